Source: an optimization exercise on an open RTL-to-GDS flow (aim: small area). Production flows keep margins and buffers that such runs may drop. In this exercise RTL edits were held to simulation tests only and were not proved equivalent to the original. Order is by start time. A run may have started before the one above it ended, and the first run may already hold edits. Some runs may be left out. An edit can pass the tests and still lose a function that they never use. Power and IR drop assume default switching activity.

**flow/design.v**
```verilog
module OpCodeALUCodeDecoder(ALUCode, ExecuteIR);
    input [31:0] ExecuteIR;
    output [4:0] ALUCode;
    wire IsRType, ALUShouldAdd;
    wire [4:0] RTypeCode, NotRTypeCode;
    assign IsRType = (~ExecuteIR[31] & ~ExecuteIR[30] & ~ExecuteIR[29] & ~ExecuteIR[28] & ~ExecuteIR[27]);
    assign RTypeCode = ExecuteIR[6:2];
    assign ALUShouldAdd = (~ExecuteIR[31] & ~ExecuteIR[30] & ExecuteIR[29] & ExecuteIR[27]) | (~ExecuteIR[31] & ExecuteIR[30] & ~ExecuteIR[29] & ~ExecuteIR[28] & ~ExecuteIR[27]);  
    assign NotRTypeCode = ALUShouldAdd ? 5'b0 : 5'b00001;
    assign ALUCode = IsRType ? RTypeCode : NotRTypeCode;
endmodule
module adder_cell(S, A, B, Cin);
    input A, B, Cin;
    output S;
    xor CALC(S, A, B, Cin); 
endmodule
module alu(data_operandA, data_operandB, ctrl_ALUopcode, ctrl_shiftamt, data_result, isNotEqual, isLessThan, overflow);
    input [31:0] data_operandA, data_operandB;
    input [4:0] ctrl_ALUopcode, ctrl_shiftamt;
    output [31:0] data_result;
    output isNotEqual, isLessThan, overflow;
    wire [31:0] NOTdata_operandB, ApmB, selectB, bitwiseAND, bitwiseOR, leftShiftedA, rightShiftedA, dontCare;
    assign dontCare = 32'd0;
    bitwise_not BNOT(NOTdata_operandB, data_operandB);
    busmux_2 NCCB(selectB, ctrl_ALUopcode[0], data_operandB, NOTdata_operandB);
    carry_lookahead_adder ADDER(ApmB, overflow, isLessThan, isNotEqual, data_operandA, selectB, ctrl_ALUopcode[0]);
    logical_left_shifter LLS(leftShiftedA, ctrl_shiftamt, data_operandA);
    arithmetic_right_shifter ARS(rightShiftedA, ctrl_shiftamt, data_operandA);
    bitwise_and BWAND(bitwiseAND, data_operandA, data_operandB);
    bitwise_or BWOR(bitwiseOR, data_operandA, data_operandB);
    busmux_32 FINALSELECT(data_result, ctrl_ALUopcode, ApmB, ApmB, bitwiseAND, bitwiseOR, leftShiftedA, rightShiftedA, dontCare, dontCare, dontCare, dontCare, dontCare, dontCare, dontCare, dontCare, dontCare, dontCare, dontCare, dontCare, dontCare, dontCare, dontCare, dontCare, dontCare, dontCare, dontCare, dontCare, dontCare, dontCare, dontCare, dontCare, dontCare, dontCare);
endmodule
module arithmetic_right_shifter(out, shamt, A);
    input [31:0] A;
    input [4:0] shamt;
    output [31:0] out;
    wire [31:0] w1, w2, w3, w4;
    ars_1 BY_ONE(w1, shamt[0], A);
    ars_2 BY_TWO(w2, shamt[1], w1);
    ars_4 BY_FOUR(w3, shamt[2], w2);
    ars_8 BY_EIGHT(w4, shamt[3], w3);
    ars_16 BY_SIXTEEN(out, shamt[4], w4);
endmodule
module ars_1(out, s, A);
    input s;
    input [31:0] A;
    output [31:0] out;
    mux_2 BIT0(out[0], s, A[0], A[1]);
    mux_2 BIT1(out[1], s, A[1], A[2]);
    mux_2 BIT2(out[2], s, A[2], A[3]);
    mux_2 BIT3(out[3], s, A[3], A[4]);
    mux_2 BIT4(out[4], s, A[4], A[5]);
    mux_2 BIT5(out[5], s, A[5], A[6]);
    mux_2 BIT6(out[6], s, A[6], A[7]);
    mux_2 BIT7(out[7], s, A[7], A[8]);
    mux_2 BIT8(out[8], s, A[8], A[9]);
    mux_2 BIT9(out[9], s, A[9], A[10]);
    mux_2 BIT10(out[10], s, A[10], A[11]);
    mux_2 BIT11(out[11], s, A[11], A[12]);
    mux_2 BIT12(out[12], s, A[12], A[13]);
    mux_2 BIT13(out[13], s, A[13], A[14]);
    mux_2 BIT14(out[14], s, A[14], A[15]);
    mux_2 BIT15(out[15], s, A[15], A[16]);
    mux_2 BIT16(out[16], s, A[16], A[17]);
    mux_2 BIT17(out[17], s, A[17], A[18]);
    mux_2 BIT18(out[18], s, A[18], A[19]);
    mux_2 BIT19(out[19], s, A[19], A[20]);
    mux_2 BIT20(out[20], s, A[20], A[21]);
    mux_2 BIT21(out[21], s, A[21], A[22]);
    mux_2 BIT22(out[22], s, A[22], A[23]);
    mux_2 BIT23(out[23], s, A[23], A[24]);
    mux_2 BIT24(out[24], s, A[24], A[25]);
    mux_2 BIT25(out[25], s, A[25], A[26]);
    mux_2 BIT26(out[26], s, A[26], A[27]);
    mux_2 BIT27(out[27], s, A[27], A[28]);
    mux_2 BIT28(out[28], s, A[28], A[29]);
    mux_2 BIT29(out[29], s, A[29], A[30]);
    mux_2 BIT30(out[30], s, A[30], A[31]);
    mux_2 BIT31(out[31], s, A[31], A[31]);
endmodule
module ars_16(out, s, A);
    input s;
    input [31:0] A;
    output [31:0] out;
    mux_2 BIT0(out[0], s, A[0], A[16]);
    mux_2 BIT1(out[1], s, A[1], A[17]);
    mux_2 BIT2(out[2], s, A[2], A[18]);
    mux_2 BIT3(out[3], s, A[3], A[19]);
    mux_2 BIT4(out[4], s, A[4], A[20]);
    mux_2 BIT5(out[5], s, A[5], A[21]);
    mux_2 BIT6(out[6], s, A[6], A[22]);
    mux_2 BIT7(out[7], s, A[7], A[23]);
    mux_2 BIT8(out[8], s, A[8], A[24]);
    mux_2 BIT9(out[9], s, A[9], A[25]);
    mux_2 BIT10(out[10], s, A[10], A[26]);
    mux_2 BIT11(out[11], s, A[11], A[27]);
    mux_2 BIT12(out[12], s, A[12], A[28]);
    mux_2 BIT13(out[13], s, A[13], A[29]);
    mux_2 BIT14(out[14], s, A[14], A[30]);
    mux_2 BIT15(out[15], s, A[15], A[31]);
    mux_2 BIT16(out[16], s, A[16], A[31]);
    mux_2 BIT17(out[17], s, A[17], A[31]);
    mux_2 BIT18(out[18], s, A[18], A[31]);
    mux_2 BIT19(out[19], s, A[19], A[31]);
    mux_2 BIT20(out[20], s, A[20], A[31]);
    mux_2 BIT21(out[21], s, A[21], A[31]);
    mux_2 BIT22(out[22], s, A[22], A[31]);
    mux_2 BIT23(out[23], s, A[23], A[31]);
    mux_2 BIT24(out[24], s, A[24], A[31]);
    mux_2 BIT25(out[25], s, A[25], A[31]);
    mux_2 BIT26(out[26], s, A[26], A[31]);
    mux_2 BIT27(out[27], s, A[27], A[31]);
    mux_2 BIT28(out[28], s, A[28], A[31]);
    mux_2 BIT29(out[29], s, A[29], A[31]);
    mux_2 BIT30(out[30], s, A[30], A[31]);
    mux_2 BIT31(out[31], s, A[31], A[31]);
endmodule
module ars_2(out, s, A);
    input s;
    input [31:0] A;
    output [31:0] out;
    mux_2 BIT0(out[0], s, A[0], A[2]);
    mux_2 BIT1(out[1], s, A[1], A[3]);
    mux_2 BIT2(out[2], s, A[2], A[4]);
    mux_2 BIT3(out[3], s, A[3], A[5]);
    mux_2 BIT4(out[4], s, A[4], A[6]);
    mux_2 BIT5(out[5], s, A[5], A[7]);
    mux_2 BIT6(out[6], s, A[6], A[8]);
    mux_2 BIT7(out[7], s, A[7], A[9]);
    mux_2 BIT8(out[8], s, A[8], A[10]);
    mux_2 BIT9(out[9], s, A[9], A[11]);
    mux_2 BIT10(out[10], s, A[10], A[12]);
    mux_2 BIT11(out[11], s, A[11], A[13]);
    mux_2 BIT12(out[12], s, A[12], A[14]);
    mux_2 BIT13(out[13], s, A[13], A[15]);
    mux_2 BIT14(out[14], s, A[14], A[16]);
    mux_2 BIT15(out[15], s, A[15], A[17]);
    mux_2 BIT16(out[16], s, A[16], A[18]);
    mux_2 BIT17(out[17], s, A[17], A[19]);
    mux_2 BIT18(out[18], s, A[18], A[20]);
    mux_2 BIT19(out[19], s, A[19], A[21]);
    mux_2 BIT20(out[20], s, A[20], A[22]);
    mux_2 BIT21(out[21], s, A[21], A[23]);
    mux_2 BIT22(out[22], s, A[22], A[24]);
    mux_2 BIT23(out[23], s, A[23], A[25]);
    mux_2 BIT24(out[24], s, A[24], A[26]);
    mux_2 BIT25(out[25], s, A[25], A[27]);
    mux_2 BIT26(out[26], s, A[26], A[28]);
    mux_2 BIT27(out[27], s, A[27], A[29]);
    mux_2 BIT28(out[28], s, A[28], A[30]);
    mux_2 BIT29(out[29], s, A[29], A[31]);
    mux_2 BIT30(out[30], s, A[30], A[31]);
    mux_2 BIT31(out[31], s, A[31], A[31]);
endmodule
module ars_2_65bit(out, s, A);
    input s;
    input [64:0] A;
    output [64:0] out;
    mux_2 BIT0(out[0], s, A[0], A[2]);
    mux_2 BIT1(out[1], s, A[1], A[3]);
    mux_2 BIT2(out[2], s, A[2], A[4]);
    mux_2 BIT3(out[3], s, A[3], A[5]);
    mux_2 BIT4(out[4], s, A[4], A[6]);
    mux_2 BIT5(out[5], s, A[5], A[7]);
    mux_2 BIT6(out[6], s, A[6], A[8]);
    mux_2 BIT7(out[7], s, A[7], A[9]);
    mux_2 BIT8(out[8], s, A[8], A[10]);
    mux_2 BIT9(out[9], s, A[9], A[11]);
    mux_2 BIT10(out[10], s, A[10], A[12]);
    mux_2 BIT11(out[11], s, A[11], A[13]);
    mux_2 BIT12(out[12], s, A[12], A[14]);
    mux_2 BIT13(out[13], s, A[13], A[15]);
    mux_2 BIT14(out[14], s, A[14], A[16]);
    mux_2 BIT15(out[15], s, A[15], A[17]);
    mux_2 BIT16(out[16], s, A[16], A[18]);
    mux_2 BIT17(out[17], s, A[17], A[19]);
    mux_2 BIT18(out[18], s, A[18], A[20]);
    mux_2 BIT19(out[19], s, A[19], A[21]);
    mux_2 BIT20(out[20], s, A[20], A[22]);
    mux_2 BIT21(out[21], s, A[21], A[23]);
    mux_2 BIT22(out[22], s, A[22], A[24]);
    mux_2 BIT23(out[23], s, A[23], A[25]);
    mux_2 BIT24(out[24], s, A[24], A[26]);
    mux_2 BIT25(out[25], s, A[25], A[27]);
    mux_2 BIT26(out[26], s, A[26], A[28]);
    mux_2 BIT27(out[27], s, A[27], A[29]);
    mux_2 BIT28(out[28], s, A[28], A[30]);
    mux_2 BIT29(out[29], s, A[29], A[31]);
    mux_2 BIT30(out[30], s, A[30], A[32]);
    mux_2 BIT31(out[31], s, A[31], A[33]);
    mux_2 BIT32(out[32], s, A[32], A[34]);
    mux_2 BIT33(out[33], s, A[33], A[35]);
    mux_2 BIT34(out[34], s, A[34], A[36]);
    mux_2 BIT35(out[35], s, A[35], A[37]);
    mux_2 BIT36(out[36], s, A[36], A[38]);
    mux_2 BIT37(out[37], s, A[37], A[39]);
    mux_2 BIT38(out[38], s, A[38], A[40]);
    mux_2 BIT39(out[39], s, A[39], A[41]);
    mux_2 BIT40(out[40], s, A[40], A[42]);
    mux_2 BIT41(out[41], s, A[41], A[43]);
    mux_2 BIT42(out[42], s, A[42], A[44]);
    mux_2 BIT43(out[43], s, A[43], A[45]);
    mux_2 BIT44(out[44], s, A[44], A[46]);
    mux_2 BIT45(out[45], s, A[45], A[47]);
    mux_2 BIT46(out[46], s, A[46], A[48]);
    mux_2 BIT47(out[47], s, A[47], A[49]);
    mux_2 BIT48(out[48], s, A[48], A[50]);
    mux_2 BIT49(out[49], s, A[49], A[51]);
    mux_2 BIT50(out[50], s, A[50], A[52]);
    mux_2 BIT51(out[51], s, A[51], A[53]);
    mux_2 BIT52(out[52], s, A[52], A[54]);
    mux_2 BIT53(out[53], s, A[53], A[55]);
    mux_2 BIT54(out[54], s, A[54], A[56]);
    mux_2 BIT55(out[55], s, A[55], A[57]);
    mux_2 BIT56(out[56], s, A[56], A[58]);
    mux_2 BIT57(out[57], s, A[57], A[59]);
    mux_2 BIT58(out[58], s, A[58], A[60]);
    mux_2 BIT59(out[59], s, A[59], A[61]);
    mux_2 BIT60(out[60], s, A[60], A[62]);
    mux_2 BIT61(out[61], s, A[61], A[63]);
    mux_2 BIT62(out[62], s, A[62], A[64]);
    mux_2 BIT63(out[63], s, A[63], A[64]);
    mux_2 BIT64(out[64], s, A[64], A[64]);
endmodule
module ars_4(out, s, A);
    input s;
    input [31:0] A;
    output [31:0] out;
    mux_2 BIT0(out[0], s, A[0], A[4]);
    mux_2 BIT1(out[1], s, A[1], A[5]);
    mux_2 BIT2(out[2], s, A[2], A[6]);
    mux_2 BIT3(out[3], s, A[3], A[7]);
    mux_2 BIT4(out[4], s, A[4], A[8]);
    mux_2 BIT5(out[5], s, A[5], A[9]);
    mux_2 BIT6(out[6], s, A[6], A[10]);
    mux_2 BIT7(out[7], s, A[7], A[11]);
    mux_2 BIT8(out[8], s, A[8], A[12]);
    mux_2 BIT9(out[9], s, A[9], A[13]);
    mux_2 BIT10(out[10], s, A[10], A[14]);
    mux_2 BIT11(out[11], s, A[11], A[15]);
    mux_2 BIT12(out[12], s, A[12], A[16]);
    mux_2 BIT13(out[13], s, A[13], A[17]);
    mux_2 BIT14(out[14], s, A[14], A[18]);
    mux_2 BIT15(out[15], s, A[15], A[19]);
    mux_2 BIT16(out[16], s, A[16], A[20]);
    mux_2 BIT17(out[17], s, A[17], A[21]);
    mux_2 BIT18(out[18], s, A[18], A[22]);
    mux_2 BIT19(out[19], s, A[19], A[23]);
    mux_2 BIT20(out[20], s, A[20], A[24]);
    mux_2 BIT21(out[21], s, A[21], A[25]);
    mux_2 BIT22(out[22], s, A[22], A[26]);
    mux_2 BIT23(out[23], s, A[23], A[27]);
    mux_2 BIT24(out[24], s, A[24], A[28]);
    mux_2 BIT25(out[25], s, A[25], A[29]);
    mux_2 BIT26(out[26], s, A[26], A[30]);
    mux_2 BIT27(out[27], s, A[27], A[31]);
    mux_2 BIT28(out[28], s, A[28], A[31]);
    mux_2 BIT29(out[29], s, A[29], A[31]);
    mux_2 BIT30(out[30], s, A[30], A[31]);
    mux_2 BIT31(out[31], s, A[31], A[31]);
endmodule
module ars_8(out, s, A);
    input s;
    input [31:0] A;
    output [31:0] out;
    mux_2 BIT0(out[0], s, A[0], A[8]);
    mux_2 BIT1(out[1], s, A[1], A[9]);
    mux_2 BIT2(out[2], s, A[2], A[10]);
    mux_2 BIT3(out[3], s, A[3], A[11]);
    mux_2 BIT4(out[4], s, A[4], A[12]);
    mux_2 BIT5(out[5], s, A[5], A[13]);
    mux_2 BIT6(out[6], s, A[6], A[14]);
    mux_2 BIT7(out[7], s, A[7], A[15]);
    mux_2 BIT8(out[8], s, A[8], A[16]);
    mux_2 BIT9(out[9], s, A[9], A[17]);
    mux_2 BIT10(out[10], s, A[10], A[18]);
    mux_2 BIT11(out[11], s, A[11], A[19]);
    mux_2 BIT12(out[12], s, A[12], A[20]);
    mux_2 BIT13(out[13], s, A[13], A[21]);
    mux_2 BIT14(out[14], s, A[14], A[22]);
    mux_2 BIT15(out[15], s, A[15], A[23]);
    mux_2 BIT16(out[16], s, A[16], A[24]);
    mux_2 BIT17(out[17], s, A[17], A[25]);
    mux_2 BIT18(out[18], s, A[18], A[26]);
    mux_2 BIT19(out[19], s, A[19], A[27]);
    mux_2 BIT20(out[20], s, A[20], A[28]);
    mux_2 BIT21(out[21], s, A[21], A[29]);
    mux_2 BIT22(out[22], s, A[22], A[30]);
    mux_2 BIT23(out[23], s, A[23], A[31]);
    mux_2 BIT24(out[24], s, A[24], A[31]);
    mux_2 BIT25(out[25], s, A[25], A[31]);
    mux_2 BIT26(out[26], s, A[26], A[31]);
    mux_2 BIT27(out[27], s, A[27], A[31]);
    mux_2 BIT28(out[28], s, A[28], A[31]);
    mux_2 BIT29(out[29], s, A[29], A[31]);
    mux_2 BIT30(out[30], s, A[30], A[31]);
    mux_2 BIT31(out[31], s, A[31], A[31]);
endmodule
module bitwise_and(out, A, B);
    input [31:0] A, B;
    output [31:0] out;
    and GATE0(out[0], A[0], B[0]);
    and GATE1(out[1], A[1], B[1]);
    and GATE2(out[2], A[2], B[2]);
    and GATE3(out[3], A[3], B[3]);
    and GATE4(out[4], A[4], B[4]);
    and GATE5(out[5], A[5], B[5]);
    and GATE6(out[6], A[6], B[6]);
    and GATE7(out[7], A[7], B[7]);
    and GATE8(out[8], A[8], B[8]);
    and GATE9(out[9], A[9], B[9]);
    and GATE10(out[10], A[10], B[10]);
    and GATE11(out[11], A[11], B[11]);
    and GATE12(out[12], A[12], B[12]);
    and GATE13(out[13], A[13], B[13]);
    and GATE14(out[14], A[14], B[14]);
    and GATE15(out[15], A[15], B[15]);
    and GATE16(out[16], A[16], B[16]);
    and GATE17(out[17], A[17], B[17]);
    and GATE18(out[18], A[18], B[18]);
    and GATE19(out[19], A[19], B[19]);
    and GATE20(out[20], A[20], B[20]);
    and GATE21(out[21], A[21], B[21]);
    and GATE22(out[22], A[22], B[22]);
    and GATE23(out[23], A[23], B[23]);
    and GATE24(out[24], A[24], B[24]);
    and GATE25(out[25], A[25], B[25]);
    and GATE26(out[26], A[26], B[26]);
    and GATE27(out[27], A[27], B[27]);
    and GATE28(out[28], A[28], B[28]);
    and GATE29(out[29], A[29], B[29]);
    and GATE30(out[30], A[30], B[30]);
    and GATE31(out[31], A[31], B[31]);
endmodule
module bitwise_not(out, A);
    input [31:0] A;
    output [31:0] out;
    not BIT0(out[0], A[0]);
    not BIT1(out[1], A[1]);
    not BIT2(out[2], A[2]);
    not BIT3(out[3], A[3]);
    not BIT4(out[4], A[4]);
    not BIT5(out[5], A[5]);
    not BIT6(out[6], A[6]);
    not BIT7(out[7], A[7]);
    not BIT8(out[8], A[8]);
    not BIT9(out[9], A[9]);
    not BIT10(out[10], A[10]);
    not BIT11(out[11], A[11]);
    not BIT12(out[12], A[12]);
    not BIT13(out[13], A[13]);
    not BIT14(out[14], A[14]);
    not BIT15(out[15], A[15]);
    not BIT16(out[16], A[16]);
    not BIT17(out[17], A[17]);
    not BIT18(out[18], A[18]);
    not BIT19(out[19], A[19]);
    not BIT20(out[20], A[20]);
    not BIT21(out[21], A[21]);
    not BIT22(out[22], A[22]);
    not BIT23(out[23], A[23]);
    not BIT24(out[24], A[24]);
    not BIT25(out[25], A[25]);
    not BIT26(out[26], A[26]);
    not BIT27(out[27], A[27]);
    not BIT28(out[28], A[28]);
    not BIT29(out[29], A[29]);
    not BIT30(out[30], A[30]);
    not BIT31(out[31], A[31]);
endmodule
module bitwise_or(out, A, B);
    input [31:0] A, B;
    output [31:0] out;
    or GATE0(out[0], A[0], B[0]);
    or GATE1(out[1], A[1], B[1]);
    or GATE2(out[2], A[2], B[2]);
    or GATE3(out[3], A[3], B[3]);
    or GATE4(out[4], A[4], B[4]);
    or GATE5(out[5], A[5], B[5]);
    or GATE6(out[6], A[6], B[6]);
    or GATE7(out[7], A[7], B[7]);
    or GATE8(out[8], A[8], B[8]);
    or GATE9(out[9], A[9], B[9]);
    or GATE10(out[10], A[10], B[10]);
    or GATE11(out[11], A[11], B[11]);
    or GATE12(out[12], A[12], B[12]);
    or GATE13(out[13], A[13], B[13]);
    or GATE14(out[14], A[14], B[14]);
    or GATE15(out[15], A[15], B[15]);
    or GATE16(out[16], A[16], B[16]);
    or GATE17(out[17], A[17], B[17]);
    or GATE18(out[18], A[18], B[18]);
    or GATE19(out[19], A[19], B[19]);
    or GATE20(out[20], A[20], B[20]);
    or GATE21(out[21], A[21], B[21]);
    or GATE22(out[22], A[22], B[22]);
    or GATE23(out[23], A[23], B[23]);
    or GATE24(out[24], A[24], B[24]);
    or GATE25(out[25], A[25], B[25]);
    or GATE26(out[26], A[26], B[26]);
    or GATE27(out[27], A[27], B[27]);
    or GATE28(out[28], A[28], B[28]);
    or GATE29(out[29], A[29], B[29]);
    or GATE30(out[30], A[30], B[30]);
    or GATE31(out[31], A[31], B[31]);
endmodule
module boothControlUnit(multiTimesTwo, addOrSub, result_or_zero, count, clk, reset, lowBits);
    input clk, reset;
    input [2:0] lowBits;
    output multiTimesTwo, addOrSub, result_or_zero;
    output [3:0] count;
    assign addOrSub = lowBits[2];
    assign multiTimesTwo = ~(lowBits[1] ^ lowBits[0]);
    assign result_or_zero = ((~lowBits[2]) & (~lowBits[1]) & (~lowBits[0])) | ((lowBits[2]) & (lowBits[1]) & (lowBits[0]));
    counter ITERCOUNTER(count, clk, reset);
endmodule
module busmux65bit_2(out, select, in0, in1);
    input select;
    input [64:0] in0, in1;
    output [64:0] out;
    assign out = select ? in1 : in0;
endmodule
module busmux_2(out, select, in0, in1);
    input select;
    input [31:0] in0, in1;
    output [31:0] out;
    assign out = select ? in1 : in0;
endmodule
module busmux_32(out, select, in0, in1, in2, in3, in4, in5, in6, in7, in8, in9, in10, in11, in12, in13, in14, in15, in16, in17, in18, in19, in20, in21, in22, in23, in24, in25, in26, in27, in28, in29, in30, in31);
    input [4:0] select;
    input [31:0] in0, in1, in2, in3, in4, in5, in6, in7, in8, in9, in10, in11, in12, in13, in14, in15, in16, in17, in18, in19, in20, in21, in22, in23, in24, in25, in26, in27, in28, in29, in30, in31;
    output [31:0] out;
    wire [31:0] w1, w2, w3, w4;
    busmux_8 first_top(w1, select[2:0], in0, in1, in2, in3, in4, in5, in6, in7);
    busmux_8 first_midtop(w2, select[2:0], in8, in9, in10, in11, in12, in13, in14, in15);
    busmux_8 first_midbottom(w3, select[2:0], in16, in17, in18, in19, in20, in21, in22, in23);
    busmux_8 first_bottom(w4, select[2:0], in24, in25, in26, in27, in28, in29, in30, in31);
    busmux_4 second(out, select[4:3], w1, w2, w3, w4);
endmodule
module busmux_4(out, select, in0, in1, in2, in3);
    input [1:0] select;
    input [31:0] in0, in1, in2, in3;
    output [31:0] out;
    wire [31:0] w1, w2;
    busmux_2 first_top(w1, select[0], in0, in1);
    busmux_2 first_bottom(w2, select[0], in2, in3);
    busmux_2 second(out, select[1], w1, w2);
endmodule
module busmux_8(out, select, in0, in1, in2, in3, in4, in5, in6, in7);
    input [2:0] select;
    input [31:0] in0, in1, in2, in3, in4, in5, in6, in7;
    output [31:0] out;
    wire [31:0] w1, w2;
    busmux_4 first_top(w1, select[1:0], in0, in1, in2, in3);
    busmux_4 first_bottom(w2, select[1:0], in4, in5, in6, in7);
    busmux_2 second(out, select[2], w1, w2);
endmodule
module carry_lookahead_adder(out, ovf, AleB, AneB, A, B, c0);
    input c0;
    input [31:0] A, B;
    output ovf, AleB, AneB;
    output [31:0] out;
    wire [7:0] w0, w1, w2, w3;
    wire P0, G0, P1, G1, P2, G2, P3, G3;
    wire c8, c16, c24, c32, w8_0, w16_0, w16_1, w24_0, w24_1, w24_2, w32_0, w32_1, w32_2, w32_3;
    wire notA_MSB, notB_MSB, notOUT_MSB, ovf1, ovf2;
    eightbit_adder_block B0_7(w0, G0, P0, A[7:0], B[7:0], c0);
    and C8T1(w8_0, P0, c0);
    or C8CALC(c8, G0, w8_0);
    eightbit_adder_block B8_15(w1, G1, P1, A[15:8], B[15:8], c8);
    and C16T1(w16_0, P1, P0, c0);
    and C16T2(w16_1, P1, G0);
    or C16CALC(c16, G1, w16_1, w16_0);
    eightbit_adder_block B16_23(w2, G2, P2, A[23:16], B[23:16], c16);
    and C24T1(w24_0, P2, P1, P0, c0);
    and C24T2(w24_1, P2, P1, G0);
    and C24T3(w24_2, P2, G1);
    or C24CALC(c24, G2, w24_2, w24_1, w24_0);
    eightbit_adder_block B24_31(w3, G3, P3, A[31:24], B[31:24], c24);
    and C32T1(w32_0, P3, P2, P1, P0, c0);
    and C32T2(w32_1, P3, P2, P1, G0);
    and C32T3(w32_2, P3, P2, G1);
    and C32T4(w32_3, P3, G2);
    or C32CALC(c32, G3, w32_3, w32_2, w32_1, w32_0);
    assign out = {w3, w2, w1, w0};
    not ANOT(notA_MSB, A[31]);
    not BNOT(notB_MSB, B[31]);
    not OUTNOT(notOUT_MSB, out[31]);
    and FIRSTOVF(ovf1, notA_MSB, notB_MSB, out[31]);
    and SECONDOVF(ovf2, A[31], B[31], notOUT_MSB);
    or OVFCALC(ovf, ovf1, ovf2);
    xor(AleB, out[31], ovf);
    or NOTEQUAL(AneB, out[0], out[1], out[2], out[3], out[4], out[5], out[6], out[7], out[8], out[9], out[10], out[11], out[12], out[13], out[14], out[15], out[16], out[17], out[18], out[19], out[20], out[21], out[22], out[23], out[24], out[25], out[26], out[27], out[28], out[29], out[30], out[31]);
endmodule
module counter(out, clk, reset);
    input clk, reset;
    output [3:0] out;
    wire in3, in2, in1, in0, q3, q2, q1, q0;
    assign in3 = (~q3 & q2 & q1 & q0) | (q3 & ~q2) | (q3 & ~q1) | (q3 & ~q0);
    assign in2 = (~q2 & q1 & q0) | (q2 & ~q1) | (q2 & ~q0);
    assign in1 = (q1 ^ q0);
    assign in0 = ~q0;
    dffe_sync BIT3(q3, in3, clk, 1'b1, reset);  
    dffe_sync BIT2(q2, in2, clk, 1'b1, reset);
    dffe_sync BIT1(q1, in1, clk, 1'b1, reset);
    dffe_sync BIT0(q0, in0, clk, 1'b1, reset);  
    assign out = {q3, q2, q1, q0};
endmodule
module decoder32(out, select, enable);
    input [4:0] select;
    input enable;
    output [31:0] out;
    assign out = enable << select;
endmodule
module dffe_ref (q, d, clk, en, clr);
   input d, clk, en, clr;
   wire clr;
   output q;
   reg q;
   always @(posedge clk or posedge clr) begin
       if (clr) begin
           q <= 1'b0;
       end else if (en) begin
           q <= d;
       end
   end
endmodule
module dffe_ref_n (q, d, clk, en, clr);
   input d, clk, en, clr;
   wire clr;
   output q;
   reg q;
   always @(negedge clk or posedge clr) begin
       if (clr) begin
           q <= 1'b0;
       end else if (en) begin
           q <= d;
       end
   end
endmodule
module dffe_sync (q, d, clk, en, clr);
   input d, clk, en, clr;
   output q;
   reg q;
   always @(posedge clk) begin
       if (clr) begin
           q <= 1'b0;
       end else if (en) begin
           q <= d;
       end
   end
endmodule
module divControlUnit(n_iter, newDiv, clk);
    output [4:0] n_iter;
    input newDiv, clk;
    wire in4, in3, in2, in1, in0, q4, q3, q2, q1, q0;
    assign in4 = (~(q4) & q3 & q2 & q1 & q0) | (q4 & ~(q3)) | (q4 & ~(q2)) | (q4 & ~(q1)) | (q4 & ~(q0));
    assign in3 = (~(q3) & q2 & q1 & q0) | (q3 & ~(q2)) | (q3 & ~(q1)) | (q3 & ~(q0));
    assign in2 = (~(q2) & q1 & q0) | (q2 & ~(q1)) | (q2 & ~(q0));
    assign in1 = (q1 ^ q0);
    assign in0 = ~q0;
    dffe_sync BIT4(q4, in4, clk, 1'b1, newDiv);  
    dffe_sync BIT3(q3, in3, clk, 1'b1, newDiv);
    dffe_sync BIT2(q2, in2, clk, 1'b1, newDiv);
    dffe_sync BIT1(q1, in1, clk, 1'b1, newDiv);
    dffe_sync BIT0(q0, in0, clk, 1'b1, newDiv);  
    assign n_iter = {q4, q3, q2, q1, q0};
endmodule
module eightbit_adder_block(out, G, P, A, B, c0);
    input [7:0] A, B;
    input c0;
    output [7:0] out;
    output G, P;
    wire c1, c2, c3, c4, c5, c6, c7;
    wire g0, g1, g2, g3, g4, g5, g6, g7, p0, p1, p2, p3, p4, p5, p6, p7, w1_0, w2_0, w2_1, w3_0, w3_1, w3_2, w4_0, w4_1, w4_2, w4_3, w5_0, w5_1, w5_2, w5_3, w5_4, w6_0, w6_1, w6_2, w6_3, w6_4, w6_5, w7_0, w7_1, w7_2, w7_3, w7_4, w7_5, w7_6, wg0, wg1, wg2, wg3, wg4, wg5, wg6;
    and A0ANDB0(g0, A[0], B[0]);
    and A1ANDB1(g1, A[1], B[1]);
    and A2ANDB2(g2, A[2], B[2]);
    and A3ANDB3(g3, A[3], B[3]);
    and A4ANDB4(g4, A[4], B[4]);
    and A5ANDB5(g5, A[5], B[5]);
    and A6ANDB6(g6, A[6], B[6]);
    and A7ANDB7(g7, A[7], B[7]);
    or A0ORB0(p0, A[0], B[0]);
    or A1ORB1(p1, A[1], B[1]);
    or A2ORB2(p2, A[2], B[2]);
    or A3ORB3(p3, A[3], B[3]);
    or A4ORB4(p4, A[4], B[4]);
    or A5ORB5(p5, A[5], B[5]);
    or A6ORB6(p6, A[6], B[6]);
    or A7ORB7(p7, A[7], B[7]);
    and C1T1(w1_0, p0, c0);
    or C1CALC(c1, g0, w1_0);
    and C2T1(w2_0, p1, p0, c0);
    and C2T2(w2_1, p1, g0);
    or C2CALC(c2, g1, w2_1, w2_0);
    and C3T1(w3_0, p2, p1, p0, c0);
    and C3T2(w3_1, p2, p1, g0);
    and C3T3(w3_2, p2, g1);
    or C3CALC(c3, g2, w3_2, w3_1, w3_0);
    and C4T1(w4_0, p3, p2, p1, p0, c0);
    and C4T2(w4_1, p3, p2, p1, g0);
    and C4T3(w4_2, p3, p2, g1);
    and C4T4(w4_3, p3, g2);
    or C4CALC(c4, g3, w4_3, w4_2, w4_1, w4_0);
    and C5T1(w5_0, p4, p3, p2, p1, p0, c0);
    and C5T2(w5_1, p4, p3, p2, p1, g0);
    and C5T3(w5_2, p4, p3, p2, g1);
    and C5T4(w5_3, p4, p3, g2);
    and C5T5(w5_4, p4, g3);
    or C5CALC(c5, g4, w5_4, w5_3, w5_2, w5_1, w5_0);
    and C6T1(w6_0, p5, p4, p3, p2, p1, p0, c0);
    and C6T2(w6_1, p5, p4, p3, p2, p1, g0);
    and C6T3(w6_2, p5, p4, p3, p2, g1);
    and C6T4(w6_3, p5, p4, p3, g2);
    and C6T5(w6_4, p5, p4, g3);
    and C6T6(w6_5, p5, g4);
    or C6CALC(c6, g5, w6_5, w6_4, w6_3, w6_2, w6_1, w6_0);
    and C7T1(w7_0, p6, p5, p4, p3, p2, p1, p0, c0);
    and C7T2(w7_1, p6, p5, p4, p3, p2, p1, g0);
    and C7T3(w7_2, p6, p5, p4, p3, p2, g1);
    and C7T4(w7_3, p6, p5, p4, p3, g2);
    and C7T5(w7_4, p6, p5, p4, g3);
    and C7T6(w7_5, p6, p5, g4);
    and C7T7(w7_6, p6, g5);
    or C7CALC(c7, g6, w7_6, w7_5, w7_4, w7_3, w7_2, w7_1, w7_0);
    and PCALC(P, p7, p6, p5, p4, p3, p2, p1, p0);
    and WG1(wg0, p7, p6, p5, p4, p3, p2, p1, g0);
    and WG2(wg1, p7, p6, p5, p4, p3, p2, g1);
    and WG3(wg2, p7, p6, p5, p4, p3, g2);
    and WG4(wg3, p7, p6, p5, p4, g3);
    and WG5(wg4, p7, p6, p5, g4);
    and WG6(wg5, p7, p6, g5);
    and WG7(wg6, p7, g6);
    or GCALC(G, g7, wg6, wg5, wg4, wg3, wg2, wg1, wg0);
    adder_cell O0(out[0], A[0], B[0], c0);
    adder_cell O1(out[1], A[1], B[1], c1);
    adder_cell O2(out[2], A[2], B[2], c2);
    adder_cell O3(out[3], A[3], B[3], c3);
    adder_cell O4(out[4], A[4], B[4], c4);
    adder_cell O5(out[5], A[5], B[5], c5);
    adder_cell O6(out[6], A[6], B[6], c6);
    adder_cell O7(out[7], A[7], B[7], c7);
endmodule
module lls_1(out, s, A);
    input s;
    input [31:0] A;
    output [31:0] out;
    mux_2 BIT0(out[0], s, A[0], 1'b0);
    mux_2 BIT1(out[1], s, A[1], A[0]);
    mux_2 BIT2(out[2], s, A[2], A[1]);
    mux_2 BIT3(out[3], s, A[3], A[2]);
    mux_2 BIT4(out[4], s, A[4], A[3]);
    mux_2 BIT5(out[5], s, A[5], A[4]);
    mux_2 BIT6(out[6], s, A[6], A[5]);
    mux_2 BIT7(out[7], s, A[7], A[6]);
    mux_2 BIT8(out[8], s, A[8], A[7]);
    mux_2 BIT9(out[9], s, A[9], A[8]);
    mux_2 BIT10(out[10], s, A[10], A[9]);
    mux_2 BIT11(out[11], s, A[11], A[10]);
    mux_2 BIT12(out[12], s, A[12], A[11]);
    mux_2 BIT13(out[13], s, A[13], A[12]);
    mux_2 BIT14(out[14], s, A[14], A[13]);
    mux_2 BIT15(out[15], s, A[15], A[14]);
    mux_2 BIT16(out[16], s, A[16], A[15]);
    mux_2 BIT17(out[17], s, A[17], A[16]);
    mux_2 BIT18(out[18], s, A[18], A[17]);
    mux_2 BIT19(out[19], s, A[19], A[18]);
    mux_2 BIT20(out[20], s, A[20], A[19]);
    mux_2 BIT21(out[21], s, A[21], A[20]);
    mux_2 BIT22(out[22], s, A[22], A[21]);
    mux_2 BIT23(out[23], s, A[23], A[22]);
    mux_2 BIT24(out[24], s, A[24], A[23]);
    mux_2 BIT25(out[25], s, A[25], A[24]);
    mux_2 BIT26(out[26], s, A[26], A[25]);
    mux_2 BIT27(out[27], s, A[27], A[26]);
    mux_2 BIT28(out[28], s, A[28], A[27]);
    mux_2 BIT29(out[29], s, A[29], A[28]);
    mux_2 BIT30(out[30], s, A[30], A[29]);
    mux_2 BIT31(out[31], s, A[31], A[30]);
endmodule
module lls_16(out, s, A);
    input s;
    input [31:0] A;
    output [31:0] out;
    mux_2 BIT0(out[0], s, A[0], 1'b0);
    mux_2 BIT1(out[1], s, A[1], 1'b0);
    mux_2 BIT2(out[2], s, A[2], 1'b0);
    mux_2 BIT3(out[3], s, A[3], 1'b0);
    mux_2 BIT4(out[4], s, A[4], 1'b0);
    mux_2 BIT5(out[5], s, A[5], 1'b0);
    mux_2 BIT6(out[6], s, A[6], 1'b0);
    mux_2 BIT7(out[7], s, A[7], 1'b0);
    mux_2 BIT8(out[8], s, A[8], 1'b0);
    mux_2 BIT9(out[9], s, A[9], 1'b0);
    mux_2 BIT10(out[10], s, A[10], 1'b0);
    mux_2 BIT11(out[11], s, A[11], 1'b0);
    mux_2 BIT12(out[12], s, A[12], 1'b0);
    mux_2 BIT13(out[13], s, A[13], 1'b0);
    mux_2 BIT14(out[14], s, A[14], 1'b0);
    mux_2 BIT15(out[15], s, A[15], 1'b0);
    mux_2 BIT16(out[16], s, A[16], A[0]);
    mux_2 BIT17(out[17], s, A[17], A[1]);
    mux_2 BIT18(out[18], s, A[18], A[2]);
    mux_2 BIT19(out[19], s, A[19], A[3]);
    mux_2 BIT20(out[20], s, A[20], A[4]);
    mux_2 BIT21(out[21], s, A[21], A[5]);
    mux_2 BIT22(out[22], s, A[22], A[6]);
    mux_2 BIT23(out[23], s, A[23], A[7]);
    mux_2 BIT24(out[24], s, A[24], A[8]);
    mux_2 BIT25(out[25], s, A[25], A[9]);
    mux_2 BIT26(out[26], s, A[26], A[10]);
    mux_2 BIT27(out[27], s, A[27], A[11]);
    mux_2 BIT28(out[28], s, A[28], A[12]);
    mux_2 BIT29(out[29], s, A[29], A[13]);
    mux_2 BIT30(out[30], s, A[30], A[14]);
    mux_2 BIT31(out[31], s, A[31], A[15]);
endmodule
module lls_2(out, s, A);
    input s;
    input [31:0] A;
    output [31:0] out;
    mux_2 BIT0(out[0], s, A[0], 1'b0);
    mux_2 BIT1(out[1], s, A[1], 1'b0);
    mux_2 BIT2(out[2], s, A[2], A[0]);
    mux_2 BIT3(out[3], s, A[3], A[1]);
    mux_2 BIT4(out[4], s, A[4], A[2]);
    mux_2 BIT5(out[5], s, A[5], A[3]);
    mux_2 BIT6(out[6], s, A[6], A[4]);
    mux_2 BIT7(out[7], s, A[7], A[5]);
    mux_2 BIT8(out[8], s, A[8], A[6]);
    mux_2 BIT9(out[9], s, A[9], A[7]);
    mux_2 BIT10(out[10], s, A[10], A[8]);
    mux_2 BIT11(out[11], s, A[11], A[9]);
    mux_2 BIT12(out[12], s, A[12], A[10]);
    mux_2 BIT13(out[13], s, A[13], A[11]);
    mux_2 BIT14(out[14], s, A[14], A[12]);
    mux_2 BIT15(out[15], s, A[15], A[13]);
    mux_2 BIT16(out[16], s, A[16], A[14]);
    mux_2 BIT17(out[17], s, A[17], A[15]);
    mux_2 BIT18(out[18], s, A[18], A[16]);
    mux_2 BIT19(out[19], s, A[19], A[17]);
    mux_2 BIT20(out[20], s, A[20], A[18]);
    mux_2 BIT21(out[21], s, A[21], A[19]);
    mux_2 BIT22(out[22], s, A[22], A[20]);
    mux_2 BIT23(out[23], s, A[23], A[21]);
    mux_2 BIT24(out[24], s, A[24], A[22]);
    mux_2 BIT25(out[25], s, A[25], A[23]);
    mux_2 BIT26(out[26], s, A[26], A[24]);
    mux_2 BIT27(out[27], s, A[27], A[25]);
    mux_2 BIT28(out[28], s, A[28], A[26]);
    mux_2 BIT29(out[29], s, A[29], A[27]);
    mux_2 BIT30(out[30], s, A[30], A[28]);
    mux_2 BIT31(out[31], s, A[31], A[29]);
endmodule
module lls_4(out, s, A);
    input s;
    input [31:0] A;
    output [31:0] out;
    mux_2 BIT0(out[0], s, A[0], 1'b0);
    mux_2 BIT1(out[1], s, A[1], 1'b0);
    mux_2 BIT2(out[2], s, A[2], 1'b0);
    mux_2 BIT3(out[3], s, A[3], 1'b0);
    mux_2 BIT4(out[4], s, A[4], A[0]);
    mux_2 BIT5(out[5], s, A[5], A[1]);
    mux_2 BIT6(out[6], s, A[6], A[2]);
    mux_2 BIT7(out[7], s, A[7], A[3]);
    mux_2 BIT8(out[8], s, A[8], A[4]);
    mux_2 BIT9(out[9], s, A[9], A[5]);
    mux_2 BIT10(out[10], s, A[10], A[6]);
    mux_2 BIT11(out[11], s, A[11], A[7]);
    mux_2 BIT12(out[12], s, A[12], A[8]);
    mux_2 BIT13(out[13], s, A[13], A[9]);
    mux_2 BIT14(out[14], s, A[14], A[10]);
    mux_2 BIT15(out[15], s, A[15], A[11]);
    mux_2 BIT16(out[16], s, A[16], A[12]);
    mux_2 BIT17(out[17], s, A[17], A[13]);
    mux_2 BIT18(out[18], s, A[18], A[14]);
    mux_2 BIT19(out[19], s, A[19], A[15]);
    mux_2 BIT20(out[20], s, A[20], A[16]);
    mux_2 BIT21(out[21], s, A[21], A[17]);
    mux_2 BIT22(out[22], s, A[22], A[18]);
    mux_2 BIT23(out[23], s, A[23], A[19]);
    mux_2 BIT24(out[24], s, A[24], A[20]);
    mux_2 BIT25(out[25], s, A[25], A[21]);
    mux_2 BIT26(out[26], s, A[26], A[22]);
    mux_2 BIT27(out[27], s, A[27], A[23]);
    mux_2 BIT28(out[28], s, A[28], A[24]);
    mux_2 BIT29(out[29], s, A[29], A[25]);
    mux_2 BIT30(out[30], s, A[30], A[26]);
    mux_2 BIT31(out[31], s, A[31], A[27]);
endmodule
module lls_8(out, s, A);
    input s;
    input [31:0] A;
    output [31:0] out;
    mux_2 BIT0(out[0], s, A[0], 1'b0);
    mux_2 BIT1(out[1], s, A[1], 1'b0);
    mux_2 BIT2(out[2], s, A[2], 1'b0);
    mux_2 BIT3(out[3], s, A[3], 1'b0);
    mux_2 BIT4(out[4], s, A[4], 1'b0);
    mux_2 BIT5(out[5], s, A[5], 1'b0);
    mux_2 BIT6(out[6], s, A[6], 1'b0);
    mux_2 BIT7(out[7], s, A[7], 1'b0);
    mux_2 BIT8(out[8], s, A[8], A[0]);
    mux_2 BIT9(out[9], s, A[9], A[1]);
    mux_2 BIT10(out[10], s, A[10], A[2]);
    mux_2 BIT11(out[11], s, A[11], A[3]);
    mux_2 BIT12(out[12], s, A[12], A[4]);
    mux_2 BIT13(out[13], s, A[13], A[5]);
    mux_2 BIT14(out[14], s, A[14], A[6]);
    mux_2 BIT15(out[15], s, A[15], A[7]);
    mux_2 BIT16(out[16], s, A[16], A[8]);
    mux_2 BIT17(out[17], s, A[17], A[9]);
    mux_2 BIT18(out[18], s, A[18], A[10]);
    mux_2 BIT19(out[19], s, A[19], A[11]);
    mux_2 BIT20(out[20], s, A[20], A[12]);
    mux_2 BIT21(out[21], s, A[21], A[13]);
    mux_2 BIT22(out[22], s, A[22], A[14]);
    mux_2 BIT23(out[23], s, A[23], A[15]);
    mux_2 BIT24(out[24], s, A[24], A[16]);
    mux_2 BIT25(out[25], s, A[25], A[17]);
    mux_2 BIT26(out[26], s, A[26], A[18]);
    mux_2 BIT27(out[27], s, A[27], A[19]);
    mux_2 BIT28(out[28], s, A[28], A[20]);
    mux_2 BIT29(out[29], s, A[29], A[21]);
    mux_2 BIT30(out[30], s, A[30], A[22]);
    mux_2 BIT31(out[31], s, A[31], A[23]);
endmodule
module logical_left_shifter(out, shamt, A);
    input [31:0] A;
    input [4:0] shamt;
    output [31:0] out;
    wire [31:0] w1, w2, w3, w4;
    lls_1 BY_ONE(w1, shamt[0], A);
    lls_2 BY_TWO(w2, shamt[1], w1);
    lls_4 BY_FOUR(w3, shamt[2], w2);
    lls_8 BY_EIGHT(w4, shamt[3], w3);
    lls_16 BY_SIXTEEN(out, shamt[4], w4);
endmodule
module minialu(data_result, data_operandA, data_operandB, ctrl_ALUopcode);
    input [31:0] data_operandA, data_operandB;
    input ctrl_ALUopcode;
    output [31:0] data_result;
    wire [31:0] NOTdata_operandB, cla_input;
    bitwise_not BNOT(NOTdata_operandB, data_operandB);
    busmux_2 NCCB(cla_input, ctrl_ALUopcode, data_operandB, NOTdata_operandB);
    minicla ADDER(data_result, data_operandA, cla_input, ctrl_ALUopcode);
endmodule
module minicla(out, A, B, c0);
    input c0;
    input [31:0] A, B;
    output [31:0] out;
    wire [7:0] w0, w1, w2, w3;
    wire P0, G0, P1, G1, P2, G2, P3, G3;
    wire c8, c16, c24, c32, w8_0, w16_0, w16_1, w24_0, w24_1, w24_2, w32_0, w32_1, w32_2, w32_3;
    wire notA_MSB, notB_MSB, notOUT_MSB, ovf1, ovf2;
    eightbit_adder_block B0_7(w0, G0, P0, A[7:0], B[7:0], c0);
    and C8T1(w8_0, P0, c0);
    or C8CALC(c8, G0, w8_0);
    eightbit_adder_block B8_15(w1, G1, P1, A[15:8], B[15:8], c8);
    and C16T1(w16_0, P1, P0, c0);
    and C16T2(w16_1, P1, G0);
    or C16CALC(c16, G1, w16_1, w16_0);
    eightbit_adder_block B16_23(w2, G2, P2, A[23:16], B[23:16], c16);
    and C24T1(w24_0, P2, P1, P0, c0);
    and C24T2(w24_1, P2, P1, G0);
    and C24T3(w24_2, P2, G1);
    or C24CALC(c24, G2, w24_2, w24_1, w24_0);
    eightbit_adder_block B24_31(w3, G3, P3, A[31:24], B[31:24], c24);
    and C32T1(w32_0, P3, P2, P1, P0, c0);
    and C32T2(w32_1, P3, P2, P1, G0);
    and C32T3(w32_2, P3, P2, G1);
    and C32T4(w32_3, P3, G2);
    or C32CALC(c32, G3, w32_3, w32_2, w32_1, w32_0);
    assign out = {w3, w2, w1, w0};
endmodule
module multModBooths(data_out, result_ready, ovf, multiplicand, multiplier, clk, newMult);
    input newMult, clk; 
    input [31:0] multiplicand, multiplier;
    output result_ready, ovf;
    output [31:0] data_out;
    wire [3:0] n_iter;
    wire [2:0] low3bitsAdj;
    wire [31:0] multiplicand_bus, twotimes_multiplicand_bus, sum_input_bus, sum_out_bus, next_high_32_product_reg;
    wire [64:0] result_reg_output, result_reg_input, resetProductReg, shiftedSum, beforeShiftSum;
    wire twotimes_multiplicand_control, add_or_sub_control, result_or_zero, notOvf;
    reg32 MULTIPLICANDREG(multiplicand_bus, multiplicand, clk, newMult, 1'b0);
    assign resetProductReg = {32'b0, multiplier, 1'b0};
    busmux65bit_2 SHIFTEDSUM_OR_MULTIPLIER(result_reg_input, newMult, shiftedSum, resetProductReg);
    reg65 RESULTREG(result_reg_output, result_reg_input, clk, 1'b1, 1'b0);
    lls_1 TWOTIMESMULTIPLICAND(twotimes_multiplicand_bus, 1'b1, multiplicand_bus);
    busmux_2 TWOTIMESMULTIPLICAND_OR_NOT(sum_input_bus, twotimes_multiplicand_control, multiplicand_bus, twotimes_multiplicand_bus);
    minialu BOOTHADDER(sum_out_bus, result_reg_output[64:33], sum_input_bus, add_or_sub_control);
    busmux_2 RESULTORZERO(next_high_32_product_reg, result_or_zero, sum_out_bus, result_reg_output[64:33]);
    assign beforeShiftSum = {next_high_32_product_reg, result_reg_output[32:0]};
    ars_2_65bit SHIFTER(shiftedSum, 1'b1, beforeShiftSum);
    assign low3bitsAdj = newMult ? resetProductReg[2:0] : result_reg_output[2:0];
    boothControlUnit CTRL(twotimes_multiplicand_control, add_or_sub_control, result_or_zero, n_iter, clk, newMult, low3bitsAdj);
    assign data_out = result_reg_output[32:1];
    dffe_sync PRODREADY(result_ready, (n_iter[3] & n_iter[2] & n_iter[1] & n_iter[0]), clk, 1'b1, newMult);
    assign notOvf = (result_reg_output[32] & result_reg_output[33] & result_reg_output[34] & result_reg_output[35] & result_reg_output[36] & result_reg_output[37] & result_reg_output[38] & result_reg_output[39] & result_reg_output[40] & result_reg_output[41] & result_reg_output[42] & result_reg_output[43] & result_reg_output[44] & result_reg_output[45] & result_reg_output[46] & result_reg_output[47] & result_reg_output[48] & result_reg_output[49] & result_reg_output[50] & result_reg_output[51] & result_reg_output[52] & result_reg_output[53] & result_reg_output[54] & result_reg_output[55] & result_reg_output[56] & result_reg_output[57] & result_reg_output[58] & result_reg_output[59] & result_reg_output[60] & result_reg_output[61] & result_reg_output[62] & result_reg_output[63] & result_reg_output[64]) | ~(result_reg_output[32] | result_reg_output[33] | result_reg_output[34] | result_reg_output[35] | result_reg_output[36] | result_reg_output[37] | result_reg_output[38] | result_reg_output[39] | result_reg_output[40] | result_reg_output[41] | result_reg_output[42] | result_reg_output[43] | result_reg_output[44] | result_reg_output[45] | result_reg_output[46] | result_reg_output[47] | result_reg_output[48] | result_reg_output[49] | result_reg_output[50] | result_reg_output[51] | result_reg_output[52] | result_reg_output[53] | result_reg_output[54] | result_reg_output[55] | result_reg_output[56] | result_reg_output[57] | result_reg_output[58] | result_reg_output[59] | result_reg_output[60] | result_reg_output[61] | result_reg_output[62] | result_reg_output[63] | result_reg_output[64]);
    assign ovf = (~notOvf) | (multiplicand[31] & multiplier[31] & result_reg_output[32]);
endmodule
module multdiv(
	data_operandA, data_operandB, 
	ctrl_MULT, ctrl_DIV, 
	clock, 
	data_result, data_exception, data_resultRDY);
    input [31:0] data_operandA, data_operandB;
    input ctrl_MULT, ctrl_DIV, clock;
    output [31:0] data_result;
    output data_exception, data_resultRDY;
    wire [31:0] multResult, divResult;
    wire multOverflow, multReady, divException, divReady, currentlyMult;
    multModBooths multUnit(multResult, multReady, multOverflow, data_operandA, data_operandB, clock, ctrl_MULT);
    nonRestDiv divUnit(divResult, divReady, divException, data_operandA, data_operandB, clock, ctrl_DIV);
    dffe_sync multOp(currentlyMult, ctrl_MULT, clock, ctrl_MULT, ctrl_DIV);
    assign data_result = currentlyMult ? multResult : divResult;
    assign data_resultRDY = ~(ctrl_MULT | ctrl_DIV) & (currentlyMult ? multReady : divReady);
    assign data_exception = currentlyMult ? multOverflow : divException;
endmodule
module mux_16(out, select, in0, in1, in2, in3, in4, in5, in6, in7, in8, in9, in10, in11, in12, in13, in14, in15);
    input [3:0] select;
    input in0, in1, in2, in3, in4, in5, in6, in7, in8, in9, in10, in11, in12, in13, in14, in15;
    output out;
    wire w1, w2;
    mux_8 TOPLEFT(w1, select[2:0], in0, in1, in2, in3, in4, in5, in6, in7);
    mux_8 BOTTOMLEFT(w2, select[2:0], in8, in9, in10, in11, in12, in13, in14, in15);
    mux_2 FINAL(out, select[3], w1, w2);
endmodule
module mux_2(out, select, in0, in1);
    input select, in0, in1;
    output out;
    assign out = select ? in1 : in0;
endmodule
module mux_4(out, select, in0, in1, in2, in3);
    input [1:0] select;
    input in0, in1, in2, in3;
    output out;
    wire w1, w2;
    mux_2 TOPLEFT(w1, select[0], in0, in1);
    mux_2 BOTTOMLEFT(w2, select[0], in2, in3);
    mux_2 FINAL(out, select[1], w1, w2);
endmodule
module mux_8(out, select, in0, in1, in2, in3, in4, in5, in6, in7);
    input [2:0] select;
    input in0, in1, in2, in3, in4, in5, in6, in7;
    output out;
    wire w1, w2;
    mux_4 TOPLEFT(w1, select[1:0], in0, in1, in2, in3);
    mux_4 BOTTOMLEFT(w2, select[1:0], in4, in5, in6, in7);
    mux_2 FINAL(out, select[2], w1, w2);
endmodule
module nonRestDiv(signed_data_out, result_ready, exception, signed_dividend, signed_divisor, clk, newDiv);
    input newDiv, clk; 
    input [31:0] signed_dividend, signed_divisor;
    output result_ready, exception;
    output [31:0] signed_data_out;
    wire [63:0] result_reg_input, result_reg_output, shiftedAQ, sumNewLSB, OpInput;
    wire [31:0] sum_out, dividend, divisor, data_out, notDividend, notDivisor, not_data_out;
    wire [4:0] n_iter;
    wire signMisMatch;
    assign signMisMatch = signed_dividend[31] ^ signed_divisor[31];
    minialu dividentInverter(notDividend, ~signed_dividend, 32'b1, 1'b0);
    minialu divisorInverter(notDivisor, ~signed_divisor, 32'b1, 1'b0);
    assign dividend = signed_dividend[31] ? notDividend : signed_dividend;
    assign divisor = signed_divisor[31] ? notDivisor : signed_divisor;
    assign result_reg_input = newDiv ? {32'b0, dividend} : sumNewLSB;
    reg64 AQreg(result_reg_output, result_reg_input, clk, 1'b1, 1'b0);
    assign OpInput = newDiv ? {32'b0, dividend} : result_reg_output;
    assign shiftedAQ = OpInput << 1;
    minialu divAdder(sum_out, shiftedAQ[63:32], divisor, ~shiftedAQ[63]);
    assign sumNewLSB = {sum_out, shiftedAQ[31:1], ~(sum_out[31])};
    divControlUnit CTRL(n_iter, newDiv, clk);
    assign data_out = result_reg_output[31:0];
    minialu resultInverter(not_data_out, ~data_out, 32'b1, 1'b0);
    assign signed_data_out = signMisMatch ? not_data_out : data_out;
    dffe_sync divReady(result_ready, (n_iter[4] & n_iter[3] & n_iter[2] & n_iter[1] & n_iter[0]), clk, 1'b1, newDiv);
    assign exception = ~(divisor[0] | divisor[1] | divisor[2] | divisor[3] | divisor[4] | divisor[5] | divisor[6] | divisor[7] | divisor[8] | divisor[9] | divisor[10] | divisor[11] | divisor[12] | divisor[13] | divisor[14] | divisor[15] | divisor[16] | divisor[17] | divisor[18] | divisor[19] | divisor[20] | divisor[21] | divisor[22] | divisor[23] | divisor[24] | divisor[25] | divisor[26] | divisor[27] | divisor[28] | divisor[29] | divisor[30] | divisor[31]);
endmodule
module reg32(data_out, data_in, clk, writeEnable, reset);
    input [31:0] data_in;
    input clk, writeEnable, reset;
    output [31:0] data_out;
    dffe_ref BIT0(data_out[0], data_in[0], clk, writeEnable, reset);
    dffe_ref BIT1(data_out[1], data_in[1], clk, writeEnable, reset);
    dffe_ref BIT2(data_out[2], data_in[2], clk, writeEnable, reset);
    dffe_ref BIT3(data_out[3], data_in[3], clk, writeEnable, reset);
    dffe_ref BIT4(data_out[4], data_in[4], clk, writeEnable, reset);
    dffe_ref BIT5(data_out[5], data_in[5], clk, writeEnable, reset);
    dffe_ref BIT6(data_out[6], data_in[6], clk, writeEnable, reset);
    dffe_ref BIT7(data_out[7], data_in[7], clk, writeEnable, reset);
    dffe_ref BIT8(data_out[8], data_in[8], clk, writeEnable, reset);
    dffe_ref BIT9(data_out[9], data_in[9], clk, writeEnable, reset);
    dffe_ref BIT10(data_out[10], data_in[10], clk, writeEnable, reset);
    dffe_ref BIT11(data_out[11], data_in[11], clk, writeEnable, reset);
    dffe_ref BIT12(data_out[12], data_in[12], clk, writeEnable, reset);
    dffe_ref BIT13(data_out[13], data_in[13], clk, writeEnable, reset);
    dffe_ref BIT14(data_out[14], data_in[14], clk, writeEnable, reset);
    dffe_ref BIT15(data_out[15], data_in[15], clk, writeEnable, reset);
    dffe_ref BIT16(data_out[16], data_in[16], clk, writeEnable, reset);
    dffe_ref BIT17(data_out[17], data_in[17], clk, writeEnable, reset);
    dffe_ref BIT18(data_out[18], data_in[18], clk, writeEnable, reset);
    dffe_ref BIT19(data_out[19], data_in[19], clk, writeEnable, reset);
    dffe_ref BIT20(data_out[20], data_in[20], clk, writeEnable, reset);
    dffe_ref BIT21(data_out[21], data_in[21], clk, writeEnable, reset);
    dffe_ref BIT22(data_out[22], data_in[22], clk, writeEnable, reset);
    dffe_ref BIT23(data_out[23], data_in[23], clk, writeEnable, reset);
    dffe_ref BIT24(data_out[24], data_in[24], clk, writeEnable, reset);
    dffe_ref BIT25(data_out[25], data_in[25], clk, writeEnable, reset);
    dffe_ref BIT26(data_out[26], data_in[26], clk, writeEnable, reset);
    dffe_ref BIT27(data_out[27], data_in[27], clk, writeEnable, reset);
    dffe_ref BIT28(data_out[28], data_in[28], clk, writeEnable, reset);
    dffe_ref BIT29(data_out[29], data_in[29], clk, writeEnable, reset);
    dffe_ref BIT30(data_out[30], data_in[30], clk, writeEnable, reset);
    dffe_ref BIT31(data_out[31], data_in[31], clk, writeEnable, reset);
endmodule
module reg64(data_out, data_in, clk, writeEnable, reset);
    input [63:0] data_in;
    input clk, writeEnable, reset;
    output [63:0] data_out;
    dffe_ref BIT0(data_out[0], data_in[0], clk, writeEnable, reset);
    dffe_ref BIT1(data_out[1], data_in[1], clk, writeEnable, reset);
    dffe_ref BIT2(data_out[2], data_in[2], clk, writeEnable, reset);
    dffe_ref BIT3(data_out[3], data_in[3], clk, writeEnable, reset);
    dffe_ref BIT4(data_out[4], data_in[4], clk, writeEnable, reset);
    dffe_ref BIT5(data_out[5], data_in[5], clk, writeEnable, reset);
    dffe_ref BIT6(data_out[6], data_in[6], clk, writeEnable, reset);
    dffe_ref BIT7(data_out[7], data_in[7], clk, writeEnable, reset);
    dffe_ref BIT8(data_out[8], data_in[8], clk, writeEnable, reset);
    dffe_ref BIT9(data_out[9], data_in[9], clk, writeEnable, reset);
    dffe_ref BIT10(data_out[10], data_in[10], clk, writeEnable, reset);
    dffe_ref BIT11(data_out[11], data_in[11], clk, writeEnable, reset);
    dffe_ref BIT12(data_out[12], data_in[12], clk, writeEnable, reset);
    dffe_ref BIT13(data_out[13], data_in[13], clk, writeEnable, reset);
    dffe_ref BIT14(data_out[14], data_in[14], clk, writeEnable, reset);
    dffe_ref BIT15(data_out[15], data_in[15], clk, writeEnable, reset);
    dffe_ref BIT16(data_out[16], data_in[16], clk, writeEnable, reset);
    dffe_ref BIT17(data_out[17], data_in[17], clk, writeEnable, reset);
    dffe_ref BIT18(data_out[18], data_in[18], clk, writeEnable, reset);
    dffe_ref BIT19(data_out[19], data_in[19], clk, writeEnable, reset);
    dffe_ref BIT20(data_out[20], data_in[20], clk, writeEnable, reset);
    dffe_ref BIT21(data_out[21], data_in[21], clk, writeEnable, reset);
    dffe_ref BIT22(data_out[22], data_in[22], clk, writeEnable, reset);
    dffe_ref BIT23(data_out[23], data_in[23], clk, writeEnable, reset);
    dffe_ref BIT24(data_out[24], data_in[24], clk, writeEnable, reset);
    dffe_ref BIT25(data_out[25], data_in[25], clk, writeEnable, reset);
    dffe_ref BIT26(data_out[26], data_in[26], clk, writeEnable, reset);
    dffe_ref BIT27(data_out[27], data_in[27], clk, writeEnable, reset);
    dffe_ref BIT28(data_out[28], data_in[28], clk, writeEnable, reset);
    dffe_ref BIT29(data_out[29], data_in[29], clk, writeEnable, reset);
    dffe_ref BIT30(data_out[30], data_in[30], clk, writeEnable, reset);
    dffe_ref BIT31(data_out[31], data_in[31], clk, writeEnable, reset);
    dffe_ref BIT32(data_out[32], data_in[32], clk, writeEnable, reset);
    dffe_ref BIT33(data_out[33], data_in[33], clk, writeEnable, reset);
    dffe_ref BIT34(data_out[34], data_in[34], clk, writeEnable, reset);
    dffe_ref BIT35(data_out[35], data_in[35], clk, writeEnable, reset);
    dffe_ref BIT36(data_out[36], data_in[36], clk, writeEnable, reset);
    dffe_ref BIT37(data_out[37], data_in[37], clk, writeEnable, reset);
    dffe_ref BIT38(data_out[38], data_in[38], clk, writeEnable, reset);
    dffe_ref BIT39(data_out[39], data_in[39], clk, writeEnable, reset);
    dffe_ref BIT40(data_out[40], data_in[40], clk, writeEnable, reset);
    dffe_ref BIT41(data_out[41], data_in[41], clk, writeEnable, reset);
    dffe_ref BIT42(data_out[42], data_in[42], clk, writeEnable, reset);
    dffe_ref BIT43(data_out[43], data_in[43], clk, writeEnable, reset);
    dffe_ref BIT44(data_out[44], data_in[44], clk, writeEnable, reset);
    dffe_ref BIT45(data_out[45], data_in[45], clk, writeEnable, reset);
    dffe_ref BIT46(data_out[46], data_in[46], clk, writeEnable, reset);
    dffe_ref BIT47(data_out[47], data_in[47], clk, writeEnable, reset);
    dffe_ref BIT48(data_out[48], data_in[48], clk, writeEnable, reset);
    dffe_ref BIT49(data_out[49], data_in[49], clk, writeEnable, reset);
    dffe_ref BIT50(data_out[50], data_in[50], clk, writeEnable, reset);
    dffe_ref BIT51(data_out[51], data_in[51], clk, writeEnable, reset);
    dffe_ref BIT52(data_out[52], data_in[52], clk, writeEnable, reset);
    dffe_ref BIT53(data_out[53], data_in[53], clk, writeEnable, reset);
    dffe_ref BIT54(data_out[54], data_in[54], clk, writeEnable, reset);
    dffe_ref BIT55(data_out[55], data_in[55], clk, writeEnable, reset);
    dffe_ref BIT56(data_out[56], data_in[56], clk, writeEnable, reset);
    dffe_ref BIT57(data_out[57], data_in[57], clk, writeEnable, reset);
    dffe_ref BIT58(data_out[58], data_in[58], clk, writeEnable, reset);
    dffe_ref BIT59(data_out[59], data_in[59], clk, writeEnable, reset);
    dffe_ref BIT60(data_out[60], data_in[60], clk, writeEnable, reset);
    dffe_ref BIT61(data_out[61], data_in[61], clk, writeEnable, reset);
    dffe_ref BIT62(data_out[62], data_in[62], clk, writeEnable, reset);
    dffe_ref BIT63(data_out[63], data_in[63], clk, writeEnable, reset);
endmodule
module reg65(data_out, data_in, clk, writeEnable, reset);
    input [64:0] data_in;
    input clk, writeEnable, reset;
    output [64:0] data_out;
    dffe_ref BIT0(data_out[0], data_in[0], clk, writeEnable, reset);
    dffe_ref BIT1(data_out[1], data_in[1], clk, writeEnable, reset);
    dffe_ref BIT2(data_out[2], data_in[2], clk, writeEnable, reset);
    dffe_ref BIT3(data_out[3], data_in[3], clk, writeEnable, reset);
    dffe_ref BIT4(data_out[4], data_in[4], clk, writeEnable, reset);
    dffe_ref BIT5(data_out[5], data_in[5], clk, writeEnable, reset);
    dffe_ref BIT6(data_out[6], data_in[6], clk, writeEnable, reset);
    dffe_ref BIT7(data_out[7], data_in[7], clk, writeEnable, reset);
    dffe_ref BIT8(data_out[8], data_in[8], clk, writeEnable, reset);
    dffe_ref BIT9(data_out[9], data_in[9], clk, writeEnable, reset);
    dffe_ref BIT10(data_out[10], data_in[10], clk, writeEnable, reset);
    dffe_ref BIT11(data_out[11], data_in[11], clk, writeEnable, reset);
    dffe_ref BIT12(data_out[12], data_in[12], clk, writeEnable, reset);
    dffe_ref BIT13(data_out[13], data_in[13], clk, writeEnable, reset);
    dffe_ref BIT14(data_out[14], data_in[14], clk, writeEnable, reset);
    dffe_ref BIT15(data_out[15], data_in[15], clk, writeEnable, reset);
    dffe_ref BIT16(data_out[16], data_in[16], clk, writeEnable, reset);
    dffe_ref BIT17(data_out[17], data_in[17], clk, writeEnable, reset);
    dffe_ref BIT18(data_out[18], data_in[18], clk, writeEnable, reset);
    dffe_ref BIT19(data_out[19], data_in[19], clk, writeEnable, reset);
    dffe_ref BIT20(data_out[20], data_in[20], clk, writeEnable, reset);
    dffe_ref BIT21(data_out[21], data_in[21], clk, writeEnable, reset);
    dffe_ref BIT22(data_out[22], data_in[22], clk, writeEnable, reset);
    dffe_ref BIT23(data_out[23], data_in[23], clk, writeEnable, reset);
    dffe_ref BIT24(data_out[24], data_in[24], clk, writeEnable, reset);
    dffe_ref BIT25(data_out[25], data_in[25], clk, writeEnable, reset);
    dffe_ref BIT26(data_out[26], data_in[26], clk, writeEnable, reset);
    dffe_ref BIT27(data_out[27], data_in[27], clk, writeEnable, reset);
    dffe_ref BIT28(data_out[28], data_in[28], clk, writeEnable, reset);
    dffe_ref BIT29(data_out[29], data_in[29], clk, writeEnable, reset);
    dffe_ref BIT30(data_out[30], data_in[30], clk, writeEnable, reset);
    dffe_ref BIT31(data_out[31], data_in[31], clk, writeEnable, reset);
    dffe_ref BIT32(data_out[32], data_in[32], clk, writeEnable, reset);
    dffe_ref BIT33(data_out[33], data_in[33], clk, writeEnable, reset);
    dffe_ref BIT34(data_out[34], data_in[34], clk, writeEnable, reset);
    dffe_ref BIT35(data_out[35], data_in[35], clk, writeEnable, reset);
    dffe_ref BIT36(data_out[36], data_in[36], clk, writeEnable, reset);
    dffe_ref BIT37(data_out[37], data_in[37], clk, writeEnable, reset);
    dffe_ref BIT38(data_out[38], data_in[38], clk, writeEnable, reset);
    dffe_ref BIT39(data_out[39], data_in[39], clk, writeEnable, reset);
    dffe_ref BIT40(data_out[40], data_in[40], clk, writeEnable, reset);
    dffe_ref BIT41(data_out[41], data_in[41], clk, writeEnable, reset);
    dffe_ref BIT42(data_out[42], data_in[42], clk, writeEnable, reset);
    dffe_ref BIT43(data_out[43], data_in[43], clk, writeEnable, reset);
    dffe_ref BIT44(data_out[44], data_in[44], clk, writeEnable, reset);
    dffe_ref BIT45(data_out[45], data_in[45], clk, writeEnable, reset);
    dffe_ref BIT46(data_out[46], data_in[46], clk, writeEnable, reset);
    dffe_ref BIT47(data_out[47], data_in[47], clk, writeEnable, reset);
    dffe_ref BIT48(data_out[48], data_in[48], clk, writeEnable, reset);
    dffe_ref BIT49(data_out[49], data_in[49], clk, writeEnable, reset);
    dffe_ref BIT50(data_out[50], data_in[50], clk, writeEnable, reset);
    dffe_ref BIT51(data_out[51], data_in[51], clk, writeEnable, reset);
    dffe_ref BIT52(data_out[52], data_in[52], clk, writeEnable, reset);
    dffe_ref BIT53(data_out[53], data_in[53], clk, writeEnable, reset);
    dffe_ref BIT54(data_out[54], data_in[54], clk, writeEnable, reset);
    dffe_ref BIT55(data_out[55], data_in[55], clk, writeEnable, reset);
    dffe_ref BIT56(data_out[56], data_in[56], clk, writeEnable, reset);
    dffe_ref BIT57(data_out[57], data_in[57], clk, writeEnable, reset);
    dffe_ref BIT58(data_out[58], data_in[58], clk, writeEnable, reset);
    dffe_ref BIT59(data_out[59], data_in[59], clk, writeEnable, reset);
    dffe_ref BIT60(data_out[60], data_in[60], clk, writeEnable, reset);
    dffe_ref BIT61(data_out[61], data_in[61], clk, writeEnable, reset);
    dffe_ref BIT62(data_out[62], data_in[62], clk, writeEnable, reset);
    dffe_ref BIT63(data_out[63], data_in[63], clk, writeEnable, reset);
    dffe_ref BIT64(data_out[64], data_in[64], clk, writeEnable, reset);
endmodule
module regfile (
	clock,
	ctrl_writeEnable, ctrl_reset, ctrl_writeReg,
	ctrl_readRegA, ctrl_readRegB, data_writeReg,
	data_readRegA, data_readRegB
);
	input clock, ctrl_writeEnable, ctrl_reset;
	input [4:0] ctrl_writeReg, ctrl_readRegA, ctrl_readRegB;
	input [31:0] data_writeReg;
	output [31:0] data_readRegA, data_readRegB;
	wire [31:0] write, read1, read2;
	wire [31:0] r0, r1, r2, r3, r4, r5, r6, r7, r8, r9, r10, r11, r12, r13, r14, r15, r16, r17, r18, r19, r20, r21, r22, r23, r24, r25, r26, r27, r28, r29, r30, r31;
	decoder32 WRITEREG(write, ctrl_writeReg, 1'b1);
	decoder32 READ1REG(read1, ctrl_readRegA, 1'b1);
	decoder32 READ2REG(read2, ctrl_readRegB, 1'b1);
	single_reg R0(r0, 32'b0, clock, write[0], ctrl_writeEnable, ctrl_reset);
	single_reg R1(r1, data_writeReg, clock, write[1], ctrl_writeEnable, ctrl_reset);
	single_reg R2(r2, data_writeReg, clock, write[2], ctrl_writeEnable, ctrl_reset);
	single_reg R3(r3, data_writeReg, clock, write[3], ctrl_writeEnable, ctrl_reset);
	single_reg R4(r4, data_writeReg, clock, write[4], ctrl_writeEnable, ctrl_reset);
	single_reg R5(r5, data_writeReg, clock, write[5], ctrl_writeEnable, ctrl_reset);
	single_reg R6(r6, data_writeReg, clock, write[6], ctrl_writeEnable, ctrl_reset);
	single_reg R7(r7, data_writeReg, clock, write[7], ctrl_writeEnable, ctrl_reset);
	single_reg R8(r8, data_writeReg, clock, write[8], ctrl_writeEnable, ctrl_reset);
	single_reg R9(r9, data_writeReg, clock, write[9], ctrl_writeEnable, ctrl_reset);
	single_reg R10(r10, data_writeReg, clock, write[10], ctrl_writeEnable, ctrl_reset);
	single_reg R11(r11, data_writeReg, clock, write[11], ctrl_writeEnable, ctrl_reset);
	single_reg R12(r12, data_writeReg, clock, write[12], ctrl_writeEnable, ctrl_reset);
	single_reg R13(r13, data_writeReg, clock, write[13], ctrl_writeEnable, ctrl_reset);
	single_reg R14(r14, data_writeReg, clock, write[14], ctrl_writeEnable, ctrl_reset);
	single_reg R15(r15, data_writeReg, clock, write[15], ctrl_writeEnable, ctrl_reset);
	single_reg R16(r16, data_writeReg, clock, write[16], ctrl_writeEnable, ctrl_reset);
	single_reg R17(r17, data_writeReg, clock, write[17], ctrl_writeEnable, ctrl_reset);
	single_reg R18(r18, data_writeReg, clock, write[18], ctrl_writeEnable, ctrl_reset);
	single_reg R19(r19, data_writeReg, clock, write[19], ctrl_writeEnable, ctrl_reset);
	single_reg R20(r20, data_writeReg, clock, write[20], ctrl_writeEnable, ctrl_reset);
	single_reg R21(r21, data_writeReg, clock, write[21], ctrl_writeEnable, ctrl_reset);
	single_reg R22(r22, data_writeReg, clock, write[22], ctrl_writeEnable, ctrl_reset);
	single_reg R23(r23, data_writeReg, clock, write[23], ctrl_writeEnable, ctrl_reset);
	single_reg R24(r24, data_writeReg, clock, write[24], ctrl_writeEnable, ctrl_reset);
	single_reg R25(r25, data_writeReg, clock, write[25], ctrl_writeEnable, ctrl_reset);
	single_reg R26(r26, data_writeReg, clock, write[26], ctrl_writeEnable, ctrl_reset);
	single_reg R27(r27, data_writeReg, clock, write[27], ctrl_writeEnable, ctrl_reset);
	single_reg R28(r28, data_writeReg, clock, write[28], ctrl_writeEnable, ctrl_reset);
	single_reg R29(r29, data_writeReg, clock, write[29], ctrl_writeEnable, ctrl_reset);
	single_reg R30(r30, data_writeReg, clock, write[30], ctrl_writeEnable, ctrl_reset);
	single_reg R31(r31, data_writeReg, clock, write[31], ctrl_writeEnable, ctrl_reset);
	assign data_readRegA = ({32{read1[0]}} & r0) |
		({32{read1[1]}} & r1) |
		({32{read1[2]}} & r2) |
		({32{read1[3]}} & r3) |
		({32{read1[4]}} & r4) |
		({32{read1[5]}} & r5) |
		({32{read1[6]}} & r6) |
		({32{read1[7]}} & r7) |
		({32{read1[8]}} & r8) |
		({32{read1[9]}} & r9) |
		({32{read1[10]}} & r10) |
		({32{read1[11]}} & r11) |
		({32{read1[12]}} & r12) |
		({32{read1[13]}} & r13) |
		({32{read1[14]}} & r14) |
		({32{read1[15]}} & r15) |
		({32{read1[16]}} & r16) |
		({32{read1[17]}} & r17) |
		({32{read1[18]}} & r18) |
		({32{read1[19]}} & r19) |
		({32{read1[20]}} & r20) |
		({32{read1[21]}} & r21) |
		({32{read1[22]}} & r22) |
		({32{read1[23]}} & r23) |
		({32{read1[24]}} & r24) |
		({32{read1[25]}} & r25) |
		({32{read1[26]}} & r26) |
		({32{read1[27]}} & r27) |
		({32{read1[28]}} & r28) |
		({32{read1[29]}} & r29) |
		({32{read1[30]}} & r30) |
		({32{read1[31]}} & r31);
	assign data_readRegB = ({32{read2[0]}} & r0) |
		({32{read2[1]}} & r1) |
		({32{read2[2]}} & r2) |
		({32{read2[3]}} & r3) |
		({32{read2[4]}} & r4) |
		({32{read2[5]}} & r5) |
		({32{read2[6]}} & r6) |
		({32{read2[7]}} & r7) |
		({32{read2[8]}} & r8) |
		({32{read2[9]}} & r9) |
		({32{read2[10]}} & r10) |
		({32{read2[11]}} & r11) |
		({32{read2[12]}} & r12) |
		({32{read2[13]}} & r13) |
		({32{read2[14]}} & r14) |
		({32{read2[15]}} & r15) |
		({32{read2[16]}} & r16) |
		({32{read2[17]}} & r17) |
		({32{read2[18]}} & r18) |
		({32{read2[19]}} & r19) |
		({32{read2[20]}} & r20) |
		({32{read2[21]}} & r21) |
		({32{read2[22]}} & r22) |
		({32{read2[23]}} & r23) |
		({32{read2[24]}} & r24) |
		({32{read2[25]}} & r25) |
		({32{read2[26]}} & r26) |
		({32{read2[27]}} & r27) |
		({32{read2[28]}} & r28) |
		({32{read2[29]}} & r29) |
		({32{read2[30]}} & r30) |
		({32{read2[31]}} & r31);
endmodule
module single_reg(data_out, data_in, clk, specificWriteEnable, generalWriteEnable, reset);
    input [31:0] data_in;
    input clk, specificWriteEnable, generalWriteEnable, reset;
    output [31:0] data_out;
    wire writeEnable;
    and WE(writeEnable, specificWriteEnable, generalWriteEnable);
    dffe_ref BIT0(data_out[0], data_in[0], clk, writeEnable, reset);
    dffe_ref BIT1(data_out[1], data_in[1], clk, writeEnable, reset);
    dffe_ref BIT2(data_out[2], data_in[2], clk, writeEnable, reset);
    dffe_ref BIT3(data_out[3], data_in[3], clk, writeEnable, reset);
    dffe_ref BIT4(data_out[4], data_in[4], clk, writeEnable, reset);
    dffe_ref BIT5(data_out[5], data_in[5], clk, writeEnable, reset);
    dffe_ref BIT6(data_out[6], data_in[6], clk, writeEnable, reset);
    dffe_ref BIT7(data_out[7], data_in[7], clk, writeEnable, reset);
    dffe_ref BIT8(data_out[8], data_in[8], clk, writeEnable, reset);
    dffe_ref BIT9(data_out[9], data_in[9], clk, writeEnable, reset);
    dffe_ref BIT10(data_out[10], data_in[10], clk, writeEnable, reset);
    dffe_ref BIT11(data_out[11], data_in[11], clk, writeEnable, reset);
    dffe_ref BIT12(data_out[12], data_in[12], clk, writeEnable, reset);
    dffe_ref BIT13(data_out[13], data_in[13], clk, writeEnable, reset);
    dffe_ref BIT14(data_out[14], data_in[14], clk, writeEnable, reset);
    dffe_ref BIT15(data_out[15], data_in[15], clk, writeEnable, reset);
    dffe_ref BIT16(data_out[16], data_in[16], clk, writeEnable, reset);
    dffe_ref BIT17(data_out[17], data_in[17], clk, writeEnable, reset);
    dffe_ref BIT18(data_out[18], data_in[18], clk, writeEnable, reset);
    dffe_ref BIT19(data_out[19], data_in[19], clk, writeEnable, reset);
    dffe_ref BIT20(data_out[20], data_in[20], clk, writeEnable, reset);
    dffe_ref BIT21(data_out[21], data_in[21], clk, writeEnable, reset);
    dffe_ref BIT22(data_out[22], data_in[22], clk, writeEnable, reset);
    dffe_ref BIT23(data_out[23], data_in[23], clk, writeEnable, reset);
    dffe_ref BIT24(data_out[24], data_in[24], clk, writeEnable, reset);
    dffe_ref BIT25(data_out[25], data_in[25], clk, writeEnable, reset);
    dffe_ref BIT26(data_out[26], data_in[26], clk, writeEnable, reset);
    dffe_ref BIT27(data_out[27], data_in[27], clk, writeEnable, reset);
    dffe_ref BIT28(data_out[28], data_in[28], clk, writeEnable, reset);
    dffe_ref BIT29(data_out[29], data_in[29], clk, writeEnable, reset);
    dffe_ref BIT30(data_out[30], data_in[30], clk, writeEnable, reset);
    dffe_ref BIT31(data_out[31], data_in[31], clk, writeEnable, reset);
endmodule
module single_reg_n(data_out, data_in, clk, specificWriteEnable, generalWriteEnable, reset);
    input [31:0] data_in;
    input clk, specificWriteEnable, generalWriteEnable, reset;
    output [31:0] data_out;
    wire writeEnable;
    and WE(writeEnable, specificWriteEnable, generalWriteEnable);
    dffe_ref_n BIT0(data_out[0], data_in[0], clk, writeEnable, reset);
    dffe_ref_n BIT1(data_out[1], data_in[1], clk, writeEnable, reset);
    dffe_ref_n BIT2(data_out[2], data_in[2], clk, writeEnable, reset);
    dffe_ref_n BIT3(data_out[3], data_in[3], clk, writeEnable, reset);
    dffe_ref_n BIT4(data_out[4], data_in[4], clk, writeEnable, reset);
    dffe_ref_n BIT5(data_out[5], data_in[5], clk, writeEnable, reset);
    dffe_ref_n BIT6(data_out[6], data_in[6], clk, writeEnable, reset);
    dffe_ref_n BIT7(data_out[7], data_in[7], clk, writeEnable, reset);
    dffe_ref_n BIT8(data_out[8], data_in[8], clk, writeEnable, reset);
    dffe_ref_n BIT9(data_out[9], data_in[9], clk, writeEnable, reset);
    dffe_ref_n BIT10(data_out[10], data_in[10], clk, writeEnable, reset);
    dffe_ref_n BIT11(data_out[11], data_in[11], clk, writeEnable, reset);
    dffe_ref_n BIT12(data_out[12], data_in[12], clk, writeEnable, reset);
    dffe_ref_n BIT13(data_out[13], data_in[13], clk, writeEnable, reset);
    dffe_ref_n BIT14(data_out[14], data_in[14], clk, writeEnable, reset);
    dffe_ref_n BIT15(data_out[15], data_in[15], clk, writeEnable, reset);
    dffe_ref_n BIT16(data_out[16], data_in[16], clk, writeEnable, reset);
    dffe_ref_n BIT17(data_out[17], data_in[17], clk, writeEnable, reset);
    dffe_ref_n BIT18(data_out[18], data_in[18], clk, writeEnable, reset);
    dffe_ref_n BIT19(data_out[19], data_in[19], clk, writeEnable, reset);
    dffe_ref_n BIT20(data_out[20], data_in[20], clk, writeEnable, reset);
    dffe_ref_n BIT21(data_out[21], data_in[21], clk, writeEnable, reset);
    dffe_ref_n BIT22(data_out[22], data_in[22], clk, writeEnable, reset);
    dffe_ref_n BIT23(data_out[23], data_in[23], clk, writeEnable, reset);
    dffe_ref_n BIT24(data_out[24], data_in[24], clk, writeEnable, reset);
    dffe_ref_n BIT25(data_out[25], data_in[25], clk, writeEnable, reset);
    dffe_ref_n BIT26(data_out[26], data_in[26], clk, writeEnable, reset);
    dffe_ref_n BIT27(data_out[27], data_in[27], clk, writeEnable, reset);
    dffe_ref_n BIT28(data_out[28], data_in[28], clk, writeEnable, reset);
    dffe_ref_n BIT29(data_out[29], data_in[29], clk, writeEnable, reset);
    dffe_ref_n BIT30(data_out[30], data_in[30], clk, writeEnable, reset);
    dffe_ref_n BIT31(data_out[31], data_in[31], clk, writeEnable, reset);
endmodule
module processor(
    clock,                           
    reset,                           
    address_imem,                    
    q_imem,                          
    address_dmem,                    
    data,                            
    wren,                            
    q_dmem,                          
    ctrl_writeEnable,                
    ctrl_writeReg,                   
    ctrl_readRegA,                   
    ctrl_readRegB,                   
    data_writeReg,                   
    data_readRegA,                   
    data_readRegB                    
	);
	input clock, reset;
    output [31:0] address_imem;
	input [31:0] q_imem;
	output [31:0] address_dmem, data;
	output wren;
	input [31:0] q_dmem;
	output ctrl_writeEnable;
	output [4:0] ctrl_writeReg, ctrl_readRegA, ctrl_readRegB;
	output [31:0] data_writeReg;
	input [31:0] data_readRegA, data_readRegB;
    wire [31:0] FetchPCP1, PCinput;
    wire [1:0] PCselect;
    wire DC1, DC2, DC3, BranchTaken;  
    single_reg_n PC_F(address_imem, PCinput, clock, PipelineOn, StallLogic, reset);
    carry_lookahead_adder PCADDER(FetchPCP1, DC1, DC2, DC3, address_imem, 32'b1, 1'b0);
    assign PCselect = {((~DXOpCode[4] & ~DXOpCode[3] & DXOpCode[2] & ~DXOpCode[1] & ~DXOpCode[0]) | (~DXOpCode[4] & ~DXOpCode[3] & DXOpCode[2] & DXOpCode[1] & ~DXOpCode[0] & rdLessThanRs) | (~DXOpCode[4] & ~DXOpCode[3] & ~DXOpCode[2] & DXOpCode[1] & ~DXOpCode[0] & rdNotEqualRs)), ((~DXOpCode[4] & ~DXOpCode[3] & ~DXOpCode[2] & DXOpCode[0]) | (~DXOpCode[4] & ~DXOpCode[3] & DXOpCode[2] & DXOpCode[1] & ~DXOpCode[0] & rdLessThanRs) | (~DXOpCode[4] & ~DXOpCode[3] & ~DXOpCode[2] & DXOpCode[1] & ~DXOpCode[0] & rdNotEqualRs) | (DXOpCode[4] & ~DXOpCode[3] & DXOpCode[2] & DXOpCode[1] & ~DXOpCode[0] & rstatusNotZero))};
    busmux_4 PCMUX(PCinput, PCselect, FetchPCP1, target, ALUinputB, PCP1PlusN);  
    assign BranchTaken = PCselect[1] | PCselect[0];
    wire [31:0] DecodePC, DecodeIR, IR_FD_INPUT;
    wire MultDivStall, StallLogic, BypassStall, LoadRDisNextRS, LoadRDisNextRT, LoadRDisNextRD;
    single_reg_n PC_FD(DecodePC, FetchPCP1, clock, PipelineOn, StallLogic, reset);
    assign IR_FD_INPUT = BranchTaken ? 32'b0 : q_imem;
    single_reg_n IR_FD(DecodeIR, IR_FD_INPUT, clock, PipelineOn, StallLogic, reset);
    assign ctrl_readRegA = (DecodeIR[31] & ~DecodeIR[30] & DecodeIR[29] & DecodeIR[28] & ~DecodeIR[27]) ? 5'b11110 : DecodeIR[21:17];
    assign ctrl_readRegB = ((~DecodeIR[31] & ~DecodeIR[30] & DecodeIR[29] & ~(DecodeIR[28] ^ DecodeIR[27])) | (~DecodeIR[31] & ~DecodeIR[30] & DecodeIR[28] & ~DecodeIR[27])) ? DecodeIR[26:22] : DecodeIR[16:12];  
    assign MultDivStall = (~DecodeIR[31] & ~DecodeIR[30] & ~DecodeIR[29] & ~DecodeIR[28] & ~DecodeIR[27] & ~DecodeIR[6] & ~DecodeIR[5] & DecodeIR[4] & DecodeIR[3] & ~ALUOp[4] & ~ALUOp[3] & ALUOp[2] & ALUOp[1]);  
    assign StallLogic = ~MultDivStall & ~BypassStall;
    assign BypassStall = (ExecuteIR[31:27] == 5'b01000) & ((LoadRDisNextRS | (LoadRDisNextRT & (DecodeIR[31:27] != 5'b00111))) | (LoadRDisNextRD & (DecodeIR[31:27] != 5'b00111) & ((DecodeIR[31:27] != 5'b00010) | (DecodeIR[31:27] != 5'b00100) | (DecodeIR[31:27] != 5'b00110))));
    assign LoadRDisNextRS = (DecodeIR[21:17] == ExecuteIR[26:22]);
    assign LoadRDisNextRT = (DecodeIR[16:12] == ExecuteIR[26:22]);
    assign LoadRDisNextRD = (DecodeIR[26:22] == ExecuteIR[26:22]);
    wire [31:0] ExecutePC, ExecuteIR, ALUinputA, ALUinputB, ImmSX, ALUinputBorImmSX, ALUResult, multDivResult, XstageResult, target, IR_DX_INPUT, PCP1PlusN, setxIsnIn, DXAReg, DXBReg, ALUinputAnoException, ALUinputBnoException;
    wire [4:0] DXOpCode, ALUOp;
    wire IsImmOp, ALessThanB, ALUovf, ctrlMult, ctrlDiv, dataException, multDivResultReady, rdLessThanRs, rdNotEqualRs, rstatusNotZero, isMultOp, isDivOp, delayedMultOp, delayedDivOp, addOverflow, addiOverflow, subOverflow, multOverflow, divOverflow, WBtoXBypassA, MtoXBypassA, WBtoXBypassB, MtoXBypassB, MchangesReg, MtoXBypassBRegular, MtoXBypassBjrbneblt, WBtoXBypassBRegular, WBtoXBypassBjrbneblt, MExceptionBypassA, MExceptionBypassB, ovfInExecute;
    wire DC5, DC6, DC7;
    single_reg_n PC_DX(ExecutePC, DecodePC, clock, PipelineOn, PipelineOn, reset);
    assign IR_DX_INPUT = BranchTaken | MultDivStall | BypassStall ? 32'b0 : DecodeIR;
    single_reg_n IR_DX(ExecuteIR, IR_DX_INPUT, clock, PipelineOn, PipelineOn, reset);
    single_reg_n A_DX(DXAReg, data_readRegA, clock, PipelineOn, PipelineOn, reset);
    single_reg_n B_DX(DXBReg, data_readRegB, clock, PipelineOn, PipelineOn, reset);
    busmux_4 InABypass(ALUinputAnoException, {WBtoXBypassA & ctrl_writeEnable, MtoXBypassA & MchangesReg}, DXAReg, address_dmem, data_writeReg, address_dmem);  
    assign WBtoXBypassA = (ExecuteIR[21:17] == ctrl_writeReg) & (ExecuteIR[21:17] != 5'b0);  
    assign MtoXBypassA = (ExecuteIR[21:17] == MemoryIR[26:22]) & (ExecuteIR[21:17] != 5'b0);
    assign MExceptionBypassA = (ExecuteIR[21:17] == 5'b11110) & (setxIsnOutXM[2] | setxIsnOutXM[1] | setxIsnOutXM[0]);
    assign ALUinputA = MExceptionBypassA ? {29'b0, setxIsnOutXM[2:0]} : ALUinputAnoException;
    busmux_4 InBBypass(ALUinputBnoException, {WBtoXBypassB & ctrl_writeEnable, MtoXBypassB & MchangesReg}, DXBReg, address_dmem, data_writeReg, address_dmem);  
    assign MtoXBypassBRegular = (ExecuteIR[16:12] == MemoryIR[26:22]) & (ExecuteIR[16:12] != 5'b0);
    assign MtoXBypassBjrbneblt = (ExecuteIR[26:22] == MemoryIR[26:22]) & (ExecuteIR[26:22] != 5'b0);
    assign MtoXBypassB = ((ExecuteIR[31:27] == 5'b00100) | (ExecuteIR[31:27] == 5'b00010) | (ExecuteIR[31:27] == 5'b00110)) ? MtoXBypassBjrbneblt : MtoXBypassBRegular;
    assign MchangesReg = ((~MemoryIR[31] & ~MemoryIR[29] & ~MemoryIR[28] & ~MemoryIR[27]) | (~MemoryIR[30] & MemoryIR[29] & ~MemoryIR[28] & MemoryIR[27]) | (~MemoryIR[31] & ~MemoryIR[30] & ~MemoryIR[29] & MemoryIR[28] & MemoryIR[27])) & ~(((MemoryIR[31:27] == 5'b00000) | (MemoryIR[31:27] == 5'b01000) | (MemoryIR[31:27] == 5'b00101)) & (MemoryIR[26:22] == 5'b0));
    assign WBtoXBypassBRegular = (ExecuteIR[16:12] == ctrl_writeReg);  
    assign WBtoXBypassBjrbneblt = (ExecuteIR[26:22] == ctrl_writeReg);
    assign WBtoXBypassB = ((ExecuteIR[31:27] == 5'b00100) | (ExecuteIR[31:27] == 5'b00010) | (ExecuteIR[31:27] == 5'b00110)) ? WBtoXBypassBjrbneblt : WBtoXBypassBRegular;
    assign MExceptionBypassB = (ExecuteIR[16:12] == 5'b11110) & (setxIsnOutXM[2] | setxIsnOutXM[1] | setxIsnOutXM[0]);
    assign ALUinputB = MExceptionBypassB ? {29'b0, setxIsnOutXM[2:0]} : ALUinputBnoException;
    assign DXOpCode = ExecuteIR[31:27];
    OpCodeALUCodeDecoder XALUDECODE(ALUOp, ExecuteIR);
    assign ImmSX = {ExecuteIR[16], ExecuteIR[16], ExecuteIR[16], ExecuteIR[16], ExecuteIR[16], ExecuteIR[16], ExecuteIR[16], ExecuteIR[16], ExecuteIR[16], ExecuteIR[16], ExecuteIR[16], ExecuteIR[16], ExecuteIR[16], ExecuteIR[16], ExecuteIR[16], ExecuteIR[16:0]};
    assign IsImmOp = (~DXOpCode[4] & ~DXOpCode[3] & DXOpCode[2] & ~DXOpCode[1] & DXOpCode[0]) | (~DXOpCode[4] & ~DXOpCode[3] & DXOpCode[2] & DXOpCode[1] & DXOpCode[0]) | (~DXOpCode[4] & DXOpCode[3] & ~DXOpCode[2] & ~DXOpCode[1] & ~DXOpCode[0]);  
    assign ALUinputBorImmSX = IsImmOp ? ImmSX : ALUinputB;
    alu MainALU(ALUinputA, ALUinputBorImmSX, ALUOp, ExecuteIR[11:7], ALUResult, rdNotEqualRs, ALessThanB, ALUovf);
    assign rstatusNotZero = (ALUinputA[0] | ALUinputA[1] | ALUinputA[2] | ALUinputA[3] | ALUinputA[4] | ALUinputA[5] | ALUinputA[6] | ALUinputA[7] | ALUinputA[8] | ALUinputA[9] | ALUinputA[10] | ALUinputA[11] | ALUinputA[12] | ALUinputA[13] | ALUinputA[14] | ALUinputA[15] | ALUinputA[16] | ALUinputA[17] | ALUinputA[18] | ALUinputA[19] | ALUinputA[20] | ALUinputA[21] | ALUinputA[22] | ALUinputA[23] | ALUinputA[24] | ALUinputA[25] | ALUinputA[26] | ALUinputA[27] | ALUinputA[28] | ALUinputA[29] | ALUinputA[30] | ALUinputA[31]);
    assign target = {5'b0, ExecuteIR[26:0]};
    assign rdLessThanRs = ~(~rdNotEqualRs | ALessThanB);
    carry_lookahead_adder PC_N_ADDER(PCP1PlusN, DC5, DC6, DC7, ExecutePC, ImmSX, 1'b0);
    wire PipelineOn, PipelineOff, PipelineOffReg;
    dffe_ref PIPELINE_CTRL(PipelineOffReg, (~ALUOp[4] & ~ALUOp[3] & ALUOp[2] & ALUOp[1]) & ~multDivResultReady, clock, 1'b1, reset);
    assign PipelineOff = PipelineOffReg & ~multDivResultReady;
    assign PipelineOn = ~PipelineOff;
    multdiv MD(ALUinputA, ALUinputB, ctrlMult, ctrlDiv, clock, multDivResult, dataException, multDivResultReady);
    assign isMultOp = (~ALUOp[4] & ~ALUOp[3] & ALUOp[2] & ALUOp[1] & ~ALUOp[0]);
    assign isDivOp = (~ALUOp[4] & ~ALUOp[3] & ALUOp[2] & ALUOp[1] & ALUOp[0]);
    dffe_ref_n DELAYED_MULT(delayedMultOp, isMultOp, clock, 1'b1, reset);
    dffe_ref_n DELAYED_DIV(delayedDivOp, isDivOp, clock, 1'b1, reset);
    assign ctrlMult = isMultOp & ~delayedMultOp;
    assign ctrlDiv = isDivOp & ~delayedDivOp;
    assign XstageResult = (~ALUOp[4] & ~ALUOp[3] & ALUOp[2] & ALUOp[1]) ? multDivResult : ALUResult;
    assign addOverflow = ALUovf & ~ExecuteIR[31] & ~ExecuteIR[30] & ~ExecuteIR[29] & ~ExecuteIR[28] & ~ExecuteIR[27] & ~ALUOp[4] & ~ALUOp[3] & ~ALUOp[2] & ~ALUOp[1] & ~ALUOp[0];
    assign addiOverflow = ALUovf & ~ExecuteIR[31] & ~ExecuteIR[30] & ExecuteIR[29] & ~ExecuteIR[28] & ExecuteIR[27] & ~ALUOp[4] & ~ALUOp[3] & ~ALUOp[2] & ~ALUOp[1] & ~ALUOp[0];
    assign subOverflow = ALUovf & ~ExecuteIR[31] & ~ExecuteIR[30] & ~ExecuteIR[29] & ~ExecuteIR[28] & ~ExecuteIR[27] & ~ALUOp[4] & ~ALUOp[3] & ~ALUOp[2] & ~ALUOp[1] & ALUOp[0];
    assign multOverflow = dataException & ~ExecuteIR[31] & ~ExecuteIR[30] & ~ExecuteIR[29] & ~ExecuteIR[28] & ~ExecuteIR[27] & ~ALUOp[4] & ~ALUOp[3] & ALUOp[2] & ALUOp[1] & ~ALUOp[0];
    assign divOverflow = dataException & ~ExecuteIR[31] & ~ExecuteIR[30] & ~ExecuteIR[29] & ~ExecuteIR[28] & ~ExecuteIR[27] & ~ALUOp[4] & ~ALUOp[3] & ALUOp[2] & ALUOp[1] & ALUOp[0];
    assign setxIsnIn = {5'b10101, 24'b0, (multOverflow | divOverflow), (addiOverflow | subOverflow), (addOverflow | subOverflow | divOverflow)};
    assign ovfInExecute = addOverflow | addiOverflow | subOverflow | multOverflow | divOverflow;
    wire [31:0] MemoryPC, MemoryIR, setxIsnOutXM, XMRegB, MemIRinput;
    wire [4:0] XMOpCode;
    wire isSetXInstruction, WMDependence;
    single_reg_n DATA_EXCEPTIONSXM(setxIsnOutXM, setxIsnIn, clock, PipelineOn, PipelineOn, reset);
    single_reg_n PC_XM(MemoryPC, ExecutePC, clock, PipelineOn, PipelineOn, reset);
    assign MemIRinput = ovfInExecute ? setxIsnIn : ExecuteIR;
    single_reg_n IR_XM(MemoryIR, MemIRinput, clock, PipelineOn, PipelineOn, reset);
    single_reg_n O_XM(address_dmem, XstageResult, clock, PipelineOn, PipelineOn, reset);
    single_reg_n B_XM(XMRegB, ALUinputB, clock, PipelineOn, PipelineOn, reset);
    assign XMOpCode = MemoryIR[31:27];
    assign wren = (~XMOpCode[4] & ~XMOpCode[3] & XMOpCode[2] & XMOpCode[1] & XMOpCode[0]);
    assign data = WMDependence & ctrl_writeEnable ? data_writeReg : XMRegB;  
    assign WMDependence = (ctrl_writeReg == MemoryIR[26:22]);
    wire [31:0] WriteBackPC, WriteBackIR, WB_ALUOut, WB_DMemOut, setxTarget, setxIsnOutMW, dataExceptionMWInput, WriteBackIRInput;
    wire [4:0] MWOpCode, WBrd, prelim_rd;
    wire [1:0] selectWB;
    wire IsJalInstruction, IsAddi;
    single_reg_n PC_MW(WriteBackPC, MemoryPC, clock, PipelineOn, PipelineOn, reset);
    single_reg_n IR_MW(WriteBackIR, MemoryIR, clock, PipelineOn, PipelineOn, reset);
    single_reg_n O_MW(WB_ALUOut, address_dmem, clock, PipelineOn, PipelineOn, reset);
    single_reg_n D_MW(WB_DMemOut, q_dmem, clock, PipelineOn, PipelineOn, reset);
    assign MWOpCode = WriteBackIR[31:27];
    assign IsJalInstruction = (~MWOpCode[4] & ~MWOpCode[3] & ~MWOpCode[2] & MWOpCode[1] & MWOpCode[0]);
    assign IsAddi = (~MWOpCode[4] & ~MWOpCode[3] & MWOpCode[2] & ~MWOpCode[1] & MWOpCode[0]);
    assign selectWB = {IsJalInstruction | isSetXInstruction, (~MWOpCode[4] & MWOpCode[3] & ~MWOpCode[2] & ~MWOpCode[1] & ~MWOpCode[0]) | isSetXInstruction};
    assign setxTarget = {5'b0, WriteBackIR[26:0]};
    assign isSetXInstruction = (MWOpCode[4] & ~MWOpCode[3] & MWOpCode[2] & ~MWOpCode[1] & MWOpCode[0]);
    busmux_4 WriteToRegFile(data_writeReg, selectWB, WB_ALUOut, WB_DMemOut, WriteBackPC, setxTarget);
    assign ctrl_writeEnable = ((~MWOpCode[4] & ~MWOpCode[2] & ~MWOpCode[1] & ~MWOpCode[0]) | IsJalInstruction | IsAddi | isSetXInstruction) & ~(((WriteBackIR[31:27] == 5'b00000) | (WriteBackIR[31:27] == 5'b01000) | (WriteBackIR[31:27] == 5'b00101)) & (WriteBackIR[26:22] == 5'b0));  
	assign WBrd = WriteBackIR[26:22];
    assign prelim_rd = IsJalInstruction ? 5'b11111 : WBrd;
    assign ctrl_writeReg = isSetXInstruction ? 5'b11110 : prelim_rd;
endmodule
module cpu(
    input         clock,
    input         reset,
    output [31:0] address_imem,
    input  [31:0] q_imem,
    output [31:0] address_dmem,
    output [31:0] data,
    output        wren,
    input  [31:0] q_dmem,
    output        ctrl_writeEnable,
    output [4:0]  ctrl_writeReg,
    output [31:0] data_writeReg
);
    wire [4:0] rs1, rs2;
    wire [31:0] regA, regB;
    processor CPU(.clock(clock), .reset(reset),
        .address_imem(address_imem), .q_imem(q_imem),
        .ctrl_writeEnable(ctrl_writeEnable), .ctrl_writeReg(ctrl_writeReg),
        .ctrl_readRegA(rs1), .ctrl_readRegB(rs2),
        .data_writeReg(data_writeReg), .data_readRegA(regA), .data_readRegB(regB),
        .wren(wren), .address_dmem(address_dmem),
        .data(data), .q_dmem(q_dmem));
    regfile RegisterFile(.clock(clock),
        .ctrl_writeEnable(ctrl_writeEnable), .ctrl_reset(reset),
        .ctrl_writeReg(ctrl_writeReg),
        .ctrl_readRegA(rs1), .ctrl_readRegB(rs2),
        .data_writeReg(data_writeReg), .data_readRegA(regA), .data_readRegB(regB));
endmodule
```
**flow/run.sh**
```bash
#!/bin/bash
# synth_recipe.tcl (not shown) runs the flow's synth.tcl, then flattens the netlist and writes it again
# the make line also repeats each setting of config.mk as NAME=value (left out here)
make -C /OpenROAD-flow-scripts/flow DESIGN_CONFIG=/design/flow/config.mk WORK_HOME=/design/flow/orfs CLKGATE_MAP_FILE= SYNTH_SCRIPT=/design/flow/synth_recipe.tcl finish
```
**flow/config.mk**
```make
export PLATFORM = sky130hd
export DESIGN_NAME = cpu
export DESIGN_NICKNAME = cpu
export VERILOG_FILES = /design/flow/design.v
export SDC_FILE = /design/flow/constraint.sdc
export NUM_CORES = 4
export LEC_CHECK = 0
export CAP_MARGIN = 20
export CORE_MARGIN = 2
export CORE_UTILIZATION = 40
export SLEW_MARGIN = 20
```
**flow/constraint.sdc**
```tcl
create_clock -name core_clock -period 20.0 [get_ports {clock}]
set_input_delay 4.0000 -clock core_clock [delete_from_list [all_inputs] [get_ports {clock}]]
set_output_delay 4.0000 -clock core_clock [all_outputs]
set_load 0.01 [all_outputs]
```
==> results.sh, run 1 <==
export IMPL_clock_root_buffer="clkbuf_16"
export IMPL_antenna_left=0
export IMPL_buffer_ports_inserted=200
export IMPL_synthFlopType="dfrtp_1"
export IMPL_post_cts_resized=0
export IMPL_cts_clk_slew_worst_paths_ps=50
export IMPL_grt_ovfl_total=0
export IMPL_worst_hold_path_type="reg -> reg"
export IMPL_layout_cells_most_common="nand2_1"
export IMPL_drv_max_cap_violation_count=0
export IMPL_hold_path_start="CPU.O_MW.BIT27.q"
export IMPL_worst_hold_path_depth=2
export IMPL_critical_path_buf_inv_count=1
export IMPL_synth_area_top_cells="dfrtp_1, dfrtn_1, nand2_1"
export IMPL_grt_total_usage_pct=41.06
export IMPL_grt_max_degree=206
export IMPL_postCtsSetupRepairBufs=0
export IMPL_ys_ff_latch=1648
export IMPL_cts_made_buffers=187
export IMPL_worstPathMaxFanout=29
export IMPL_path_class="reg -> out"
export IMPL_tritonroute_pass_1_iters=11
export IMPL_rows=176
export IMPL_synthCells=10500
export IMPL_placement_cell_area_sq_um=97590
export IMPL_worst_r2r_cell_count=26
export IMPL_floorplan_die_height_microns=484.7
export IMPL_setup_tns_final_ps=0
export IMPL_post_dp_hpwl_microns=320500
export IMPL_rsz0062_at_grt="false"
export IMPL_first_global_vias=84480
export IMPL_crit_top_cell="nor2_1"
export IMPL_route_detailed_drc=0
export IMPL_synthArstFlopShare_pct=89.68
export IMPL_run_status="complete, no violations"
export IMPL_syn_num_nets=10860
export IMPL_total_die_area_sq_um=234900
export IMPL_h_tree_depth=4
export IMPL_avgSynthCellArea_sq_um=8.800
export IMPL_finalHoldViolCount=0
export IMPL_synth_enable_flop_cells=32
export IMPL_routed_via_count=91060
export IMPL_regArea_sq_um=40710
export IMPL_cp_arrival_ps=15520
export IMPL_chipWidth_microns=484.7
export IMPL_critical_path_slowest_cell="o21a_2"
export IMPL_critical_path_max_stage_delay_ps=760
export IMPL_sort_of_element_at_the_start_of_the_critical_path="flip-flop"
export IMPL_synth_largest_type_area_fraction_pct=26.89
export IMPL_number_of_clock_sinks=1648
export IMPL_maxSlewViolCount=0
export IMPL_worstPathCellList="nor3b_1 > o21a_2 > nor2_1 > xor2_1 > nand4_1 > nor2_4 > nor2_1 > a21oi_1 > clkdlybuf4s50_1"
export IMPL_fillCellCount=22310
export IMPL_placer_congestion=1.041
export IMPL_initialDrtViolationCount=15100
export IMPL_initial_utilization_pct=40.20
export IMPL_crit_reg2reg_launch="CPU.IR_MW.BIT28.q"
export IMPL_cp_top_family="simple AND/OR/NAND/NOR gates"
export IMPL_finalClockSkew_ps=150.0
export IMPL_areaGrowthSynthToFinish_pct=13.05
export IMPL_insertion_delay_ps=870
export IMPL_synth_cell_area_sq_um=92410
export IMPL_cts_tree="done"
export IMPL_fp_coreArea_sq_um=229900
export IMPL_kind_of_end_point_of_the_critical_path="output port"
export IMPL_drive_above_1_share_pct=9.194
export IMPL_multi_input_comb_area_sq_um=47070
export IMPL_mostFrequentLayoutCells="nand2_1, o21ai_0, dfrtp_1"
export IMPL_setup_violations_final=0
export IMPL_synth_distinct_cells=114
export IMPL_avgViaCountPerCell=6.750
export IMPL_synthDominantAreaCellType="dfrtp_1"
export IMPL_synth_warning_count=3
export IMPL_postLayoutCellArea_sq_um=104500
export IMPL_initial_antenna_violation_count=55
export IMPL_cts_path_max_buffers=3
export IMPL_fin_nets=10630
export IMPL_avgRoutedWirePerCell_microns=36.89
export IMPL_max_slew_headroom_pct=13.29
export IMPL_postCtsHoldBufs=0
export IMPL_crit_path_start="CPU.IR_MW.BIT28.q"
export IMPL_worst_path_stages=9
export IMPL_required_ps=16000
export IMPL_wire_length_of_the_first_global_routing_pass_microns=682400
export IMPL_tightest_slew_ps=1301
export IMPL_postRouteWirelength_microns=497700
export IMPL_top_level_ports=201
export IMPL_synth_seq_area_share_pct=44.05
## final cells by class
class | count | area share (%)
timing repair buffer | 537 | 4.452
clock inverter | 90 | 1.216
multi-input combinational | 7503 | 45.06
sequential | 1648 | 38.97
antenna | 34 | 0.08144
inverter | 390 | 1.405
clock buffer | 263 | 5.195
tap | 3026 | 3.624
## metrics by stage
step                      setup WS (ps)  utilization (%)  cells  hold WS (ps)
after detailed placement           1121            42.45  13100         413.6
after CTS                         589.7            45.36  13460         412.9
after global routing              279.6            45.41  13460         438.4
final                             483.0            45.44  13490         411.9
after floorplan                  -13950                -  10500         391.6
after global placement             1298            42.44  13100         407.6
## per-layer routing
| metal | vias to the layer above | wire (microns) | track usage, % |
|---|---|---|---|
| met2 | 7401 | 192600 | 55.14 |
| met5 | - | 394 | 0.7348 |
| met1 | 44390 | 191400 | 54.07 |
| met3 | 2187 | 71860 | 16.56 |
| met4 | 49 | 41400 | 26.44 |
| li1 | 37030 | - | - |
## Yosys cell counts (all sizes together) (14+ instances only)
cell     count
nand2     1953
o21ai     1423
dfrtp      993
clkbuf     734
nor2       552
dfrtn      485
inv        387
a22oi      360
a21oi      328
a22o       319
a221oi     299
ha         281
buf        227
nand4      183
mux2i      181
xor2       178
nand3      169
xnor2      160
dfxtp      138
nor3       125
a222oi      67
o211ai      61
a31oi       58
nor4        50
mux2        47
o31ai       45
a211oi      42
nand2b      38
or3         35
and3        34
a221o       33
o21bai      33
o32a        33
edfxtp      32
maj3        30
nor2b       30
mux4        29
a211o       28
and2        26
a21o        22
a311oi      22
or2         19
or4         18
o21a        15
o2111ai     14
## path summary, 6_finish.rpt
| path | to | slack (ps) |
|---|---|---|
| worst min-delay path | CPU.O_MW.BIT27.q | 410 |
| worst max register to register | CPU.MD.multUnit.RESULTREG.BIT64.q | 1020 |
| max in group asynchronous | CPU.A_DX.BIT30.q | 4520 |
| min in group asynchronous | RegisterFile.R2.BIT27.q | 4140 |
| worst max-delay path | data[7] | 480 |
| worst min register to register | CPU.O_MW.BIT27.q | 410 |
## tightest hold or removal path, cell delays in order, from the launching register on
cell     delay (ps)
dfrtn_1         400
nand2_1          50
nand2_1          50
## cells by family after synthesis
| logic type | Yosys count | share of synthesized area (%) |
|---|---|---|
| AND/OR/NAND/NOR | 3276 | 15.25 |
| multiplexers | 257 | 3.240 |
| adder cells (fa/ha/maj) | 323 | 4.389 |
| flip-flops | 1648 | 44.05 |
| XOR/XNOR | 338 | 3.203 |
| buffers and inverters | 1351 | 6.099 |
| AO/OA/AOI/OAI | 3309 | 23.76 |
Power of run 1 is not shown: the default activity estimate is doubtful for this run.
==> inputs of run 2 (changes only) <==
==> flow/design.v (replaced) <==
module alu (
    input  [31:0] a,
    input  [31:0] b,
    input  [4:0]  op,
    input  [4:0]  shamt,
    output reg [31:0] result,
    output        ne,
    output        lt,
    output        ovf
);
    wire        sub = op[0];
    wire [31:0] bs  = sub ? ~b : b;
    wire [31:0] sum = a + bs + {31'b0, sub};
    assign ovf = (~a[31] & ~bs[31] & sum[31]) | (a[31] & bs[31] & ~sum[31]);
    assign lt  = sum[31] ^ ovf;
    assign ne  = |sum;
    wire        left = ~op[0];
    wire [31:0] ar;
    genvar i;
    generate
        for (i = 0; i < 32; i = i + 1) begin : REV
            assign ar[i] = a[31 - i];
        end
    endgenerate
    wire [31:0] sin = left ? ar : a;
    wire        fill = ~left & a[31];
    wire [31:0] s1 = shamt[0] ? {fill, sin[31:1]} : sin;
    wire [31:0] s2 = shamt[1] ? {{2{fill}}, s1[31:2]} : s1;
    wire [31:0] s3 = shamt[2] ? {{4{fill}}, s2[31:4]} : s2;
    wire [31:0] s4 = shamt[3] ? {{8{fill}}, s3[31:8]} : s3;
    wire [31:0] sh = shamt[4] ? {{16{fill}}, s4[31:16]} : s4;
    wire [31:0] shr;
    generate
        for (i = 0; i < 32; i = i + 1) begin : REV2
            assign shr[i] = sh[31 - i];
        end
    endgenerate
    always @* begin
        case (op)
            5'd0, 5'd1: result = sum;
            5'd2:       result = a & b;
            5'd3:       result = a | b;
            5'd4:       result = shr;
            5'd5:       result = sh;
            default:    result = 32'b0;
        endcase
    end
endmodule
module multdiv (
    input         clock,
    input  [31:0] a,
    input  [31:0] b,
    input         start_mul,
    input         start_div,
    output [31:0] result,
    output        exception,
    output        ready
);
    reg  [64:0] p;
    reg  [4:0]  cnt;
    reg         rdy;
    reg         mode;    
    wire zero   = (p[2:0] == 3'b000) | (p[2:0] == 3'b111);
    wire times2 = ~(p[1] ^ p[0]);
    reg         xz, sub;
    reg  [31:0] y;
    always @* begin
        if (start_div) begin
            xz = 1'b1; y = a; sub = a[31];                   
        end else if (mode) begin
            xz = 1'b0; sub = p[2];
            y = zero ? 32'b0 : (times2 ? {a[30:0], 1'b0} : a);
        end else if (rdy) begin
            xz = 1'b1; y = p[33:2]; sub = a[31] ^ b[31];     
        end else begin
            xz = 1'b0; y = b; sub = ~(p[64] ^ b[31]);        
        end
    end
    wire [31:0] x = xz ? 32'b0 : p[64:33];
    wire [31:0] sum = x + (sub ? ~y : y) + {31'b0, sub};
    always @(posedge clock) begin
        if (start_mul) begin
            p    <= {32'b0, b, 1'b0};
            cnt  <= 5'd16;
            mode <= 1'b1;
        end else if (start_div) begin
            p    <= {31'b0, sum, 2'b0};
            cnt  <= 5'd0;
            mode <= 1'b0;
        end else begin
            if (mode) p <= {sum[31], sum[31], sum, p[32:2]};
            else      p <= {sum[30:0], p[32:2], ~sum[31], p[1:0]};
            cnt <= cnt + 5'd1;
        end
        rdy <= ~(start_mul | start_div) & (cnt == 5'd31);
    end
    wire not_ovf = (&p[64:32]) | ~(|p[64:32]);
    wire mul_ovf = ~not_ovf | (a[31] & b[31] & p[32]);
    assign result    = mode ? p[32:1] : sum;
    assign exception = mode ? mul_ovf : ~(|b);
    assign ready     = ~(start_mul | start_div) & rdy;
endmodule
module regfile (
    input         clock,
    input         reset,
    input         we,
    input  [4:0]  wr,
    input  [31:0] wd,
    input  [4:0]  ra,
    input  [4:0]  rb,
    output [31:0] qa,
    output [31:0] qb
);
    reg  [31:1] vld;
    wire [31:0] sel_a, sel_b;
    wire [31:0] rf [0:31];
    assign rf[0] = 32'b0;
    assign sel_a[0] = 1'b0;
    assign sel_b[0] = 1'b0;
    always @(posedge clock or posedge reset) begin
        if (reset) vld <= 31'b0;
        else if (we) vld[wr] <= 1'b1;
    end
    genvar i;
    generate
        for (i = 1; i < 32; i = i + 1) begin : R
            reg [31:0] q;
            always @(posedge clock)
                if (we && wr == i) q <= wd;
            assign rf[i] = q;
            assign sel_a[i] = (ra == i) & vld[i];
            assign sel_b[i] = (rb == i) & vld[i];
        end
    endgenerate
    reg [31:0] oa, ob;
    integer k;
    always @* begin
        oa = 32'b0;
        ob = 32'b0;
        for (k = 1; k < 32; k = k + 1) begin
            oa = oa | ({32{sel_a[k]}} & rf[k]);
            ob = ob | ({32{sel_b[k]}} & rf[k]);
        end
    end
    assign qa = oa;
    assign qb = ob;
endmodule
module cpu(
    input         clock,
    input         reset,
    output [31:0] address_imem,
    input  [31:0] q_imem,
    output [31:0] address_dmem,
    output [31:0] data,
    output        wren,
    input  [31:0] q_dmem,
    output        ctrl_writeEnable,
    output [4:0]  ctrl_writeReg,
    output [31:0] data_writeReg
);
    reg  [31:0] pc;           
    reg  [31:0] ir_d;         
    reg  [31:0] ir_x;         
    reg  [31:0] a_x, b_x;     
    reg  [31:0] o_m;          
    reg  [31:0] b_m;          
    reg  [4:0]  rd_m;         
    reg         m_sw, m_lw, m_jal, m_setx, m_chg, m_exc;
    reg  [31:0] w_val;        
    reg  [4:0]  w_rd;
    reg         w_we;
    reg         dly_mul, dly_div;
    reg         p_off;
    wire        pipe_on;
    wire        stall_ok;
    wire        fetch_en = pipe_on & stall_ok;
    wire [4:0] op_x   = ir_x[31:27];
    wire       r_x    = (op_x == 5'b00000);
    wire       addi_x = (op_x == 5'b00101);
    wire       sw_x   = (op_x == 5'b00111);
    wire       lw_x   = (op_x == 5'b01000);
    wire       jr_x   = (op_x == 5'b00100);
    wire       bne_x  = (op_x == 5'b00010);
    wire       blt_x  = (op_x == 5'b00110);
    wire       bex_x  = (op_x == 5'b10110);
    wire       jal_x  = (op_x == 5'b00011);
    wire       setx_x = (op_x == 5'b10101);
    wire       jj_x   = (op_x[4:2] == 3'b000) & op_x[0];      
    wire       jbb_x  = jr_x | bne_x | blt_x;
    wire [4:0] aluop  = r_x ? ir_x[6:2] : ((addi_x | sw_x | lw_x) ? 5'd0 : 5'd1);
    wire       md_x   = (aluop[4:1] == 4'b0011);
    wire       mul_x  = md_x & ~aluop[0];
    wire       div_x  = md_x & aluop[0];
    wire [4:0] rs_x = ir_x[21:17];
    wire [4:0] rt_x = ir_x[16:12];
    wire [4:0] rd_x = ir_x[26:22];
    wire        fwd_m_a = m_chg & (rs_x == rd_m) & (rs_x != 5'b0);
    wire        fwd_w_a = w_we & (rs_x == w_rd) & (rs_x != 5'b0);
    wire        exc_a   = m_exc & (rs_x == 5'd30);
    wire [31:0] alu_a   = exc_a ? b_m : fwd_m_a ? o_m : fwd_w_a ? w_val : a_x;
    wire [4:0]  rb_x    = jbb_x ? rd_x : rt_x;
    wire        fwd_m_b = m_chg & (rb_x == rd_m) & (rb_x != 5'b0);
    wire        fwd_w_b = w_we & (rb_x == w_rd);
    wire        exc_b   = m_exc & (rt_x == 5'd30);
    wire [31:0] alu_b   = exc_b ? b_m : fwd_m_b ? o_m : fwd_w_b ? w_val : b_x;
    wire [31:0] immsx = {{15{ir_x[16]}}, ir_x[16:0]};
    wire [31:0] alu_bi = (addi_x | sw_x | lw_x) ? immsx : alu_b;
    wire [31:0] alu_res;
    wire        ne, lt, alu_ovf;
    alu ALU(.a(alu_a), .b(alu_bi), .op(aluop), .shamt(ir_x[11:7]),
            .result(alu_res), .ne(ne), .lt(lt), .ovf(alu_ovf));
    wire        start_mul = mul_x & ~dly_mul;
    wire        start_div = div_x & ~dly_div;
    wire [31:0] md_res;
    wire        md_exc, md_rdy;
    multdiv MD(.clock(clock), .a(alu_a), .b(alu_b), .start_mul(start_mul),
               .start_div(start_div), .result(md_res), .exception(md_exc), .ready(md_rdy));
    always @(posedge clock or posedge reset)
        if (reset) p_off <= 1'b0;
        else       p_off <= md_x & ~md_rdy;
    assign pipe_on = ~(p_off & ~md_rdy);
    always @(negedge clock or posedge reset)
        if (reset) begin
            dly_mul <= 1'b0;
            dly_div <= 1'b0;
        end else begin
            dly_mul <= mul_x;
            dly_div <= div_x;
        end
    wire [31:0] x_res = md_x ? md_res : alu_res;
    wire add_ov  = alu_ovf & r_x & (aluop == 5'd0);
    wire addi_ov = alu_ovf & addi_x;
    wire sub_ov  = alu_ovf & r_x & (aluop == 5'd1);
    wire mul_ov  = md_exc & mul_x;
    wire div_ov  = md_exc & div_x;
    wire [2:0] code = {mul_ov | div_ov, addi_ov | sub_ov, add_ov | sub_ov | div_ov};
    wire exc_x = add_ov | addi_ov | sub_ov | mul_ov | div_ov;
    wire [17:0] imm_m1 = (jal_x ? 18'd0 : {ir_x[16], ir_x[16:0]}) - 18'd1;
    wire [31:0] pcx    = pc + {{14{imm_m1[17]}}, imm_m1};    
    wire        rs_lt  = ne & ~lt;
    wire        tk_b   = (blt_x & rs_lt) | (bne_x & ne);
    wire        sel1   = jr_x | tk_b;
    wire        sel0   = jj_x | tk_b | (bex_x & (|alu_a));
    wire        branch = sel1 | sel0;
    wire [31:0] pc_p1  = pc + 32'd1;
    wire [31:0] pc_in  = sel1 ? (sel0 ? pcx : alu_b) : (sel0 ? {5'b0, ir_x[26:0]} : pc_p1);
    wire [4:0] op_d = ir_d[31:27];
    wire [4:0] ra = (op_d == 5'b10110) ? 5'd30 : ir_d[21:17];
    wire       rd_as_b = (op_d == 5'b00111) | (op_d == 5'b00100) | (op_d == 5'b00010) | (op_d == 5'b00110);
    wire [4:0] rb = rd_as_b ? ir_d[26:22] : ir_d[16:12];
    wire       sw_d = (op_d == 5'b00111);
    wire       md_stall = (op_d == 5'b00000) & (ir_d[6:3] == 4'b0011) & md_x;
    wire       ld_stall = lw_x & ((ir_d[21:17] == rd_x) | (((ir_d[16:12] == rd_x) | (ir_d[26:22] == rd_x)) & ~sw_d));
    assign stall_ok = ~md_stall & ~ld_stall;
    wire [31:0] rf_a, rf_b;
    regfile RF(.clock(clock), .reset(reset), .we(w_we), .wr(w_rd), .wd(w_val),
               .ra(ra), .rb(rb), .qa(rf_a), .qb(rf_b));
    always @(negedge clock or posedge reset)
        if (reset) begin
            pc   <= 32'b0;
            ir_d <= 32'b0;
        end else if (fetch_en) begin
            pc   <= pc_in;
            ir_d <= branch ? 32'b0 : q_imem;
        end
    always @(negedge clock or posedge reset)
        if (reset) begin
            ir_x <= 32'b0;
            a_x  <= 32'b0;
            b_x  <= 32'b0;
        end else if (pipe_on) begin
            ir_x <= (branch | ~stall_ok) ? 32'b0 : ir_d;
            a_x  <= rf_a;
            b_x  <= rf_b;
        end
    wire [4:0] op_mi = exc_x ? 5'b10101 : op_x;
    wire [4:0] rd_mi = exc_x ? 5'b0 : rd_x;
    wire chg_mi = ((op_mi == 5'b00000) | (op_mi == 5'b01000) | (op_mi == 5'b00101)) ? (rd_mi != 5'b0)
                : ((op_mi == 5'b00011) | (op_mi == 5'b10101));
    always @(negedge clock or posedge reset)
        if (reset) begin
            m_sw <= 1'b0; m_lw <= 1'b0; m_jal <= 1'b0; m_setx <= 1'b0; m_chg <= 1'b0; m_exc <= 1'b0;
        end else if (pipe_on) begin
            m_sw   <= (op_mi == 5'b00111);
            m_lw   <= (op_mi == 5'b01000);
            m_jal  <= (op_mi == 5'b00011);
            m_setx <= (op_mi == 5'b10101);
            m_chg  <= chg_mi;
            m_exc  <= exc_x;
        end
    always @(negedge clock)
        if (pipe_on) begin
            rd_m <= rd_mi;
            o_m  <= x_res;
            b_m  <= exc_x ? {29'b0, code} : setx_x ? {5'b0, ir_x[26:0]} : jal_x ? pcx : alu_b;
        end
    always @(negedge clock or posedge reset)
        if (reset)        w_we <= 1'b0;
        else if (pipe_on) w_we <= m_chg;
    always @(negedge clock)
        if (pipe_on) begin
            w_val <= m_lw ? q_dmem : (m_jal | m_setx) ? b_m : o_m;
            w_rd  <= m_setx ? 5'd30 : m_jal ? 5'd31 : rd_m;
        end
    assign address_imem     = pc;
    assign address_dmem     = o_m;
    assign wren             = m_sw;
    assign data             = (w_we & (w_rd == rd_m)) ? w_val : b_m;
    assign ctrl_writeEnable = w_we;
    assign ctrl_writeReg    = w_rd;
    assign data_writeReg    = w_val;
endmodule
==> run 2 against run 1 <==
  * Critical path depth is 24 higher
  * Via count is 27% lower
  * Synthesized cell count is 40% lower
  * Global-route usage is 0.45 points lower
  * Setup slack better by 1200 ps
  * Utilization is 0.96 points higher
  * Still clean on timing, DRC and antenna
  * Clock-buffer cell count is 65 lower
  * Clock skew is 17 ps lower
  * Largest cell class is now registers
==> results.sh, run 2 <==
export IMPL_instances_no_fill=8989
export IMPL_grt_ovfl_total=0
export IMPL_static_leakage_power_nw=30.67
export IMPL_ys_ff_latch=1371
export IMPL_cts_made_buffers=153
export IMPL_regToRegEndpoint="MD.p[32]"
export IMPL_synth_largest_type_area_fraction_pct=45.94
export IMPL_rows=155
export IMPL_crit_path_start="ir_x[29]"
export IMPL_max_vdd_ir_drop_v=0.0001835
export IMPL_clock_root_buffer="clkbuf_16"
export IMPL_tightest_slew_ps=1229
export IMPL_largest_registers="RF.R.q x992, MD.p x65"
export IMPL_syn_num_nets=6489
export IMPL_route_detailed_drc=0
export IMPL_required_ps=20670
export IMPL_placement_cell_area_sq_um=77200
export IMPL_hold_path_start="m_sw"
export IMPL_finalHoldViolCount=0
export IMPL_grt_total_usage_pct=40.61
export IMPL_worst_hold_path_type="reg -> reg"
export IMPL_kind_of_end_point_of_the_critical_path="flip-flop"
export IMPL_synth_area_top_cells="edfxtp_1, dfrtn_1, mux2i_1"
export IMPL_cp_arrival_ps=19000
export IMPL_h_tree_depth=4
export IMPL_critical_path_max_stage_delay_ps=750
export IMPL_total_die_area_sq_um=183000
export IMPL_cts_clk_slew_worst_paths_ps=60
export IMPL_power_per_cell_area_nw_per_um2=192.0
export IMPL_synth_warning_count=4
export IMPL_postCtsSetupRepairBufs=0
export IMPL_number_of_clock_sinks=1371
export IMPL_post_dp_hpwl_microns=227300
export IMPL_critical_path_slowest_cell="a2111oi_0"
export IMPL_avgSynthCellArea_sq_um=11.39
export IMPL_chipWidth_microns=427.8
export IMPL_finalClockSkew_ps=132.9
export IMPL_synthArstFlopShare_pct=14.66
export IMPL_reg2reg_slack_ps=1670
export IMPL_layout_cells_most_common="edfxtp_1"
export IMPL_postCtsHoldBufs=0
export IMPL_wl_met3_microns=62130
export IMPL_crit_reg2reg_launch="ir_x[29]"
export IMPL_synthDominantAreaCellType="edfxtp_1"
export IMPL_placer_congestion=1.016
export IMPL_placement_stage_worst_setup_slack_ps=1902
export IMPL_post_cts_resized=0
export IMPL_fin_nets=6681
export IMPL_detailroute_wirelength_met2_microns=153600
export IMPL_postRouteWirelength_microns=382100
export IMPL_synthFlopType="edfxtp_1"
export IMPL_synth_seq_area_share_pct=54.92
export IMPL_drive_above_1_share_pct=10.59
export IMPL_first_global_vias=62010
export IMPL_synth_enable_flop_cells=1099
export IMPL_maxSlewViolCount=0
export IMPL_critical_path_buf_inv_count=3
export IMPL_initialDrtViolationCount=14670
export IMPL_floorplan_die_height_microns=427.8
export IMPL_synth_distinct_cells=95
export IMPL_setup_tns_final_ps=0
export IMPL_top_level_ports=201
export IMPL_setup_violations_final=0
export IMPL_path_class="reg -> reg"
export IMPL_synth_cell_area_sq_um=71840
export IMPL_largest_reg_flops=992
export IMPL_cts_path_max_buffers=3
export IMPL_antenna_left=0
export IMPL_final_hold_worst_slack_ps=443.3
export IMPL_synthCells=6305
export IMPL_fp_coreArea_sq_um=178400
export IMPL_routed_via_count=66270
export IMPL_cts_tree="done"
export IMPL_worstPathMaxFanout=33
export IMPL_initial_antenna_violation_count=31
export IMPL_mostFrequentLayoutCells="edfxtp_1, a21oi_1, nor2_1"
export IMPL_run_status="complete, no violations"
export IMPL_timing_final_ws_setup_ps=1673
export IMPL_worst_hold_path_endpoint="m_sw"
export IMPL_tritonroute_pass_1_iters=14
export IMPL_postLayoutCellArea_sq_um=82800
export IMPL_grt_max_degree=118
export IMPL_sort_of_element_at_the_start_of_the_critical_path="flip-flop"
export IMPL_rsz0062_at_grt="false"
export IMPL_avgViaCountPerCell=7.372
export IMPL_drv_max_cap_violation_count=0
export IMPL_avgRoutedWirePerCell_microns=42.51
export IMPL_cp_top_family="compound AO/OA/AOI/OAI gates"
export IMPL_crit_top_cell="a21oi_1"
export IMPL_max_flop_register="RF.R.q"
export IMPL_detail_route_wirelength_met1_microns=130200
export IMPL_worst_hold_path_depth=2
export IMPL_worst_r2r_cell_count=33
export IMPL_maxUsedRoutingLayer="met5"
export IMPL_synth_commonest_cells="edfxtp_1, clkbuf_1, nor2_1"
export IMPL_buffer_ports_inserted=200
export IMPL_initial_utilization_pct=40.26
export IMPL_areaGrowthSynthToFinish_pct=15.25
export IMPL_place_inst=8590
export IMPL_wire_length_of_the_first_global_routing_pass_microns=513600
export IMPL_yosys_cell_count_top_type="edfxtp_1"
export IMPL_max_slew_headroom_pct=17.29
export IMPL_insertion_delay_ps=840
==> run 2: changes by cell type after synthesis, sizes merged, moves of 137 or more <==
cell / change
nand2: -1632
o21ai: -1158
edfxtp: +1067
dfrtp: -961
dfrtn: -316
clkbuf: -294
inv: -274
ha: -166
nor2: -155
buf: -137
==> run 2: worst reg2reg max path: cells and delay by family, from the launching register on <==
family	cells	cell delay (ps)
buf+inv	3	980
flops	1	700
mux	2	840
compound gates	13	2980
simple gates	11	1830
xor+xnor	2	290
fa+ha+maj	2	660
==> run 2: cell families (layout without fill, tap and decap cells) <==
family	count (synthesis)	count (layout)	synth area share, %
other	0	7	0
xor gates and xnor gates	210	210	2.560
AOI/OAI and AO/OA	2115	2115	21.61
muxes	331	331	4.835
buffers and inverters	646	968	3.435
DFF	1371	1371	54.92
adders and majority gates	143	143	2.435
and+or+nand+nor	1489	1489	10.21
==> run 2: worst max path at each step <==
| stage | end | cells after the start |
|---|---|---|
| 2_1_floorplan | a_x[0] | 1 |
| 3_3_place_gp | MD.p[55] | 32 |
| 3_5_place_dp | MD.p[55] | 32 |
| 4_1_cts | MD.p[58] | 32 |
| 5_1_grt | MD.p[32] | 33 |
| 6_report | MD.p[32] | 33 |
==> run 2: power breakdown <==
group | leakage, nW | internal (mW) | total, mW | switching [mW]
clock | 3.06 | 1.70 | 3.04 | 1.35
combinational | 14.2 | 2.79 | 8.24 | 5.45
sequential | 13.4 | 3.92 | 4.61 | 0.694
total | 30.7 | 8.41 | 15.9 | 7.49
==> run 2: layout make-up <==
class	count	area, sq um
Timing Repair Buffer	462	3998
Sequential cell	1371	39460
Antenna cell	7	17.52
Clock inverter	193	1376
Fill cell	16300	95620
Inverter	115	446.7
Tap cell	2355	2947
Multi-Input combinational cell	4288	30380
Clock buffer	198	4174
==> run 2: routing by layer <==
metal | global-route usage [%] | vias to the layer above
met4 | 28.36 | 36
li1 | - | 25590
met1 | 50.29 | 32120
met2 | 57.48 | 6654
met5 | 0.8333 | -
met3 | 16.35 | 1860
==> run 2: per-stage QoR <==
step                utilization, %  power, mW
floorplan                        -      9.290
global placement             43.27      12.52
detailed placement           43.27      12.50
CTS                          46.38      15.50
global route                 46.40      16.41
finish                       46.41      15.90
==> inputs of run 3 (changes only) <==
--- a/flow/design.v
+++ b/flow/design.v
@@ -1,3 +1,21 @@
+module rca #(parameter W = 32) (
+    input  [W-1:0] a,
+    input  [W-1:0] b,
+    input          ci,
+    output [W-1:0] s,
+    output         co
+);
+    wire [W:0] c;
+    assign c[0] = ci;
+    genvar j;
+    generate
+        for (j = 0; j < W; j = j + 1) begin : FA
+            assign s[j]   = a[j] ^ b[j] ^ c[j];
+            assign c[j+1] = (a[j] & b[j]) | (c[j] & (a[j] ^ b[j]));
+        end
+    endgenerate
+    assign co = c[W];
+endmodule
 module alu (
     input  [31:0] a,
     input  [31:0] b,
@@ -10,7 +28,9 @@
 );
     wire        sub = op[0];
     wire [31:0] bs  = sub ? ~b : b;
-    wire [31:0] sum = a + bs + {31'b0, sub};
+    wire [31:0] sum;
+    wire        co;
+    rca #(32) ADD(.a(a), .b(bs), .ci(sub), .s(sum), .co(co));
     assign ovf = (~a[31] & ~bs[31] & sum[31]) | (a[31] & bs[31] & ~sum[31]);
     assign lt  = sum[31] ^ ovf;
     assign ne  = |sum;
@@ -62,22 +82,16 @@
     reg         mode;    
     wire zero   = (p[2:0] == 3'b000) | (p[2:0] == 3'b111);
     wire times2 = ~(p[1] ^ p[0]);
-    reg         xz, sub;
-    reg  [31:0] y;
-    always @* begin
-        if (start_div) begin
-            xz = 1'b1; y = a; sub = a[31];                   
-        end else if (mode) begin
-            xz = 1'b0; sub = p[2];
-            y = zero ? 32'b0 : (times2 ? {a[30:0], 1'b0} : a);
-        end else if (rdy) begin
-            xz = 1'b1; y = p[33:2]; sub = a[31] ^ b[31];     
-        end else begin
-            xz = 1'b0; y = b; sub = ~(p[64] ^ b[31]);        
-        end
-    end
-    wire [31:0] x = xz ? 32'b0 : p[64:33];
-    wire [31:0] sum = x + (sub ? ~y : y) + {31'b0, sub};
+    wire sel_a  = start_div | (~start_div & mode & ~zero & ~times2);
+    wire sel_a2 = ~start_div & mode & ~zero & times2;
+    wire sel_q  = ~start_div & ~mode & rdy;
+    wire sel_b  = ~start_div & ~mode & ~rdy;
+    wire xz     = start_div | sel_q;
+    wire sub    = start_div ? a[31] : mode ? p[2] : rdy ? (a[31] ^ b[31]) : ~(p[64] ^ b[31]);
+    wire [31:0] y = ({32{sel_a}} & a) | ({32{sel_a2}} & {a[30:0], 1'b0})
+                  | ({32{sel_q}} & p[33:2]) | ({32{sel_b}} & b);
+    wire [31:0] x = {32{~xz}} & p[64:33];
+    wire [31:0] sum = x + (y ^ {32{sub}}) + {31'b0, sub};
     always @(posedge clock) begin
         if (start_mul) begin
             p    <= {32'b0, b, 1'b0};
@@ -107,16 +121,13 @@
     input  [4:0]  wr,
     input  [31:0] wd,
     input  [4:0]  ra,
-    input  [4:0]  rb,
-    output [31:0] qa,
-    output [31:0] qb
+    output [31:0] q
 );
     reg  [31:1] vld;
-    wire [31:0] sel_a, sel_b;
+    wire [31:0] sel;
     wire [31:0] rf [0:31];
     assign rf[0] = 32'b0;
-    assign sel_a[0] = 1'b0;
-    assign sel_b[0] = 1'b0;
+    assign sel[0] = 1'b0;
     always @(posedge clock or posedge reset) begin
         if (reset) vld <= 31'b0;
         else if (we) vld[wr] <= 1'b1;
@@ -128,22 +139,17 @@
             always @(posedge clock)
                 if (we && wr == i) q <= wd;
             assign rf[i] = q;
-            assign sel_a[i] = (ra == i) & vld[i];
-            assign sel_b[i] = (rb == i) & vld[i];
+            assign sel[i] = (ra == i) & vld[i];
         end
     endgenerate
-    reg [31:0] oa, ob;
+    reg [31:0] o;
     integer k;
     always @* begin
-        oa = 32'b0;
-        ob = 32'b0;
-        for (k = 1; k < 32; k = k + 1) begin
-            oa = oa | ({32{sel_a[k]}} & rf[k]);
-            ob = ob | ({32{sel_b[k]}} & rf[k]);
-        end
+        o = 32'b0;
+        for (k = 1; k < 32; k = k + 1)
+            o = o | ({32{sel[k]}} & rf[k]);
     end
-    assign qa = oa;
-    assign qb = ob;
+    assign q = o;
 endmodule
 module cpu(
     input         clock,
@@ -171,6 +177,7 @@
     reg         w_we;
     reg         dly_mul, dly_div;
     reg         p_off;
+    reg         x_ok;
     wire        pipe_on;
     wire        stall_ok;
     wire        fetch_en = pipe_on & stall_ok;
@@ -219,11 +226,7 @@
         if (reset) p_off <= 1'b0;
         else       p_off <= md_x & ~md_rdy;
     assign pipe_on = ~(p_off & ~md_rdy);
-    always @(negedge clock or posedge reset)
-        if (reset) begin
-            dly_mul <= 1'b0;
-            dly_div <= 1'b0;
-        end else begin
+    always @(negedge clock) begin
             dly_mul <= mul_x;
             dly_div <= div_x;
         end
@@ -234,9 +237,11 @@
     wire mul_ov  = md_exc & mul_x;
     wire div_ov  = md_exc & div_x;
     wire [2:0] code = {mul_ov | div_ov, addi_ov | sub_ov, add_ov | sub_ov | div_ov};
-    wire exc_x = add_ov | addi_ov | sub_ov | mul_ov | div_ov;
+    wire exc_x = (add_ov | addi_ov | sub_ov | mul_ov | div_ov) & x_ok;
     wire [17:0] imm_m1 = (jal_x ? 18'd0 : {ir_x[16], ir_x[16:0]}) - 18'd1;
-    wire [31:0] pcx    = pc + {{14{imm_m1[17]}}, imm_m1};    
+    wire [31:0] pcx;                                           
+    wire        pcx_co;
+    rca #(32) PCX(.a(pc), .b({{14{imm_m1[17]}}, imm_m1}), .ci(1'b0), .s(pcx), .co(pcx_co));
     wire        rs_lt  = ne & ~lt;
     wire        tk_b   = (blt_x & rs_lt) | (bne_x & ne);
     wire        sel1   = jr_x | tk_b;
@@ -252,26 +257,52 @@
     wire       md_stall = (op_d == 5'b00000) & (ir_d[6:3] == 4'b0011) & md_x;
     wire       ld_stall = lw_x & ((ir_d[21:17] == rd_x) | (((ir_d[16:12] == rd_x) | (ir_d[26:22] == rd_x)) & ~sw_d));
     assign stall_ok = ~md_stall & ~ld_stall;
-    wire [31:0] rf_a, rf_b;
+    reg tp, tn;
+    always @(posedge clock or posedge reset)
+        if (reset) tp <= 1'b0;
+        else       tp <= ~tp;
+    always @(negedge clock or posedge reset)
+        if (reset) tn <= 1'b0;
+        else       tn <= tp;
+    wire phase = tp ^ tn;
+    wire [31:0] rf_q;
     regfile RF(.clock(clock), .reset(reset), .we(w_we), .wr(w_rd), .wd(w_val),
-               .ra(ra), .rb(rb), .qa(rf_a), .qb(rf_b));
+               .ra(phase ? rb : ra), .q(rf_q));
+    reg [31:0] a_d;
+    always @(posedge clock)
+        a_d <= (w_we & (w_rd == ra) & (ra != 5'b0)) ? w_val : rf_q;
     always @(negedge clock or posedge reset)
         if (reset) begin
-            pc   <= 32'b0;
-            ir_d <= 32'b0;
+            pc            <= 32'b0;
+            ir_d[31:22]   <= 10'b0;
+            ir_d[6:2]     <= 5'b0;
         end else if (fetch_en) begin
-            pc   <= pc_in;
-            ir_d <= branch ? 32'b0 : q_imem;
+            pc            <= pc_in;
+            ir_d[31:22]   <= branch ? 10'b0 : q_imem[31:22];
+            ir_d[6:2]     <= branch ? 5'b0 : q_imem[6:2];
         end
+    always @(negedge clock)
+        if (fetch_en) begin
+            ir_d[21:7]    <= branch ? 15'b0 : q_imem[21:7];
+            ir_d[1:0]     <= branch ? 2'b0 : q_imem[1:0];
+        end
+    wire kill_x = branch | ~stall_ok;
     always @(negedge clock or posedge reset)
         if (reset) begin
-            ir_x <= 32'b0;
-            a_x  <= 32'b0;
-            b_x  <= 32'b0;
+            ir_x[31:22]   <= 10'b0;
+            ir_x[6:2]     <= 5'b0;
+            x_ok          <= 1'b0;
         end else if (pipe_on) begin
-            ir_x <= (branch | ~stall_ok) ? 32'b0 : ir_d;
-            a_x  <= rf_a;
-            b_x  <= rf_b;
+            ir_x[31:22]   <= kill_x ? 10'b0 : ir_d[31:22];
+            ir_x[6:2]     <= kill_x ? 5'b0 : ir_d[6:2];
+            x_ok          <= 1'b1;
+        end
+    always @(negedge clock)
+        if (pipe_on) begin
+            ir_x[21:7]    <= kill_x ? 15'b0 : ir_d[21:7];
+            ir_x[1:0]     <= kill_x ? 2'b0 : ir_d[1:0];
+            a_x           <= a_d;
+            b_x           <= rf_q;
         end
     wire [4:0] op_mi = exc_x ? 5'b10101 : op_x;
     wire [4:0] rd_mi = exc_x ? 5'b0 : rd_x;
--- a/flow/config.mk
+++ b/flow/config.mk
@@ -7,5 +7,7 @@
 export LEC_CHECK = 0
 export CAP_MARGIN = 20
 export CORE_MARGIN = 2
-export CORE_UTILIZATION = 40
+export CORE_UTILIZATION = 60
+export CTS_CLUSTER_DIAMETER = 100
+export CTS_CLUSTER_SIZE = 20
 export SLEW_MARGIN = 20
==> run 3 against run 2 <==
  * Sequential share of layout area up 7.1 points
  * Global-route usage increased by 6.1 points
  * Setup slack worse by 1000 ps
  * Die area is 38% lower
  * Synthesized area decreased by 7.8%
  * Clock-buffer cell count is 73 lower
  * Flip-flop and latch count increased by 35
  * Highest routed layer unchanged
  * Via count shrank 20%
  * Critical path type unchanged
  * First-iteration DRC count decreased by 31%
  * Critical path depth grew 19
  * Cell count decreased by 20%
==> results.sh, run 3 <==
export IMPL_run_status="complete, no violations"
export IMPL_post_dp_hpwl_microns=165800
export IMPL_post_route_period_util_pct=96.72
export IMPL_cts_clk_slew_worst_paths_ps=70
export IMPL_min_period_ps=19340
export IMPL_sort_of_element_at_the_start_of_the_critical_path="flip-flop"
export IMPL_hold_path_start="m_sw"
export IMPL_wire_length_of_the_first_global_routing_pass_microns=370400
export IMPL_critical_path_slowest_cell="fa_1"
export IMPL_wl_met3_microns=40150
export IMPL_synth_cell_area_sq_um=66240
export IMPL_crit_top_cell="fa_1"
export IMPL_critical_path_buf_inv_count=5
export IMPL_worstPathMaxFanout=13
export IMPL_setup_tns_final_ps=0
export IMPL_ys_ff_latch=1406
export IMPL_avgRoutedWirePerCell_microns=37.01
export IMPL_synth_commonest_cells="edfxtp_1, a22oi_1, nand2_1"
export IMPL_chipWidth_microns=336.3
export IMPL_rsz0062_at_grt="false"
export IMPL_cts_tree="done"
export IMPL_tightest_slew_ps=1167
export IMPL_crit_reg2reg_launch="rd_m[3]"
export IMPL_placer_congestion=1.090
export IMPL_insertion_delay_ps=750
export IMPL_fp_coreArea_sq_um=109200
export IMPL_finalHoldViolCount=0
export IMPL_synth_largest_type_area_fraction_pct=54.26
export IMPL_cp_arrival_ps=30010
export IMPL_route_detailed_drc=0
export IMPL_tritonroute_pass_1_iters=9
export IMPL_top_level_ports=201
export IMPL_cp_top_family="adder cells"
export IMPL_maxSlewViolCount=0
export IMPL_mostFrequentLayoutCells="edfxtp_1, a22oi_1, nand2_1"
export IMPL_reg2reg_slack_ps=660
export IMPL_synthArstFlopShare_pct=7.397
export IMPL_total_die_area_sq_um=113100
export IMPL_path_class="reg -> reg"
export IMPL_avgSynthCellArea_sq_um=12.44
export IMPL_grt_total_usage_pct=46.68
export IMPL_worst_hold_path_type="reg -> reg"
export IMPL_worst_hold_path_depth=2
export IMPL_cts_made_buffers=83
export IMPL_number_of_clock_sinks=1406
export IMPL_kind_of_end_point_of_the_critical_path="flip-flop"
export IMPL_largest_reg_flops=992
export IMPL_worst_r2r_cell_count=52
export IMPL_clock_root_buffer="clkbuf_16"
export IMPL_synth_distinct_cells=96
export IMPL_synth_seq_area_share_pct=61.37
export IMPL_fmaxAchievable_mhz=51.70
export IMPL_rows=121
export IMPL_layout_cells_most_common="edfxtp_1"
export IMPL_synthCells=5324
export IMPL_initial_utilization_pct=60.68
export IMPL_finalClockSkew_ps=105.1
export IMPL_first_global_vias=49140
export IMPL_synth_enable_flop_cells=1197
export IMPL_synthDominantAreaCellType="edfxtp_1"
export IMPL_grt_max_degree=77
export IMPL_yosys_cell_count_top_type="edfxtp_1"
export IMPL_buffer_ports_inserted=200
export IMPL_postRouteWirelength_microns=266100
export IMPL_h_tree_depth=3
export IMPL_detailroute_wirelength_met2_microns=114300
export IMPL_required_ps=30670
export IMPL_synth_area_top_cells="edfxtp_1, a22oi_1, dfxtp_1"
export IMPL_drive_above_1_share_pct=11.06
export IMPL_synth_warning_count=4
export IMPL_grt_ovfl_total=0
export IMPL_cts_path_max_buffers=3
export IMPL_max_flop_register="RF.R.q"
export IMPL_regToRegEndpoint="pc[28]"
export IMPL_detail_route_wirelength_met1_microns=91300
export IMPL_floorplan_die_height_microns=336.3
export IMPL_avgViaCountPerCell=7.369
export IMPL_areaGrowthSynthToFinish_pct=12.05
export IMPL_largest_registers="RF.R.q x992, MD.p x65"
export IMPL_worst_hold_path_endpoint="m_sw"
export IMPL_fin_nets=5832
export IMPL_antenna_left=0
export IMPL_critical_path_max_stage_delay_ps=640
export IMPL_synthFlopType="edfxtp_1"
export IMPL_initial_antenna_violation_count=10
export IMPL_drv_max_cap_violation_count=0
export IMPL_setup_violations_final=0
export IMPL_initialDrtViolationCount=10080
export IMPL_syn_num_nets=5504
export IMPL_routed_via_count=52990
export IMPL_maxUsedRoutingLayer="met5"
export IMPL_max_slew_headroom_pct=21.92
==> run 3: worst max-delay path by stage <==
stage,startpoint,cells after the start,slack (ps),end
detailed placement,ir_x[27],51,300,pc[28]
global placement,ir_x[27],51,410,pc[28]
global route,rd_m[3],52,20,pc[28]
floorplan,w_rd[4],56,1610,pc[14]
CTS,ir_x[27],51,220,pc[28]
finish,rd_m[3],52,660,pc[28]
==> run 3: cell type report <==
cell class	instances	area, sq um
well taps	1476	1847
fillers	7868	34930
diodes	3	7.507
inverters	80	310.3
clock buffers	125	2311
multi-input cells	3423	24200
clock inverters	226	988.4
flip-flops and latches	1406	40650
repair buffers	452	3908
==> run 3: worst min-delay path: stages (launching register included) <==
cell and delay [ps]:
dfrtn_1 420, nand2_1 60, o21ai_0 70
==> run 3: repair_timing <==
item,4_1_cts,5_1_grt
buffers inserted,0,4
hold buffers,0,0
setup endpoints to repair,0,96
gates resized for setup,0,16
==> run 3: cells by family after synthesis <==
family / count (synthesis) / share of synthesized area (%)
AOI/OAI and AO/OA: 1461 / 15.43
DFF: 1406 / 61.37
and+or+nand+nor: 1384 / 10.38
buffers and inverters: 495 / 2.898
muxes: 278 / 4.560
xor gates and xnor gates: 158 / 2.089
adders and majority gates: 142 / 3.279
==> run 3: routing by layer <==
| layer | global-route usage (%) | up-vias |
|---|---|---|
| li1 | - | 21360 |
| met1 | 62.06 | 25660 |
| met2 | 68.91 | 4900 |
| met3 | 12.01 | 1076 |
| met4 | 29.18 | 4 |
| met5 | 0.2979 | - |
==> run 3: stage by stage <==
stage	cell area, sq um	cells	setup WS [ps]	hold slack (ps)	util (%)
finish	74220	7191	656.6	452.0	68.00
global route	74210	7188	15.53	470.1	67.99
floorplan	66240	5324	1610	400.2	-
CTS	74080	7183	220.3	453.8	67.86
detailed placement	70780	6833	303.0	441.2	64.84
global placement	70780	6833	408.8	431.7	64.84
Power of run 3 is not shown: the default activity estimate is doubtful for this run.
==> inputs of run 4 (changes only) <==
--- a/flow/design.v
+++ b/flow/design.v
@@ -82,14 +82,15 @@
     reg         mode;    
     wire zero   = (p[2:0] == 3'b000) | (p[2:0] == 3'b111);
     wire times2 = ~(p[1] ^ p[0]);
-    wire sel_a  = start_div | (~start_div & mode & ~zero & ~times2);
-    wire sel_a2 = ~start_div & mode & ~zero & times2;
+    wire sel_a  = start_div | (~start_div & mode & ~rdy & ~zero & ~times2);
+    wire sel_a2 = ~start_div & mode & ~rdy & ~zero & times2;
     wire sel_q  = ~start_div & ~mode & rdy;
+    wire sel_p  = ~start_div & mode & rdy;
     wire sel_b  = ~start_div & ~mode & ~rdy;
-    wire xz     = start_div | sel_q;
-    wire sub    = start_div ? a[31] : mode ? p[2] : rdy ? (a[31] ^ b[31]) : ~(p[64] ^ b[31]);
+    wire xz     = start_div | rdy;
+    wire sub    = start_div ? a[31] : mode ? (p[2] & ~rdy) : rdy ? (a[31] ^ b[31]) : ~(p[64] ^ b[31]);
     wire [31:0] y = ({32{sel_a}} & a) | ({32{sel_a2}} & {a[30:0], 1'b0})
-                  | ({32{sel_q}} & p[33:2]) | ({32{sel_b}} & b);
+                  | ({32{sel_q}} & p[33:2]) | ({32{sel_p}} & p[32:1]) | ({32{sel_b}} & b);
     wire [31:0] x = {32{~xz}} & p[64:33];
     wire [31:0] sum = x + (y ^ {32{sub}}) + {31'b0, sub};
     always @(posedge clock) begin
@@ -110,7 +111,7 @@
     end
     wire not_ovf = (&p[64:32]) | ~(|p[64:32]);
     wire mul_ovf = ~not_ovf | (a[31] & b[31] & p[32]);
-    assign result    = mode ? p[32:1] : sum;
+    assign result    = sum;
     assign exception = mode ? mul_ovf : ~(|b);
     assign ready     = ~(start_mul | start_div) & rdy;
 endmodule
@@ -204,12 +205,12 @@
     wire        fwd_m_a = m_chg & (rs_x == rd_m) & (rs_x != 5'b0);
     wire        fwd_w_a = w_we & (rs_x == w_rd) & (rs_x != 5'b0);
     wire        exc_a   = m_exc & (rs_x == 5'd30);
-    wire [31:0] alu_a   = exc_a ? b_m : fwd_m_a ? o_m : fwd_w_a ? w_val : a_x;
+    wire [31:0] alu_a   = exc_a ? {29'b0, b_m[2:0]} : fwd_m_a ? o_m : fwd_w_a ? w_val : a_x;
     wire [4:0]  rb_x    = jbb_x ? rd_x : rt_x;
     wire        fwd_m_b = m_chg & (rb_x == rd_m) & (rb_x != 5'b0);
     wire        fwd_w_b = w_we & (rb_x == w_rd);
     wire        exc_b   = m_exc & (rt_x == 5'd30);
-    wire [31:0] alu_b   = exc_b ? b_m : fwd_m_b ? o_m : fwd_w_b ? w_val : b_x;
+    wire [31:0] alu_b   = exc_b ? {29'b0, b_m[2:0]} : fwd_m_b ? o_m : fwd_w_b ? w_val : b_x;
     wire [31:0] immsx = {{15{ir_x[16]}}, ir_x[16:0]};
     wire [31:0] alu_bi = (addi_x | sw_x | lw_x) ? immsx : alu_b;
     wire [31:0] alu_res;
@@ -238,17 +239,15 @@
     wire div_ov  = md_exc & div_x;
     wire [2:0] code = {mul_ov | div_ov, addi_ov | sub_ov, add_ov | sub_ov | div_ov};
     wire exc_x = (add_ov | addi_ov | sub_ov | mul_ov | div_ov) & x_ok;
-    wire [17:0] imm_m1 = (jal_x ? 18'd0 : {ir_x[16], ir_x[16:0]}) - 18'd1;
-    wire [31:0] pcx;                                           
-    wire        pcx_co;
-    rca #(32) PCX(.a(pc), .b({{14{imm_m1[17]}}, imm_m1}), .ci(1'b0), .s(pcx), .co(pcx_co));
     wire        rs_lt  = ne & ~lt;
     wire        tk_b   = (blt_x & rs_lt) | (bne_x & ne);
+    wire [16:0] off    = jal_x ? 17'd0 : tk_b ? ir_x[16:0] : 17'd2;
+    wire [17:0] off_m1 = {off[16], off} - 18'd1;
+    wire [31:0] pcx    = pc + {{14{off_m1[17]}}, off_m1};
     wire        sel1   = jr_x | tk_b;
     wire        sel0   = jj_x | tk_b | (bex_x & (|alu_a));
     wire        branch = sel1 | sel0;
-    wire [31:0] pc_p1  = pc + 32'd1;
-    wire [31:0] pc_in  = sel1 ? (sel0 ? pcx : alu_b) : (sel0 ? {5'b0, ir_x[26:0]} : pc_p1);
+    wire [31:0] pc_in  = (sel1 & ~sel0) ? alu_b : (sel0 & ~sel1) ? {5'b0, ir_x[26:0]} : pcx;
     wire [4:0] op_d = ir_d[31:27];
     wire [4:0] ra = (op_d == 5'b10110) ? 5'd30 : ir_d[21:17];
     wire       rd_as_b = (op_d == 5'b00111) | (op_d == 5'b00100) | (op_d == 5'b00010) | (op_d == 5'b00110);
==> flow/flow/run.sh (new file) <==
#!/bin/bash
# The standard layout (standard.sh: ORFS synthesis, floorplan, placement,
# CTS and routing, unchanged), with two settings that make it smaller:
#  - the port buffers that every input and output gets are buf_1 cells rather
#    than the 10 um2 delay buffers ORFS picks by default;
#  - clock tree synthesis inserts no dummy loads.
# Each tool's full output goes to ORFS's own logs under orfs/logs; the make
# output goes to standard.log here.
set -euo pipefail
export BUFFER_PORTS_ARGS="-buffer_cell sky130_fd_sc_hd__buf_1"
export CTS_ARGS="-sink_clustering_enable -repair_clock_nets -sink_clustering_size 20 -sink_clustering_max_diameter 100 -dont_use_dummy_load"
bash standard.sh > standard.log 2>&1
==> flow/standard.sh (new file) <==
#!/bin/bash
# synth_recipe.tcl (not shown) runs the flow's synth.tcl, then flattens the netlist and writes it again
# the make line also repeats each setting of config.mk as NAME=value (left out here)
make -C /OpenROAD-flow-scripts/flow DESIGN_CONFIG=/design/flow/config.mk WORK_HOME=/design/flow/orfs CLKGATE_MAP_FILE= SYNTH_SCRIPT=/design/flow/synth_recipe.tcl "${@:-finish}"
removed: flow/run.sh
==> run 4 against run 3 <==
  * Still clean on timing, DRC and antenna
  * Synthesized area is 0.47% lower
  * Cell count is 0.46% higher
  * First-iteration DRC count is 0.60% higher
  * Flip-flop and latch count stayed put
  * Cell area is 0.49% lower
  * Via count hardly changed
  * Clock-buffer cell count is 41 lower
  * Setup slack better by 36 ps
==> results.sh, run 4 <==
export IMPL_grt_max_degree=91
export IMPL_reg2reg_slack_ps=690
export IMPL_multi_input_comb_area_sq_um=24070
export IMPL_chipWidth_microns=335.5
export IMPL_setup_tns_final_ps=0
export IMPL_synth_enable_flop_cells=1197
export IMPL_fp_coreArea_sq_um=108900
export IMPL_min_period_ps=19310
export IMPL_muxShareOfSynthArea_pct=5.048
export IMPL_cts_clk_slew_worst_paths_ps=60
export IMPL_cts_made_buffers=84
export IMPL_fillCellCount=7790
export IMPL_required_ps=30450
export IMPL_maxSlewViolCount=0
export IMPL_cts_tree="done"
export IMPL_max_flop_register="RF.R.q"
export IMPL_drive_above_1_share_pct=13.89
export IMPL_synth_distinct_cells=99
export IMPL_path_class="reg -> reg"
export IMPL_initial_antenna_violation_count=20
export IMPL_mostFrequentLayoutCells="edfxtp_1, buf_4, nand2_1"
export IMPL_syn_num_nets=5436
export IMPL_synth_commonest_cells="edfxtp_1, nand2_1, clkbuf_1"
export IMPL_avgSynthCellArea_sq_um=12.55
export IMPL_first_global_vias=49090
export IMPL_drv_max_cap_violation_count=0
export IMPL_finalHoldViolCount=0
export IMPL_synthFlopType="edfxtp_1"
export IMPL_top_level_ports=201
export IMPL_clock_root_buffer="clkbuf_16"
export IMPL_max_slew_headroom_pct=15.65
export IMPL_fmaxAchievable_mhz=51.79
export IMPL_synth_largest_type_area_fraction_pct=54.52
export IMPL_run_status="complete, no violations"
export IMPL_worst_r2r_cell_count=66
export IMPL_setup_violations_final=0
export IMPL_placer_congestion=1.107
export IMPL_grt_total_usage_pct=46.08
export IMPL_synth_warning_count=4
export IMPL_layout_cells_most_common="edfxtp_1"
export IMPL_initialDrtViolationCount=10140
export IMPL_wire_length_of_the_first_global_routing_pass_microns=364200
export IMPL_largest_registers="RF.R.q x992, MD.p x65"
export IMPL_route_detailed_drc=0
export IMPL_largest_reg_flops=992
export IMPL_synth_compound_area_share_pct=15.70
export IMPL_worstPathMaxFanout=7
export IMPL_yosys_cell_count_top_type="edfxtp_1"
export IMPL_fin_nets=5983
export IMPL_post_route_period_util_pct=96.54
export IMPL_postRouteWirelength_microns=263100
export IMPL_tightest_slew_ps=1265
export IMPL_regToRegEndpoint="b_m[30]"
export IMPL_buffer_ports_inserted=200
export IMPL_insertion_delay_ps=740
export IMPL_areaGrowthSynthToFinish_pct=12.03
export IMPL_rsz0062_at_grt="false"
export IMPL_routed_via_count=53030
export IMPL_tritonroute_pass_1_iters=10
export IMPL_worst_hold_path_type="reg -> reg"
export IMPL_synthXorXnorAreaFrac_pct=2.298
export IMPL_synth_cell_area_sq_um=65930
export IMPL_finalClockSkew_ps=121.5
export IMPL_synth_top_family_by_area="compound AO/OA/AOI/OAI gates"
export IMPL_initial_utilization_pct=60.57
export IMPL_post_dp_hpwl_microns=167100
export IMPL_antenna_left=0
export IMPL_crit_reg2reg_launch="ir_x[27]"
export IMPL_synth_seq_area_share_pct=61.66
export IMPL_cp_arrival_ps=29760
export IMPL_avgRoutedWirePerCell_microns=36.42
export IMPL_critical_path_max_stage_delay_ps=520
export IMPL_worst_hold_path_depth=2
export IMPL_rows=121
export IMPL_cts_path_max_buffers=3
export IMPL_number_of_clock_sinks=1406
export IMPL_post_synth_fa_ha_maj_area_fraction_pct=2.888
export IMPL_total_die_area_sq_um=112600
export IMPL_floorplan_die_height_microns=335.5
export IMPL_synthDominantAreaCellType="edfxtp_1"
export IMPL_kind_of_end_point_of_the_critical_path="flip-flop"
export IMPL_crit_top_cell="fa_2"
export IMPL_hold_path_start="x_ok"
export IMPL_avgViaCountPerCell=7.340
export IMPL_placement_cell_area_sq_um=70760
export IMPL_synthArstFlopShare_pct=7.397
export IMPL_worst_hold_path_endpoint="x_ok"
export IMPL_ys_ff_latch=1406
export IMPL_regArea_sq_um=40650
export IMPL_critical_path_slowest_cell="fa_1"
export IMPL_synthCells=5252
export IMPL_grt_ovfl_total=0
export IMPL_h_tree_depth=3
export IMPL_final_hold_worst_slack_ps=431.7
export IMPL_synth_simple_gate_area_share_pct=9.618
export IMPL_synth_area_top_cells="edfxtp_1, mux2i_1, dfxtp_1"
export IMPL_postLayoutCellArea_sq_um=73860
export IMPL_sort_of_element_at_the_start_of_the_critical_path="flip-flop"
run 4: cell type report:
class | instances | share of cell area, %
sequential | 1406 | 55.04
multi-input combinational | 3367 | 32.59
timing repair buffer | 641 | 5.555
clock buffer | 84 | 2.846
tap | 1414 | 2.395
clock inverter | 206 | 1.047
inverter | 93 | 0.4862
antenna | 13 | 0.04405
run 4: worst max path at each step:
stage | startpoint | slack, ps | depth (start not counted) | end
floorplan | w_rd[4] | 20 | 69 | b_m[30]
global placement | ir_x[27] | -550 | 66 | b_m[31]
global route | ir_x[31] | 1 | 71 | b_m[30]
detailed placement | ir_x[27] | -690 | 66 | b_m[31]
CTS | ir_x[27] | 50 | 67 | b_m[30]
finish | ir_x[27] | 690 | 66 | b_m[30]
run 4: kinds of logic after synthesis:
group | after synthesis
simple gates | 1283
compound gates | 1461
flops | 1406
xor+xnor | 173
buf+inv | 479
fa+ha+maj | 136
mux | 314
run 4: timing repair:
item                                    4_1_cts  5_1_grt
hold buffers                                  0        0
endpoints found under the setup margin       34       40
buffers inserted                              4        4
pin swaps                                     8       20
resized for setup                            31       11
run 4: stage by stage:
| step | worst slack (ps) | util (%) | instances |
|---|---|---|---|
| after floorplan | 16.76 | - | 5252 |
| after detailed placement | -692.2 | 65.01 | 6914 |
| final | 692.7 | 67.85 | 7224 |
| after CTS | 54.94 | 67.77 | 7207 |
| after global placement | -548.6 | 65.01 | 6914 |
| after global routing | 1.389 | 67.82 | 7211 |
run 4: metal layers:
metal	track usage (%)	part of all wire [%]	vias to the layer above
met4	20.46	5.7	12
met2	65.40	41	4939
met1	64.50	36	25720
li1	-	-	21500
met3	15.53	17	856
met5	0	0.042	-
run 4: worst max-delay path: cells and delay by family (launching register included):
kind,cells,cell delay (ps)
AOI/OAI and AO/OA,20,3550
xor gates and xnor gates,1,190
adders and majority gates,33,13010
buffers and inverters,7,740
DFF,1,390
muxes,1,350
and+or+nand+nor,4,850
Power of run 4 is not shown: the default activity estimate is doubtful for this run.
==> inputs of run 5 (changes only) <==
--- a/flow/design.v
+++ b/flow/design.v
@@ -239,15 +239,15 @@
     wire div_ov  = md_exc & div_x;
     wire [2:0] code = {mul_ov | div_ov, addi_ov | sub_ov, add_ov | sub_ov | div_ov};
     wire exc_x = (add_ov | addi_ov | sub_ov | mul_ov | div_ov) & x_ok;
+    wire [17:0] imm_m1 = (jal_x ? 18'd0 : {ir_x[16], ir_x[16:0]}) - 18'd1;
+    wire [31:0] pcx    = pc + {{14{imm_m1[17]}}, imm_m1};    
     wire        rs_lt  = ne & ~lt;
     wire        tk_b   = (blt_x & rs_lt) | (bne_x & ne);
-    wire [16:0] off    = jal_x ? 17'd0 : tk_b ? ir_x[16:0] : 17'd2;
-    wire [17:0] off_m1 = {off[16], off} - 18'd1;
-    wire [31:0] pcx    = pc + {{14{off_m1[17]}}, off_m1};
     wire        sel1   = jr_x | tk_b;
     wire        sel0   = jj_x | tk_b | (bex_x & (|alu_a));
     wire        branch = sel1 | sel0;
-    wire [31:0] pc_in  = (sel1 & ~sel0) ? alu_b : (sel0 & ~sel1) ? {5'b0, ir_x[26:0]} : pcx;
+    wire [31:0] pc_p1  = pc + 32'd1;
+    wire [31:0] pc_in  = sel1 ? (sel0 ? pcx : alu_b) : (sel0 ? {5'b0, ir_x[26:0]} : pc_p1);
     wire [4:0] op_d = ir_d[31:27];
     wire [4:0] ra = (op_d == 5'b10110) ? 5'd30 : ir_d[21:17];
     wire       rd_as_b = (op_d == 5'b00111) | (op_d == 5'b00100) | (op_d == 5'b00010) | (op_d == 5'b00110);
==> flow/flow/run.sh (replaced) <==
#!/bin/bash
# The standard layout (standard.sh: ORFS synthesis with the standard flow's
# synthesis script, floorplan, placement, CTS and routing) with three changes
# that make it smaller:
#  - synthesis maps the logic with an area-oriented ABC script (flow/abc.script)
#    in place of ORFS's abc_speed.script; everything else in synthesis, the
#    flip-flop mapping and register names included, is the standard one;
#  - the port buffers that every input and output gets are buf_1 cells rather
#    than the 10 um2 delay buffers ORFS picks by default;
#  - clock tree synthesis inserts no dummy loads.
# Each tool's full output goes to ORFS's logs under orfs/logs; the make output
# goes to synth.log and standard.log here.
set -euo pipefail
export BUFFER_PORTS_ARGS="-buffer_cell sky130_fd_sc_hd__buf_1"
export CTS_ARGS="-sink_clustering_enable -repair_clock_nets -sink_clustering_size 20 -sink_clustering_max_diameter 100 -dont_use_dummy_load"

rm -rf scripts_abc
cp -r "$FLOW_HOME/scripts" scripts_abc
cp flow/abc.script scripts_abc/abc_speed.script
sed "s|CLKGATE_MAP_FILE= |CLKGATE_MAP_FILE= SCRIPTS_DIR=$PWD/scripts_abc |" standard.sh > standard_abc.sh
grep -q "SCRIPTS_DIR=$PWD/scripts_abc" standard_abc.sh
bash standard_abc.sh synth > synth.log 2>&1
bash standard.sh > standard.log 2>&1
==> flow/flow/abc.script (new file) <==
strash
&get -n
&st
&syn2
&dch -f
&nf -R 1000 -p -C 32
&st
&syn2
&dch -f
&nf -R 1000 -p -C 32
&st
&syn2
&dch -f
&nf -R 1000 -p -C 32
&put
buffer -c
topo
stime -c
upsize -c
dnsize -c
==> run 5 against run 4 <==
  * Cell area fell by 4.8%
  * First-iteration DRC count fell by 4.2%
  * Setup slack got worse by 180 ps
  * Clock skew fell by 22 ps
  * Critical path depth fell by 11
  * Wire length fell by 4.8%
  * Via count fell by 6.1%
  * Non-clock buffer count fell by 169
  * Fmax fell by 0.91%
  * Cell count fell by 6.3%
  * Synthesized cell count fell by 5.6%
  * Die area fell by 3.5%
==> results.sh, run 5 <==
export IMPL_avgViaCountPerCell=7.353
export IMPL_crit_path_start="ir_x[27]"
export IMPL_hold_path_start="MD.cnt[0]"
export IMPL_worstPathMaxFanout=29
export IMPL_wire_length_of_the_first_global_routing_pass_microns=345400
export IMPL_grt_max_degree=77
export IMPL_grt_total_usage_pct=45.55
export IMPL_placer_congestion=1.040
export IMPL_fin_nets=5557
export IMPL_insertion_delay_ps=730
export IMPL_synth_cell_area_sq_um=63620
export IMPL_initial_antenna_violation_count=15
export IMPL_avgSynthCellArea_sq_um=12.83
export IMPL_initialDrtViolationCount=9714
export IMPL_reg2reg_slack_ps=520
export IMPL_cp_arrival_ps=29990
export IMPL_synthArstFlopShare_pct=7.397
export IMPL_worst_hold_path_depth=1
export IMPL_synth_distinct_cells=80
export IMPL_grt_met3_use_pct=15.79
export IMPL_grt_ovfl_total=0
export IMPL_post_route_period_util_pct=97.42
export IMPL_routed_via_count=49800
export IMPL_rows=119
export IMPL_antenna_left=0
export IMPL_regToRegEndpoint="pc[15]"
export IMPL_mostFrequentLayoutCells="edfxtp_1, nand2_1, o21ai_0"
export IMPL_synth_enable_flop_cells=1197
export IMPL_post_dp_hpwl_microns=154900
export IMPL_route_detailed_drc=0
export IMPL_top_level_ports=201
export IMPL_drv_max_cap_violation_count=0
export IMPL_min_period_ps=19480
export IMPL_global_route_usage_met1_pct=62.64
export IMPL_required_ps=30500
export IMPL_critical_path_max_stage_delay_ps=590
export IMPL_synth_largest_type_area_fraction_pct=56.50
export IMPL_maxSlewViolCount=0
export IMPL_cts_path_max_buffers=3
export IMPL_h_tree_depth=3
export IMPL_synth_area_top_cells="edfxtp_1, dfxtp_1, dfrtn_1"
export IMPL_path_class="reg -> reg"
export IMPL_yosys_cell_count_top_type="edfxtp_1"
export IMPL_cts_tree="done"
export IMPL_avgRoutedWirePerCell_microns=37.01
export IMPL_areaGrowthSynthToFinish_pct=10.57
export IMPL_placement_stage_worst_setup_slack_ps=43.87
export IMPL_fmaxAchievable_mhz=51.33
export IMPL_worst_hold_path_type="reg -> reg"
export IMPL_synth_warning_count=4
export IMPL_kind_of_end_point_of_the_critical_path="flip-flop"
export IMPL_tightest_slew_ps=1158
export IMPL_tritonroute_pass_1_iters=10
export IMPL_max_slew_headroom_pct=22.22
export IMPL_chipWidth_microns=329.6
export IMPL_clock_root_buffer="clkbuf_16"
export IMPL_cts_made_buffers=85
export IMPL_synthCells=4960
export IMPL_ys_ff_latch=1406
export IMPL_number_of_clock_sinks=1406
export IMPL_worst_r2r_cell_count=55
export IMPL_finalHoldViolCount=0
export IMPL_synthDominantAreaCellType="edfxtp_1"
export IMPL_gr_max_usage_layer="met2"
export IMPL_worst_hold_path_endpoint="MD.cnt[0]"
export IMPL_synth_seq_area_share_pct=63.89
export IMPL_max_flop_register="RF.R.q"
export IMPL_synth_commonest_cells="edfxtp_1, nand2_1, clkbuf_1"
export IMPL_setup_violations_final=0
export IMPL_run_status="complete, no violations"
export IMPL_syn_num_nets=5142
export IMPL_total_die_area_sq_um=108700
export IMPL_initial_utilization_pct=60.44
export IMPL_buffer_ports_inserted=200
export IMPL_crit_reg2reg_launch="ir_x[27]"
export IMPL_critical_path_slowest_cell="fa_1"
export IMPL_global_route_usage_met2_pct=64.66
export IMPL_largest_reg_flops=992
export IMPL_first_global_vias=46550
export IMPL_timing_final_ws_setup_ps=516.3
export IMPL_postRouteWirelength_microns=250600
export IMPL_cts_clk_slew_worst_paths_ps=80
export IMPL_sort_of_element_at_the_start_of_the_critical_path="flip-flop"
export IMPL_largest_registers="RF.R.q x992, MD.p x65"
export IMPL_fp_coreArea_sq_um=105300
export IMPL_postCtsHoldBufs=0
export IMPL_layout_cells_most_common="edfxtp_1"
export IMPL_finalClockSkew_ps=99.97
export IMPL_floorplan_die_height_microns=329.6
export IMPL_crit_top_cell="fa_1"
export IMPL_synthFlopType="edfxtp_1"
export IMPL_drive_above_1_share_pct=10.55
## run 5: cell types whose count changed after synthesis, moves of 29 or more
| cell | change |
|---|---|
| nor2_1 | -29 |
| mux2i_1 | -51 |
| a22o_1 | -100 |
| o21ai_0 | +57 |
| a311oi_1 | -43 |
| a221oi_1 | -118 |
| nand3_1 | -39 |
| or3_1 | -32 |
| a222oi_1 | +143 |
| nand2_1 | +44 |
| o22ai_1 | +35 |
## run 5: worst max-delay path: cells and delay by family (launching register included)
family	cells	cell delay, ps
buf+inv	4	480
fa+ha+maj	31	14310
mux	3	1000
compound gates	6	1040
simple gates	11	2140
flops	1	380
## run 5: cells by family after synthesis
| family | after synthesis | synth area share [%] |
|---|---|---|
| DFF | 1406 | 63.89 |
| xor gates and xnor gates | 182 | 2.505 |
| muxes | 244 | 4.039 |
| AOI/OAI and AO/OA | 1449 | 15.75 |
| and+or+nand+nor | 1128 | 8.452 |
| adders and majority gates | 127 | 2.844 |
| buffers and inverters | 424 | 2.521 |
## run 5: how the worst max path moves through the flow
| stage | to | slack [ps] | cells after the start |
|---|---|---|---|
| after floorplan | pc[25] | 240 | 60 |
| after global placement | ir_x[13] | 240 | 52 |
| after detailed placement | ir_x[11] | 40 | 52 |
| after CTS | pc[2] | 10 | 55 |
| after global routing | pc[15] | -70 | 55 |
| final | pc[15] | 520 | 55 |
## run 5: what timing repair did
item / 4_1_cts / 5_1_grt
resized for setup: 1 / 24
buffers inserted: 0 / 8
pin swaps: 0 / 6
cloned: 0 / 4
endpoints found under the setup margin: 3 / 117
## run 5: final cells by class
type                    instances  area [sq um]
clock buffers                  85          2127
diodes                          8         20.02
repair buffers                472          2899
fillers                      7752         34920
multi-input cells            3133         21860
inverters                      71         276.5
flip-flops and latches       1406         40650
well taps                    1391          1740
clock inverters               206         773.2
## run 5: metrics by stage
step                      util (%)  std cells  cell area, sq um  setup TNS [ps]  hold slack (ps)
after floorplan                  -       4960             63620               0            415.0
after global placement       63.82       6460             67180               0            429.0
after detailed placement     63.84       6461             67200               0            435.9
after CTS                    66.59       6751             70100               0            451.0
after global routing         66.81       6764             70330          -91.52            465.7
final                        66.83       6772             70350               0            446.4
## run 5: layer usage
| layer | part of all wire (%) | vias to the layer above | routed length [microns] |
|---|---|---|---|
| li1 | - | 20210 | - |
| met1 | 36 | 24230 | 89390 |
| met2 | 42 | 4430 | 104400 |
| met3 | 16 | 899 | 41080 |
| met4 | 6.1 | 28 | 15350 |
| met5 | 0.17 | - | 436 |
Power of run 5 is not shown: the default activity estimate is doubtful for this run.
==> inputs of run 6 (changes only) <==
--- a/flow/design.v
+++ b/flow/design.v
@@ -176,7 +176,7 @@
     reg  [31:0] w_val;        
     reg  [4:0]  w_rd;
     reg         w_we;
-    reg         dly_mul, dly_div;
+    reg         dly_md;
     reg         p_off;
     reg         x_ok;
     wire        pipe_on;
@@ -217,8 +217,8 @@
     wire        ne, lt, alu_ovf;
     alu ALU(.a(alu_a), .b(alu_bi), .op(aluop), .shamt(ir_x[11:7]),
             .result(alu_res), .ne(ne), .lt(lt), .ovf(alu_ovf));
-    wire        start_mul = mul_x & ~dly_mul;
-    wire        start_div = div_x & ~dly_div;
+    wire        start_mul = mul_x & ~dly_md;
+    wire        start_div = div_x & ~dly_md;
     wire [31:0] md_res;
     wire        md_exc, md_rdy;
     multdiv MD(.clock(clock), .a(alu_a), .b(alu_b), .start_mul(start_mul),
@@ -227,10 +227,8 @@
         if (reset) p_off <= 1'b0;
         else       p_off <= md_x & ~md_rdy;
     assign pipe_on = ~(p_off & ~md_rdy);
-    always @(negedge clock) begin
-            dly_mul <= mul_x;
-            dly_div <= div_x;
-        end
+    always @(negedge clock)
+        dly_md <= md_x;
     wire [31:0] x_res = md_x ? md_res : alu_res;
     wire add_ov  = alu_ovf & r_x & (aluop == 5'd0);
     wire addi_ov = alu_ovf & addi_x;
--- a/flow/flow/run.sh
+++ b/flow/flow/run.sh
@@ -12,7 +12,7 @@
 # goes to synth.log and standard.log here.
 set -euo pipefail
 export BUFFER_PORTS_ARGS="-buffer_cell sky130_fd_sc_hd__buf_1"
-export CTS_ARGS="-sink_clustering_enable -repair_clock_nets -sink_clustering_size 20 -sink_clustering_max_diameter 100 -dont_use_dummy_load"
+export CTS_ARGS="-sink_clustering_enable -repair_clock_nets -sink_clustering_size 25 -sink_clustering_max_diameter 80 -dont_use_dummy_load"
 
 rm -rf scripts_abc
 cp -r "$FLOW_HOME/scripts" scripts_abc
--- a/flow/config.mk
+++ b/flow/config.mk
@@ -8,6 +8,6 @@
 export CAP_MARGIN = 20
 export CORE_MARGIN = 2
 export CORE_UTILIZATION = 60
-export CTS_CLUSTER_DIAMETER = 100
-export CTS_CLUSTER_SIZE = 20
+export CTS_CLUSTER_DIAMETER = 80
+export CTS_CLUSTER_SIZE = 25
 export SLEW_MARGIN = 20
==> run 6 against run 5 <==
  * Die area about the same
  * Synthesized cell count increased by 0.99%
  * Still clean on timing, DRC and antenna
  * Via count about the same
  * Register-to-register slack improved by 80 ps
  * Utilization decreased by 0.61 points
  * Critical path depth decreased by 9
  * Sequential share of layout area increased by 0.50 points
==> results.sh, run 6 <==
export IMPL_rows=119
export IMPL_postCtsHoldBufs=0
export IMPL_synth_cell_area_sq_um=63600
export IMPL_synth_area_top_cells="edfxtp_1, dfxtp_1, dfrtn_1"
export IMPL_reg2reg_slack_ps=600
export IMPL_antenna_left=0
export IMPL_synth_top_family_by_area="compound AO/OA/AOI/OAI gates"
export IMPL_post_synth_fa_ha_maj_area_fraction_pct=2.703
export IMPL_tritonroute_pass_1_iters=10
export IMPL_max_flop_register="RF.R.q"
export IMPL_fillCellCount=7795
export IMPL_worst_hold_path_type="reg -> reg"
export IMPL_finalClockSkew_ps=122.3
export IMPL_post_dp_hpwl_microns=155100
export IMPL_initial_antenna_violation_count=19
export IMPL_synthXorXnorAreaFrac_pct=2.200
export IMPL_synth_largest_type_area_fraction_pct=56.52
export IMPL_grt_met3_use_pct=15.13
export IMPL_synth_simple_gate_area_share_pct=9.491
export IMPL_cts_clk_slew_worst_paths_ps=70
export IMPL_largest_registers="RF.R.q x992, MD.p x65"
export IMPL_drv_max_cap_violation_count=0
export IMPL_global_route_usage_met2_pct=64.40
export IMPL_synth_warning_count=4
export IMPL_top_level_ports=201
export IMPL_synth_compound_area_share_pct=15.68
export IMPL_route_detailed_drc=0
export IMPL_synthArstFlopShare_pct=7.402
export IMPL_grt_max_degree=94
export IMPL_setup_tns_final_ps=0
export IMPL_tightest_slew_ps=1293
export IMPL_finalHoldViolCount=0
export IMPL_synth_commonest_cells="edfxtp_1, nand2_1, nor2_1"
export IMPL_sort_of_element_at_the_start_of_the_critical_path="flip-flop"
export IMPL_mostFrequentLayoutCells="edfxtp_1, nand2_1, inv_1"
export IMPL_synth_seq_area_share_pct=63.88
export IMPL_chipWidth_microns=329.6
export IMPL_avgRoutedWirePerCell_microns=36.66
export IMPL_insertion_delay_ps=720
export IMPL_areaGrowthSynthToFinish_pct=9.615
export IMPL_maxSlewViolCount=0
export IMPL_final_core_util_pct=66.22
export IMPL_post_route_period_util_pct=97.01
export IMPL_grt_ovfl_total=0
export IMPL_setup_violations_final=0
export IMPL_initial_utilization_pct=60.42
export IMPL_cp_arrival_ps=19890
export IMPL_clock_root_buffer="clkbuf_16"
export IMPL_worstPathMaxFanout=9
export IMPL_worst_r2r_cell_count=46
export IMPL_fp_coreArea_sq_um=105300
export IMPL_avgSynthCellArea_sq_um=12.70
export IMPL_regToRegEndpoint="MD.p[64]"
export IMPL_number_of_clock_sinks=1405
export IMPL_path_class="reg -> reg"
export IMPL_cts_tree="done"
export IMPL_critical_path_max_stage_delay_ps=490
export IMPL_synthDominantAreaCellType="edfxtp_1"
export IMPL_global_route_usage_met1_pct=63.54
export IMPL_placer_congestion=1.096
export IMPL_cts_made_buffers=72
export IMPL_cts_path_max_buffers=3
export IMPL_buffer_ports_inserted=200
export IMPL_largest_reg_flops=992
export IMPL_muxShareOfSynthArea_pct=3.392
export IMPL_kind_of_end_point_of_the_critical_path="flip-flop"
export IMPL_routed_via_count=49840
export IMPL_yosys_cell_count_top_type="edfxtp_1"
export IMPL_drive_above_1_share_pct=9.911
export IMPL_postCtsSetupRepairBufs=0
export IMPL_avgViaCountPerCell=7.332
export IMPL_required_ps=20490
export IMPL_syn_num_nets=5191
export IMPL_max_slew_headroom_pct=13.02
export IMPL_synthCells=5009
export IMPL_run_status="complete, no violations"
export IMPL_rsz0062_at_grt="true"
export IMPL_ys_ff_latch=1405
export IMPL_floorplan_die_height_microns=329.6
export IMPL_crit_reg2reg_launch="ir_x[27]"
export IMPL_crit_top_cell="a21o_1"
export IMPL_synth_enable_flop_cells=1197
export IMPL_layout_cells_most_common="edfxtp_1"
export IMPL_h_tree_depth=3
export IMPL_gr_max_usage_layer="met2"
export IMPL_fin_nets=5582
export IMPL_post_cts_resized=0
export IMPL_synthFlopType="edfxtp_1"
export IMPL_postRouteWirelength_microns=249200
export IMPL_worst_hold_path_depth=1
export IMPL_wire_length_of_the_first_global_routing_pass_microns=344300
export IMPL_grt_total_usage_pct=45.37
export IMPL_initialDrtViolationCount=9626
export IMPL_worst_hold_path_endpoint="ir_x[2]"
export IMPL_total_die_area_sq_um=108600
export IMPL_critical_path_slowest_cell="mux2i_1"
export IMPL_first_global_vias=46280
export IMPL_fmaxAchievable_mhz=51.55
export IMPL_synth_distinct_cells=93
export IMPL_hold_path_start="ir_d[2]"
export IMPL_min_period_ps=19400
## run 6: routing by layer
metal | vias to the layer above | share of wire, %
met5 | - | 0.056
met4 | 22 | 5.6
met3 | 812 | 17
met2 | 4550 | 42
met1 | 24200 | 35
li1 | 20260 | -
## run 6: metrics by stage
step | worst slack (ps) | hold WS, ps | std cells | cell area (sq um)
finish | 598.1 | 450.8 | 6798 | 69710
detailed placement | 278.6 | 437.1 | 6512 | 67030
global route | -21.38 | 467.3 | 6789 | 69690
global placement | 553.9 | 429.8 | 6512 | 67030
CTS | 232.1 | 448.5 | 6788 | 69590
floorplan | 1202 | 417.6 | 5009 | 63600
## run 6: worst max-delay path by stage
| stage | from | endpoint | slack (ps) |
|---|---|---|---|
| floorplan | ir_x[27] | pc[5] | 1200 |
| global placement | ir_x[27] | ir_x[21] | 550 |
| detailed placement | ir_x[27] | ir_x[13] | 280 |
| CTS | ir_x[27] | ir_x[21] | 230 |
| global route | ir_x[27] | pc[13] | -20 |
| finish | ir_x[27] | MD.p[64] | 600 |
## run 6: kinds of logic after synthesis
kind of cell	after synthesis
mux	203
fa+ha+maj	118
simple gates	1279
buf+inv	431
compound gates	1415
flops	1405
xor+xnor	158
## run 6: cell type report
class,instances,area [sq um],share of cell area (%)
Antenna cell,9,22.52,0.03231
Clock buffer,72,1802,2.585
Clock inverter,205,769.5,1.104
Inverter,87,336.6,0.4828
Multi-Input combinational cell,3173,21720,31.16
Sequential cell,1405,40630,58.28
Tap cell,1391,1740,2.497
Timing Repair Buffer,456,2689,3.857
## run 6: critical path: cells and delay by family (launching register included)
kind / cells / cell delay (ps)
xor+xnor: 3 / 700
flops: 1 / 360
compound gates: 28 / 5160
buf+inv: 3 / 450
simple gates: 8 / 1130
fa+ha+maj: 2 / 660
mux: 2 / 830
Power of run 6 is not shown: the default activity estimate is doubtful for this run.
==> inputs of run 7 (changes only) <==
--- a/flow/design.v
+++ b/flow/design.v
@@ -74,7 +74,8 @@
     input         start_div,
     output [31:0] result,
     output        exception,
-    output        ready
+    output        ready,
+    output        ready_next    
 );
     reg  [64:0] p;
     reg  [4:0]  cnt;
@@ -114,6 +115,7 @@
     assign result    = sum;
     assign exception = mode ? mul_ovf : ~(|b);
     assign ready     = ~(start_mul | start_div) & rdy;
+    assign ready_next = ~(start_mul | start_div) & (cnt == 5'd31);
 endmodule
 module regfile (
     input         clock,
@@ -220,13 +222,15 @@
     wire        start_mul = mul_x & ~dly_md;
     wire        start_div = div_x & ~dly_md;
     wire [31:0] md_res;
-    wire        md_exc, md_rdy;
+    wire        md_exc, md_rdy, md_rdy_next;
     multdiv MD(.clock(clock), .a(alu_a), .b(alu_b), .start_mul(start_mul),
-               .start_div(start_div), .result(md_res), .exception(md_exc), .ready(md_rdy));
+               .start_div(start_div), .result(md_res), .exception(md_exc), .ready(md_rdy),
+               .ready_next(md_rdy_next));
     always @(posedge clock or posedge reset)
         if (reset) p_off <= 1'b0;
         else       p_off <= md_x & ~md_rdy;
     assign pipe_on = ~(p_off & ~md_rdy);
+    wire   on_next = ~(md_x & ~md_rdy & ~md_rdy_next);
     always @(negedge clock)
         dly_md <= md_x;
     wire [31:0] x_res = md_x ? md_res : alu_res;
@@ -262,12 +266,14 @@
         if (reset) tn <= 1'b0;
         else       tn <= tp;
     wire phase = tp ^ tn;
+    wire [4:0]  ra_p = on_next ? ra : rs_x;
+    wire [4:0]  rb_p = pipe_on ? rb : rb_x;
     wire [31:0] rf_q;
     regfile RF(.clock(clock), .reset(reset), .we(w_we), .wr(w_rd), .wd(w_val),
-               .ra(phase ? rb : ra), .q(rf_q));
+               .ra(phase ? rb_p : ra_p), .q(rf_q));
     reg [31:0] a_d;
     always @(posedge clock)
-        a_d <= (w_we & (w_rd == ra) & (ra != 5'b0)) ? w_val : rf_q;
+        a_d <= (w_we & (w_rd == ra_p) & (ra_p != 5'b0)) ? w_val : rf_q;
     always @(negedge clock or posedge reset)
         if (reset) begin
             pc            <= 32'b0;
@@ -298,9 +304,11 @@
         if (pipe_on) begin
             ir_x[21:7]    <= kill_x ? 15'b0 : ir_d[21:7];
             ir_x[1:0]     <= kill_x ? 2'b0 : ir_d[1:0];
-            a_x           <= a_d;
-            b_x           <= rf_q;
         end
+    always @(negedge clock) begin
+        a_x <= a_d;
+        b_x <= rf_q;
+    end
     wire [4:0] op_mi = exc_x ? 5'b10101 : op_x;
     wire [4:0] rd_mi = exc_x ? 5'b0 : rd_x;
     wire chg_mi = ((op_mi == 5'b00000) | (op_mi == 5'b01000) | (op_mi == 5'b00101)) ? (rd_mi != 5'b0)
--- a/flow/config.mk
+++ b/flow/config.mk
@@ -10,4 +10,5 @@
 export CORE_UTILIZATION = 60
 export CTS_CLUSTER_DIAMETER = 80
 export CTS_CLUSTER_SIZE = 25
+export PLACE_DENSITY = 0.75
 export SLEW_MARGIN = 20
==> run 7 against run 6 <==
  * Non-clock buffer count increased by 3
  * Cell area decreased by 0.82%
  * Utilization grew 0.39 points
  * Largest cell class unchanged
  * Synthesized cell count is essentially flat
  * Still clean
  * Worst hold slack got worse by 23 ps
  * Setup slack improved by 50 ps
==> results.sh, run 7 <==
export IMPL_run_status="complete, no violations"
export IMPL_cp_top_family="adder cells"
export IMPL_fillCellCount=7723
export IMPL_worst_hold_path_type="reg -> reg"
export IMPL_avgSynthCellArea_sq_um=12.55
export IMPL_layout_cells_most_common="edfxtp_1"
export IMPL_synth_compound_area_share_pct=15.55
export IMPL_fp_coreArea_sq_um=103800
export IMPL_antenna_left=0
export IMPL_chipWidth_microns=327.8
export IMPL_postLayoutCellArea_sq_um=69140
export IMPL_setup_violations_final=0
export IMPL_cts_made_buffers=72
export IMPL_placement_cell_area_sq_um=66280
export IMPL_synth_top_family_by_area="compound AO/OA/AOI/OAI gates"
export IMPL_placer_congestion=1.090
export IMPL_insertion_delay_ps=720
export IMPL_areaGrowthSynthToFinish_pct=9.935
export IMPL_cts_clk_slew_worst_paths_ps=70
export IMPL_buffer_ports_inserted=200
export IMPL_cts_path_max_buffers=3
export IMPL_max_slew_headroom_pct=16.19
export IMPL_critical_path_max_stage_delay_ps=590
export IMPL_synth_largest_type_area_fraction_pct=54.10
export IMPL_drv_max_cap_violation_count=0
export IMPL_grt_ovfl_total=0
export IMPL_total_die_area_sq_um=107400
export IMPL_synthFlopType="edfxtp_1"
export IMPL_worstPathMaxFanout=39
export IMPL_critical_path_slowest_cell="fa_2"
export IMPL_postCtsHoldBufs=0
export IMPL_synth_distinct_cells=88
export IMPL_muxShareOfSynthArea_pct=3.366
export IMPL_required_ps=30490
export IMPL_grt_total_usage_pct=44.81
export IMPL_post_synth_fa_ha_maj_area_fraction_pct=2.761
export IMPL_avgRoutedWirePerCell_microns=36.03
export IMPL_first_global_vias=46350
export IMPL_finalClockSkew_ps=115.0
export IMPL_synth_simple_gate_area_share_pct=9.782
export IMPL_largest_registers="RF.R.q x992, MD.p x65"
export IMPL_postRouteWirelength_microns=244700
export IMPL_maxSlewViolCount=0
export IMPL_max_flop_register="RF.R.q"
export IMPL_kind_of_end_point_of_the_critical_path="flip-flop"
export IMPL_crit_top_cell="fa_1"
export IMPL_initial_utilization_pct=60.60
export IMPL_syn_num_nets=5193
export IMPL_h_tree_depth=3
export IMPL_clock_root_buffer="clkbuf_16"
export IMPL_yosys_cell_count_top_type="edfxtp_1"
export IMPL_routed_via_count=49540
export IMPL_finalHoldViolCount=0
export IMPL_wire_length_of_the_first_global_routing_pass_microns=339700
export IMPL_largest_reg_flops=992
export IMPL_path_class="reg -> reg"
export IMPL_post_dp_hpwl_microns=151900
export IMPL_synth_commonest_cells="edfxtp_1, nand2_1, nor2_1"
export IMPL_cts_tree="done"
export IMPL_synth_warning_count=4
export IMPL_synthCells=5012
export IMPL_fin_nets=5583
export IMPL_synth_enable_flop_cells=1133
export IMPL_fmaxAchievable_mhz=51.68
export IMPL_drive_above_1_share_pct=10.02
export IMPL_number_of_clock_sinks=1405
export IMPL_critical_path_buf_inv_count=6
export IMPL_tightest_slew_ps=1244
export IMPL_initial_antenna_violation_count=10
export IMPL_synthArstFlopShare_pct=7.402
export IMPL_initialDrtViolationCount=9252
export IMPL_min_period_ps=19350
export IMPL_floorplan_die_height_microns=327.8
export IMPL_rows=118
export IMPL_avgViaCountPerCell=7.295
export IMPL_ys_ff_latch=1405
export IMPL_synth_area_top_cells="edfxtp_1, dfxtp_1, dfrtn_1"
export IMPL_sort_of_element_at_the_start_of_the_critical_path="flip-flop"
export IMPL_post_route_period_util_pct=96.76
export IMPL_rsz0062_at_grt="false"
export IMPL_synth_cell_area_sq_um=62890
export IMPL_synthXorXnorAreaFrac_pct=2.423
export IMPL_synth_seq_area_share_pct=63.58
export IMPL_route_detailed_drc=0
export IMPL_grt_max_degree=79
export IMPL_top_level_ports=201
export IMPL_cp_arrival_ps=29840
export IMPL_mostFrequentLayoutCells="edfxtp_1, nand2_1, nor2_1"
export IMPL_tritonroute_pass_1_iters=9
export IMPL_synthDominantAreaCellType="edfxtp_1"
## run 7: final cells by class
cell class,count,area [sq um],share of cell area [%]
sequential,1405,39990,57.84
timing repair buffer,459,2801,4.052
antenna,11,27.53,0.03981
clock inverter,205,769.5,1.113
clock buffer,72,1802,2.606
tap,1380,1727,2.497
multi-input combinational,3196,21780,31.50
inverter,63,244.0,0.3529
## run 7: worst register-to-register path: cells and delay by family, from the launching register on
kind	cells	cell delay [ps]
buffers and inverters	6	930
AO/OA/AOI/OAI	9	1190
multiplexers	3	870
AND/OR/NAND/NOR	9	1550
adder cells (fa/ha/maj)	31	14320
flip-flops	1	360
## run 7: cell families after synthesis
group	count (synthesis)
DFF	1405
AOI/OAI and AO/OA	1391
muxes	199
xor gates and xnor gates	174
adders and majority gates	120
and+or+nand+nor	1312
buffers and inverters	411
## run 7: what timing repair did
action,in CTS,in global routing
endpoints found under the setup margin,11,118
hold endpoints to repair,0,0
cloned,0,2
resized for setup,1,25
pin swaps,0,4
setup buffers,0,7
## run 7: per-stage QoR
step | setup TNS [ps] | hold WS, ps | std cells | utilization [%] | setup WS, ps
floorplan | 0 | 410.8 | 5012 | - | 532.6
global placement | 0 | 417.1 | 6491 | 63.85 | 278.7
detailed placement | -85.39 | 416.7 | 6492 | 63.86 | -79.64
CTS | 0 | 428.2 | 6768 | 66.34 | 26.24
global route | 0 | 447.3 | 6780 | 66.59 | 27.48
finish | 0 | 427.5 | 6791 | 66.62 | 648.6
## run 7: final timing paths
path | startpoint | cells after the start | slack [ps] | end
max | ir_x[27] | 58 | 650 | pc[27]
min | m_sw | 2 | 430 | m_sw
max reg2reg | ir_x[27] | 58 | 650 | pc[27]
min reg2reg | m_sw | 2 | 430 | m_sw
max in group asynchronous | reset | 3 | 5400 | tn
min in group asynchronous | reset | 2 | 3540 | p_off
## run 7: layer usage
layer	vias up	track usage [%]	part of all wire [%]	routed length [microns]
li1	20190	-	-	-
met1	23970	57.67	34	82480
met2	4424	68.17	44	107400
met3	956	11.40	15	35690
met4	0	28.62	7.8	19160
met5	-	0	0	0
Power of run 7 is not shown: the default activity estimate is doubtful for this run.
==> inputs of run 8 (changes only) <==
--- a/flow/design.v
+++ b/flow/design.v
@@ -55,16 +55,14 @@
             assign shr[i] = sh[31 - i];
         end
     endgenerate
-    always @* begin
-        case (op)
-            5'd0, 5'd1: result = sum;
-            5'd2:       result = a & b;
-            5'd3:       result = a | b;
-            5'd4:       result = shr;
-            5'd5:       result = sh;
-            default:    result = 32'b0;
-        endcase
-    end
+    wire op_as  = (op[4:1] == 4'd0);
+    wire op_and = (op == 5'd2);
+    wire op_or  = (op == 5'd3);
+    wire op_sl  = (op == 5'd4);
+    wire op_sr  = (op == 5'd5);
+    always @*
+        result = ({32{op_as}} & sum) | ({32{op_and}} & (a & b)) | ({32{op_or}} & (a | b))
+               | ({32{op_sl}} & shr) | ({32{op_sr}} & sh);
 endmodule
 module multdiv (
     input         clock,
@@ -207,12 +205,18 @@
     wire        fwd_m_a = m_chg & (rs_x == rd_m) & (rs_x != 5'b0);
     wire        fwd_w_a = w_we & (rs_x == w_rd) & (rs_x != 5'b0);
     wire        exc_a   = m_exc & (rs_x == 5'd30);
-    wire [31:0] alu_a   = exc_a ? {29'b0, b_m[2:0]} : fwd_m_a ? o_m : fwd_w_a ? w_val : a_x;
+    wire        sa_m = ~exc_a & fwd_m_a;
+    wire        sa_w = ~exc_a & ~fwd_m_a & fwd_w_a;
+    wire        sa_x = ~exc_a & ~fwd_m_a & ~fwd_w_a;
+    wire [31:0] alu_a   = ({32{exc_a}} & {29'b0, b_m[2:0]}) | ({32{sa_m}} & o_m) | ({32{sa_w}} & w_val) | ({32{sa_x}} & a_x);
     wire [4:0]  rb_x    = jbb_x ? rd_x : rt_x;
     wire        fwd_m_b = m_chg & (rb_x == rd_m) & (rb_x != 5'b0);
     wire        fwd_w_b = w_we & (rb_x == w_rd);
     wire        exc_b   = m_exc & (rt_x == 5'd30);
-    wire [31:0] alu_b   = exc_b ? {29'b0, b_m[2:0]} : fwd_m_b ? o_m : fwd_w_b ? w_val : b_x;
+    wire        sb_m = ~exc_b & fwd_m_b;
+    wire        sb_w = ~exc_b & ~fwd_m_b & fwd_w_b;
+    wire        sb_x = ~exc_b & ~fwd_m_b & ~fwd_w_b;
+    wire [31:0] alu_b   = ({32{exc_b}} & {29'b0, b_m[2:0]}) | ({32{sb_m}} & o_m) | ({32{sb_w}} & w_val) | ({32{sb_x}} & b_x);
     wire [31:0] immsx = {{15{ir_x[16]}}, ir_x[16:0]};
     wire [31:0] alu_bi = (addi_x | sw_x | lw_x) ? immsx : alu_b;
     wire [31:0] alu_res;
@@ -249,7 +253,8 @@
     wire        sel0   = jj_x | tk_b | (bex_x & (|alu_a));
     wire        branch = sel1 | sel0;
     wire [31:0] pc_p1  = pc + 32'd1;
-    wire [31:0] pc_in  = sel1 ? (sel0 ? pcx : alu_b) : (sel0 ? {5'b0, ir_x[26:0]} : pc_p1);
+    wire [31:0] pc_in  = ({32{sel1 & sel0}} & pcx) | ({32{sel1 & ~sel0}} & alu_b)
+                       | ({32{~sel1 & sel0}} & {5'b0, ir_x[26:0]}) | ({32{~sel1 & ~sel0}} & pc_p1);
     wire [4:0] op_d = ir_d[31:27];
     wire [4:0] ra = (op_d == 5'b10110) ? 5'd30 : ir_d[21:17];
     wire       rd_as_b = (op_d == 5'b00111) | (op_d == 5'b00100) | (op_d == 5'b00010) | (op_d == 5'b00110);
@@ -328,14 +333,16 @@
         if (pipe_on) begin
             rd_m <= rd_mi;
             o_m  <= x_res;
-            b_m  <= exc_x ? {29'b0, code} : setx_x ? {5'b0, ir_x[26:0]} : jal_x ? pcx : alu_b;
+            b_m  <= ({32{exc_x}} & {29'b0, code}) | ({32{~exc_x & setx_x}} & {5'b0, ir_x[26:0]})
+                  | ({32{~exc_x & jal_x}} & pcx) | ({32{~exc_x & ~setx_x & ~jal_x}} & alu_b);
         end
     always @(negedge clock or posedge reset)
         if (reset)        w_we <= 1'b0;
         else if (pipe_on) w_we <= m_chg;
     always @(negedge clock)
         if (pipe_on) begin
-            w_val <= m_lw ? q_dmem : (m_jal | m_setx) ? b_m : o_m;
+            w_val <= ({32{m_lw}} & q_dmem) | ({32{~m_lw & (m_jal | m_setx)}} & b_m)
+                   | ({32{~m_lw & ~m_jal & ~m_setx}} & o_m);
             w_rd  <= m_setx ? 5'd30 : m_jal ? 5'd31 : rd_m;
         end
     assign address_imem     = pc;
==> run 8 against run 7 <==
  * Still clean
  * Via count shrank 0.49%
  * Clock skew down 7.4 ps
  * Global-route usage is 0.87 points higher
  * Cell area decreased by 0.48%
  * Clock-buffer cell count up 3
  * Critical path depth fell by 13
  * Synthesized cell count is 2.3% lower
==> results.sh, run 8 <==
export IMPL_cts_tree="done"
export IMPL_placer_congestion=1.072
export IMPL_worstPathMaxFanout=6
export IMPL_kind_of_end_point_of_the_critical_path="flip-flop"
export IMPL_areaGrowthSynthToFinish_pct=10.12
export IMPL_largest_registers="RF.R.q x992, MD.p x65"
export IMPL_place_inst=6379
export IMPL_tritonroute_pass_1_iters=9
export IMPL_finalClockSkew_ps=107.6
export IMPL_crit_top_cell="a21o_1"
export IMPL_placement_stage_worst_setup_slack_ps=-31.34
export IMPL_cts_made_buffers=75
export IMPL_max_slew_headroom_pct=18.58
export IMPL_yosys_cell_count_top_type="edfxtp_1"
export IMPL_initialDrtViolationCount=10750
export IMPL_critical_path_max_stage_delay_ps=540
export IMPL_insertion_delay_ps=720
export IMPL_initial_utilization_pct=60.46
export IMPL_final_hold_worst_slack_ps=436.2
export IMPL_synth_enable_flop_cells=1133
export IMPL_cts_path_max_buffers=3
export IMPL_synth_warning_count=4
export IMPL_cts_clk_slew_worst_paths_ps=70
export IMPL_cp_arrival_ps=19980
export IMPL_synth_seq_area_share_pct=64.00
export IMPL_avgRoutedWirePerCell_microns=37.34
export IMPL_crit_path_start="ir_x[30]"
export IMPL_finalHoldViolCount=0
export IMPL_fp_coreArea_sq_um=103300
export IMPL_required_ps=20550
export IMPL_grt_ovfl_total=0
export IMPL_maxSlewViolCount=0
export IMPL_setup_tns_final_ps=0
export IMPL_route_detailed_drc=0
export IMPL_setup_violations_final=0
export IMPL_critical_path_slowest_cell="or4_1"
export IMPL_fmaxAchievable_mhz=51.87
export IMPL_synth_distinct_cells=95
export IMPL_antenna_left=0
export IMPL_largest_reg_flops=992
export IMPL_first_global_vias=45940
export IMPL_run_status="complete, no violations"
export IMPL_top_level_ports=201
export IMPL_avgSynthCellArea_sq_um=12.76
export IMPL_fillCellCount=7520
export IMPL_min_period_ps=19430
export IMPL_wire_length_of_the_first_global_routing_pass_microns=343100
export IMPL_tightest_slew_ps=1221
export IMPL_synth_cell_area_sq_um=62490
export IMPL_sort_of_element_at_the_start_of_the_critical_path="flip-flop"
export IMPL_syn_num_nets=5079
export IMPL_synth_largest_type_area_fraction_pct=54.45
export IMPL_synthFlopType="edfxtp_1"
export IMPL_rows=118
export IMPL_synth_area_top_cells="edfxtp_1, dfxtp_1, a222oi_1"
export IMPL_grt_total_usage_pct=45.68
export IMPL_mostFrequentLayoutCells="edfxtp_1, nand2_1, inv_1"
export IMPL_timing_final_ws_setup_ps=571.5
export IMPL_drv_max_cap_violation_count=0
export IMPL_total_die_area_sq_um=106700
export IMPL_synthDominantAreaCellType="edfxtp_1"
export IMPL_post_route_period_util_pct=97.14
export IMPL_max_flop_register="RF.R.q"
export IMPL_h_tree_depth=3
export IMPL_number_of_clock_sinks=1405
export IMPL_clock_root_buffer="clkbuf_16"
export IMPL_drive_above_1_share_pct=10.19
export IMPL_floorplan_die_height_microns=326.7
export IMPL_ys_ff_latch=1405
export IMPL_worst_hold_path_type="reg -> reg"
export IMPL_chipWidth_microns=326.7
export IMPL_grt_max_degree=74
export IMPL_crit_reg2reg_launch="ir_x[30]"
export IMPL_hold_path_start="x_ok"
export IMPL_path_class="reg -> reg"
export IMPL_routed_via_count=49300
export IMPL_post_dp_hpwl_microns=155500
export IMPL_synthArstFlopShare_pct=7.402
export IMPL_instances_no_fill=6674
export IMPL_layout_cells_most_common="edfxtp_1"
export IMPL_rsz0062_at_grt="false"
export IMPL_avgViaCountPerCell=7.387
export IMPL_synthCells=4898
export IMPL_postRouteWirelength_microns=249200
export IMPL_synth_commonest_cells="edfxtp_1, nand2_1, clkbuf_1"
export IMPL_initial_antenna_violation_count=12
export IMPL_fin_nets=5473
export IMPL_buffer_ports_inserted=200
## run 8: changes by cell type in the layout (fill, tap and decap cells not counted), sizes merged, moves of 25 or more
cell,previous run,this run
inv,267,292
a21o,32,59
a221oi,40,73
nor2,345,312
a222oi,171,233
o21ai,277,242
nand2,454,415
o211ai,69,23
## run 8: metrics by stage
| step | utilization (%) | cell area [sq um] |
|---|---|---|
| 4_1_cts | 66.34 | 68560 |
| 5_1_grt | 66.57 | 68800 |
| 6_report | 66.58 | 68810 |
| 3_3_place_gp | 63.77 | 65910 |
| 3_5_place_dp | 63.78 | 65910 |
| 2_1_floorplan | - | 62490 |
## run 8: cell type report
class | count | area, sq um | area share [%]
inverter | 88 | 340.3 | 0.4946
multi-input combinational | 3059 | 21310 | 30.97
antenna | 4 | 10.01 | 0.01455
timing repair buffer | 458 | 2786 | 4.050
clock inverter | 205 | 769.5 | 1.118
clock buffer | 75 | 1877 | 2.728
tap | 1380 | 1727 | 2.509
sequential | 1405 | 39990 | 58.12
## run 8: worst max-delay path, delay by kind of cell (launching register included)
kind | cells | cell delay [ps]
flip-flops | 1 | 390
AO/OA/AOI/OAI | 28 | 5550
adder cells (fa/ha/maj) | 2 | 610
AND/OR/NAND/NOR | 9 | 1700
multiplexers | 1 | 320
buffers and inverters | 2 | 310
XOR/XNOR | 3 | 450
## run 8: repair_timing
action	4_1_cts	5_1_grt
gates cloned	0	2
resized for setup	1	22
hold buffers	0	0
buffers inserted	0	7
setup endpoints to repair	43	140
pin swaps	0	5
## run 8: routing by layer
metal	global-route usage [%]	vias up	wire length, microns
met1	60.49	23910	84170
met4	26.97	6	18710
met2	69.06	4547	109700
met3	11.10	900	36570
li1	-	19940	-
met5	0	-	42
## run 8: cell families after synthesis
family	share of synthesized area, %
XOR/XNOR	2.185
buffers and inverters	2.645
multiplexers	3.004
adder cells (fa/ha/maj)	2.779
AO/OA/AOI/OAI	16.19
flip-flops	64.00
AND/OR/NAND/NOR	9.201
## run 8: path summary, 6_finish.rpt
kind	endpoint	cells past startpoint	slack (ps)
max in group asynchronous	tn	3	5580
worst max-delay path	MD.p[32]	45	570
worst min register to register	x_ok	1	440
worst max register to register	MD.p[32]	45	570
worst min-delay path	x_ok	1	440
min in group asynchronous	RF.vld[20]	3	3930
Power of run 8 is not shown: the default activity estimate is doubtful for this run.
==> inputs of run 9 (changes only) <==
--- a/flow/design.v
+++ b/flow/design.v
@@ -347,7 +347,7 @@
         end
     assign address_imem     = pc;
     assign address_dmem     = o_m;
-    assign wren             = m_sw;
+    assign wren             = m_sw & ~reset;
     assign data             = (w_we & (w_rd == rd_m)) ? w_val : b_m;
     assign ctrl_writeEnable = w_we;
     assign ctrl_writeReg    = w_rd;
==> run 9 against run 8 <==
  * Still clean on timing, DRC and antenna
  * Clock-buffer cell count shrank 2
  * Worst hold slack better by 20 ps
  * Non-clock buffer count down 7
  * Die area is 0.22% higher
  * Utilization fell by 0.12 points
  * Register-to-register slack got worse by 50 ps
  * Flip-flop and latch count unchanged
  * Setup slack got worse by 47 ps
  * Critical endpoint unchanged
  * Highest routed layer unchanged
==> results.sh, run 9 <==
export IMPL_run_status="complete, no violations"
export IMPL_worstPathMaxFanout=15
export IMPL_areaGrowthSynthToFinish_pct=9.830
export IMPL_postCtsSetupRepairBufs=0
export IMPL_avgViaCountPerCell=7.390
export IMPL_floorplan_die_height_microns=327.1
export IMPL_max_slew_headroom_pct=18.28
export IMPL_number_of_clock_sinks=1405
export IMPL_synthArstFlopShare_pct=7.402
export IMPL_cts_made_buffers=73
export IMPL_avgSynthCellArea_sq_um=12.76
export IMPL_crit_top_cell="a21o_1"
export IMPL_buffer_ports_inserted=200
export IMPL_path_class="reg -> reg"
export IMPL_worst_r2r_cell_count=49
export IMPL_reg2reg_slack_ps=520
export IMPL_postRouteWirelength_microns=249400
export IMPL_finalHoldViolCount=0
export IMPL_h_tree_depth=3
export IMPL_final_core_util_pct=66.46
export IMPL_synthDominantAreaCellType="edfxtp_1"
export IMPL_synthCells=4906
export IMPL_clock_root_buffer="clkbuf_16"
export IMPL_placer_congestion=1.092
export IMPL_critical_path_max_stage_delay_ps=380
export IMPL_maxUsedRoutingLayer="met5"
export IMPL_syn_num_nets=5087
export IMPL_mostFrequentLayoutCells="edfxtp_1, nand2_1, a21oi_1"
export IMPL_worst_hold_path_endpoint="RF.vld[6]"
export IMPL_avgRoutedWirePerCell_microns=37.35
export IMPL_detail_route_wirelength_met1_microns=87940
export IMPL_yosys_cell_count_top_type="edfxtp_1"
export IMPL_grt_max_degree=81
export IMPL_fin_nets=5472
export IMPL_routed_via_count=49350
export IMPL_total_die_area_sq_um=107000
export IMPL_largest_reg_flops=992
export IMPL_fp_coreArea_sq_um=103500
export IMPL_worst_hold_path_depth=1
export IMPL_synth_warning_count=4
export IMPL_setup_violations_final=0
export IMPL_tritonroute_pass_1_iters=8
export IMPL_fillCellCount=7651
export IMPL_insertion_delay_ps=730
export IMPL_wl_met3_microns=42040
export IMPL_worst_hold_path_type="reg -> reg"
export IMPL_top_level_ports=201
export IMPL_finalClockSkew_ps=122.6
export IMPL_grt_ovfl_total=0
export IMPL_synthFlopType="edfxtp_1"
export IMPL_synth_area_top_cells="edfxtp_1, dfxtp_1, a222oi_1"
export IMPL_cts_path_max_buffers=3
export IMPL_largest_registers="RF.R.q x992, MD.p x65"
export IMPL_cts_tree="done"
export IMPL_required_ps=20580
export IMPL_antenna_left=0
export IMPL_post_dp_hpwl_microns=157600
export IMPL_maxSlewViolCount=0
export IMPL_regToRegEndpoint="MD.p[32]"
export IMPL_synth_seq_area_share_pct=63.85
export IMPL_synth_distinct_cells=91
export IMPL_tightest_slew_ps=1217
export IMPL_placement_stage_worst_setup_slack_ps=225.1
export IMPL_synth_commonest_cells="edfxtp_1, nand2_1, clkbuf_1"
export IMPL_cts_clk_slew_worst_paths_ps=100
export IMPL_route_detailed_drc=0
export IMPL_grt_total_usage_pct=45.88
export IMPL_postCtsHoldBufs=0
export IMPL_timing_final_ws_setup_ps=524.9
export IMPL_synth_enable_flop_cells=1133
export IMPL_ys_ff_latch=1405
export IMPL_crit_reg2reg_launch="ir_x[30]"
export IMPL_layout_cells_most_common="edfxtp_1"
export IMPL_max_flop_register="RF.R.q"
export IMPL_drv_max_cap_violation_count=0
export IMPL_cp_arrival_ps=20050
export IMPL_wire_length_of_the_first_global_routing_pass_microns=345200
export IMPL_drive_above_1_share_pct=9.907
export IMPL_post_cts_resized=0
export IMPL_chipWidth_microns=327.1
export IMPL_synth_cell_area_sq_um=62620
export IMPL_detailroute_wirelength_met2_microns=105000
export IMPL_sort_of_element_at_the_start_of_the_critical_path="flip-flop"
export IMPL_kind_of_end_point_of_the_critical_path="flip-flop"
export IMPL_initial_utilization_pct=60.51
export IMPL_synth_largest_type_area_fraction_pct=54.33
export IMPL_hold_path_start="RF.vld[6]"
export IMPL_initial_antenna_violation_count=16
export IMPL_first_global_vias=46180
export IMPL_initialDrtViolationCount=10480
export IMPL_rows=118
export IMPL_critical_path_slowest_cell="dfrtn_1"
==> run 9: cell count changes after synthesis, moves of 14 or more <==
| cell | previous run | this run |
|---|---|---|
| mux2i_1 | 97 | 127 |
| nand2_1 | 414 | 384 |
| a21oi_1 | 267 | 296 |
| o21ai_0 | 230 | 254 |
| o221ai_1 | 51 | 32 |
| a222oi_1 | 233 | 216 |
| inv_1 | 85 | 68 |
| nor2_1 | 312 | 295 |
| a221oi_1 | 72 | 86 |
==> run 9: through the flow <==
stage               cells  hold slack, ps  area (sq um)  TNS (ps)
global route         6669           471.0         68760    -105.6
floorplan            4906           391.6         62620         0
CTS                  6668           446.4         68660         0
finish               6678           456.7         68780         0
detailed placement   6391           436.0         66070         0
global placement     6391           427.3         66070         0
==> run 9: worst max-delay path, delay by kind of cell, from the launching register on <==
| kind | cells | cell delay (ps) |
|---|---|---|
| AOI/OAI and AO/OA | 28 | 5460 |
| and+or+nand+nor | 10 | 1500 |
| buffers and inverters | 5 | 640 |
| adders and majority gates | 2 | 550 |
| xor gates and xnor gates | 3 | 540 |
| DFF | 1 | 380 |
| muxes | 1 | 320 |
==> run 9: how the worst max path moves through the flow <==
| stage | depth (start not counted) | slack [ps] | start | to |
|---|---|---|---|---|
| CTS | 55 | 110 | ir_x[31] | pc[15] |
| finish | 49 | 520 | ir_x[30] | MD.p[32] |
| global placement | 55 | 360 | ir_x[31] | pc[15] |
| global route | 55 | -40 | ir_x[30] | pc[30] |
| floorplan | 45 | 990 | w_rd[3] | MD.p[32] |
| detailed placement | 55 | 230 | ir_x[31] | pc[15] |
==> run 9: metal layers <==
layer  global-route usage, %  up-vias
met5                       0        -
met4                   21.09       22
met3                   15.42      850
met2                   65.74     4636
met1                   63.69    23830
li1                        -    20020
==> run 9: kinds of logic after synthesis <==
group	Yosys count	share of synthesized area [%]
AOI/OAI and AO/OA	1427	16.18
DFF	1405	63.85
and+or+nand+nor	1175	9.043
buffers and inverters	418	2.515
muxes	202	3.401
xor gates and xnor gates	155	2.168
adders and majority gates	124	2.837
==> run 9: area by class of cell <==
cell class                      instances  area [sq um]  share of cell area [%]
Clock inverter                        205         769.5                   1.119
Inverter                               71         274.0                  0.3984
Tap cell                             1380          1727                   2.510
Sequential cell                      1405         39990                   58.14
Timing Repair Buffer                  451          2646                   3.847
Antenna cell                            9         22.52                 0.03274
Multi-Input combinational cell       3084         21520                   31.29
Clock buffer                           73          1827                   2.656
Power of run 9 is not shown: the default activity estimate is doubtful for this run.
==> inputs of run 10 (changes only) <==
--- a/flow/design.v
+++ b/flow/design.v
@@ -28,9 +28,12 @@
 );
     wire        sub = op[0];
     wire [31:0] bs  = sub ? ~b : b;
-    wire [31:0] sum;
-    wire        co;
-    rca #(32) ADD(.a(a), .b(bs), .ci(sub), .s(sum), .co(co));
+    wire [15:0] s_lo, s_h0, s_h1;
+    wire        c16, co0, co1;
+    rca #(16) ADDL (.a(a[15:0]),  .b(bs[15:0]),  .ci(sub),  .s(s_lo), .co(c16));
+    rca #(16) ADDH0(.a(a[31:16]), .b(bs[31:16]), .ci(1'b0), .s(s_h0), .co(co0));
+    rca #(16) ADDH1(.a(a[31:16]), .b(bs[31:16]), .ci(1'b1), .s(s_h1), .co(co1));
+    wire [31:0] sum = {c16 ? s_h1 : s_h0, s_lo};
     assign ovf = (~a[31] & ~bs[31] & sum[31]) | (a[31] & bs[31] & ~sum[31]);
     assign lt  = sum[31] ^ ovf;
     assign ne  = |sum;
--- a/flow/flow/run.sh
+++ b/flow/flow/run.sh
@@ -12,7 +12,7 @@
 # goes to synth.log and standard.log here.
 set -euo pipefail
 export BUFFER_PORTS_ARGS="-buffer_cell sky130_fd_sc_hd__buf_1"
-export CTS_ARGS="-sink_clustering_enable -repair_clock_nets -sink_clustering_size 25 -sink_clustering_max_diameter 80 -dont_use_dummy_load"
+export CTS_ARGS="-sink_clustering_enable -repair_clock_nets -sink_clustering_size 14 -sink_clustering_max_diameter 60 -buf_list sky130_fd_sc_hd__clkbuf_8 -dont_use_dummy_load"
 
 rm -rf scripts_abc
 cp -r "$FLOW_HOME/scripts" scripts_abc
--- a/flow/config.mk
+++ b/flow/config.mk
@@ -8,7 +8,8 @@
 export CAP_MARGIN = 20
 export CORE_MARGIN = 2
 export CORE_UTILIZATION = 60
-export CTS_CLUSTER_DIAMETER = 80
-export CTS_CLUSTER_SIZE = 25
+export CTS_BUF_LIST = sky130_fd_sc_hd__clkbuf_8
+export CTS_CLUSTER_DIAMETER = 60
+export CTS_CLUSTER_SIZE = 14
 export PLACE_DENSITY = 0.75
 export SLEW_MARGIN = 20
==> run 10 against run 9 <==
  * Still clean
  * Clock-buffer cell count is 57 higher
  * Clock skew is 59 ps higher
  * Via count is 0.37% higher
  * Register-to-register slack better by 160 ps
  * Wire length is 2.0% lower
  * Highest routed layer unchanged
==> results.sh, run 10 <==
export IMPL_critical_path_slowest_cell="or4_4"
export IMPL_synthDominantAreaCellType="edfxtp_1"
export IMPL_crit_top_cell="a21o_1"
export IMPL_drv_max_cap_violation_count=0
export IMPL_tritonroute_pass_1_iters=17
export IMPL_top_level_ports=201
export IMPL_synth_distinct_cells=88
export IMPL_synth_cell_area_sq_um=62740
export IMPL_worst_hold_path_type="reg -> reg"
export IMPL_finalHoldViolCount=0
export IMPL_avgViaCountPerCell=7.325
export IMPL_floorplan_die_height_microns=327.4
export IMPL_hold_path_start="m_sw"
export IMPL_number_of_clock_sinks=1405
export IMPL_cts_path_max_buffers=3
export IMPL_max_flop_register="RF.R.q"
export IMPL_routed_via_count=49540
export IMPL_cp_top_family="compound AO/OA/AOI/OAI gates"
export IMPL_kind_of_end_point_of_the_critical_path="flip-flop"
export IMPL_post_dp_hpwl_microns=152800
export IMPL_grt_ovfl_total=0
export IMPL_chipWidth_microns=327.4
export IMPL_initial_utilization_pct=60.53
export IMPL_grt_total_usage_pct=45.17
export IMPL_required_ps=20700
export IMPL_path_class="reg -> reg"
export IMPL_worst_hold_path_depth=2
export IMPL_largest_reg_flops=992
export IMPL_max_slew_headroom_pct=9.665
export IMPL_mostFrequentLayoutCells="edfxtp_1, nand2_1, a21oi_1"
export IMPL_synth_seq_area_share_pct=63.74
export IMPL_initialDrtViolationCount=9707
export IMPL_critical_path_max_stage_delay_ps=570
export IMPL_place_inst=6411
export IMPL_synth_commonest_cells="edfxtp_1, nand2_1, a21oi_1"
export IMPL_synth_warning_count=4
export IMPL_synth_largest_type_area_fraction_pct=54.23
export IMPL_postCtsHoldBufs=0
export IMPL_areaGrowthSynthToFinish_pct=9.633
export IMPL_worst_r2r_cell_count=44
export IMPL_initial_antenna_violation_count=12
export IMPL_clock_root_buffer="clkbuf_8"
export IMPL_worstPathMaxFanout=20
export IMPL_synthCells=4956
export IMPL_largest_registers="RF.R.q x992, MD.p x65"
export IMPL_drive_above_1_share_pct=10.65
export IMPL_route_detailed_drc=0
export IMPL_rows=118
export IMPL_regToRegEndpoint="MD.p[32]"
export IMPL_setup_tns_final_ps=0
export IMPL_grt_max_degree=85
export IMPL_cts_tree="done"
export IMPL_run_status="complete, no violations"
export IMPL_avgRoutedWirePerCell_microns=36.15
export IMPL_cp_arrival_ps=20010
export IMPL_synth_area_top_cells="edfxtp_1, dfxtp_1, a222oi_1"
export IMPL_layout_cells_most_common="edfxtp_1"
export IMPL_setup_violations_final=0
export IMPL_timing_final_ws_setup_ps=683.1
export IMPL_critical_path_buf_inv_count=4
export IMPL_placement_stage_worst_setup_slack_ps=535.3
export IMPL_rsz0062_at_grt="false"
export IMPL_synth_enable_flop_cells=1133
export IMPL_synthFlopType="edfxtp_1"
export IMPL_yosys_cell_count_top_type="edfxtp_1"
export IMPL_tightest_slew_ps=1355
export IMPL_maxSlewViolCount=0
export IMPL_final_hold_worst_slack_ps=419.2
export IMPL_worst_hold_path_endpoint="m_sw"
export IMPL_insertion_delay_ps=880
export IMPL_ys_ff_latch=1405
export IMPL_postRouteWirelength_microns=244500
export IMPL_avgSynthCellArea_sq_um=12.66
export IMPL_wire_length_of_the_first_global_routing_pass_microns=341400
export IMPL_antenna_left=0
export IMPL_cts_clk_slew_worst_paths_ps=90
export IMPL_first_global_vias=46800
export IMPL_syn_num_nets=5138
export IMPL_placer_congestion=1.063
export IMPL_sort_of_element_at_the_start_of_the_critical_path="flip-flop"
export IMPL_reg2reg_slack_ps=680
export IMPL_total_die_area_sq_um=107200
export IMPL_buffer_ports_inserted=200
export IMPL_synthArstFlopShare_pct=7.402
export IMPL_cts_made_buffers=130
export IMPL_fin_nets=5562
export IMPL_instances_no_fill=6763
export IMPL_finalClockSkew_ps=181.3
export IMPL_h_tree_depth=4
export IMPL_fp_coreArea_sq_um=103600
export IMPL_crit_reg2reg_launch="ir_x[29]"
==> run 10: cell count changes in the layout (fill, tap and decap cells not counted), sizes merged, moves of 24 or more <==
cell    delta
a21oi     +47
a221oi    +24
a22oi     -47
and3      -24
clkbuf    +57
mux2i     -43
nand2b    +24
o21ai     -24
==> run 10: cells by family after synthesis <==
kind of cell | Yosys count | synth area share, %
AOI/OAI and AO/OA | 1457 | 16.51
DFF | 1405 | 63.74
and+or+nand+nor | 1231 | 9.577
buffers and inverters | 429 | 2.573
xor gates and xnor gates | 164 | 2.302
muxes | 153 | 2.587
adders and majority gates | 117 | 2.712
==> run 10: worst max path at each step <==
stage / startpoint / to / slack (ps) / cells after the start
4_1_cts: ir_x[27] / ir_x[7] / 530 / 56
6_report: ir_x[29] / MD.p[32] / 680 / 44
3_3_place_gp: ir_x[27] / MD.p[32] / 650 / 45
3_5_place_dp: ir_x[27] / MD.p[32] / 540 / 45
2_1_floorplan: ir_x[28] / MD.p[32] / 1260 / 46
5_1_grt: ir_x[29] / pc[19] / 20 / 57
==> run 10: metal layers <==
metal | part of all wire [%] | global-route usage (%) | vias up | wire, microns
li1 | - | - | 20200 | -
met1 | 34 | 58.17 | 23970 | 82900
met2 | 44 | 69.50 | 4428 | 108300
met3 | 15 | 11.80 | 937 | 35660
met4 | 7.2 | 26.64 | 2 | 17660
met5 | 0.0029 | 0 | - | 7
==> run 10: stage by stage <==
step | util (%) | instance area, sq um
2_1_floorplan | - | 62740
3_3_place_gp | 63.63 | 65950
3_5_place_dp | 63.64 | 65960
4_1_cts | 66.10 | 68510
5_1_grt | 66.35 | 68770
6_report | 66.36 | 68780
==> run 10: layout make-up <==
cell class / instances / area, sq um
fillers: 7644 / 34870
clock inverters: 205 / 769.5
well taps: 1380 / 1727
inverters: 74 / 285.3
clock buffers: 130 / 1789
flip-flops and latches: 1405 / 39990
repair buffers: 441 / 2650
multi-input cells: 3123 / 21560
diodes: 5 / 12.51
==> run 10: tightest hold or removal path, delay by kind of cell, from the launching register on <==
family,cells,cell delay [ps]
flops,1,400
simple gates,2,100
==> run 10: repair_timing <==
item / 4_1_cts / 5_1_grt
endpoints found under the setup margin: 0 / 94
setup buffers: 0 / 5
gates resized for setup: 0 / 17
Power of run 10 is not shown: the default activity estimate is doubtful for this run.
